Context: an optimization exercise on an open-source flow, tuned for small area. The choices shown serve that exercise and are no tape-out recipe. Where RTL was checked, it was by simulation tests only, not by an equivalence proof against the original. Order is by start time. A run may have started before the one above it ended, and the first run may already hold edits. Some runs may be left out. An edit can pass the tests and still lose a function that they never use. The RTL of runs 4 and 5 was laid out without a check of its function. Power and IR drop assume default switching activity.

==> design.v <==
module en_clk_time (
	input	wire	clk, rst,
	output	reg	en_1clk,
	output	reg	en_clk,
	output	wire	deb_en,		 
	output	wire	sw_en		 
);
	reg	[3:0]	a;
	reg	[2:0]	b;
	reg	[6:0]	cnt_1clk;
	wire	a9	= a[3] & a[0];
	assign	deb_en	= b[1] & ~b[0] & ~a[3] & a[2] & ~a[1] & ~a[0];
	assign	sw_en		= b[1] & ~b[0] & ~a[3] & a[2] &  a[1] & ~a[0];
	always @(posedge clk or negedge rst) begin
		if (!rst) begin
			a <= 0; b <= 0; en_clk <= 0;
		end
		else if (a9) begin
			a <= 0; en_clk <= 1'b1;
			b <= b[2] ? 3'd0 : b + 1'b1;
		end
		else begin
			a <= a + 1'b1; en_clk <= 0;
		end
	end
	always @(posedge clk or negedge rst) begin
		if (!rst) begin
			en_1clk <= 0; cnt_1clk <= 0;
		end
		else if (en_clk) begin
			if (cnt_1clk[6] & cnt_1clk[5] & cnt_1clk[2]) begin
				en_1clk <= 1'b1; cnt_1clk <= 0;
			end
			else begin
				en_1clk <= 0; cnt_1clk <= cnt_1clk + 1'b1;
			end
		end
		else
			en_1clk <= 0;
	end
endmodule
module debouncer_control(
	input	wire			clk, rst,
	input	wire			deb_en, sw_en,
	input	wire	[4:0]	in_sw,
	output	wire	[4:0]	sw);
	reg	[4:0]	q, q2;
	always @(posedge clk or negedge rst) begin
		if (!rst) begin
			q <= 0; q2 <= 0;
		end
		else if (deb_en) begin
			q <= in_sw; q2 <= q;
		end
	end
	assign	sw = sw_en ? (q & ~q2) : 5'd0;
endmodule
module fsm (
	input	wire			clk, rst,
	input	wire	[4:0]	sw,
	output	wire	[5:0]	en_state,
	output	reg	[3:0]	cursor);
	reg	[2:0]	state;
	assign	en_state = {state == 3'd5, state == 3'd4, state == 3'd3,
							 state == 3'd2, state == 3'd1, state == 3'd0};
	always @(posedge clk or negedge rst) begin
		if (!rst)
			state <= 0;
		else if (sw[4])
			state <= (state == 3'd5) ? 3'd0 : state + 1'b1;
	end
	always @(posedge clk or negedge rst) begin
		if (!rst)
			cursor <= 0;
		else begin
			case (state)
				3'd1 : begin
					if (sw[0])
						cursor <= (cursor == 4'd5) ? 4'd0 : cursor + 1'b1;
					else if (sw[3])
						cursor <= (cursor == 4'd0) ? 4'd5 : cursor - 1'b1;
				end
				3'd2 : begin
					if (sw[0])
						cursor <= (cursor == 4'd7) ? 4'd0 : cursor + 1'b1;
					else if (sw[3])
						cursor <= (cursor == 4'd0) ? 4'd7 : cursor - 1'b1;
				end
				3'd3 : begin
					if (sw[0])
						cursor <= (cursor == 4'd13) ? 4'd0 : cursor + 1'b1;
					else if (sw[3])
						cursor <= (cursor == 4'd0) ? 4'd13 : cursor - 1'b1;
				end
				3'd5 : begin
					if (sw[0])
						cursor <= (cursor >= 4'd5) ? 4'd0 : cursor + 1'b1;
					else if (sw[3])
						cursor <= (cursor == 4'd0) ? 4'd5 : cursor - 1'b1;
				end
				default : cursor <= 0;
			endcase
		end
	end
endmodule
module watch_time (
	input	wire			clk, rst, en_1hz,
	input	wire			set_watch,
	input	wire	[5:0]	ld_hour,		 
	input	wire	[6:0]	ld_min, ld_sec,
	output	wire			ampm,
	output	reg	[1:0]	ht,
	output	reg	[3:0]	ho,
	output	reg	[2:0]	mt,
	output	reg	[3:0]	mo,
	output	reg	[2:0]	st,
	output	reg	[3:0]	so,
	output	reg			en_day);
	assign	ampm	= ht[1] | (ht[0] & (ho[3] | ho[2] | ho[1]));
	wire	s59	= st[2] & st[0] & so[3] & so[0];
	wire	m59	= mt[2] & mt[0] & mo[3] & mo[0];
	wire	h23	= ht[1] & ~ht[0] & ~ho[2] & ho[1] & ho[0];
	always @(posedge clk or negedge rst) begin
		if (!rst) begin
			{ht, ho, mt, mo, st, so} <= 0;
			en_day <= 0;
		end
		else if (set_watch) begin
			{ht, ho}	<= ld_hour;
			{mt, mo}	<= ld_min;
			{st, so}	<= ld_sec;
			en_day	<= 0;
		end
		else begin
			en_day <= 0;
			if (en_1hz) begin
				if (s59) begin
					{st, so} <= 0;
					if (m59) begin
						{mt, mo} <= 0;
						if (h23) begin
							{ht, ho} <= 0;
							en_day <= 1'b1;
						end
						else if (ht[1] & ht[0] & ho[0])
							{ht, ho} <= 0;
						else if (ho[3] & ho[0]) begin
							ht <= ht + 1'b1; ho <= 0;
						end
						else
							ho <= ho + 1'b1;
					end
					else if (mo[3] & mo[0]) begin
						mt <= mt + 1'b1; mo <= 0;
					end
					else
						mo <= mo + 1'b1;
				end
				else if (so[3] & so[0]) begin
					st <= st + 1'b1; so <= 0;
				end
				else
					so <= so + 1'b1;
			end
		end
	end
endmodule
module watch_date (
	input	wire			clk, rst, en_day,
	input	wire			set_date,
	input	wire	[15:0]	ld_year,
	input	wire	[3:0]	ld_month,
	input	wire	[4:0]	ld_day,
	output	reg	[4:0]	max_date,
	output	reg	[15:0]	year,
	output	reg	[3:0]	month,
	output	reg	[4:0]	day,
	output	wire	[2:0]	week);
	wire	[3:0]	y3 = year[15:12], y2 = year[11:8], y1 = year[7:4], y0 = year[3:0];
	wire	low0	= (year[7:0] == 8'd0);
	wire	leap	= (low0 ? (~y2[0] & ~(y2[1] ^ y3[0])) : (~y0[0] & ~(y0[1] ^ y1[0])));
	always @(*) begin
		case (month)
			4'd1, 4'd3, 4'd5, 4'd7, 4'd8, 4'd10, 4'd12 : max_date = 5'd31;
			4'd2		:	max_date = {4'b1110, leap};
			4'd4, 4'd6, 4'd9, 4'd11 : max_date = 5'd30;
			default	:	max_date = 5'd0;
		endcase
	end
	wire			jf		= (month == 4'd1) | (month == 4'd2);
	wire	[6:0]	klo	= {y1, 3'b0} + {y1, 1'b0} + y0;
	wire	[3:0]	hi		= {y3[0], 3'b0} + {y3[2:0], 1'b0} + y2;		 
	wire			yzero	= low0 & (year[15:8] == 8'd0);
	reg	[6:0]	k;
	reg	[3:0]	j;
	always @(*) begin
		if (!jf) begin
			k = klo; j = hi;
		end
		else if (yzero) begin
			k = 7'd83; j = 4'd3;
		end
		else if (low0) begin
			k = 7'd99; j = hi - 1'b1;
		end
		else begin
			k = klo - 1'b1; j = hi;
		end
	end
	reg	[5:0]	mterm;
	always @(*) begin
		case (month)
			4'd0 : mterm = 6'd2;		4'd1 : mterm = 6'd36;
			4'd2 : mterm = 6'd39;	4'd3 : mterm = 6'd10;
			4'd4 : mterm = 6'd13;	4'd5 : mterm = 6'd15;
			4'd6 : mterm = 6'd18;	4'd7 : mterm = 6'd20;
			4'd8 : mterm = 6'd23;	4'd9 : mterm = 6'd26;
			4'd10: mterm = 6'd28;	4'd11: mterm = 6'd31;
			4'd12: mterm = 6'd33;	4'd13: mterm = 6'd36;
			4'd14: mterm = 6'd39;	default: mterm = 6'd41;
		endcase
	end
	wire	[7:0]	wsum	= day + mterm + k + k[6:2] + j[3:2] - {j, 1'b0};
	wire	[4:0]	f1		= wsum[7:6] + wsum[5:3] + wsum[2:0];
	wire	[3:0]	f2		= f1[4:3] + f1[2:0];
	assign	week	= (f2 >= 4'd7) ? f2 - 4'd7 : f2[2:0];
	reg	[15:0]	year_inc;
	always @(*) begin
		year_inc = year;
		if (y0 != 4'd9)			year_inc[3:0] = y0 + 1'b1;
		else begin
			year_inc[3:0] = 0;
			if (y1 != 4'd9)		year_inc[7:4] = y1 + 1'b1;
			else begin
				year_inc[7:4] = 0;
				if (y2 != 4'd9)	year_inc[11:8] = y2 + 1'b1;
				else begin
					year_inc[11:8] = 0;
					year_inc[15:12] = y3 + 1'b1;
				end
			end
		end
	end
	wire	dmax	= (day == max_date);
	wire	m12	= (month == 4'd12);
	always @(posedge clk or negedge rst) begin
		if (!rst) begin
			year <= 0; month <= 0; day <= 0;
		end
		else if (set_date) begin
			year <= ld_year; month <= ld_month; day <= ld_day;
		end
		else if (en_day) begin
			if (dmax) begin
				day <= 5'd1;
				if (m12) begin
					month <= 4'd1;
					year <= (year == 16'h9999) ? 16'h0001 : year_inc;
				end
				else
					month <= month + 1'b1;
			end
			else
				day <= day + 1'b1;
		end
	end
endmodule
module set (
	input	wire			clk, rst,
	input	wire	[5:0]	en_state,
	input	wire	[4:0]	sw,
	input	wire	[3:0]	cursor,
	input	wire	[7:0]	bcd_hour, bcd_min, bcd_sec,
	input	wire	[15:0]	bcd_year,
	input	wire	[7:0]	bcd_month, bcd_day,
	input	wire	[4:0]	max_date,
	output	wire	[7:0]	o_hour, o_min, o_sec,
	output	wire	[15:0]	o_year,
	output	wire	[7:0]	o_month, o_day,
	output	wire	[7:0]	save_hour_q, save_min_q, save_sec_q,
	output	wire	[15:0]	save_year_q,
	output	wire	[7:0]	save_mon_q, save_day_q,
	output	wire	[7:0]	save_hour_d, save_min_d, save_sec_d,
	output	wire	[15:0]	save_year_d,
	output	wire	[7:0]	save_mon_d, save_day_d,
	output	wire	[7:0]	timer_hour_q, timer_min_q, timer_sec_q);
	reg		[7:0]	hour, hour_n;
	reg		[7:0]	min, min_n;
	reg		[7:0]	sec, sec_n;
	reg		[15:0]	year, year_n;
	reg		[7:0]	month, month_n;
	reg		[7:0]	day, day_n;
	reg		[7:0]	save_hour, save_hour_n;
	reg		[7:0]	save_min, save_min_n;
	reg		[7:0]	save_sec, save_sec_n;
	reg		[15:0]	save_year, save_year_n;
	reg		[7:0]	save_mon, save_mon_n;
	reg		[7:0]	save_day, save_day_n;
	reg		[7:0]	timer_hour, timer_hour_n;
	reg		[7:0]	timer_min, timer_min_n;
	reg		[7:0]	timer_sec, timer_sec_n;
	assign	{o_hour, o_min, o_sec, o_year, o_month, o_day} = {hour, min, sec, year, month, day};
	assign	{save_hour_q, save_min_q, save_sec_q, save_year_q, save_mon_q, save_day_q} =
				{save_hour, save_min, save_sec, save_year, save_mon, save_day};
	assign	{save_hour_d, save_min_d, save_sec_d, save_year_d, save_mon_d, save_day_d} =
				{save_hour_n, save_min_n, save_sec_n, save_year_n, save_mon_n, save_day_n};
	assign	{timer_hour_q, timer_min_q, timer_sec_q} = {timer_hour, timer_min, timer_sec};
	always @(*) begin
		hour_n = hour;
		min_n = min;
		sec_n = sec;
		year_n = year;
		month_n = month;
		day_n = day;
		save_hour_n = save_hour;
		save_min_n = save_min;
		save_sec_n = save_sec;
		save_year_n = save_year;
		save_mon_n = save_mon;
		save_day_n = save_day;
		timer_hour_n = timer_hour;
		timer_min_n = timer_min;
		timer_sec_n = timer_sec;
			case(en_state)
				6'b000001 : begin
					hour_n = bcd_hour;
					min_n = bcd_min; 
					sec_n = bcd_sec;
					year_n = bcd_year;
					month_n = bcd_month; 
					day_n = bcd_day;
				end
				6'b000010 : begin
					case(cursor)
						3'd0 : begin
							if (sw[1])
								if (sec[3:0] == 4'd9)
									sec_n[3:0]   = 4'd0;
								else
									sec_n[3:0]   = sec[3:0] + 1'd1;
							else if (sw[2])
								if (sec[3:0] == 4'd0)
									sec_n[3:0]   = 4'd9;
								else
									sec_n[3:0]   = sec[3:0] - 1'd1;
						end
						3'd1 : begin
							if (sw[1])
								if (sec[7:4] == 4'd5)
									sec_n[7:4]   = 4'd0;
								else
									sec_n[7:4]   = sec[7:4] + 1'd1;
							else if (sw[2])
								if (sec[7:4] == 4'd0)
									sec_n[7:4]   = 4'd5;
								else
									sec_n[7:4]   = sec[7:4] - 1'd1;
						end
						3'd2 : begin
							if (sw[1])
								if (min[3:0] == 4'd9)
									min_n[3:0]   = 4'd0;
								else
									min_n[3:0]   = min[3:0] + 1'd1;
							else if (sw[2])
								if (min[3:0] == 4'd0)
									min_n[3:0]   = 4'd9;
								else
									min_n[3:0]   = min[3:0] - 1'd1;
						end
						3'd3 : begin
							if (sw[1])
								if (min[7:4] == 4'd5)
									min_n[7:4]   = 4'd0;
								else
									min_n[7:4]   = min[7:4] + 1'd1;
							else if (sw[2])
								if (min[7:4] == 4'd0)
									min_n[7:4]   = 4'd5;
								else
									min_n[7:4]   = min[7:4] - 1'd1;
						end
						3'd4 : begin
							if (sw[1])
								if ((hour[7:4] == 4'd2) && (hour[3:0] >= 4'd4))
									hour_n[3:0]   = 4'd0;
								else if (hour[3:0] == 4'd9)
									hour_n[3:0]   = 4'd0;
								else
									hour_n[3:0]   = hour[3:0] + 1'd1;  
							else if (sw[2])
								if ((hour[7:4] == 4'd2) && (hour[3:0] == 4'd0))
									hour_n[3:0]   = 4'd3;
								else if (hour[3:0] == 4'd0)
									hour_n[3:0]   = 4'd9;
								else
									hour_n[3:0]   = hour[3:0] - 1'd1;
						end
						3'd5 : begin
							if (sw[1])
								if ((hour[7:4] == 4'd1) && (hour[3:0] >= 4'd4))
									hour_n[7:4]   = 4'd0;
								else if (hour[7:4] == 4'd2)
									hour_n[7:4]   = 4'd0;
								else
								hour_n[7:4]   = hour[7:4] + 1'd1; 
							else if (sw[2])
								if ((hour[7:4] == 4'd0) && (hour[3:0] >= 4'd4))
									hour_n[7:4]   = 4'd1;
								else if (hour[7:4] == 4'd0)
									hour_n[7:4]   = 4'd2;
								else
									hour_n[7:4]   = hour[7:4] - 1'd1;
						end
					endcase
				end
				6'b000100 : begin
					case(cursor)
						3'd0 : begin
							if (sw[1])
								if ((day[7:4] == (max_date / 4'd10)) && (day[3:0] >= (max_date % 4'd10)))
									day_n[3:0]    = day[7:4] ? 4'd0 : 4'd1;
								else if (day[3:0] == 4'd9)
									day_n[3:0]    = 4'd0;
								else
									day_n[3:0]    = day[3:0] + 1'd1;
							else if (sw[2])
								if ((day[7:4] == (max_date / 4'd10)) && (day[3:0] == 4'd0))
									day_n[3:0]    = (max_date % 4'd10);
								else if (((day[7:4] == 0) && (day[3:0] == 4'd1)) || (day[3:0] == 4'd0))
									day_n[3:0]    = 4'd9;
								else
									day_n[3:0]    = day[3:0] - 1'd1;
						end
						3'd1 : begin
							if (sw[1])
								if ((day[7:4] == (max_date / 4'd10 - 1'd1)) && (day[3:0] >= (max_date % 4'd10)))
									day_n[7:4]    = 4'd0;
								else if (day[7:4] == (max_date / 4'd10))
									day_n[7:4]    = day[3:0] ? 4'd0 : 4'd1;
								else
									day_n[7:4]    = day[7:4] + 1'd1;
							else if (sw[2])
								if ((day[7:4] == (max_date / 4'd10)) && (day[3:0] == 4'd0))
									day_n[3:0]    = (max_date % 4'd10);
								else if (day[7:4] == 4'd0)
									day_n[7:4]    = 4'd9;
								else
									day_n[3:0]    = day[3:0] - 1'd1;
						end
						3'd2 : begin
							if (sw[1])
								if ((month[7:4] == 4'd1) && (month[3:0] >= 4'd2))
									month_n[3:0]   = 4'd0;
								else if (month[3:0] == 4'd9)
									month_n[3:0]   = 4'd1;
								else
									month_n[3:0]  = month[3:0] + 1'd1;
							else if (sw[2])
								if ((month[7:4] == 4'd1) && (month[3:0] == 4'd0))
									month_n[3:0]   = 4'd2;
								else if (month[3:0] <= 4'd1)
									month_n[3:0]   = 4'd9;
								else
									month_n[3:0]  = month[3:0] - 1'd1;
						end
						3'd3 : begin
							if (sw[1])
								if ((month[7:4] == 4'd1) && (month[3:0] != 4'd0))
									month_n[7:4]  = 4'd0;
								else if (month[3:0] > 4'd2)
									month_n[7:4]  = 4'd0;
								else
									month_n[7:4]  = month[7:4] + 1'd1;
							else if (sw[2])
								if ((month[7:4] == 4'd0) && (month[3:0] > 4'd2))
									month_n[7:4]  = 4'd0;
								else
									month_n[7:4]  = !month[7:4];
						end
						3'd4 : begin
							if(sw[1])
								if (year[3:0] == 4'd9)
									year_n[3:0]   = year[15:4] ? 4'd0 : 4'd1;
								else
									year_n[3:0]   = year[3:0] + 1'd1;
							else if (sw[2])
								if ((!year[15:4] && (year[3:0] <= 4'd1)) || (year[3:0] == 4'd0))
									year_n[3:0]   = 4'd9;
								else
									year_n[3:0]   = year[3:0] - 4'd1;
						end
						3'd5 : begin
							if(sw[1])
								if (year[7:4] == 4'd9)
									year_n[7:4]   = {year[15:8], year[3:0]} ? 4'd0 : 4'd1;
								else
									year_n[7:4]   = year[7:4] + 1'd1;
							else if (sw[2])
									if ((!{year[15:8], year[3:0]} && (year[7:4] <= 4'd1)) || (year[7:4] == 4'd0))
										year_n[7:4]   = 4'd9;
									else
										year_n[7:4]   = year[7:4] - 4'd1;
						end
						3'd6 : begin
							if(sw[1])
								if (year[11:8] == 4'd9)
									year_n[11:8]   = {year[15:12], year[7:0]} ? 4'd0 : 4'd1;
								else
									year_n[11:8]   = year[11:8] + 1'd1;
							else if (sw[2])
								if ((!{year[15:12], year[7:0]} && (year[11:8] <= 4'd1)) || (year[11:8] == 4'd0))
									year_n[11:8]   = 4'd9;
								else
									year_n[11:8]   = year[11:8] - 4'd1;
						end
						3'd7 : begin
							if(sw[1])
								if (year[15:12] == 4'd9)
									year_n[15:12]   = year[11:0] ? 4'd0 : 4'd1;
								else
									year_n[15:12]   = year[15:12] + 1'd1;
							else if (sw[2])
								if ((!year[11:0] && (year[15:12] <= 4'd1)) || (year[15:12] == 4'd0))
									year_n[15:12]   = 4'd9;
								else
									year_n[15:12]   = year[15:12] - 4'd1;
						end
					endcase
				end
				6'b001000	:	begin
					case(cursor)
						4'd0 : begin
							if (sw[1])
								if (save_sec[3:0] == 4'd9)
									save_sec_n[3:0]   = 4'd0;
								else
									save_sec_n[3:0]   = save_sec[3:0] + 1'd1;
							else if (sw[2])
								if (save_sec[3:0] == 4'd0)
									save_sec_n[3:0]   = 4'd9;
								else
									save_sec_n[3:0]   = save_sec[3:0] - 1'd1;
						end
						4'd1 : begin
							if (sw[1])
								if (save_sec[7:4] == 4'd5)
									save_sec_n[7:4]   = 4'd0;
								else
									sec_n[7:4]   = save_sec[7:4] + 1'd1;
							else if (sw[2])
								if (save_sec[7:4] == 4'd0)
									save_sec_n[7:4]   = 4'd5;
								else
									save_sec_n[7:4]   = save_sec[7:4] - 1'd1;
						end
						4'd2 : begin
							if (sw[1])
								if (save_min[3:0] == 4'd9)
									save_min_n[3:0]   = 4'd0;
								else
									save_min_n[3:0]   = save_min[3:0] + 1'd1;
							else if (sw[2])
								if (save_min[3:0] == 4'd0)
									save_min_n[3:0]   = 4'd9;
								else
									save_min_n[3:0]   = save_min[3:0] - 1'd1;
						end
						4'd3 : begin
							if (sw[1])
								if (save_min[7:4] == 4'd5)
									save_min_n[7:4]   = 4'd0;
								else
									save_min_n[7:4]   = save_min[7:4] + 1'd1;
							else if (sw[2])
								if (save_min[7:4] == 4'd0)
									save_min_n[7:4]   = 4'd5;
								else
									save_min_n[7:4]   = save_min[7:4] - 1'd1;
						end
						4'd4 : begin
							if (sw[1])
								if ((save_hour[7:4] == 4'd2) && (save_hour[3:0] >= 4'd4))
									save_hour_n[3:0]   = 4'd0;
								else if (save_hour[3:0] == 4'd9)
									save_hour_n[3:0]   = 4'd0;
								else
									save_hour_n[3:0]   = save_hour[3:0] + 1'd1;  
							else if (sw[2])
								if ((save_hour[7:4] == 4'd2) && (save_hour[3:0] == 4'd0))
									save_hour_n[3:0]   = 4'd3;
								else if (save_hour[3:0] == 4'd0)
									save_hour_n[3:0]   = 4'd9;
								else
									save_hour_n[3:0]   = save_hour[3:0] - 1'd1;
						end
						4'd5 : begin
							if (sw[1])
								if ((save_hour[7:4] == 4'd1) && (save_hour[3:0] >= 4'd4))
									save_hour_n[7:4]   = 4'd0;
								else if (save_hour[7:4] == 4'd2)
									save_hour_n[7:4]   = 4'd0;
								else
									save_hour_n[7:4]   = save_hour[7:4] + 1'd1;  
							else if (sw[2])
								if ((save_hour[7:4] == 4'd0) && (save_hour[3:0] >= 4'd4))
									save_hour_n[7:4]   = 4'd1;
								else if (save_hour[7:4] == 4'd0)
									save_hour_n[7:4]   = 4'd2;
								else
									save_hour_n[7:4]   = save_hour[7:4] - 1'd1;
						end
						4'd6 : begin
							if (sw[1])
								if ((save_day[7:4] == (max_date / 4'd10)) && (save_day[3:0] >= (max_date % 4'd10)))
									save_day_n[3:0]    = save_day[7:4] ? 4'd0 : 4'd1;
								else if (save_day[3:0] == 4'd9)
									save_day_n[3:0]    = 4'd0;
								else
									save_day_n[3:0]    = save_day[3:0] + 1'd1;
							else if (sw[2])
								if ((save_day[7:4] == (max_date / 4'd10)) && (save_day[3:0] == 4'd0))
									save_day_n[3:0]    = (max_date % 4'd10);
								else if (((save_day[7:4] == 0) && (save_day[3:0] == 4'd1)) || (save_day[3:0] == 4'd0))
									save_day_n[3:0]    = 4'd9;
								else
									save_day_n[3:0]    = save_day[3:0] - 1'd1;
						end
						4'd7 : begin
							if (sw[1])
								if ((save_day[7:4] == (max_date / 4'd10 - 1'd1)) && (save_day[3:0] >= (max_date % 4'd10)))
									save_day_n[7:4]    = 4'd0;
								else if (save_day[7:4] == (max_date / 4'd10))
									save_day_n[7:4]    = save_day[3:0] ? 4'd0 : 4'd1;
								else
									save_day_n[7:4]    = save_day[7:4] + 1'd1;
							else if (sw[2])
								if ((save_day[7:4] == (max_date / 4'd10)) && (save_day[3:0] == 4'd0))
									save_day_n[3:0]    = (max_date % 4'd10);
								else if (save_day[7:4] == 4'd0)
									save_day_n[7:4]    = 4'd9;
								else
									save_day_n[3:0]    = save_day[3:0] - 1'd1;
						end
						4'd8 : begin
							if (sw[1])
								if ((save_mon[7:4] == 4'd1) && (save_mon[3:0] >= 4'd2))
									save_mon_n[3:0]   = 4'd0;
								else if (save_mon[3:0] == 4'd9)
									save_mon_n[3:0]   = 4'd1;
								else
									save_mon_n[3:0]  = save_mon[3:0] + 1'd1;
							else if (sw[2])
								if ((save_mon[7:4] == 4'd1) && (save_mon[3:0] == 4'd0))
									save_mon_n[3:0]   = 4'd2;
								else if (save_mon[3:0] <= 4'd1)
									save_mon_n[3:0]   = 4'd9;
								else
									save_mon_n[3:0]  = save_mon[3:0] - 1'd1;
						end
						4'd9 : begin
							if (sw[1])
								if ((save_mon[7:4] == 4'd1) && (save_mon[3:0] != 4'd0))
									save_mon_n[7:4]  = 4'd0;
								else if (save_mon[3:0] > 4'd2)
									save_mon_n[7:4]  = 4'd0;
								else
									save_mon_n[7:4]  = save_mon[7:4] + 1'd1;
							else if (sw[2])
								if ((save_mon[7:4] == 4'd0) && (save_mon[3:0] > 4'd2))
									save_mon_n[7:4]  = 4'd0;
								else
									save_mon_n[7:4]  = !save_mon[7:4];
						end
						4'd10 : begin
							if(sw[1])
								if (save_year[3:0] == 4'd9)
									save_year_n[3:0]   = save_year[15:4] ? 4'd0 : 4'd1;
								else
									save_year_n[3:0]   = save_year[3:0] + 1'd1;
							else if (sw[2])
								if ((!save_year[15:4] && (save_year[3:0] <= 4'd1)) || (save_year[3:0] == 4'd0))
									save_year_n[3:0]   = 4'd9;
								else
									save_year_n[3:0]   = save_year[3:0] - 4'd1;
						end
						4'd11 : begin
							if(sw[1])
								if (save_year[7:4] == 4'd9)
									save_year_n[7:4]   = {save_year[15:8], save_year[3:0]} ? 4'd0 : 4'd1;
								else
									save_year_n[7:4]   = save_year[7:4] + 1'd1;
							else if (sw[2])
								if ((!{save_year[15:8], save_year[3:0]} && (save_year[7:4] <= 4'd1)) || (save_year[7:4] == 4'd0))
									save_year_n[7:4]   = 4'd9;
								else
									save_year_n[7:4]   = save_year[7:4] - 4'd1;
						end
						4'd12 : begin
							if(sw[1])
								if (save_year[11:8] == 4'd9)
									save_year_n[11:8]   = {save_year[15:12], save_year[7:0]} ? 4'd0 : 4'd1;
								else
									save_year_n[11:8]   = save_year[11:8] + 1'd1;
							else if (sw[2])
								if ((!{save_year[15:12], save_year[7:0]} && (save_year[11:8] <= 4'd1)) || (save_year[11:8] == 4'd0))
									save_year_n[11:8]   = 4'd9;
								else
									save_year_n[11:8]   = save_year[11:8] - 4'd1;
						end
						4'd13 : begin
							if(sw[1])
								if (save_year[15:12] == 4'd9)
									save_year_n[15:12]   = save_year[11:0] ? 4'd0 : 4'd1;
								else
									save_year_n[15:12]   = save_year[15:12] + 1'd1;
							else if (sw[2])
								if ((!save_year[11:0] && (save_year[15:12] <= 4'd1)) || (save_year[15:12] == 4'd0))
									save_year_n[15:12]   = 4'd9;
								else
									save_year_n[15:12]   = save_year[15:12] - 4'd1;
						end	
					endcase  
				end
				6'b100000 	: 	begin
					case(cursor)
						3'd0 : begin
							if (sw[1])
								if (timer_sec[3:0] == 4'd9)
									timer_sec_n[3:0]   = 4'd0;
								else
									timer_sec_n[3:0]   = timer_sec[3:0] + 1'd1;
							else if (sw[2])
								if (timer_sec[3:0] == 4'd0)
									timer_sec_n[3:0]   = 4'd9;
								else
									timer_sec_n[3:0]   = timer_sec[3:0] - 1'd1;
						end
						3'd1 : begin
							if (sw[1])
								if (timer_sec[7:4] == 4'd5)
									timer_sec_n[7:4]   = 4'd0;
								else
									timer_sec_n[7:4]   = timer_sec[7:4] + 1'd1;
							else if (sw[2])
								if (timer_sec[7:4] == 4'd0)
									timer_sec_n[7:4]   = 4'd5;
								else
									timer_sec_n[7:4]   = timer_sec[7:4] - 1'd1;
						end
						3'd2 : begin
							if (sw[1])
								if (timer_min[3:0] == 4'd9)
									timer_min_n[3:0]   = 4'd0;
								else
									timer_min_n[3:0]   = timer_min[3:0] + 1'd1;
							else if (sw[2])
								if (timer_min[3:0] == 4'd0)
									timer_min_n[3:0]   = 4'd9;
								else
									timer_min_n[3:0]   = timer_min[3:0] - 1'd1;
						end
						3'd3 : begin
							if (sw[1])
								if (timer_min[7:4] == 4'd5)
									timer_min_n[7:4]   = 4'd0;
								else
									timer_min_n[7:4]   = timer_min[7:4] + 1'd1;
							else if (sw[2])
								if (timer_min[7:4] == 4'd0)
									timer_min_n[7:4]   = 4'd5;
								else
									timer_min_n[7:4]   = timer_min[7:4] - 1'd1;
						end
						3'd4 : begin
							if (sw[1])
								if ((timer_hour[7:4] == 4'd2) && (timer_hour[3:0] >= 4'd4))
									timer_hour_n[3:0]   = 4'd0;
								else if (timer_hour[3:0] == 4'd9)
									timer_hour_n[3:0]   = 4'd0;
								else
									timer_hour_n[3:0]   = timer_hour[3:0] + 1'd1;  
							else if (sw[2])
								if ((timer_hour[7:4] == 4'd0) && (timer_hour[3:0] == 4'd0))
									timer_hour_n[3:0]   = 4'd3;
								else if (timer_hour[3:0] == 4'd0)
									timer_hour_n[3:0]   = 4'd9;
								else
									timer_hour_n[3:0]   = timer_hour[3:0] - 1'd1;
						end
						3'd5 : begin
							if (sw[1])
								if ((timer_hour[7:4] == 4'd2) && (timer_hour[3:0] >= 4'd4))
									timer_hour_n[7:4]   = 4'd0;
								else if (timer_hour[7:4] == 4'd2)
									timer_hour_n[7:4]   = 4'd0;
								else
									timer_hour_n[7:4]   = timer_hour[7:4] + 1'd1;  
							else if (sw[2])
								if ((timer_hour[7:4] == 4'd0) && (timer_hour[3:0] >= 4'd0))
									timer_hour_n[7:4]   = 4'd2;
								else if (hour[7:4] == 4'd0)
									timer_hour_n[7:4]   = 4'd2;
								else
									timer_hour_n[7:4]   = timer_hour[7:4] - 1'd1;
						end
					endcase
				end
			endcase
	end
	always @(posedge clk or negedge rst) begin
		if (!rst) begin
			hour <= 0;
			min <= 0;
			sec <= 0;
			year <= 0;
			month <= 0;
			day <= 0;
			save_hour <= 0;
			save_min <= 0;
			save_sec <= 0;
			save_year <= 0;
			save_mon <= 0;
			save_day <= 0;
			timer_hour <= 0;
			timer_min <= 0;
			timer_sec <= 0;
		end
		else begin
			hour <= hour_n;
			min <= min_n;
			sec <= sec_n;
			year <= year_n;
			month <= month_n;
			day <= day_n;
			save_hour <= save_hour_n;
			save_min <= save_min_n;
			save_sec <= save_sec_n;
			save_year <= save_year_n;
			save_mon <= save_mon_n;
			save_day <= save_day_n;
			timer_hour <= timer_hour_n;
			timer_min <= timer_min_n;
			timer_sec <= timer_sec_n;
		end
	end
endmodule
module alarm (
	input	wire	clk, rst,		 
	input	wire	rst_sw,
	input	wire	match,			 
	output	reg	led);
	reg	hit, on;
	always @(posedge clk) begin
		hit <= match;
		if (!rst)
			on <= 0;
		else if (rst_sw)
			on <= 0;
		else if (hit)
			on <= 1'b1;
		led <= on;
	end
endmodule
module timer (
	input	wire			clk, rst, stop, en_1clk,
	input	wire	[7:0]	timer_hour, timer_min, timer_sec,
	output	reg	[1:0]	ht,
	output	reg	[3:0]	ho,
	output	reg	[2:0]	mt,
	output	reg	[3:0]	mo,
	output	reg	[2:0]	st,
	output	reg	[3:0]	so);
	wire	s0	= ({st, so} == 7'd0);
	wire	m0	= ({mt, mo} == 7'd0);
	wire	h0	= ({ht, ho} == 6'd0);
	always @(posedge clk or negedge rst) begin
		if (!rst)
			{ht, ho, mt, mo, st, so} <= 0;
		else if (stop) begin
			{ht, ho} <= {timer_hour[5:4], timer_hour[3:0]};
			{mt, mo} <= {timer_min[6:4], timer_min[3:0]};
			{st, so} <= {timer_sec[6:4], timer_sec[3:0]};
		end
		else if (en_1clk) begin
			if (s0) begin
				if (m0) begin
					if (!h0) begin
						if (ho == 4'd0) begin
							ht <= ht - 1'b1; ho <= 4'd9;
						end
						else
							ho <= ho - 1'b1;
						{mt, mo} <= {3'd5, 4'd9};
						{st, so} <= {3'd5, 4'd9};
					end
				end
				else begin
					if (mo == 4'd0) begin
						mt <= mt - 1'b1; mo <= 4'd9;
					end
					else
						mo <= mo - 1'b1;
					{st, so} <= {3'd5, 4'd9};
				end
			end
			else if (so == 4'd0) begin
				st <= st - 1'b1; so <= 4'd9;
			end
			else
				so <= so - 1'b1;
		end
	end
endmodule
module stopwatch (
	input	wire			clk, rst,
	input	wire			en_stop,
	input	wire	[4:0]	sw,
	input	wire			set_stop,
	output	reg	[2:0]	ht,
	output	reg	[3:0]	ho,
	output	reg	[2:0]	mt,
	output	reg	[3:0]	mo,
	output	reg	[3:0]	st,
	output	reg	[3:0]	so);
	reg	stop;
	always @(posedge clk or negedge rst) begin
		if (!rst)
			stop <= 0;
		else if (set_stop & sw[1])
			stop <= ~stop;
	end
	wire	s100	= st[3] & st[1];				 
	wire	m59	= mt[2] & mt[0] & mo[3] & mo[0];
	wire	h59	= ht[2] & ht[0] & ho[3] & ho[0];
	always @(posedge clk or negedge rst) begin
		if (!rst)
			{ht, ho, mt, mo, st, so} <= 0;
		else if (stop) begin
			if (en_stop) begin
				if (s100) begin
					{st, so} <= 0;
					if (m59) begin
						{mt, mo} <= 0;
						if (h59)
							{ht, ho} <= 0;
						else if (ho[3] & ho[0]) begin
							ht <= ht + 1'b1; ho <= 0;
						end
						else
							ho <= ho + 1'b1;
					end
					else if (mo[3] & mo[0]) begin
						mt <= mt + 1'b1; mo <= 0;
					end
					else
						mo <= mo + 1'b1;
				end
				else if (so[3] & so[0]) begin
					st <= st + 1'b1; so <= 0;
				end
				else
					so <= so + 1'b1;
			end
		end
		else if (sw[2])
			{ht, ho, mt, mo, st, so} <= 0;
	end
endmodule
module lcd_display_string (
	input	wire			clk,
	input	wire	[4:0]	index,
	input	wire	[5:0]	mode,			 
	input	wire	[15:0]	year,
	input	wire	[7:0]	month, day,
	input	wire	[7:0]	hour, min, sec,
	input	wire	[2:0]	week,
	input	wire			ampm,
	input	wire	[15:0]	save_year,
	input	wire	[7:0]	save_mon, save_day,
	input	wire	[7:0]	save_hour, save_min, save_sec,
	input	wire	[7:0]	sw_hour, sw_min, sw_sec,
	input	wire	[7:0]	tm_hour, tm_min, tm_sec,
	output	reg	[7:0]	out);
	function [3:0] dg;		 
		input [3:0] n;
		dg = (n > 4'd9) ? 4'd0 : n;
	endfunction
	function [7:0] ch;
		input [3:0] d;
		ch = {4'h3, d};
	endfunction
	reg	[15:0]	l_year;
	reg	[7:0]		l_month, l_day;
	reg	[7:0]		l_hour, l_min, l_sec;
	reg	[2:0]		l_week;
	reg				l_ampm;
	wire	m_watch = mode[0], m_setw = mode[1], m_setd = mode[2], m_alarm = mode[3],
			m_stop = mode[4], m_timer = mode[5];
	wire	m_time = m_watch | m_setw | m_setd;
	always @(posedge clk) begin
		if (m_time) begin
			l_year	<= year;
			l_month	<= month;
			l_day		<= day;
			l_hour	<= hour;
			l_min		<= min;
			l_sec		<= sec;
		end
		else if (m_alarm) begin
			l_year	<= {dg(save_year[15:12]), dg(save_year[11:8]), dg(save_year[7:4]), dg(save_year[3:0])};
			l_month	<= {dg(save_mon[7:4]), dg(save_mon[3:0])};
			l_day		<= {dg(save_day[7:4]), dg(save_day[3:0])};
			l_hour	<= {dg(save_hour[7:4]), dg(save_hour[3:0])};
			l_min		<= {dg(save_min[7:4]), dg(save_min[3:0])};
			l_sec		<= {dg(save_sec[7:4]), dg(save_sec[3:0])};
		end
		else if (m_stop) begin
			l_hour	<= sw_hour;
			l_min		<= sw_min;
			l_sec		<= {dg(sw_sec[7:4]), sw_sec[3:0]};
		end
		else if (m_timer) begin
			l_hour	<= tm_hour;
			l_min		<= tm_min;
			l_sec		<= tm_sec;
		end
		if (m_time | m_alarm) begin
			l_week	<= week;
			l_ampm	<= ampm;
		end
	end
	reg	[7:0]	w0, w1, w2;
	always @(*) begin
		case (l_week)
			3'd1 : {w0, w1, w2} = {8'h53, 8'h55, 8'h4E};	 
			3'd2 : {w0, w1, w2} = {8'h4D, 8'h4F, 8'h4E};	 
			3'd3 : {w0, w1, w2} = {8'h54, 8'h55, 8'h45};	 
			3'd4 : {w0, w1, w2} = {8'h57, 8'h45, 8'h44};	 
			3'd5 : {w0, w1, w2} = {8'h54, 8'h48, 8'h55};	 
			3'd6 : {w0, w1, w2} = {8'h46, 8'h52, 8'h49};	 
			default : {w0, w1, w2} = {8'h53, 8'h41, 8'h54};	 
		endcase
	end
	wire	[7:0]	am = l_ampm ? 8'h50 : 8'h41;
	reg	[7:0]	c_date;
	always @(*) begin
		case (index[3:0])
			4'd0 : c_date = 8'h59;
			4'd1 : c_date = 8'h3A;
			4'd2 : c_date = ch(l_year[15:12]);
			4'd3 : c_date = ch(l_year[11:8]);
			4'd4 : c_date = ch(l_year[7:4]);
			4'd5 : c_date = ch(l_year[3:0]);
			4'd6 : c_date = 8'h20;
			4'd7 : c_date = 8'h4D;
			4'd8 : c_date = 8'h3A;
			4'd9 : c_date = ch(l_month[7:4]);
			4'd10: c_date = ch(l_month[3:0]);
			4'd11: c_date = 8'h20;
			4'd12: c_date = 8'h44;
			4'd13: c_date = 8'h3A;
			4'd14: c_date = ch(l_day[7:4]);
			default: c_date = ch(l_day[3:0]);
		endcase
	end
	reg	[7:0]	c_hms;
	always @(*) begin
		case (index[2:0])
			3'd0 : c_hms = ch(l_hour[7:4]);
			3'd1 : c_hms = ch(l_hour[3:0]);
			3'd2 : c_hms = 8'h3A;
			3'd3 : c_hms = ch(l_min[7:4]);
			3'd4 : c_hms = ch(l_min[3:0]);
			3'd5 : c_hms = 8'h3A;
			3'd6 : c_hms = ch(l_sec[7:4]);
			default : c_hms = ch(l_sec[3:0]);
		endcase
	end
	reg	[7:0]	c;
	always @(*) begin
		c = 8'h20;
		if (m_watch) begin
			if (!index[4])
				c = c_date;
			else case (index[3:0])
				4'd0 : c = am;
				4'd1 : c = 8'h4D;
				4'd2 : c = 8'h20;
				4'd3 : c = ch(l_hour[7:4]);
				4'd4 : c = ch(l_hour[3:0]);
				4'd5 : c = 8'h3A;
				4'd6 : c = ch(l_min[7:4]);
				4'd7 : c = ch(l_min[3:0]);
				4'd8 : c = 8'h3A;
				4'd9 : c = ch(l_sec[7:4]);
				4'd10: c = ch(l_sec[3:0]);
				4'd11: c = 8'h20;
				4'd12: c = 8'h20;
				4'd13: c = w0;
				4'd14: c = w1;
				default: c = w2;
			endcase
		end
		else if (m_setw) begin
			case (index)
				5'd0 : c = 8'h54;	5'd1 : c = 8'h69;	5'd2 : c = 8'h6D;	5'd3 : c = 8'h65;
				5'd4 : c = 8'h20;	5'd5 : c = 8'h53;	5'd6 : c = 8'h65;	5'd7 : c = 8'h74;
				5'd8 : c = 8'h20;	5'd9 : c = 8'h4D;	5'd10: c = 8'h6F;	5'd11: c = 8'h64;
				5'd12: c = 8'h65;	5'd13: c = 8'h20;	5'd14: c = 8'h20;	5'd15: c = 8'h20;
				5'd16: c = w0;		5'd17: c = w1;		5'd18: c = w2;		5'd19: c = 8'h20;
				5'd20: c = 8'h20;	5'd21: c = am;		5'd22: c = 8'h4D;	5'd23: c = 8'h20;
				default: c = c_hms;
			endcase
		end
		else if (m_setd) begin
			if (!index[4])
				c = c_date;
			else case (index[3:0])
				4'd0 : c = 8'h44;	4'd1 : c = 8'h61;	4'd2 : c = 8'h74;	4'd3 : c = 8'h65;
				4'd4 : c = 8'h20;	4'd5 : c = 8'h53;	4'd6 : c = 8'h65;	4'd7 : c = 8'h74;
				4'd8 : c = 8'h20;	4'd9 : c = 8'h4D;	4'd10: c = 8'h6F;	4'd11: c = 8'h64;
				4'd12: c = 8'h65;	default: c = 8'h20;
			endcase
		end
		else if (m_alarm) begin
			if (!index[4])
				c = c_date;
			else case (index[3:0])
				4'd0 : c = 8'h61;	4'd1 : c = 8'h6c;	4'd2 : c = 8'h61;	4'd3 : c = 8'h72;
				4'd4 : c = 8'h6d;	4'd5 : c = am;		4'd6 : c = 8'h4D;	4'd7 : c = 8'h20;
				default: c = c_hms;
			endcase
		end
		else if (m_stop) begin
			case (index)
				5'd0 : c = 8'h73;	5'd1 : c = 8'h74;	5'd2 : c = 8'h6f;	5'd3 : c = 8'h70;
				5'd5 : c = 8'h77;	5'd6 : c = 8'h61;	5'd7 : c = 8'h74;	5'd8 : c = 8'h63;
				5'd9 : c = 8'h68;
				default: c = (index[4] & index[3]) ? c_hms : 8'h20;
			endcase
		end
		else if (m_timer) begin
			case (index)
				5'd5 : c = 8'h77;	5'd6 : c = 8'h61;	5'd7 : c = 8'h74;	5'd8 : c = 8'h63;
				5'd9 : c = 8'h68;
				default: c = (index[4] & index[3]) ? c_hms : 8'h20;
			endcase
		end
	end
	always @(posedge clk)
		out <= c;
endmodule
module lcd_driver (
	input	wire			clk, rst,
	input	wire	[7:0]	data_char,
	output	reg	[4:0]	index_char,
	output	reg			lcd_rs,
	output	wire			lcd_rw,
	output	wire			lcd_e,
	output	wire	[7:0]	lcd_data);
	parameter	IDLE			= 4'h0;
	parameter	FUNC_SET		= 4'h1;
	parameter	DISP_OFF		= 4'h2;
	parameter	DISP_CLEAR	= 4'h3;
	parameter	DISP_ON		= 4'h4;
	parameter	MODE_SET		= 4'h5;
	parameter	PRINT_STRING= 4'h6;
	parameter	LINE2			= 4'h7;
	parameter	RETURN_HOME	= 4'h8;
	reg	[5:0]	cnt_en;
	reg			en_clk;
	reg	[2:0]	wait_cnt;
	reg	[3:0]	state;
	reg	[7:0]	data_bus;
	assign	lcd_rw	= 1'b0;
	assign	lcd_data	= data_bus;
	assign	lcd_e		= (state != IDLE) & (cnt_en[5] ? (cnt_en[4:0] == 5'd0) : (cnt_en[4:1] != 4'd0));
	always @(posedge clk or negedge rst) begin
		if (!rst) begin
			cnt_en <= 0; en_clk <= 0;
		end
		else begin
			cnt_en <= cnt_en + 1'b1;
			en_clk <= &cnt_en;
		end
	end
	always @(posedge clk or negedge rst) begin
		if (!rst) begin
			state <= IDLE; wait_cnt <= 0;
		end
		else if (en_clk) begin
			case (state)
				IDLE : begin
					wait_cnt <= wait_cnt + 1'b1;
					if (&wait_cnt) state <= FUNC_SET;
				end
				FUNC_SET		: state <= DISP_OFF;
				DISP_OFF		: state <= DISP_CLEAR;
				DISP_CLEAR	: state <= DISP_ON;
				DISP_ON		: state <= MODE_SET;
				MODE_SET		: state <= PRINT_STRING;
				PRINT_STRING: if (index_char == 5'd15)
									state <= LINE2;
								  else if (index_char == 5'd31)
									state <= RETURN_HOME;
				default		: state <= PRINT_STRING;		 
			endcase
		end
	end
	always @(posedge clk or negedge rst) begin
		if (!rst)
			index_char <= 0;
		else if (state == PRINT_STRING && en_clk)
			index_char <= index_char + 1'b1;
	end
	always @(posedge clk or negedge rst) begin
		if (!rst) begin
			lcd_rs <= 0; data_bus <= 0;
		end
		else begin
			lcd_rs <= (state == PRINT_STRING);
			case (state)
				IDLE			: data_bus <= 8'h01;
				FUNC_SET		: data_bus <= 8'h38;
				DISP_OFF		: data_bus <= 8'h08;
				DISP_CLEAR	: data_bus <= 8'h01;
				DISP_ON		: data_bus <= 8'h0C;
				MODE_SET		: data_bus <= 8'h06;
				PRINT_STRING: data_bus <= data_char;
				LINE2			: data_bus <= 8'hC0;
				default		: data_bus <= 8'h80;		 
			endcase
		end
	end
endmodule
module clock(
	clk,
	rst,
	rst_sw,
	stop,
	in_sw,
	lcd_rs,
	lcd_rw,
	lcd_e,
	lcd_data,
	led);
	input					clk, rst;
	input		[4:0]		in_sw;
	input					rst_sw;
	input					stop;
	output				lcd_rs;			 
	output				lcd_rw;			 
	output				lcd_e;			 
	output	[7:0]		lcd_data;
	output				led;
	wire	rstn = ~rst;
	function [5:0] bcd5;		 
		input [4:0] x;
		bcd5 = {x / 5'd10, 4'd0} | (x % 5'd10);
	endfunction
	function [4:0] bcd4;		 
		input [3:0] x;
		bcd4 = (x > 4'd9) ? {1'b1, x - 4'd10} : {1'b0, x};
	endfunction
	wire	en_1hz, en_stop, deb_en, sw_en;
	en_clk_time EN_TIME (.clk(clk), .rst(rstn), .en_1clk(en_1hz), .en_clk(en_stop),
		.deb_en(deb_en), .sw_en(sw_en));
	wire	[4:0]	sw;
	debouncer_control DEB (.clk(clk), .rst(rstn), .deb_en(deb_en), .sw_en(sw_en),
		.in_sw(in_sw), .sw(sw));
	wire	[5:0]	en_state;
	wire	[3:0]	cursor;
	fsm FSM (.clk(clk), .rst(rstn), .sw(sw), .en_state(en_state), .cursor(cursor));
	wire	[7:0]		s_hour, s_min, s_sec, s_month, s_day;
	wire	[15:0]	s_year;
	wire	[7:0]		a_hour, a_min, a_sec, a_mon, a_day;
	wire	[15:0]	a_year;
	wire	[7:0]		an_hour, an_min, an_sec, an_mon, an_day;
	wire	[15:0]	an_year;
	wire	[7:0]		t_hour, t_min, t_sec;
	wire	[1:0]	w_ht;
	wire	[3:0]	w_ho, w_mo, w_so;
	wire	[2:0]	w_mt, w_st;
	wire			ampm, en_day;
	wire	[15:0]	year;
	wire	[3:0]	month;
	wire	[4:0]	day;
	wire	[2:0]	week;
	wire	[4:0]	max_date;
	wire	[4:0]	ld_hour_bin	= {s_hour[5:4], 3'b0} + {s_hour[7:4], 1'b0} + s_hour[3:0];
	wire	[5:0]	ld_hour		= bcd5(ld_hour_bin);
	wire	[3:0]	ld_month		= {s_month[4], 3'b0} + {s_month[6:4], 1'b0} + s_month[3:0];
	wire	[4:0]	ld_day		= {s_day[5:4], 3'b0} + {s_day[7:4], 1'b0} + s_day[3:0];
	wire	[7:0]	bcd_hour		= {2'b0, w_ht, w_ho};
	wire	[7:0]	bcd_min		= {1'b0, w_mt, w_mo};
	wire	[7:0]	bcd_sec		= {1'b0, w_st, w_so};
	wire	[7:0]	bcd_month	= {3'b0, bcd4(month)};
	wire	[7:0]	bcd_day		= {2'b0, bcd5(day)};
	set SET (
		.clk(clk), .rst(rstn), .en_state(en_state), .sw(sw), .cursor(cursor),
		.bcd_hour(bcd_hour), .bcd_min(bcd_min), .bcd_sec(bcd_sec),
		.bcd_year(year), .bcd_month(bcd_month), .bcd_day(bcd_day),
		.max_date(max_date),
		.o_hour(s_hour), .o_min(s_min), .o_sec(s_sec), .o_year(s_year), .o_month(s_month), .o_day(s_day),
		.save_hour_q(a_hour), .save_min_q(a_min), .save_sec_q(a_sec),
		.save_year_q(a_year), .save_mon_q(a_mon), .save_day_q(a_day),
		.save_hour_d(an_hour), .save_min_d(an_min), .save_sec_d(an_sec),
		.save_year_d(an_year), .save_mon_d(an_mon), .save_day_d(an_day),
		.timer_hour_q(t_hour), .timer_min_q(t_min), .timer_sec_q(t_sec));
	watch_time TIME (
		.clk(clk), .rst(rstn), .en_1hz(en_1hz), .set_watch(en_state[1]),
		.ld_hour(ld_hour), .ld_min(s_min[6:0]), .ld_sec(s_sec[6:0]),
		.ampm(ampm), .ht(w_ht), .ho(w_ho), .mt(w_mt), .mo(w_mo), .st(w_st), .so(w_so),
		.en_day(en_day));
	watch_date DATE (
		.clk(clk), .rst(rstn), .en_day(en_day), .set_date(en_state[2]),
		.ld_year(s_year), .ld_month(ld_month), .ld_day(ld_day),
		.max_date(max_date), .year(year), .month(month), .day(day), .week(week));
	wire	match	= (an_sec == s_sec) && (an_min == s_min) && (an_hour == {2'b0, ld_hour}) &&
					  (an_year == s_year) && (an_mon == {3'b0, bcd4(ld_month)}) &&
					  (an_day == {2'b0, bcd5(ld_day)});
	alarm ALARM (.clk(clk), .rst(rstn), .rst_sw(rst_sw), .match(match), .led(led));
	wire	[1:0]	tm_ht;
	wire	[3:0]	tm_ho, tm_mo, tm_so;
	wire	[2:0]	tm_mt, tm_st;
	timer TIMER (
		.clk(clk), .rst(rstn), .stop(stop), .en_1clk(en_1hz),
		.timer_hour(t_hour), .timer_min(t_min), .timer_sec(t_sec),
		.ht(tm_ht), .ho(tm_ho), .mt(tm_mt), .mo(tm_mo), .st(tm_st), .so(tm_so));
	wire	[2:0]	sp_ht, sp_mt;
	wire	[3:0]	sp_ho, sp_mo, sp_st, sp_so;
	stopwatch STOP (
		.clk(clk), .rst(rstn), .en_stop(en_stop), .sw(sw), .set_stop(en_state[4]),
		.ht(sp_ht), .ho(sp_ho), .mt(sp_mt), .mo(sp_mo), .st(sp_st), .so(sp_so));
	wire	[7:0]	data_char;
	wire	[4:0]	index_char;
	lcd_display_string STR (
		.clk(clk), .index(index_char), .mode(en_state),
		.year(year), .month(bcd_month), .day(bcd_day),
		.hour(bcd_hour), .min(bcd_min), .sec(bcd_sec), .week(week), .ampm(ampm),
		.save_year(a_year), .save_mon(a_mon), .save_day(a_day),
		.save_hour(a_hour), .save_min(a_min), .save_sec(a_sec),
		.sw_hour({1'b0, sp_ht, sp_ho}), .sw_min({1'b0, sp_mt, sp_mo}), .sw_sec({sp_st, sp_so}),
		.tm_hour({2'b0, tm_ht, tm_ho}), .tm_min({1'b0, tm_mt, tm_mo}), .tm_sec({1'b0, tm_st, tm_so}),
		.out(data_char));
	lcd_driver DRV (
		.clk(clk), .rst(rstn), .data_char(data_char), .index_char(index_char),
		.lcd_rs(lcd_rs), .lcd_rw(lcd_rw), .lcd_e(lcd_e), .lcd_data(lcd_data));
endmodule
==> run.sh <==
#!/bin/bash
# synth_recipe.tcl (not shown) runs the flow's synth.tcl, then flattens the netlist and writes it again
# the make line also repeats each setting of config.mk as NAME=value (left out here)
make -C /OpenROAD-flow-scripts/flow DESIGN_CONFIG=/design/flow/config.mk WORK_HOME=/design/flow/orfs CLKGATE_MAP_FILE= SYNTH_SCRIPT=/design/flow/synth_recipe.tcl finish
==> config.mk <==
export PLATFORM = sky130hd
export DESIGN_NAME = clock
export DESIGN_NICKNAME = clock
export VERILOG_FILES = /design/flow/design.v
export SDC_FILE = /design/flow/constraint.sdc
export NUM_CORES = 4
export LEC_CHECK = 0
export CAP_MARGIN = 20
export CORE_MARGIN = 2
export CORE_UTILIZATION = 40
export SLEW_MARGIN = 20
==> constraint.sdc <==
create_clock -name core_clock -period 25.0 [get_ports {clk}]
set_input_delay 5.0000 -clock core_clock [delete_from_list [all_inputs] [get_ports {clk}]]
set_output_delay 5.0000 -clock core_clock [all_outputs]
set_load 0.01 [all_outputs]
==> run_results.csv, run 1 <==
group,metric,value,unit
synthesis,yosysWarnings,12,
worst_setup_path,crit_fanout,7,
detailed_routing,vias,30500,
timing,fin_crit,8430,ps
timing,final_max_slew_viol_count,0,
timing,setup_slack,16570,ps
outcome,status,"timing/DRC/antenna clean",
synthesis,synthDistinctLibCells,102,
detailed_routing,ant_nets,0,
detailed_routing,drtPass1Iterations,7,
placement,pre_cts_ws,16660,ps
global_routing,grt_antenna_before_repair,3,
synthesis,netlist_instances,3890,
timing,worst_slew_margin_rel,0.205,
placement,placed_area,32000,µm²
timing,rsz0062_at_grt,"false",
timing,tns,0,ps
cells_and_area,seqCellArea,9070,µm²
worst_setup_path,max_stage_delay,610,ps
power_and_ir_drop,leakage,13.6,nW
cts,cts-root-buf,"clkbuf_16",
power_and_ir_drop,p_per_area,56.9,nW/µm²
worst_setup_path,cp_common_cell,"ha_1",
cts,cts_tree,"built",
timing,period_share,0.337,
cts,clk_latency,610,ps
detailed_routing,vias_per_cell,6.31,
global_routing,grt_max_degree,144,
detailed_routing,drtIter0Drc,3660,
cells_and_area,n_fill_cell,7750,
worst_setup_path,path_class,"reg2reg",
global_routing,grt.overflow.total,0,
worst_setup_path,critPathSlowestCell,"fa_1",
cts,ctsHoldBuffers,0,
placement,dpl.hpwl,79.4,mm
floorplanning,io_pins,21,
cts,clock_sinks,356,
floorplanning,die_x,282,µm
detailed_routing,routedWlPerCell,22.6,µm
cells_and_area,stdcell_area,33600,µm²
timing,setup-violations-final,0,
cts,ctsResizeCount,0,
global_routing,grt_pass1_vias,27800,
worst_setup_path,worstPathArrival,8770,ps
floorplanning,die_y,282,µm
worst_hold_path,hp-class,"reg2reg",
cts,cts_setup_buffers,0,
synthesis,syn_area,31000,µm²
worst_setup_path,critPathBufInv,5,
cts,cts_buffer_depth,3,
placement,io_buffers,19,
timing,skew,17.1,ps
global_routing,track_usage,0.270,
worst_setup_path,cp_num_cells,35,
synthesis,synth_seq_cells,356,
worst_setup_path,cp.required,25340,ps
worst_hold_path,holdPathStages,0,
floorplanning,dieArea,79800,µm²
timing,fmax,0.119,GHz
cells_and_area,multi_input_area,20200,µm²
detailed_routing,drt-total-wl,109,mm
detailed_routing,post-route-drc-count,0,
synthesis,async_flop_share,0.803,
timing,worst_pin_slew,1190,ps
cts,numCtsBuffers,44,
cts,h-tree-depth,2,
synthesis,syn_avg_cell_area,7.97,µm²
run,maxCapViolCount,0,
timing,hold_viol_final,0,
floorplanning,num_rows,102,
synthesis,synth-main-ff-cell,"dfrtp_1",
cts,clk_pin_slew,60,ps
cells_and_area,final_nets,4033,
cells_and_area,fin_util,0.435,
floorplanning,initial_core_util,0.402,
cells_and_area,area_growth,8.24,%
placement,gp_congestion,0.997,
synthesis,synth_edf_count,51,
synthesis,yosysSeqAreaShare,0.292,
power_and_ir_drop,peakVddDrop,64.4,µV
worst_setup_path,path_delay_family,"adder cells",
global_routing,grt_pass1_wl,168,mm
floorplanning,coreArea,77100,µm²
power_and_ir_drop,power,1.91,mW
cells_and_area,drive_gt1_frac,0.0640,
worst_setup_path,end_kind,"flop",
cells_and_area,n_antenna_cell,0,
synthesis,syn-num-nets,4159,
worst_setup_path,worstSetupStartpointType,"flop",
worst_setup_path,worstRegToRegCells,35,
==> synth_stat cells (25+ instances only) <==
master | count | area [µm²]
o211ai_1 | 53 | 398
nor4_1 | 37 | 231
xor2_1 | 41 | 359
nand3b_1 | 31 | 233
a211oi_1 | 39 | 293
mux2i_1 | 42 | 420
nor3_1 | 121 | 606
a31oi_1 | 58 | 363
a22oi_1 | 29 | 218
a21oi_1 | 286 | 1430
nand2b_1 | 35 | 219
o22ai_1 | 41 | 257
o221ai_1 | 25 | 219
or3_1 | 31 | 194
o31ai_1 | 40 | 300
clkbuf_1 | 211 | 792
and3_1 | 40 | 250
edfxtp_1 | 51 | 1530
and2_1 | 25 | 156
inv_1 | 205 | 769
nand3_1 | 159 | 796
ha_1 | 240 | 3000
nor3b_1 | 36 | 270
nor2b_1 | 43 | 269
or2_2 | 28 | 175
nand4_1 | 33 | 206
nor2_1 | 307 | 1150
o21ai_0 | 339 | 1700
xnor2_1 | 86 | 753
nand2_1 | 384 | 1440
dfrtp_1 | 286 | 7160
mux2_2 | 35 | 394
==> final cells by class <==
class / count / area share
repair buffers: 79 / 0.0195
well taps: 1040 / 0.0388
inverters: 208 / 0.0235
multi-input cells: 3075 / 0.603
clock inverters: 20 / 0.00865
flip-flops and latches: 356 / 0.270
clock buffers: 61 / 0.0368
==> final timing paths <==
check,start,to,slack [ps]
setup reg to reg,DATE.month[1],STR.l_week[1],16570
max in group asynchronous,rst,SET.timer_hour[7],18720
hold reg to reg,ALARM.on,ALARM.led,350
hold / removal,ALARM.on,ALARM.led,350
min in group asynchronous,rst,SET.day[3],4880
setup / recovery,DATE.month[1],STR.l_week[1],16570
==> power by group <==
part           switching (mW)  leakage, nW  internal, mW
Sequential             0.0816         4.56         0.631
Clock                   0.284        0.740         0.402
Combinational           0.316         8.29         0.195
==> cell usage in the layout (no fill, tap or decap), types with 24 or more instances in the layout <==
cell	instances
o21ai_0	339
mux2i_1	42
a211oi_1	39
mux2_2	35
a22oi_1	29
nand2b_1	35
xnor2_1	86
a221oi_1	24
or3_1	31
and3_1	40
xor2_1	41
or2_2	28
and2_1	24
nand4_1	33
nor4_1	37
nand3b_1	31
nand2_1	384
nor2_1	304
dfrtp_1	286
o211ai_1	53
nand3_1	158
edfxtp_1	51
nor3b_1	36
ha_1	239
a31oi_1	58
nor2b_1	42
o31ai_1	40
o221ai_1	25
a21oi_1	286
nor3_1	120
clkbuf_16	44
buf_4	59
inv_1	204
o22ai_1	41
==> through the flow <==
step / std cells / hold WS [ps]
after floorplan: 3890 / 331
after global placement: 4758 / 334
after detailed placement: 4758 / 343
after CTS: 4839 / 355
after global routing: 4839 / 367
final: 4839 / 353
==> layer usage <==
| layer | wire (µm) | GRT usage |
|---|---|---|
| met1 | 47200 | 0.379 |
| met4 | 4840 | 0.108 |
| met5 | 39 | 0 |
| met2 | 47100 | 0.411 |
| met3 | 10200 | 0.0453 |
==> registers in the layout (all words and copies together) (netlist names), 16 cells and up <==
signal / cells
SET.year: 16
SET.save_year: 16
DATE.year: 16
STR.l_year: 16
==> kinds of logic (layout without fill, tap and decap cells) <==
family	count (synthesis)	after routing	share of synthesized area
simple gates	1388	1388	0.222
flops	356	356	0.292
mux	78	78	0.0270
fa+ha+maj	263	263	0.111
other cells	1	1	0.000121
buf+inv	459	368	0.0568
compound gates	1217	1217	0.254
xor+xnor	128	128	0.0366
==> run 2, diff against run 1 <==
--- a/design.v
+++ b/design.v
@@ -274,574 +274,166 @@
 	input	wire	[15:0]	bcd_year,
 	input	wire	[7:0]	bcd_month, bcd_day,
 	input	wire	[4:0]	max_date,
-	output	wire	[7:0]	o_hour, o_min, o_sec,
-	output	wire	[15:0]	o_year,
-	output	wire	[7:0]	o_month, o_day,
-	output	wire	[7:0]	save_hour_q, save_min_q, save_sec_q,
-	output	wire	[15:0]	save_year_q,
-	output	wire	[7:0]	save_mon_q, save_day_q,
-	output	wire	[7:0]	save_hour_d, save_min_d, save_sec_d,
-	output	wire	[15:0]	save_year_d,
-	output	wire	[7:0]	save_mon_d, save_day_d,
-	output	wire	[7:0]	timer_hour_q, timer_min_q, timer_sec_q);
-	reg		[7:0]	hour, hour_n;
-	reg		[7:0]	min, min_n;
-	reg		[7:0]	sec, sec_n;
-	reg		[15:0]	year, year_n;
-	reg		[7:0]	month, month_n;
-	reg		[7:0]	day, day_n;
-	reg		[7:0]	save_hour, save_hour_n;
-	reg		[7:0]	save_min, save_min_n;
-	reg		[7:0]	save_sec, save_sec_n;
-	reg		[15:0]	save_year, save_year_n;
-	reg		[7:0]	save_mon, save_mon_n;
-	reg		[7:0]	save_day, save_day_n;
-	reg		[7:0]	timer_hour, timer_hour_n;
-	reg		[7:0]	timer_min, timer_min_n;
-	reg		[7:0]	timer_sec, timer_sec_n;
-	assign	{o_hour, o_min, o_sec, o_year, o_month, o_day} = {hour, min, sec, year, month, day};
-	assign	{save_hour_q, save_min_q, save_sec_q, save_year_q, save_mon_q, save_day_q} =
-				{save_hour, save_min, save_sec, save_year, save_mon, save_day};
-	assign	{save_hour_d, save_min_d, save_sec_d, save_year_d, save_mon_d, save_day_d} =
-				{save_hour_n, save_min_n, save_sec_n, save_year_n, save_mon_n, save_day_n};
-	assign	{timer_hour_q, timer_min_q, timer_sec_q} = {timer_hour, timer_min, timer_sec};
+	output	reg	[7:0]	s_hour, s_min, s_sec,
+	output	reg	[15:0]	s_year,
+	output	reg	[7:0]	s_mon, s_day,
+	output	reg	[7:0]	a_hour, a_min, a_sec,
+	output	reg	[15:0]	a_year,
+	output	reg	[7:0]	a_mon, a_day,
+	output	reg	[7:0]	an_hour, an_min, an_sec,
+	output	reg	[15:0]	an_year,
+	output	reg	[7:0]	an_mon, an_day,
+	output	reg	[7:0]	t_hour, t_min, t_sec);
+	wire	mW = en_state[0], mSW = en_state[1], mSD = en_state[2], mAL = en_state[3], mTM = en_state[5];
+	wire	inc = sw[1];
+	wire	dec = ~sw[1] & sw[2];
+	wire	act = sw[1] | sw[2];
+	wire	hsel	= mSW | mTM | (mAL & (cursor < 4'd6));
+	wire	[2:0]	hp = cursor[2:0];
+	wire	[7:0]	H	= ({8{mSW}} & s_hour) | ({8{mAL}} & a_hour) | ({8{mTM}} & t_hour);
+	wire	[7:0]	Mi	= ({8{mSW}} & s_min)  | ({8{mAL}} & a_min)  | ({8{mTM}} & t_min);
+	wire	[7:0]	Se	= ({8{mSW}} & s_sec)  | ({8{mAL}} & a_sec)  | ({8{mTM}} & t_sec);
+	wire	[7:0]	F	= hp[1] ? Mi : Se;
+	wire	[3:0]	ht = H[7:4], ho = H[3:0];
+	reg	[3:0]	hn;
 	always @(*) begin
-		hour_n = hour;
-		min_n = min;
-		sec_n = sec;
-		year_n = year;
-		month_n = month;
-		day_n = day;
-		save_hour_n = save_hour;
-		save_min_n = save_min;
-		save_sec_n = save_sec;
-		save_year_n = save_year;
-		save_mon_n = save_mon;
-		save_day_n = save_day;
-		timer_hour_n = timer_hour;
-		timer_min_n = timer_min;
-		timer_sec_n = timer_sec;
-			case(en_state)
-				6'b000001 : begin
-					hour_n = bcd_hour;
-					min_n = bcd_min; 
-					sec_n = bcd_sec;
-					year_n = bcd_year;
-					month_n = bcd_month; 
-					day_n = bcd_day;
-				end
-				6'b000010 : begin
-					case(cursor)
-						3'd0 : begin
-							if (sw[1])
-								if (sec[3:0] == 4'd9)
-									sec_n[3:0]   = 4'd0;
-								else
-									sec_n[3:0]   = sec[3:0] + 1'd1;
-							else if (sw[2])
-								if (sec[3:0] == 4'd0)
-									sec_n[3:0]   = 4'd9;
-								else
-									sec_n[3:0]   = sec[3:0] - 1'd1;
-						end
-						3'd1 : begin
-							if (sw[1])
-								if (sec[7:4] == 4'd5)
-									sec_n[7:4]   = 4'd0;
-								else
-									sec_n[7:4]   = sec[7:4] + 1'd1;
-							else if (sw[2])
-								if (sec[7:4] == 4'd0)
-									sec_n[7:4]   = 4'd5;
-								else
-									sec_n[7:4]   = sec[7:4] - 1'd1;
-						end
-						3'd2 : begin
-							if (sw[1])
-								if (min[3:0] == 4'd9)
-									min_n[3:0]   = 4'd0;
-								else
-									min_n[3:0]   = min[3:0] + 1'd1;
-							else if (sw[2])
-								if (min[3:0] == 4'd0)
-									min_n[3:0]   = 4'd9;
-								else
-									min_n[3:0]   = min[3:0] - 1'd1;
-						end
-						3'd3 : begin
-							if (sw[1])
-								if (min[7:4] == 4'd5)
-									min_n[7:4]   = 4'd0;
-								else
-									min_n[7:4]   = min[7:4] + 1'd1;
-							else if (sw[2])
-								if (min[7:4] == 4'd0)
-									min_n[7:4]   = 4'd5;
-								else
-									min_n[7:4]   = min[7:4] - 1'd1;
-						end
-						3'd4 : begin
-							if (sw[1])
-								if ((hour[7:4] == 4'd2) && (hour[3:0] >= 4'd4))
-									hour_n[3:0]   = 4'd0;
-								else if (hour[3:0] == 4'd9)
-									hour_n[3:0]   = 4'd0;
-								else
-									hour_n[3:0]   = hour[3:0] + 1'd1;  
-							else if (sw[2])
-								if ((hour[7:4] == 4'd2) && (hour[3:0] == 4'd0))
-									hour_n[3:0]   = 4'd3;
-								else if (hour[3:0] == 4'd0)
-									hour_n[3:0]   = 4'd9;
-								else
-									hour_n[3:0]   = hour[3:0] - 1'd1;
-						end
-						3'd5 : begin
-							if (sw[1])
-								if ((hour[7:4] == 4'd1) && (hour[3:0] >= 4'd4))
-									hour_n[7:4]   = 4'd0;
-								else if (hour[7:4] == 4'd2)
-									hour_n[7:4]   = 4'd0;
-								else
-								hour_n[7:4]   = hour[7:4] + 1'd1; 
-							else if (sw[2])
-								if ((hour[7:4] == 4'd0) && (hour[3:0] >= 4'd4))
-									hour_n[7:4]   = 4'd1;
-								else if (hour[7:4] == 4'd0)
-									hour_n[7:4]   = 4'd2;
-								else
-									hour_n[7:4]   = hour[7:4] - 1'd1;
-						end
-					endcase
-				end
-				6'b000100 : begin
-					case(cursor)
-						3'd0 : begin
-							if (sw[1])
-								if ((day[7:4] == (max_date / 4'd10)) && (day[3:0] >= (max_date % 4'd10)))
-									day_n[3:0]    = day[7:4] ? 4'd0 : 4'd1;
-								else if (day[3:0] == 4'd9)
-									day_n[3:0]    = 4'd0;
-								else
-									day_n[3:0]    = day[3:0] + 1'd1;
-							else if (sw[2])
-								if ((day[7:4] == (max_date / 4'd10)) && (day[3:0] == 4'd0))
-									day_n[3:0]    = (max_date % 4'd10);
-								else if (((day[7:4] == 0) && (day[3:0] == 4'd1)) || (day[3:0] == 4'd0))
-									day_n[3:0]    = 4'd9;
-								else
-									day_n[3:0]    = day[3:0] - 1'd1;
-						end
-						3'd1 : begin
-							if (sw[1])
-								if ((day[7:4] == (max_date / 4'd10 - 1'd1)) && (day[3:0] >= (max_date % 4'd10)))
-									day_n[7:4]    = 4'd0;
-								else if (day[7:4] == (max_date / 4'd10))
-									day_n[7:4]    = day[3:0] ? 4'd0 : 4'd1;
-								else
-									day_n[7:4]    = day[7:4] + 1'd1;
-							else if (sw[2])
-								if ((day[7:4] == (max_date / 4'd10)) && (day[3:0] == 4'd0))
-									day_n[3:0]    = (max_date % 4'd10);
-								else if (day[7:4] == 4'd0)
-									day_n[7:4]    = 4'd9;
-								else
-									day_n[3:0]    = day[3:0] - 1'd1;
-						end
-						3'd2 : begin
-							if (sw[1])
-								if ((month[7:4] == 4'd1) && (month[3:0] >= 4'd2))
-									month_n[3:0]   = 4'd0;
-								else if (month[3:0] == 4'd9)
-									month_n[3:0]   = 4'd1;
-								else
-									month_n[3:0]  = month[3:0] + 1'd1;
-							else if (sw[2])
-								if ((month[7:4] == 4'd1) && (month[3:0] == 4'd0))
-									month_n[3:0]   = 4'd2;
-								else if (month[3:0] <= 4'd1)
-									month_n[3:0]   = 4'd9;
-								else
-									month_n[3:0]  = month[3:0] - 1'd1;
-						end
-						3'd3 : begin
-							if (sw[1])
-								if ((month[7:4] == 4'd1) && (month[3:0] != 4'd0))
-									month_n[7:4]  = 4'd0;
-								else if (month[3:0] > 4'd2)
-									month_n[7:4]  = 4'd0;
-								else
-									month_n[7:4]  = month[7:4] + 1'd1;
-							else if (sw[2])
-								if ((month[7:4] == 4'd0) && (month[3:0] > 4'd2))
-									month_n[7:4]  = 4'd0;
-								else
-									month_n[7:4]  = !month[7:4];
-						end
-						3'd4 : begin
-							if(sw[1])
-								if (year[3:0] == 4'd9)
-									year_n[3:0]   = year[15:4] ? 4'd0 : 4'd1;
-								else
-									year_n[3:0]   = year[3:0] + 1'd1;
-							else if (sw[2])
-								if ((!year[15:4] && (year[3:0] <= 4'd1)) || (year[3:0] == 4'd0))
-									year_n[3:0]   = 4'd9;
-								else
-									year_n[3:0]   = year[3:0] - 4'd1;
-						end
-						3'd5 : begin
-							if(sw[1])
-								if (year[7:4] == 4'd9)
-									year_n[7:4]   = {year[15:8], year[3:0]} ? 4'd0 : 4'd1;
-								else
-									year_n[7:4]   = year[7:4] + 1'd1;
-							else if (sw[2])
-									if ((!{year[15:8], year[3:0]} && (year[7:4] <= 4'd1)) || (year[7:4] == 4'd0))
-										year_n[7:4]   = 4'd9;
-									else
-										year_n[7:4]   = year[7:4] - 4'd1;
-						end
-						3'd6 : begin
-							if(sw[1])
-								if (year[11:8] == 4'd9)
-									year_n[11:8]   = {year[15:12], year[7:0]} ? 4'd0 : 4'd1;
-								else
-									year_n[11:8]   = year[11:8] + 1'd1;
-							else if (sw[2])
-								if ((!{year[15:12], year[7:0]} && (year[11:8] <= 4'd1)) || (year[11:8] == 4'd0))
-									year_n[11:8]   = 4'd9;
-								else
-									year_n[11:8]   = year[11:8] - 4'd1;
-						end
-						3'd7 : begin
-							if(sw[1])
-								if (year[15:12] == 4'd9)
-									year_n[15:12]   = year[11:0] ? 4'd0 : 4'd1;
-								else
-									year_n[15:12]   = year[15:12] + 1'd1;
-							else if (sw[2])
-								if ((!year[11:0] && (year[15:12] <= 4'd1)) || (year[15:12] == 4'd0))
-									year_n[15:12]   = 4'd9;
-								else
-									year_n[15:12]   = year[15:12] - 4'd1;
-						end
-					endcase
-				end
-				6'b001000	:	begin
-					case(cursor)
-						4'd0 : begin
-							if (sw[1])
-								if (save_sec[3:0] == 4'd9)
-									save_sec_n[3:0]   = 4'd0;
-								else
-									save_sec_n[3:0]   = save_sec[3:0] + 1'd1;
-							else if (sw[2])
-								if (save_sec[3:0] == 4'd0)
-									save_sec_n[3:0]   = 4'd9;
-								else
-									save_sec_n[3:0]   = save_sec[3:0] - 1'd1;
-						end
-						4'd1 : begin
-							if (sw[1])
-								if (save_sec[7:4] == 4'd5)
-									save_sec_n[7:4]   = 4'd0;
-								else
-									sec_n[7:4]   = save_sec[7:4] + 1'd1;
-							else if (sw[2])
-								if (save_sec[7:4] == 4'd0)
-									save_sec_n[7:4]   = 4'd5;
-								else
-									save_sec_n[7:4]   = save_sec[7:4] - 1'd1;
-						end
-						4'd2 : begin
-							if (sw[1])
-								if (save_min[3:0] == 4'd9)
-									save_min_n[3:0]   = 4'd0;
-								else
-									save_min_n[3:0]   = save_min[3:0] + 1'd1;
-							else if (sw[2])
-								if (save_min[3:0] == 4'd0)
-									save_min_n[3:0]   = 4'd9;
-								else
-									save_min_n[3:0]   = save_min[3:0] - 1'd1;
-						end
-						4'd3 : begin
-							if (sw[1])
-								if (save_min[7:4] == 4'd5)
-									save_min_n[7:4]   = 4'd0;
-								else
-									save_min_n[7:4]   = save_min[7:4] + 1'd1;
-							else if (sw[2])
-								if (save_min[7:4] == 4'd0)
-									save_min_n[7:4]   = 4'd5;
-								else
-									save_min_n[7:4]   = save_min[7:4] - 1'd1;
-						end
-						4'd4 : begin
-							if (sw[1])
-								if ((save_hour[7:4] == 4'd2) && (save_hour[3:0] >= 4'd4))
-									save_hour_n[3:0]   = 4'd0;
-								else if (save_hour[3:0] == 4'd9)
-									save_hour_n[3:0]   = 4'd0;
-								else
-									save_hour_n[3:0]   = save_hour[3:0] + 1'd1;  
-							else if (sw[2])
-								if ((save_hour[7:4] == 4'd2) && (save_hour[3:0] == 4'd0))
-									save_hour_n[3:0]   = 4'd3;
-								else if (save_hour[3:0] == 4'd0)
-									save_hour_n[3:0]   = 4'd9;
-								else
-									save_hour_n[3:0]   = save_hour[3:0] - 1'd1;
-						end
-						4'd5 : begin
-							if (sw[1])
-								if ((save_hour[7:4] == 4'd1) && (save_hour[3:0] >= 4'd4))
-									save_hour_n[7:4]   = 4'd0;
-								else if (save_hour[7:4] == 4'd2)
-									save_hour_n[7:4]   = 4'd0;
-								else
-									save_hour_n[7:4]   = save_hour[7:4] + 1'd1;  
-							else if (sw[2])
-								if ((save_hour[7:4] == 4'd0) && (save_hour[3:0] >= 4'd4))
-									save_hour_n[7:4]   = 4'd1;
-								else if (save_hour[7:4] == 4'd0)
-									save_hour_n[7:4]   = 4'd2;
-								else
-									save_hour_n[7:4]   = save_hour[7:4] - 1'd1;
-						end
-						4'd6 : begin
-							if (sw[1])
-								if ((save_day[7:4] == (max_date / 4'd10)) && (save_day[3:0] >= (max_date % 4'd10)))
-									save_day_n[3:0]    = save_day[7:4] ? 4'd0 : 4'd1;
-								else if (save_day[3:0] == 4'd9)
-									save_day_n[3:0]    = 4'd0;
-								else
-									save_day_n[3:0]    = save_day[3:0] + 1'd1;
-							else if (sw[2])
-								if ((save_day[7:4] == (max_date / 4'd10)) && (save_day[3:0] == 4'd0))
-									save_day_n[3:0]    = (max_date % 4'd10);
-								else if (((save_day[7:4] == 0) && (save_day[3:0] == 4'd1)) || (save_day[3:0] == 4'd0))
-									save_day_n[3:0]    = 4'd9;
-								else
-									save_day_n[3:0]    = save_day[3:0] - 1'd1;
-						end
-						4'd7 : begin
-							if (sw[1])
-								if ((save_day[7:4] == (max_date / 4'd10 - 1'd1)) && (save_day[3:0] >= (max_date % 4'd10)))
-									save_day_n[7:4]    = 4'd0;
-								else if (save_day[7:4] == (max_date / 4'd10))
-									save_day_n[7:4]    = save_day[3:0] ? 4'd0 : 4'd1;
-								else
-									save_day_n[7:4]    = save_day[7:4] + 1'd1;
-							else if (sw[2])
-								if ((save_day[7:4] == (max_date / 4'd10)) && (save_day[3:0] == 4'd0))
-									save_day_n[3:0]    = (max_date % 4'd10);
-								else if (save_day[7:4] == 4'd0)
-									save_day_n[7:4]    = 4'd9;
-								else
-									save_day_n[3:0]    = save_day[3:0] - 1'd1;
-						end
-						4'd8 : begin
-							if (sw[1])
-								if ((save_mon[7:4] == 4'd1) && (save_mon[3:0] >= 4'd2))
-									save_mon_n[3:0]   = 4'd0;
-								else if (save_mon[3:0] == 4'd9)
-									save_mon_n[3:0]   = 4'd1;
-								else
-									save_mon_n[3:0]  = save_mon[3:0] + 1'd1;
-							else if (sw[2])
-								if ((save_mon[7:4] == 4'd1) && (save_mon[3:0] == 4'd0))
-									save_mon_n[3:0]   = 4'd2;
-								else if (save_mon[3:0] <= 4'd1)
-									save_mon_n[3:0]   = 4'd9;
-								else
-									save_mon_n[3:0]  = save_mon[3:0] - 1'd1;
-						end
-						4'd9 : begin
-							if (sw[1])
-								if ((save_mon[7:4] == 4'd1) && (save_mon[3:0] != 4'd0))
-									save_mon_n[7:4]  = 4'd0;
-								else if (save_mon[3:0] > 4'd2)
-									save_mon_n[7:4]  = 4'd0;
-								else
-									save_mon_n[7:4]  = save_mon[7:4] + 1'd1;
-							else if (sw[2])
-								if ((save_mon[7:4] == 4'd0) && (save_mon[3:0] > 4'd2))
-									save_mon_n[7:4]  = 4'd0;
-								else
-									save_mon_n[7:4]  = !save_mon[7:4];
-						end
-						4'd10 : begin
-							if(sw[1])
-								if (save_year[3:0] == 4'd9)
-									save_year_n[3:0]   = save_year[15:4] ? 4'd0 : 4'd1;
-								else
-									save_year_n[3:0]   = save_year[3:0] + 1'd1;
-							else if (sw[2])
-								if ((!save_year[15:4] && (save_year[3:0] <= 4'd1)) || (save_year[3:0] == 4'd0))
-									save_year_n[3:0]   = 4'd9;
-								else
-									save_year_n[3:0]   = save_year[3:0] - 4'd1;
-						end
-						4'd11 : begin
-							if(sw[1])
-								if (save_year[7:4] == 4'd9)
-									save_year_n[7:4]   = {save_year[15:8], save_year[3:0]} ? 4'd0 : 4'd1;
-								else
-									save_year_n[7:4]   = save_year[7:4] + 1'd1;
-							else if (sw[2])
-								if ((!{save_year[15:8], save_year[3:0]} && (save_year[7:4] <= 4'd1)) || (save_year[7:4] == 4'd0))
-									save_year_n[7:4]   = 4'd9;
-								else
-									save_year_n[7:4]   = save_year[7:4] - 4'd1;
-						end
-						4'd12 : begin
-							if(sw[1])
-								if (save_year[11:8] == 4'd9)
-									save_year_n[11:8]   = {save_year[15:12], save_year[7:0]} ? 4'd0 : 4'd1;
-								else
-									save_year_n[11:8]   = save_year[11:8] + 1'd1;
-							else if (sw[2])
-								if ((!{save_year[15:12], save_year[7:0]} && (save_year[11:8] <= 4'd1)) || (save_year[11:8] == 4'd0))
-									save_year_n[11:8]   = 4'd9;
-								else
-									save_year_n[11:8]   = save_year[11:8] - 4'd1;
-						end
-						4'd13 : begin
-							if(sw[1])
-								if (save_year[15:12] == 4'd9)
-									save_year_n[15:12]   = save_year[11:0] ? 4'd0 : 4'd1;
-								else
-									save_year_n[15:12]   = save_year[15:12] + 1'd1;
-							else if (sw[2])
-								if ((!save_year[11:0] && (save_year[15:12] <= 4'd1)) || (save_year[15:12] == 4'd0))
-									save_year_n[15:12]   = 4'd9;
-								else
-									save_year_n[15:12]   = save_year[15:12] - 4'd1;
-						end	
-					endcase  
+		case (hp)
+			3'd0, 3'd2 : begin			 
+				if (inc)	hn = (F[3:0] == 4'd9) ? 4'd0 : F[3:0] + 1'b1;
+				else		hn = (F[3:0] == 4'd0) ? 4'd9 : F[3:0] - 1'b1;
+			end
+			3'd1, 3'd3 : begin			 
+				if (inc)	hn = (F[7:4] == 4'd5) ? 4'd0 : F[7:4] + 1'b1;
+				else		hn = (F[7:4] == 4'd0) ? 4'd5 : F[7:4] - 1'b1;
+			end
+			3'd4 : begin					 
+				if (inc)
+					hn = ((ht == 4'd2) && (ho >= 4'd4)) ? 4'd0 : (ho == 4'd9) ? 4'd0 : ho + 1'b1;
+				else
+					hn = (((mTM ? ht == 4'd0 : ht == 4'd2)) && (ho == 4'd0)) ? 4'd3 :
+						  (ho == 4'd0) ? 4'd9 : ho - 1'b1;
+			end
+			default : begin				 
+				if (inc)
+					hn = ((ht == 4'd2) || (!mTM && (ht == 4'd1) && (ho >= 4'd4))) ? 4'd0 : ht + 1'b1;
+				else if (mTM)
+					hn = ((ht == 4'd0) || (s_hour[7:4] == 4'd0)) ? 4'd2 : ht - 1'b1;
+				else
+					hn = (ht == 4'd0) ? ((ho >= 4'd4) ? 4'd1 : 4'd2) : ht - 1'b1;
+			end
+		endcase
+	end
+	wire	[5:0]	hwe	= (hsel & act) ? (6'd1 << hp) : 6'd0;
+	wire			bug	= mAL & inc & (hp == 3'd1) & (a_sec[7:4] != 4'd5);
+	wire	[5:0]	we_S	= {6{mSW}} & hwe | {4'b0, bug, 1'b0};
+	wire	[5:0]	we_A	= {6{mAL & ~bug}} & hwe;
+	wire	[5:0]	we_T	= {6{mTM}} & hwe;
+	wire	dsel	= mSD | (mAL & (cursor >= 4'd6));
+	wire	[2:0]	dp = mSD ? cursor[2:0] : cursor[2:0] - 3'd6;
+	wire	[7:0]	D	= mSD ? s_day : a_day;
+	wire	[7:0]	Mo	= mSD ? s_mon : a_mon;
+	wire	[15:0]	Y	= mSD ? s_year : a_year;
+	wire	[3:0]	dt = D[7:4], dd = D[3:0];
+	wire	[3:0]	mt = Mo[7:4], mo = Mo[3:0];
+	reg	[3:0]	mx, mr;		 
+	always @(*) begin
+		case (max_date)
+			5'd28 : begin mx = 4'd2; mr = 4'd8; end
+			5'd29 : begin mx = 4'd2; mr = 4'd9; end
+			5'd30 : begin mx = 4'd3; mr = 4'd0; end
+			5'd31 : begin mx = 4'd3; mr = 4'd1; end
+			default : begin mx = 4'd0; mr = 4'd0; end
+		endcase
+	end
+	wire	[3:0]	yd = Y[{dp[1:0], 2'b00} +: 4];
+	wire			yz = ((Y & ~(16'hF << {dp[1:0], 2'b00})) == 16'd0);
+	reg	[3:0]	dn;
+	reg			d_ones;		 
+	always @(*) begin
+		d_ones = 0;
+		case (dp)
+			3'd0 : begin					 
+				if (inc)
+					dn = ((dt == mx) && (dd >= mr)) ? ((dt != 4'd0) ? 4'd0 : 4'd1) :
+						  (dd == 4'd9) ? 4'd0 : dd + 1'b1;
+				else
+					dn = ((dt == mx) && (dd == 4'd0)) ? mr :
+						  (((dt == 4'd0) && (dd == 4'd1)) || (dd == 4'd0)) ? 4'd9 : dd - 1'b1;
+			end
+			3'd1 : begin					 
+				if (inc)
+					dn = ((mx != 4'd0) && (dt == mx - 1'b1) && (dd >= mr)) ? 4'd0 :
+						  (dt == mx) ? ((dd != 4'd0) ? 4'd0 : 4'd1) : dt + 1'b1;
+				else if ((dt == mx) && (dd == 4'd0)) begin
+					dn = mr; d_ones = 1'b1;
 				end
-				6'b100000 	: 	begin
-					case(cursor)
-						3'd0 : begin
-							if (sw[1])
-								if (timer_sec[3:0] == 4'd9)
-									timer_sec_n[3:0]   = 4'd0;
-								else
-									timer_sec_n[3:0]   = timer_sec[3:0] + 1'd1;
-							else if (sw[2])
-								if (timer_sec[3:0] == 4'd0)
-									timer_sec_n[3:0]   = 4'd9;
-								else
-									timer_sec_n[3:0]   = timer_sec[3:0] - 1'd1;
-						end
-						3'd1 : begin
-							if (sw[1])
-								if (timer_sec[7:4] == 4'd5)
-									timer_sec_n[7:4]   = 4'd0;
-								else
-									timer_sec_n[7:4]   = timer_sec[7:4] + 1'd1;
-							else if (sw[2])
-								if (timer_sec[7:4] == 4'd0)
-									timer_sec_n[7:4]   = 4'd5;
-								else
-									timer_sec_n[7:4]   = timer_sec[7:4] - 1'd1;
-						end
-						3'd2 : begin
-							if (sw[1])
-								if (timer_min[3:0] == 4'd9)
-									timer_min_n[3:0]   = 4'd0;
-								else
-									timer_min_n[3:0]   = timer_min[3:0] + 1'd1;
-							else if (sw[2])
-								if (timer_min[3:0] == 4'd0)
-									timer_min_n[3:0]   = 4'd9;
-								else
-									timer_min_n[3:0]   = timer_min[3:0] - 1'd1;
-						end
-						3'd3 : begin
-							if (sw[1])
-								if (timer_min[7:4] == 4'd5)
-									timer_min_n[7:4]   = 4'd0;
-								else
-									timer_min_n[7:4]   = timer_min[7:4] + 1'd1;
-							else if (sw[2])
-								if (timer_min[7:4] == 4'd0)
-									timer_min_n[7:4]   = 4'd5;
-								else
-									timer_min_n[7:4]   = timer_min[7:4] - 1'd1;
-						end
-						3'd4 : begin
-							if (sw[1])
-								if ((timer_hour[7:4] == 4'd2) && (timer_hour[3:0] >= 4'd4))
-									timer_hour_n[3:0]   = 4'd0;
-								else if (timer_hour[3:0] == 4'd9)
-									timer_hour_n[3:0]   = 4'd0;
-								else
-									timer_hour_n[3:0]   = timer_hour[3:0] + 1'd1;  
-							else if (sw[2])
-								if ((timer_hour[7:4] == 4'd0) && (timer_hour[3:0] == 4'd0))
-									timer_hour_n[3:0]   = 4'd3;
-								else if (timer_hour[3:0] == 4'd0)
-									timer_hour_n[3:0]   = 4'd9;
-								else
-									timer_hour_n[3:0]   = timer_hour[3:0] - 1'd1;
-						end
-						3'd5 : begin
-							if (sw[1])
-								if ((timer_hour[7:4] == 4'd2) && (timer_hour[3:0] >= 4'd4))
-									timer_hour_n[7:4]   = 4'd0;
-								else if (timer_hour[7:4] == 4'd2)
-									timer_hour_n[7:4]   = 4'd0;
-								else
-									timer_hour_n[7:4]   = timer_hour[7:4] + 1'd1;  
-							else if (sw[2])
-								if ((timer_hour[7:4] == 4'd0) && (timer_hour[3:0] >= 4'd0))
-									timer_hour_n[7:4]   = 4'd2;
-								else if (hour[7:4] == 4'd0)
-									timer_hour_n[7:4]   = 4'd2;
-								else
-									timer_hour_n[7:4]   = timer_hour[7:4] - 1'd1;
-						end
-					endcase
+				else if (dt == 4'd0)
+					dn = 4'd9;
+				else begin
+					dn = dd - 1'b1; d_ones = 1'b1;
 				end
-			endcase
+			end
+			3'd2 : begin					 
+				if (inc)
+					dn = ((mt == 4'd1) && (mo >= 4'd2)) ? 4'd0 : (mo == 4'd9) ? 4'd1 : mo + 1'b1;
+				else
+					dn = ((mt == 4'd1) && (mo == 4'd0)) ? 4'd2 : (mo <= 4'd1) ? 4'd9 : mo - 1'b1;
+			end
+			3'd3 : begin					 
+				if (inc)
+					dn = (((mt == 4'd1) && (mo != 4'd0)) || (mo > 4'd2)) ? 4'd0 : mt + 1'b1;
+				else
+					dn = ((mt == 4'd0) && (mo > 4'd2)) ? 4'd0 : {3'b0, mt == 4'd0};
+			end
+			default : begin				 
+				if (inc)
+					dn = (yd == 4'd9) ? {3'b0, yz} : yd + 1'b1;
+				else
+					dn = ((yz && (yd <= 4'd1)) || (yd == 4'd0)) ? 4'd9 : yd - 1'b1;
+			end
+		endcase
+	end
+	wire	[2:0]	dwp	= d_ones ? 3'd0 : dp;
+	wire	[7:0]	dwe	= (dsel & act) ? (8'd1 << dwp) : 8'd0;
+	wire	[7:0]	we_SD	= {8{mSD}} & dwe;
+	wire	[7:0]	we_AD	= {8{mAL}} & dwe;
+	reg	[7:0]	sn_hour, sn_min, sn_sec, sn_mon, sn_day, tn_hour, tn_min, tn_sec;
+	reg	[15:0]	sn_year;
+	always @(*) begin
+		if (mW) begin
+			{sn_hour, sn_min, sn_sec} = {bcd_hour, bcd_min, bcd_sec};
+			{sn_year, sn_mon, sn_day} = {bcd_year, bcd_month, bcd_day};
+		end
+		else begin
+			sn_sec	= {we_S[1] ? hn : s_sec[7:4],  we_S[0] ? hn : s_sec[3:0]};
+			sn_min	= {we_S[3] ? hn : s_min[7:4],  we_S[2] ? hn : s_min[3:0]};
+			sn_hour	= {we_S[5] ? hn : s_hour[7:4], we_S[4] ? hn : s_hour[3:0]};
+			sn_day	= {we_SD[1] ? dn : s_day[7:4], we_SD[0] ? dn : s_day[3:0]};
+			sn_mon	= {we_SD[3] ? dn : s_mon[7:4], we_SD[2] ? dn : s_mon[3:0]};
+			sn_year	= {we_SD[7] ? dn : s_year[15:12], we_SD[6] ? dn : s_year[11:8],
+						   we_SD[5] ? dn : s_year[7:4],   we_SD[4] ? dn : s_year[3:0]};
+		end
+		an_sec	= {we_A[1] ? hn : a_sec[7:4],  we_A[0] ? hn : a_sec[3:0]};
+		an_min	= {we_A[3] ? hn : a_min[7:4],  we_A[2] ? hn : a_min[3:0]};
+		an_hour	= {we_A[5] ? hn : a_hour[7:4], we_A[4] ? hn : a_hour[3:0]};
+		an_day	= {we_AD[1] ? dn : a_day[7:4], we_AD[0] ? dn : a_day[3:0]};
+		an_mon	= {we_AD[3] ? dn : a_mon[7:4], we_AD[2] ? dn : a_mon[3:0]};
+		an_year	= {we_AD[7] ? dn : a_year[15:12], we_AD[6] ? dn : a_year[11:8],
+					   we_AD[5] ? dn : a_year[7:4],   we_AD[4] ? dn : a_year[3:0]};
+		tn_sec	= {we_T[1] ? hn : t_sec[7:4],  we_T[0] ? hn : t_sec[3:0]};
+		tn_min	= {we_T[3] ? hn : t_min[7:4],  we_T[2] ? hn : t_min[3:0]};
+		tn_hour	= {we_T[5] ? hn : t_hour[7:4], we_T[4] ? hn : t_hour[3:0]};
 	end
 	always @(posedge clk or negedge rst) begin
 		if (!rst) begin
-			hour <= 0;
-			min <= 0;
-			sec <= 0;
-			year <= 0;
-			month <= 0;
-			day <= 0;
-			save_hour <= 0;
-			save_min <= 0;
-			save_sec <= 0;
-			save_year <= 0;
-			save_mon <= 0;
-			save_day <= 0;
-			timer_hour <= 0;
-			timer_min <= 0;
-			timer_sec <= 0;
+			{s_hour, s_min, s_sec, s_year, s_mon, s_day} <= 0;
+			{a_hour, a_min, a_sec, a_year, a_mon, a_day} <= 0;
+			{t_hour, t_min, t_sec} <= 0;
 		end
 		else begin
-			hour <= hour_n;
-			min <= min_n;
-			sec <= sec_n;
-			year <= year_n;
-			month <= month_n;
-			day <= day_n;
-			save_hour <= save_hour_n;
-			save_min <= save_min_n;
-			save_sec <= save_sec_n;
-			save_year <= save_year_n;
-			save_mon <= save_mon_n;
-			save_day <= save_day_n;
-			timer_hour <= timer_hour_n;
-			timer_min <= timer_min_n;
-			timer_sec <= timer_sec_n;
+			{s_hour, s_min, s_sec, s_year, s_mon, s_day} <= {sn_hour, sn_min, sn_sec, sn_year, sn_mon, sn_day};
+			{a_hour, a_min, a_sec, a_year, a_mon, a_day} <= {an_hour, an_min, an_sec, an_year, an_mon, an_day};
+			{t_hour, t_min, t_sec} <= {tn_hour, tn_min, tn_sec};
 		end
 	end
 endmodule
@@ -1302,12 +894,10 @@
 		.bcd_hour(bcd_hour), .bcd_min(bcd_min), .bcd_sec(bcd_sec),
 		.bcd_year(year), .bcd_month(bcd_month), .bcd_day(bcd_day),
 		.max_date(max_date),
-		.o_hour(s_hour), .o_min(s_min), .o_sec(s_sec), .o_year(s_year), .o_month(s_month), .o_day(s_day),
-		.save_hour_q(a_hour), .save_min_q(a_min), .save_sec_q(a_sec),
-		.save_year_q(a_year), .save_mon_q(a_mon), .save_day_q(a_day),
-		.save_hour_d(an_hour), .save_min_d(an_min), .save_sec_d(an_sec),
-		.save_year_d(an_year), .save_mon_d(an_mon), .save_day_d(an_day),
-		.timer_hour_q(t_hour), .timer_min_q(t_min), .timer_sec_q(t_sec));
+		.s_hour(s_hour), .s_min(s_min), .s_sec(s_sec), .s_year(s_year), .s_mon(s_month), .s_day(s_day),
+		.a_hour(a_hour), .a_min(a_min), .a_sec(a_sec), .a_year(a_year), .a_mon(a_mon), .a_day(a_day),
+		.an_hour(an_hour), .an_min(an_min), .an_sec(an_sec), .an_year(an_year), .an_mon(an_mon), .an_day(an_day),
+		.t_hour(t_hour), .t_min(t_min), .t_sec(t_sec));
 	watch_time TIME (
 		.clk(clk), .rst(rstn), .en_1hz(en_1hz), .set_watch(en_state[1]),
 		.ld_hour(ld_hour), .ld_min(s_min[6:0]), .ld_sec(s_sec[6:0]),
==> run 2 against run 1 <==
Total power fell by 6.2%. Count of clock-buffer cells in the layout rose by 1. Non-clock buffer count down 4. Global-route usage rose by 0.14 points. Worst hold slack lost 3.0 ps. Wire length shrank 5.9%. Maximum frequency rose by 4.8%. Die area fell by 7.4%. Combinational power shrank 14%. Largest power group is now the clock network. Highest routed layer is now met4.
==> run_results.csv, run 2 <==
group,metric,value,unit
floorplanning,die_x,272,µm
detailed_routing,routedWlPerCell,23.4,µm
synthesis,async_flop_share,0.803,
floorplanning,die_y,272,µm
synthesis,yosysWarnings,12,
timing,fmax,0.124,GHz
cts,clk_latency,610,ps
global_routing,grt_max_degree,100,
worst_hold_path,hold_end,"ALARM.led",
synthesis,synth_most_common_cell,"nand2_1",
worst_setup_path,critPathSlowestCell,"fa_1",
timing,skew,22.4,ps
synthesis,netlist_instances,3487,
global_routing,track_usage,0.271,
detailed_routing,vias,27300,
worst_setup_path,path_class,"reg2reg",
floorplanning,initial_core_util,0.402,
synthesis,syn_avg_cell_area,8.22,µm²
cts,ctsHoldBuffers,0,
worst_setup_path,worstRegToRegCells,33,
power_and_ir_drop,p_per_area,57.2,nW/µm²
cts,ctsResizeCount,0,
timing,worst_pin_slew,1100,ps
floorplanning,coreArea,71200,µm²
run,maxCapViolCount,0,
worst_hold_path,holdPathStages,0,
worst_setup_path,crit_fanout,7,
synthesis,synth_area_leaders,"dfrtp_1, ha_1, o21ai_0",
power_and_ir_drop,power,1.79,mW
detailed_routing,vias_per_cell,6.20,
timing,rsz0062_at_grt,"false",
timing,tns,0,ps
outcome,status,"timing/DRC/antenna clean",
synthesis,synth_top_area_frac,0.250,
synthesis,synth_edf_count,51,
detailed_routing,drtIter0Drc,3331,
worst_setup_path,cp.required,25350,ps
global_routing,grt.overflow.total,0,
detailed_routing,ant_nets,0,
timing,hold_viol_final,0,
synthesis,synthDistinctLibCells,107,
cts,cts_tree,"built",
worst_setup_path,cp_common_cell,"ha_1",
worst_hold_path,hp-class,"reg2reg",
worst_setup_path,r2r-start,"DATE.month[1]",
cts,numCtsBuffers,46,
cells_and_area,final_nets,3613,
cts,cts_setup_buffers,0,
floorplanning,num_rows,98,
cts,clock_sinks,356,
cts,cts_buffer_depth,3,
synthesis,synth_seq_cells,356,
synthesis,yosysSeqAreaShare,0.316,
worst_hold_path,hold_start,"ALARM.on",
floorplanning,io_pins,21,
synthesis,synth-main-ff-cell,"dfrtp_1",
timing,fin_crit,8050,ps
worst_setup_path,rrSetupSlack,16950,ps
floorplanning,dieArea,73800,µm²
global_routing,grt_pass1_wl,157,mm
cells_and_area,n_fill_cell,7152,
cells_and_area,multi_input_area,18200,µm²
synthesis,syn_area,28700,µm²
timing,period_share,0.322,
global_routing,grt_pass1_vias,25400,
detailed_routing,post-route-drc-count,0,
cts,cts-root-buf,"clkbuf_16",
power_and_ir_drop,peakVddDrop,67.5,µV
cells_and_area,mostFrequentLayoutCell,"nand2_1",
cts,clk_pin_slew,60,ps
worst_setup_path,worstSetupStartpointType,"flop",
timing,final_max_slew_viol_count,0,
worst_setup_path,max_stage_delay,600,ps
global_routing,grt_antenna_before_repair,0,
cells_and_area,seqCellArea,9070,µm²
cells_and_area,n_antenna_cell,0,
cells_and_area,layout_common_cells,"nand2_1, nor2_1, o21ai_0",
detailed_routing,drtPass1Iterations,6,
synthesis,synthTopCellsByCount,"nand2_1, nor2_1, o21ai_0",
detailed_routing,drt-total-wl,103,mm
cells_and_area,drive_gt1_frac,0.0754,
timing,worst_slew_margin_rel,0.261,
placement,io_buffers,19,
cts,h-tree-depth,2,
worst_setup_path,worstPathArrival,8400,ps
synthesis,yosysTopAreaCell,"dfrtp_1",
power_and_ir_drop,leakage,13.1,nW
placement,gp_congestion,1.02,
placement,dpl.hpwl,74.8,mm
worst_setup_path,end_kind,"flop",
cells_and_area,area_growth,9.28,%
timing,setup-violations-final,0,
worst_setup_path,worstReg2RegEnd,"STR.l_week[1]",
synthesis,syn-num-nets,3688,
-- run 2: cell count changes in the layout (fill, tap and decap cells not counted), moves of 36 or more --
cell     previous run  this run
ha_1              239       171
nand3_1           158        99
mux2i_1            42        99
a21oi_1           286       243
inv_1             204       161
nor3_1            120        82
nor2_1            304       340
-- run 2: layout make-up --
cell class              count  share of cell area
clock buffers              62              0.0425
multi-input cells        2768               0.582
clock inverters            23             0.00827
repair buffers             75              0.0195
well taps                 950              0.0379
inverters                 165              0.0200
flip-flops and latches    356               0.289
-- run 2: worst max path at each step --
| stage | start | end | slack, ps | depth (start not counted) |
|---|---|---|---|---|
| floorplan | rst | DATE.day[0] | 12110 | 1 |
| CTS | DATE.month[1] | STR.l_week[1] | 16890 | 33 |
| finish | DATE.month[1] | STR.l_week[1] | 16950 | 33 |
| detailed placement | DATE.month[1] | STR.l_week[1] | 16920 | 33 |
| global placement | DATE.month[1] | STR.l_week[1] | 17010 | 33 |
| global route | DATE.month[1] | STR.l_week[1] | 16410 | 33 |
-- run 2: kinds of logic after synthesis --
kind of cell / count (synthesis) / share of synthesized area
compound gates: 1021 / 0.231
xor+xnor: 121 / 0.0379
fa+ha+maj: 194 / 0.0897
buf+inv: 363 / 0.0497
flops: 356 / 0.316
mux: 163 / 0.0643
other cells: 1 / 0.000131
simple gates: 1268 / 0.211
-- run 2: power breakdown --
| part | internal, mW | switching (mW) | total (mW) |
|---|---|---|---|
| combinational | 0.156 | 0.280 | 0.437 |
| clock | 0.417 | 0.287 | 0.705 |
| sequential | 0.614 | 0.0368 | 0.651 |
| total | 1.19 | 0.605 | 1.79 |
-- run 2: per-layer routing --
metal	global-route usage	share of wire
met5	0	0
met3	0.0496	0.086
met4	0.118	0.047
met2	0.417	0.44
met1	0.372	0.43
-- run 2: critical path: cells and delay by family (launching register included) --
| family | cells | cell delay (ps) |
|---|---|---|
| flops | 1 | 460 |
| simple gates | 3 | 270 |
| buf+inv | 5 | 390 |
| mux | 1 | 360 |
| xor+xnor | 3 | 500 |
| compound gates | 9 | 1460 |
| fa+ha+maj | 12 | 4360 |
-- run 2: stage by stage --
step | area [µm²] | utilization | setup WS [ps] | hold WS [ps] | instances
CTS | 31300 | 0.440 | 16890 | 352 | 4399
floorplan | 28700 | - | 12110 | 331 | 3487
global placement | 29700 | 0.417 | 17010 | 338 | 4314
finish | 31300 | 0.440 | 16950 | 350 | 4399
detailed placement | 29700 | 0.417 | 16920 | 341 | 4314
global route | 31300 | 0.440 | 16410 | 366 | 4399
==> run 3, diff against run 2 <==
--- a/config.mk
+++ b/config.mk
@@ -5,6 +5,7 @@
 export SDC_FILE = /design/flow/constraint.sdc
 export NUM_CORES = 4
 export LEC_CHECK = 0
+export ABC_AREA = 1
 export CAP_MARGIN = 20
 export CORE_MARGIN = 2
 export CORE_UTILIZATION = 40
==> run 3 against run 2 <==
Critical path depth up 4. First-iteration DRC count is 13% lower. Count of clock-buffer cells in the layout decreased by 4. Non-clock buffer count is 31 lower.
==> run_results.csv, run 3 <==
group,metric,value,unit
cells_and_area,stdcell_area,30300,µm²
floorplanning,die_x,267,µm
timing,fin_crit,8270,ps
placement,io_buffers,19,
cts,cts_setup_buffers,0,
global_routing,grt_antenna_before_repair,2,
power_and_ir_drop,seq_power_share,0.423,
timing,fmax,0.121,GHz
synthesis,synth_most_common_cell,"nand2_1",
global_routing,grt_pass1_vias,24700,
synthesis,synth_top_area_frac,0.258,
synthesis,syn_avg_cell_area,7.17,µm²
floorplanning,io_pins,21,
worst_setup_path,worstRegToRegCells,37,
synthesis,synth_area_leaders,"dfrtp_1, nand2_1, ha_1",
timing,worst_slew_margin_rel,0.246,
run,maxCapViolCount,0,
placement,pre_cts_ws,16730,ps
power_and_ir_drop,pwr-share-comb,0.122,
power_and_ir_drop,leakage,14.7,nW
cts,cts_tree,"built",
timing,rsz0062_at_grt,"false",
synthesis,synth_top_family_by_area,"simple AND/OR/NAND/NOR gates",
timing,tns,0,ps
cts,numCtsBuffers,45,
worst_setup_path,worstPathArrival,8610,ps
detailed_routing,drtPass1Iterations,9,
floorplanning,num_rows,96,
synthesis,synth_edf_count,51,
synthesis,yosysWarnings,12,
placement,placed_area,28800,µm²
worst_setup_path,worstSetupStartpointType,"flop",
placement,dpl.cell_count,4743,
detailed_routing,drt-total-wl,94.1,mm
synthesis,yosysTopAreaCell,"dfrtp_1",
floorplanning,die_y,267,µm
power_and_ir_drop,p_per_area,49.8,nW/µm²
timing,hold_viol_final,0,
worst_setup_path,end_kind,"flop",
cts,cts_buffer_depth,3,
detailed_routing,routedWlPerCell,19.5,µm
worst_hold_path,hp-class,"reg2reg",
cells_and_area,area_growth,9.22,%
synthesis,yosysSeqAreaShare,0.327,
synthesis,synth-xor-area-share,0.0287,
worst_setup_path,critPathCapture,"STR.l_week[0]",
synthesis,synth_seq_cells,356,
cells_and_area,layout_common_cells,"nand2_1, inv_1, nand3_1",
power_and_ir_drop,clkPwrFrac,0.455,
power_and_ir_drop,power,1.51,mW
cts,ctsResizeCount,0,
cts,cts-root-buf,"clkbuf_16",
synthesis,synth_fa_ha_area_frac,0.0920,
global_routing,track_usage,0.261,
placement,gp_congestion,0.998,
synthesis,synthTopCellsByCount,"nand2_1, inv_1, nand3_1",
timing,setup-violations-final,0,
synthesis,async_flop_share,0.803,
synthesis,synth-main-ff-cell,"dfrtp_1",
synthesis,netlist_instances,3867,
cells_and_area,final_nets,4060,
floorplanning,dieArea,71500,µm²
synthesis,synth-simple-area-share,0.303,
timing,period_share,0.331,
cts,h-tree-depth,2,
synthesis,synthMuxAreaShare,0.00365,
detailed_routing,vias_per_cell,5.55,
cts,clock_sinks,356,
worst_setup_path,rrSetupSlack,16730,ps
global_routing,grt.overflow.total,0,
timing,skew,28.2,ps
global_routing,grt_max_degree,111,
worst_setup_path,critPathLaunch,"DATE.month[0]",
detailed_routing,drtIter0Drc,2906,
placement,dpl.hpwl,70.9,mm
cells_and_area,mostFrequentLayoutCell,"nand2_1",
power_and_ir_drop,p_sw,0.423,mW
synthesis,syn_area,27700,µm²
timing,final_max_slew_viol_count,0,
synthesis,syn-num-nets,4068,
worst_setup_path,r2r-start,"DATE.month[0]",
floorplanning,initial_core_util,0.404,
timing,holdWs,346,ps
synthesis,synth_compound_area_frac,0.152,
detailed_routing,ant_nets,0,
timing,setup_slack,16730,ps
detailed_routing,vias,26800,
synthesis,synthDistinctLibCells,71,
worst_setup_path,worstReg2RegEnd,"STR.l_week[0]",
worst_setup_path,max_stage_delay,500,ps
cts,clk_latency,590,ps
outcome,status,"timing/DRC/antenna clean",
worst_setup_path,crit_fanout,10,
power_and_ir_drop,p_int,1.09,mW
power_and_ir_drop,swShare,0.280,
cts,ctsHoldBuffers,0,
cells_and_area,drive_gt1_frac,0.0707,
worst_setup_path,cp.required,25340,ps
timing,worst_pin_slew,1130,ps
power_and_ir_drop,peakVddDrop,35.6,µV
global_routing,grt_pass1_wl,144,mm
cts,clk_pin_slew,70,ps
detailed_routing,post-route-drc-count,0,
floorplanning,coreArea,68600,µm²
cells_and_area,fin_util,0.442,
cells_and_area,finalNonFillerCells,4824,
worst_setup_path,path_class,"reg2reg",
worst_setup_path,critPathSlowestCell,"fa_1",
-- run 3: cell types whose count changed in the layout (fill, tap and decap cells not counted), moves of 41 or more --
| cell | before | now |
|---|---|---|
| nand2_1 | 406 | 954 |
| inv_1 | 161 | 509 |
| nand3_1 | 99 | 358 |
| a21oi_1 | 243 | 130 |
| mux2i_1 | 99 | 0 |
| o221ai_1 | 15 | 70 |
| nor2b_1 | 54 | 0 |
| xnor2_1 | 82 | 33 |
| nand4_1 | 28 | 69 |
-- run 3: layout make-up --
| type | instances | area [µm²] |
|---|---|---|
| Clock inverter | 22 | 280 |
| Clock buffer | 58 | 1260 |
| Tap cell | 931 | 1160 |
| Inverter | 543 | 2050 |
| Sequential cell | 356 | 9070 |
| Fill cell | 6989 | 38300 |
| Timing Repair Buffer | 44 | 378 |
| Antenna cell | 1 | 2.50 |
| Multi-Input combinational cell | 2869 | 16100 |
-- run 3: kinds of logic after synthesis --
logic type | after synthesis
buf+inv | 642
mux | 9
simple gates | 1889
compound gates | 688
other cells | 1
xor+xnor | 90
flops | 356
fa+ha+maj | 192
-- run 3: worst min path at each step --
stage / startpoint / end / cells after the start
finish: ALARM.on / ALARM.led / 0
global route: ALARM.on / ALARM.led / 0
CTS: ALARM.on / ALARM.led / 0
detailed placement: ALARM.on / ALARM.led / 0
global placement: ALARM.on / ALARM.led / 0
floorplan: ALARM.on / ALARM.led / 0
-- run 3: metal layers --
layer  global-route usage  vias to the layer above  part of all wire
met5                    0                        -           0.00014
met4               0.0891                        2             0.035
met3               0.0666                      202              0.11
met2                0.389                     1197              0.42
met1                0.366                    12500              0.44
li1                     -                    12900                 -
-- run 3: critical path: cells and delay by family, from the launching register on --
family / cells / cell delay [ps]
simple gates: 9 / 1300
flops: 1 / 410
compound gates: 6 / 1210
buf+inv: 7 / 720
fa+ha+maj: 11 / 3750
xor+xnor: 4 / 630
-- run 3: power groups by stage --
stage	registers [mW]	clock network, mW	logic [mW]
floorplan	0.639	0	0.123
global placement	0.647	0	0.176
detailed placement	0.647	0	0.177
CTS	0.637	0.698	0.178
global route	0.641	0.721	0.204
finish	0.637	0.687	0.184
==> run 4, diff against run 3 <==
--- a/design.v
+++ b/design.v
@@ -59,15 +59,19 @@
 	input	wire			clk, rst,
 	input	wire	[4:0]	sw,
 	output	wire	[5:0]	en_state,
+	output	wire	[2:0]	mode,
+	output	wire	[2:0]	mode_nx,
 	output	reg	[3:0]	cursor);
 	reg	[2:0]	state;
+	assign	mode = state;
 	assign	en_state = {state == 3'd5, state == 3'd4, state == 3'd3,
 							 state == 3'd2, state == 3'd1, state == 3'd0};
+	assign	mode_nx = sw[4] ? ((state == 3'd5) ? 3'd0 : state + 1'b1) : state;
 	always @(posedge clk or negedge rst) begin
 		if (!rst)
 			state <= 0;
-		else if (sw[4])
-			state <= (state == 3'd5) ? 3'd0 : state + 1'b1;
+		else
+			state <= mode_nx;
 	end
 	always @(posedge clk or negedge rst) begin
 		if (!rst)
@@ -423,6 +427,9 @@
 		tn_sec	= {we_T[1] ? hn : t_sec[7:4],  we_T[0] ? hn : t_sec[3:0]};
 		tn_min	= {we_T[3] ? hn : t_min[7:4],  we_T[2] ? hn : t_min[3:0]};
 		tn_hour	= {we_T[5] ? hn : t_hour[7:4], we_T[4] ? hn : t_hour[3:0]};
+		sn_sec[7] = 1'b0;		sn_min[7] = 1'b0;
+		an_sec[7] = 1'b0;		an_min[7] = 1'b0;		an_hour[7:6] = 2'b0;
+		tn_sec[7] = 1'b0;		tn_min[7] = 1'b0;		tn_hour[7:6] = 2'b0;
 	end
 	always @(posedge clk or negedge rst) begin
 		if (!rst) begin
@@ -561,8 +568,9 @@
 endmodule
 module lcd_display_string (
 	input	wire			clk,
-	input	wire	[4:0]	index,
-	input	wire	[5:0]	mode,			 
+	input	wire	[4:0]	index_nx,		 
+	input	wire	[2:0]	mode,			 
+	input	wire	[2:0]	mode_nx,		 
 	input	wire	[15:0]	year,
 	input	wire	[7:0]	month, day,
 	input	wire	[7:0]	hour, min, sec,
@@ -574,200 +582,197 @@
 	input	wire	[7:0]	sw_hour, sw_min, sw_sec,
 	input	wire	[7:0]	tm_hour, tm_min, tm_sec,
 	output	reg	[7:0]	out);
-	function [3:0] dg;		 
-		input [3:0] n;
-		dg = (n > 4'd9) ? 4'd0 : n;
-	endfunction
-	function [7:0] ch;
-		input [3:0] d;
-		ch = {4'h3, d};
-	endfunction
 	reg	[15:0]	l_year;
 	reg	[7:0]		l_month, l_day;
-	reg	[7:0]		l_hour, l_min, l_sec;
 	reg	[2:0]		l_week;
 	reg				l_ampm;
-	wire	m_watch = mode[0], m_setw = mode[1], m_setd = mode[2], m_alarm = mode[3],
-			m_stop = mode[4], m_timer = mode[5];
-	wire	m_time = m_watch | m_setw | m_setd;
-	always @(posedge clk) begin
-		if (m_time) begin
-			l_year	<= year;
-			l_month	<= month;
-			l_day		<= day;
-			l_hour	<= hour;
-			l_min		<= min;
-			l_sec		<= sec;
-		end
-		else if (m_alarm) begin
-			l_year	<= {dg(save_year[15:12]), dg(save_year[11:8]), dg(save_year[7:4]), dg(save_year[3:0])};
-			l_month	<= {dg(save_mon[7:4]), dg(save_mon[3:0])};
-			l_day		<= {dg(save_day[7:4]), dg(save_day[3:0])};
-			l_hour	<= {dg(save_hour[7:4]), dg(save_hour[3:0])};
-			l_min		<= {dg(save_min[7:4]), dg(save_min[3:0])};
-			l_sec		<= {dg(save_sec[7:4]), dg(save_sec[3:0])};
-		end
-		else if (m_stop) begin
-			l_hour	<= sw_hour;
-			l_min		<= sw_min;
-			l_sec		<= {dg(sw_sec[7:4]), sw_sec[3:0]};
-		end
-		else if (m_timer) begin
-			l_hour	<= tm_hour;
-			l_min		<= tm_min;
-			l_sec		<= tm_sec;
-		end
-		if (m_time | m_alarm) begin
-			l_week	<= week;
-			l_ampm	<= ampm;
-		end
-	end
-	reg	[7:0]	w0, w1, w2;
-	always @(*) begin
-		case (l_week)
-			3'd1 : {w0, w1, w2} = {8'h53, 8'h55, 8'h4E};	 
-			3'd2 : {w0, w1, w2} = {8'h4D, 8'h4F, 8'h4E};	 
-			3'd3 : {w0, w1, w2} = {8'h54, 8'h55, 8'h45};	 
-			3'd4 : {w0, w1, w2} = {8'h57, 8'h45, 8'h44};	 
-			3'd5 : {w0, w1, w2} = {8'h54, 8'h48, 8'h55};	 
-			3'd6 : {w0, w1, w2} = {8'h46, 8'h52, 8'h49};	 
-			default : {w0, w1, w2} = {8'h53, 8'h41, 8'h54};	 
-		endcase
-	end
-	wire	[7:0]	am = l_ampm ? 8'h50 : 8'h41;
-	reg	[7:0]	c_date;
-	always @(*) begin
-		case (index[3:0])
-			4'd0 : c_date = 8'h59;
-			4'd1 : c_date = 8'h3A;
-			4'd2 : c_date = ch(l_year[15:12]);
-			4'd3 : c_date = ch(l_year[11:8]);
-			4'd4 : c_date = ch(l_year[7:4]);
-			4'd5 : c_date = ch(l_year[3:0]);
-			4'd6 : c_date = 8'h20;
-			4'd7 : c_date = 8'h4D;
-			4'd8 : c_date = 8'h3A;
-			4'd9 : c_date = ch(l_month[7:4]);
-			4'd10: c_date = ch(l_month[3:0]);
-			4'd11: c_date = 8'h20;
-			4'd12: c_date = 8'h44;
-			4'd13: c_date = 8'h3A;
-			4'd14: c_date = ch(l_day[7:4]);
-			default: c_date = ch(l_day[3:0]);
+	wire	m_time	= (mode == 3'd0) | (mode == 3'd1) | (mode == 3'd2);
+	wire	m_alarm	= (mode == 3'd3);
+	wire	[15:0]	n_year	= m_time ? year  : m_alarm ? save_year : l_year;
+	wire	[7:0]		n_month	= m_time ? month : m_alarm ? save_mon  : l_month;
+	wire	[7:0]		n_day		= m_time ? day   : m_alarm ? save_day  : l_day;
+	wire	[2:0]		n_week	= (m_time | m_alarm) ? week : l_week;
+	wire				n_ampm	= (m_time | m_alarm) ? ampm : l_ampm;
+	reg	[7:0]		n_hour, n_min, n_sec;
+	always @(*) begin
+		case (mode)
+			3'd0, 3'd1, 3'd2 : {n_hour, n_min, n_sec} = {hour, min, sec};
+			3'd3 : {n_hour, n_min, n_sec} = {save_hour, save_min, save_sec};
+			3'd4 : {n_hour, n_min, n_sec} = {sw_hour, sw_min, sw_sec};
+			default : {n_hour, n_min, n_sec} = {tm_hour, tm_min, tm_sec};
 		endcase
 	end
-	reg	[7:0]	c_hms;
-	always @(*) begin
-		case (index[2:0])
-			3'd0 : c_hms = ch(l_hour[7:4]);
-			3'd1 : c_hms = ch(l_hour[3:0]);
-			3'd2 : c_hms = 8'h3A;
-			3'd3 : c_hms = ch(l_min[7:4]);
-			3'd4 : c_hms = ch(l_min[3:0]);
-			3'd5 : c_hms = 8'h3A;
-			3'd6 : c_hms = ch(l_sec[7:4]);
-			default : c_hms = ch(l_sec[3:0]);
-		endcase
-	end
-	reg	[7:0]	c;
-	always @(*) begin
-		c = 8'h20;
-		if (m_watch) begin
-			if (!index[4])
-				c = c_date;
-			else case (index[3:0])
-				4'd0 : c = am;
-				4'd1 : c = 8'h4D;
-				4'd2 : c = 8'h20;
-				4'd3 : c = ch(l_hour[7:4]);
-				4'd4 : c = ch(l_hour[3:0]);
-				4'd5 : c = 8'h3A;
-				4'd6 : c = ch(l_min[7:4]);
-				4'd7 : c = ch(l_min[3:0]);
-				4'd8 : c = 8'h3A;
-				4'd9 : c = ch(l_sec[7:4]);
-				4'd10: c = ch(l_sec[3:0]);
-				4'd11: c = 8'h20;
-				4'd12: c = 8'h20;
-				4'd13: c = w0;
-				4'd14: c = w1;
-				default: c = w2;
-			endcase
-		end
-		else if (m_setw) begin
-			case (index)
-				5'd0 : c = 8'h54;	5'd1 : c = 8'h69;	5'd2 : c = 8'h6D;	5'd3 : c = 8'h65;
-				5'd4 : c = 8'h20;	5'd5 : c = 8'h53;	5'd6 : c = 8'h65;	5'd7 : c = 8'h74;
-				5'd8 : c = 8'h20;	5'd9 : c = 8'h4D;	5'd10: c = 8'h6F;	5'd11: c = 8'h64;
-				5'd12: c = 8'h65;	5'd13: c = 8'h20;	5'd14: c = 8'h20;	5'd15: c = 8'h20;
-				5'd16: c = w0;		5'd17: c = w1;		5'd18: c = w2;		5'd19: c = 8'h20;
-				5'd20: c = 8'h20;	5'd21: c = am;		5'd22: c = 8'h4D;	5'd23: c = 8'h20;
-				default: c = c_hms;
-			endcase
-		end
-		else if (m_setd) begin
-			if (!index[4])
-				c = c_date;
-			else case (index[3:0])
-				4'd0 : c = 8'h44;	4'd1 : c = 8'h61;	4'd2 : c = 8'h74;	4'd3 : c = 8'h65;
-				4'd4 : c = 8'h20;	4'd5 : c = 8'h53;	4'd6 : c = 8'h65;	4'd7 : c = 8'h74;
-				4'd8 : c = 8'h20;	4'd9 : c = 8'h4D;	4'd10: c = 8'h6F;	4'd11: c = 8'h64;
-				4'd12: c = 8'h65;	default: c = 8'h20;
+	always @(posedge clk) begin
+		l_year	<= n_year;
+		l_month	<= n_month;
+		l_day		<= n_day;
+		l_week	<= n_week;
+		l_ampm	<= n_ampm;
+	end
+	wire	[4:0]	index = index_nx;
+	wire	[2:0]	md = mode_nx;
+	localparam	K_CONST = 2'd0, K_DIGIT = 2'd1, K_WEEK = 2'd2, K_AMPM = 2'd3;
+	reg	[1:0]	kind;
+	reg	[3:0]	dsel;		 
+	reg	[1:0]	wsel;		 
+	reg	[7:0]	k;			 
+	always @(*) begin
+		kind = K_CONST; dsel = 4'd0; wsel = 2'd0; k = 8'h20;
+		if ((md == 3'd0 || md == 3'd2 || md == 3'd3) && !index[4]) begin
+			case (index[3:0])
+				4'd0 : k = 8'h59;
+				4'd1 : k = 8'h3A;
+				4'd2, 4'd3, 4'd4, 4'd5 : begin kind = K_DIGIT; dsel = {2'b00, index[1:0] - 2'd2}; end
+				4'd7 : k = 8'h4D;
+				4'd8 : k = 8'h3A;
+				4'd9 : begin kind = K_DIGIT; dsel = 4'd4; end
+				4'd10: begin kind = K_DIGIT; dsel = 4'd5; end
+				4'd12: k = 8'h44;
+				4'd13: k = 8'h3A;
+				4'd14: begin kind = K_DIGIT; dsel = 4'd6; end
+				4'd15: begin kind = K_DIGIT; dsel = 4'd7; end
+				default : k = 8'h20;
 			endcase
 		end
-		else if (m_alarm) begin
-			if (!index[4])
-				c = c_date;
-			else case (index[3:0])
-				4'd0 : c = 8'h61;	4'd1 : c = 8'h6c;	4'd2 : c = 8'h61;	4'd3 : c = 8'h72;
-				4'd4 : c = 8'h6d;	4'd5 : c = am;		4'd6 : c = 8'h4D;	4'd7 : c = 8'h20;
-				default: c = c_hms;
+		else if (md == 3'd0) begin		 
+			case (index[3:0])
+				4'd0 : kind = K_AMPM;
+				4'd1 : k = 8'h4D;
+				4'd3 : begin kind = K_DIGIT; dsel = 4'd8; end
+				4'd4 : begin kind = K_DIGIT; dsel = 4'd9; end
+				4'd5 : k = 8'h3A;
+				4'd6 : begin kind = K_DIGIT; dsel = 4'd10; end
+				4'd7 : begin kind = K_DIGIT; dsel = 4'd11; end
+				4'd8 : k = 8'h3A;
+				4'd9 : begin kind = K_DIGIT; dsel = 4'd12; end
+				4'd10: begin kind = K_DIGIT; dsel = 4'd13; end
+				4'd13: begin kind = K_WEEK; wsel = 2'd0; end
+				4'd14: begin kind = K_WEEK; wsel = 2'd1; end
+				4'd15: begin kind = K_WEEK; wsel = 2'd2; end
+				default : k = 8'h20;
 			endcase
 		end
-		else if (m_stop) begin
-			case (index)
-				5'd0 : c = 8'h73;	5'd1 : c = 8'h74;	5'd2 : c = 8'h6f;	5'd3 : c = 8'h70;
-				5'd5 : c = 8'h77;	5'd6 : c = 8'h61;	5'd7 : c = 8'h74;	5'd8 : c = 8'h63;
-				5'd9 : c = 8'h68;
-				default: c = (index[4] & index[3]) ? c_hms : 8'h20;
+		else if (index[4] & index[3] & (md != 3'd2)) begin	 
+			case (index[2:0])
+				3'd0 : begin kind = K_DIGIT; dsel = 4'd8; end
+				3'd1 : begin kind = K_DIGIT; dsel = 4'd9; end
+				3'd3 : begin kind = K_DIGIT; dsel = 4'd10; end
+				3'd4 : begin kind = K_DIGIT; dsel = 4'd11; end
+				3'd6 : begin kind = K_DIGIT; dsel = 4'd12; end
+				3'd7 : begin kind = K_DIGIT; dsel = 4'd13; end
+				default : k = 8'h3A;
 			endcase
 		end
-		else if (m_timer) begin
-			case (index)
-				5'd5 : c = 8'h77;	5'd6 : c = 8'h61;	5'd7 : c = 8'h74;	5'd8 : c = 8'h63;
-				5'd9 : c = 8'h68;
-				default: c = (index[4] & index[3]) ? c_hms : 8'h20;
+		else begin
+			case (md)
+				3'd1 : case (index)			 
+					5'd0 : k = 8'h54;	5'd1 : k = 8'h69;	5'd2 : k = 8'h6D;	5'd3 : k = 8'h65;
+					5'd5 : k = 8'h53;	5'd6 : k = 8'h65;	5'd7 : k = 8'h74;
+					5'd9 : k = 8'h4D;	5'd10: k = 8'h6F;	5'd11: k = 8'h64;	5'd12: k = 8'h65;
+					5'd16: begin kind = K_WEEK; wsel = 2'd0; end
+					5'd17: begin kind = K_WEEK; wsel = 2'd1; end
+					5'd18: begin kind = K_WEEK; wsel = 2'd2; end
+					5'd21: kind = K_AMPM;
+					5'd22: k = 8'h4D;
+					default : k = 8'h20;
+				endcase
+				3'd2 : case (index[3:0])	 
+					4'd0 : k = 8'h44;	4'd1 : k = 8'h61;	4'd2 : k = 8'h74;	4'd3 : k = 8'h65;
+					4'd5 : k = 8'h53;	4'd6 : k = 8'h65;	4'd7 : k = 8'h74;
+					4'd9 : k = 8'h4D;	4'd10: k = 8'h6F;	4'd11: k = 8'h64;	4'd12: k = 8'h65;
+					default : k = 8'h20;
+				endcase
+				3'd3 : case (index[3:0])	 
+					4'd0 : k = 8'h61;	4'd1 : k = 8'h6c;	4'd2 : k = 8'h61;	4'd3 : k = 8'h72;
+					4'd4 : k = 8'h6d;	4'd5 : kind = K_AMPM;	4'd6 : k = 8'h4D;
+					default : k = 8'h20;
+				endcase
+				3'd4 : case (index)			 
+					5'd0 : k = 8'h73;	5'd1 : k = 8'h74;	5'd2 : k = 8'h6f;	5'd3 : k = 8'h70;
+					5'd5 : k = 8'h77;	5'd6 : k = 8'h61;	5'd7 : k = 8'h74;	5'd8 : k = 8'h63;
+					5'd9 : k = 8'h68;
+					default : k = 8'h20;
+				endcase
+				default : case (index)		 
+					5'd5 : k = 8'h77;	5'd6 : k = 8'h61;	5'd7 : k = 8'h74;	5'd8 : k = 8'h63;
+					5'd9 : k = 8'h68;
+					default : k = 8'h20;
+				endcase
 			endcase
 		end
 	end
-	always @(posedge clk)
-		out <= c;
+	reg	[3:0]	d;
+	always @(*) begin
+		case (dsel)
+			4'd0 : d = n_year[15:12];
+			4'd1 : d = n_year[11:8];
+			4'd2 : d = n_year[7:4];
+			4'd3 : d = n_year[3:0];
+			4'd4 : d = n_month[7:4];
+			4'd5 : d = n_month[3:0];
+			4'd6 : d = n_day[7:4];
+			4'd7 : d = n_day[3:0];
+			4'd8 : d = n_hour[7:4];
+			4'd9 : d = n_hour[3:0];
+			4'd10: d = n_min[7:4];
+			4'd11: d = n_min[3:0];
+			4'd12: d = n_sec[7:4];
+			default : d = n_sec[3:0];
+		endcase
+	end
+	reg	[7:0]	wl;
+	always @(*) begin
+		case ({n_week, wsel})
+			{3'd1, 2'd0}, {3'd0, 2'd0}, {3'd7, 2'd0} : wl = 8'h53;
+			{3'd2, 2'd0} : wl = 8'h4D;
+			{3'd3, 2'd0}, {3'd5, 2'd0} : wl = 8'h54;
+			{3'd4, 2'd0} : wl = 8'h57;
+			{3'd6, 2'd0} : wl = 8'h46;
+			{3'd0, 2'd1}, {3'd7, 2'd1} : wl = 8'h41;
+			{3'd1, 2'd1}, {3'd3, 2'd1} : wl = 8'h55;
+			{3'd2, 2'd1} : wl = 8'h4F;
+			{3'd4, 2'd1} : wl = 8'h45;
+			{3'd5, 2'd1} : wl = 8'h48;
+			{3'd6, 2'd1} : wl = 8'h52;
+			{3'd0, 2'd2}, {3'd7, 2'd2} : wl = 8'h54;
+			{3'd1, 2'd2}, {3'd2, 2'd2} : wl = 8'h4E;
+			{3'd3, 2'd2} : wl = 8'h45;
+			{3'd4, 2'd2} : wl = 8'h44;
+			{3'd5, 2'd2} : wl = 8'h55;
+			default : wl = 8'h49;		 
+		endcase
+	end
+	reg	[7:0]	chr;
+	always @(posedge clk) begin
+		case (kind)
+			K_DIGIT : chr <= {4'h3, (d > 4'd9) ? 4'd0 : d};
+			K_WEEK  : chr <= wl;
+			K_AMPM  : chr <= n_ampm ? 8'h50 : 8'h41;
+			default : chr <= k;
+		endcase
+		out <= chr;
+	end
 endmodule
 module lcd_driver (
 	input	wire			clk, rst,
 	input	wire	[7:0]	data_char,
-	output	reg	[4:0]	index_char,
+	output	wire	[4:0]	index_char,
+	output	wire	[4:0]	index_nx,		 
 	output	reg			lcd_rs,
 	output	wire			lcd_rw,
 	output	wire			lcd_e,
 	output	wire	[7:0]	lcd_data);
-	parameter	IDLE			= 4'h0;
-	parameter	FUNC_SET		= 4'h1;
-	parameter	DISP_OFF		= 4'h2;
-	parameter	DISP_CLEAR	= 4'h3;
-	parameter	DISP_ON		= 4'h4;
-	parameter	MODE_SET		= 4'h5;
-	parameter	PRINT_STRING= 4'h6;
-	parameter	LINE2			= 4'h7;
-	parameter	RETURN_HOME	= 4'h8;
+	localparam	P_INIT = 2'd0, P_PRINT = 2'd1, P_CMD = 2'd2;
 	reg	[5:0]	cnt_en;
 	reg			en_clk;
-	reg	[2:0]	wait_cnt;
-	reg	[3:0]	state;
+	reg	[1:0]	phase;
+	reg	[4:0]	cnt;
 	reg	[7:0]	data_bus;
+	wire	idle	= (phase == P_INIT) & ~cnt[3];
 	assign	lcd_rw	= 1'b0;
 	assign	lcd_data	= data_bus;
-	assign	lcd_e		= (state != IDLE) & (cnt_en[5] ? (cnt_en[4:0] == 5'd0) : (cnt_en[4:1] != 4'd0));
+	assign	lcd_e		= ~idle & (cnt_en[5] ? (cnt_en[4:0] == 5'd0) : (cnt_en[4:1] != 4'd0));
+	assign	index_char = (phase == P_INIT) ? 5'd0 : cnt;
 	always @(posedge clk or negedge rst) begin
 		if (!rst) begin
 			cnt_en <= 0; en_clk <= 0;
@@ -777,51 +782,53 @@
 			en_clk <= &cnt_en;
 		end
 	end
-	always @(posedge clk or negedge rst) begin
-		if (!rst) begin
-			state <= IDLE; wait_cnt <= 0;
-		end
-		else if (en_clk) begin
-			case (state)
-				IDLE : begin
-					wait_cnt <= wait_cnt + 1'b1;
-					if (&wait_cnt) state <= FUNC_SET;
-				end
-				FUNC_SET		: state <= DISP_OFF;
-				DISP_OFF		: state <= DISP_CLEAR;
-				DISP_CLEAR	: state <= DISP_ON;
-				DISP_ON		: state <= MODE_SET;
-				MODE_SET		: state <= PRINT_STRING;
-				PRINT_STRING: if (index_char == 5'd15)
-									state <= LINE2;
-								  else if (index_char == 5'd31)
-									state <= RETURN_HOME;
-				default		: state <= PRINT_STRING;		 
+	reg	[1:0]	phase_nx;
+	reg	[4:0]	cnt_nx;
+	always @(*) begin
+		phase_nx = phase; cnt_nx = cnt;
+		if (en_clk) begin
+			case (phase)
+				P_INIT : begin
+					if (cnt[3] & cnt[2]) begin		 
+						phase_nx = P_PRINT; cnt_nx = 5'd0;
+					end
+					else
+						cnt_nx = cnt + 1'b1;
+				end
+				P_PRINT : begin
+					cnt_nx = cnt + 1'b1;
+					if (cnt[3:0] == 4'd15)				 
+						phase_nx = P_CMD;
+				end
+				default : phase_nx = P_PRINT;
 			endcase
 		end
 	end
+	assign	index_nx = (phase_nx == P_INIT) ? 5'd0 : cnt_nx;
 	always @(posedge clk or negedge rst) begin
-		if (!rst)
-			index_char <= 0;
-		else if (state == PRINT_STRING && en_clk)
-			index_char <= index_char + 1'b1;
+		if (!rst) begin
+			phase <= P_INIT; cnt <= 0;
+		end
+		else begin
+			phase <= phase_nx; cnt <= cnt_nx;
+		end
 	end
 	always @(posedge clk or negedge rst) begin
 		if (!rst) begin
 			lcd_rs <= 0; data_bus <= 0;
 		end
 		else begin
-			lcd_rs <= (state == PRINT_STRING);
-			case (state)
-				IDLE			: data_bus <= 8'h01;
-				FUNC_SET		: data_bus <= 8'h38;
-				DISP_OFF		: data_bus <= 8'h08;
-				DISP_CLEAR	: data_bus <= 8'h01;
-				DISP_ON		: data_bus <= 8'h0C;
-				MODE_SET		: data_bus <= 8'h06;
-				PRINT_STRING: data_bus <= data_char;
-				LINE2			: data_bus <= 8'hC0;
-				default		: data_bus <= 8'h80;		 
+			lcd_rs <= (phase == P_PRINT);
+			case (phase)
+				P_INIT : case (cnt[3:0])
+					4'd8  : data_bus <= 8'h38;		 
+					4'd9  : data_bus <= 8'h08;		 
+					4'd11 : data_bus <= 8'h0C;		 
+					4'd12 : data_bus <= 8'h06;		 
+					default : data_bus <= 8'h01;	 
+				endcase
+				P_PRINT : data_bus <= data_char;
+				default : data_bus <= cnt[4] ? 8'hC0 : 8'h80;	 
 			endcase
 		end
 	end
@@ -863,7 +870,9 @@
 		.in_sw(in_sw), .sw(sw));
 	wire	[5:0]	en_state;
 	wire	[3:0]	cursor;
-	fsm FSM (.clk(clk), .rst(rstn), .sw(sw), .en_state(en_state), .cursor(cursor));
+	wire	[2:0]	mode;
+	wire	[2:0]	mode_nx;
+	fsm FSM (.clk(clk), .rst(rstn), .sw(sw), .en_state(en_state), .mode(mode), .mode_nx(mode_nx), .cursor(cursor));
 	wire	[7:0]		s_hour, s_min, s_sec, s_month, s_day;
 	wire	[15:0]	s_year;
 	wire	[7:0]		a_hour, a_min, a_sec, a_mon, a_day;
@@ -924,9 +933,9 @@
 		.clk(clk), .rst(rstn), .en_stop(en_stop), .sw(sw), .set_stop(en_state[4]),
 		.ht(sp_ht), .ho(sp_ho), .mt(sp_mt), .mo(sp_mo), .st(sp_st), .so(sp_so));
 	wire	[7:0]	data_char;
-	wire	[4:0]	index_char;
+	wire	[4:0]	index_char, index_nx;
 	lcd_display_string STR (
-		.clk(clk), .index(index_char), .mode(en_state),
+		.clk(clk), .index_nx(index_nx), .mode(mode), .mode_nx(mode_nx),
 		.year(year), .month(bcd_month), .day(bcd_day),
 		.hour(bcd_hour), .min(bcd_min), .sec(bcd_sec), .week(week), .ampm(ampm),
 		.save_year(a_year), .save_mon(a_mon), .save_day(a_day),
@@ -935,6 +944,6 @@
 		.tm_hour({2'b0, tm_ht, tm_ho}), .tm_min({1'b0, tm_mt, tm_mo}), .tm_sec({1'b0, tm_st, tm_so}),
 		.out(data_char));
 	lcd_driver DRV (
-		.clk(clk), .rst(rstn), .data_char(data_char), .index_char(index_char),
+		.clk(clk), .rst(rstn), .data_char(data_char), .index_char(index_char), .index_nx(index_nx),
 		.lcd_rs(lcd_rs), .lcd_rw(lcd_rw), .lcd_e(lcd_e), .lcd_data(lcd_data));
 endmodule
--- a/config.mk
+++ b/config.mk
@@ -9,4 +9,7 @@
 export CAP_MARGIN = 20
 export CORE_MARGIN = 2
 export CORE_UTILIZATION = 40
+export CTS_CLUSTER_DIAMETER = 100
+export CTS_CLUSTER_SIZE = 24
+export GPL_TIMING_DRIVEN = 0
 export SLEW_MARGIN = 20
==> run 4 against run 3 <==
Critical path depth increased by 10. Utilization shrank 0.45 points. First-iteration DRC count increased by 4.9%. Highest routed layer is now met4.
==> run_results.csv, run 4 <==
group,metric,value,unit
outcome,status,"timing/DRC/antenna clean",
floorplanning,die_x,257,µm
global_routing,grt_max_degree,101,
timing,fmax,0.0991,GHz
global_routing,track_usage,0.275,
synthesis,syn_avg_cell_area,6.71,µm²
synthesis,synthTopCellsByCount,"nand2_1, inv_1, nor2_1",
global_routing,grt_pass1_wl,142,mm
timing,skew,23.7,ps
synthesis,synth-main-ff-cell,"dfrtp_1",
detailed_routing,vias,26300,
cts,cts_setup_buffers,0,
synthesis,syn-num-nets,4026,
worst_setup_path,crit_fanout,10,
timing,hold_viol_final,0,
worst_setup_path,critPathSlowestCell,"fa_1",
cells_and_area,n_antenna_cell,0,
worst_setup_path,path_class,"reg2reg",
synthesis,async_flop_share,0.836,
detailed_routing,drt-total-wl,93.1,mm
detailed_routing,drtPass1Iterations,6,
worst_setup_path,cp.required,25430,ps
detailed_routing,vias_per_cell,5.55,
worst_setup_path,rrSetupSlack,14900,ps
worst_setup_path,worstSetupStartpointType,"flop",
cells_and_area,fin_util,0.437,
timing,setup-violations-final,0,
cts,ctsResizeCount,0,
floorplanning,die_y,257,µm
detailed_routing,routedWlPerCell,19.7,µm
detailed_routing,post-route-drc-count,0,
timing,fin_crit,10100,ps
worst_setup_path,max_stage_delay,500,ps
synthesis,synthDistinctLibCells,61,
floorplanning,coreArea,63200,µm²
worst_setup_path,cp_common_cell,"inv_1",
detailed_routing,ant_nets,0,
cells_and_area,drive_gt1_frac,0.0430,
synthesis,synth_top_area_frac,0.264,
floorplanning,dieArea,66200,µm²
timing,worst_slew_margin_rel,0.186,
placement,io_buffers,19,
cts,h-tree-depth,1,
floorplanning,num_rows,92,
cts,clk_pin_slew,90,ps
worst_setup_path,end_kind,"flop",
cells_and_area,layout_common_cells,"nand2_1, inv_1, nor2_1",
cells_and_area,final_nets,4070,
global_routing,grt.overflow.total,0,
worst_setup_path,worstPathArrival,10530,ps
cts,ctsHoldBuffers,0,
cells_and_area,mostFrequentLayoutCell,"nand2_1",
cts,cts-root-buf,"clkbuf_16",
floorplanning,initial_core_util,0.406,
timing,worst_pin_slew,1220,ps
synthesis,syn_area,25700,µm²
timing,rsz0062_at_grt,"false",
synthesis,synth_seq_cells,324,
cts,numCtsBuffers,20,
timing,period_share,0.404,
synthesis,netlist_instances,3826,
worst_hold_path,hp-class,"reg2reg",
synthesis,yosysSeqAreaShare,0.306,
cts,clock_sinks,324,
synthesis,synth_area_leaders,"dfrtp_1, nand2_1, ha_1",
placement,dpl.hpwl,73.6,mm
synthesis,synth_most_common_cell,"nand2_1",
global_routing,grt_pass1_vias,24200,
synthesis,yosysWarnings,12,
placement,gp_congestion,1.02,
detailed_routing,drtIter0Drc,3048,
cts,cts_tree,"built",
synthesis,yosysTopAreaCell,"dfrtp_1",
cells_and_area,area_growth,7.67,%
run,maxCapViolCount,0,
global_routing,grt_antenna_before_repair,0,
floorplanning,io_pins,21,
timing,tns,0,ps
cts,clk_latency,570,ps
timing,final_max_slew_viol_count,0,
cts,cts_buffer_depth,3,
synthesis,synth_edf_count,0,
[run 4: stage by stage]
step	instances	cell area [µm²]	worst slack, ps	hold WS [ps]
4_1_cts	4728	27600	14920	336
5_1_grt	4728	27600	13980	340
3_3_place_gp	4691	26900	8230	313
2_1_floorplan	3826	25700	12530	310
6_report	4728	27600	14900	334
3_5_place_dp	4694	27000	14950	314
[run 4: worst paths after layout]
| path | startpoint | end | depth (start not counted) |
|---|---|---|---|
| setup reg to reg | DATE.month[0] | STR.chr[0] | 47 |
| hold reg to reg | STR.chr[1] | STR.out[1] | 0 |
| min in group asynchronous | rst | SET.a_year[7] | 2 |
| hold / removal | STR.chr[1] | STR.out[1] | 0 |
| setup / recovery | DATE.month[0] | STR.chr[0] | 47 |
| max in group asynchronous | rst | DEB.q[3] | 4 |
[run 4: cell families (layout without fill, tap and decap cells)]
| family | after synthesis | after routing | share of synthesized area |
|---|---|---|---|
| AO/OA/AOI/OAI | 659 | 659 | 0.153 |
| XOR/XNOR | 87 | 87 | 0.0297 |
| adder cells (fa/ha/maj) | 191 | 191 | 0.0990 |
| buffers and inverters | 624 | 680 | 0.0937 |
| flip-flops | 324 | 324 | 0.306 |
| multiplexers | 3 | 3 | 0.00132 |
| other | 1 | 1 | 0.000146 |
| AND/OR/NAND/NOR | 1937 | 1937 | 0.318 |
[run 4: metal layers]
| layer | track usage | wire (µm) |
|---|---|---|
| met3 | 0.0344 | 6800 |
| met5 | 0 | 0 |
| met2 | 0.438 | 41100 |
| met1 | 0.377 | 40600 |
| met4 | 0.115 | 4590 |
[run 4: final cells by class]
class                           count  area, µm²
Multi-Input combinational cell   2878      15400
Timing Repair Buffer               22        253
Inverter                          538       2030
Clock inverter                     10        101
Clock buffer                       24        537
Buffer                             86        385
Tap cell                          846       1060
Fill cell                        6690      35600
Sequential cell                   324       7840
[run 4: critical path: cells and delay by family, from the launching register on]
kind	cells	cell delay, ps
adders and majority gates	11	3660
and+or+nand+nor	12	2440
AOI/OAI and AO/OA	10	1680
buffers and inverters	11	1240
xor gates and xnor gates	3	520
DFF	1	420
Power of run 4 is not shown: default switching activity piles up to over one toggle a cycle in this logic, so the estimate is an artifact.
==> run 5, diff against run 4 <==
--- a/config.mk
+++ b/config.mk
@@ -9,7 +9,7 @@
 export CAP_MARGIN = 20
 export CORE_MARGIN = 2
 export CORE_UTILIZATION = 40
-export CTS_CLUSTER_DIAMETER = 100
-export CTS_CLUSTER_SIZE = 24
+export CTS_CLUSTER_DIAMETER = 70
+export CTS_CLUSTER_SIZE = 30
 export GPL_TIMING_DRIVEN = 0
 export SLEW_MARGIN = 20
==> run 5 against run 4 <==
Still clean. First-iteration DRC count shrank 4.1%. Maximum frequency is essentially flat. Worst hold slack gained 1.4 ps. Critical path depth is the same. Count of clock-buffer cells in the layout grew 4. Final cell count grew 0.38%. Synthesized cell count is the same. Utilization grew 0.71 points. Non-clock buffer count is the same. Via count grew 0.38%. Register-to-register slack is essentially flat. Highest routed layer unchanged.
==> run_results.csv, run 5 <==
group,metric,value,unit
worst_setup_path,critPathBufInv,11,
synthesis,yosysTopAreaCell,"dfrtp_1",
global_routing,grt_pass1_wl,143,mm
timing,hold_viol_final,0,
worst_setup_path,end_kind,"flop",
cells_and_area,area_growth,9.43,%
cells_and_area,final_nets,4078,
detailed_routing,drtPass1Iterations,8,
timing,tns,0,ps
timing,rsz0062_at_grt,"false",
floorplanning,dieArea,66200,µm²
worst_setup_path,cp.required,25510,ps
worst_setup_path,worstSetupStartpointType,"flop",
global_routing,track_usage,0.276,
timing,setup-violations-final,0,
floorplanning,initial_core_util,0.406,
cts,cts-root-buf,"clkbuf_16",
detailed_routing,drtIter0Drc,2923,
floorplanning,coreArea,63200,µm²
placement,gp_congestion,1.02,
cts,cts_setup_buffers,0,
synthesis,synth_area_leaders,"dfrtp_1, nand2_1, ha_1",
synthesis,synth_top_area_frac,0.264,
cts,cts_buffer_depth,3,
synthesis,synthTopCellsByCount,"nand2_1, inv_1, nor2_1",
floorplanning,die_x,257,µm
worst_setup_path,path_class,"reg2reg",
synthesis,syn_avg_cell_area,6.71,µm²
worst_setup_path,max_stage_delay,500,ps
worst_setup_path,path_delay_family,"adder cells",
outcome,status,"timing/DRC/antenna clean",
global_routing,grt_max_degree,101,
synthesis,synth_edf_count,0,
run,maxCapViolCount,0,
floorplanning,io_pins,21,
cells_and_area,n_antenna_cell,0,
detailed_routing,drt-total-wl,93.5,mm
worst_setup_path,worstPathArrival,10610,ps
timing,period_share,0.404,
timing,fin_crit,10100,ps
timing,worst_slew_margin_rel,0.216,
synthesis,netlist_instances,3826,
synthesis,synth_most_common_cell,"nand2_1",
cts,cts_tree,"built",
placement,pre_cts_ws,14950,ps
detailed_routing,ant_nets,0,
floorplanning,die_y,257,µm
worst_setup_path,cp_common_cell,"inv_1",
worst_setup_path,crit_fanout,10,
global_routing,grt.overflow.total,0,
worst_hold_path,hp-class,"reg2reg",
synthesis,yosysWarnings,12,
cells_and_area,layout_common_cells,"nand2_1, inv_1, nor2_1",
detailed_routing,vias,26400,
global_routing,grt_antenna_before_repair,0,
synthesis,syn_area,25700,µm²
cts,clock_sinks,324,
cts,ctsHoldBuffers,0,
synthesis,async_flop_share,0.836,
floorplanning,num_rows,92,
placement,dpl.hpwl,73.6,mm
detailed_routing,vias_per_cell,5.55,
cells_and_area,mostFrequentLayoutCell,"nand2_1",
synthesis,synthDistinctLibCells,61,
synthesis,synth-main-ff-cell,"dfrtp_1",
timing,final_max_slew_viol_count,0,
cts,numCtsBuffers,28,
synthesis,yosysSeqAreaShare,0.306,
detailed_routing,routedWlPerCell,19.7,µm
detailed_routing,post-route-drc-count,0,
timing,setup_slack,14900,ps
timing,fmax,0.0990,GHz
timing,skew,36.0,ps
cts,clk_pin_slew,100,ps
cts,clk_latency,640,ps
global_routing,grt_pass1_vias,24300,
worst_setup_path,critPathSlowestCell,"nor3_2",
cells_and_area,drive_gt1_frac,0.0482,
cts,ctsResizeCount,0,
synthesis,synth_seq_cells,324,
synthesis,syn-num-nets,4026,
placement,io_buffers,19,
cts,h-tree-depth,1,
timing,worst_pin_slew,1180,ps
==> run 5: cell counts after synthesis <==
No cell type changed its count.
==> run 5: cell type report <==
type                            count  area, µm²
Sequential cell                   324       7840
Multi-Input combinational cell   2878      15400
Clock buffer                       28        701
Buffer                             86        385
Fill cell                        6652      35100
Tap cell                          846       1060
Clock inverter                     24        389
Timing Repair Buffer               22        253
Inverter                          538       2030
==> run 5: worst reg2reg max path: cells and delay by family, from the launching register on <==
family,cells,cell delay [ps]
fa+ha+maj,11,3670
simple gates,12,2470
buf+inv,11,1250
flops,1,420
compound gates,10,1680
xor+xnor,3,520
==> run 5: final timing paths <==
kind / from / to / slack [ps] / cells past startpoint
min in group asynchronous: rst / DATE.year[11] / 4910 / 2
min reg2reg: STR.chr[4] / STR.out[4] / 340 / 0
min: STR.chr[4] / STR.out[4] / 340 / 0
max: DATE.month[0] / STR.chr[0] / 14900 / 47
max reg2reg: DATE.month[0] / STR.chr[0] / 14900 / 47
max in group asynchronous: rst / EN_TIME.b[1] / 18650 / 4
==> run 5: kinds of logic after synthesis <==
logic type	synth area share
other cells	0.000146
mux	0.00132
compound gates	0.153
xor+xnor	0.0297
simple gates	0.318
buf+inv	0.0937
fa+ha+maj	0.0990
flops	0.306
==> run 5: routing by layer <==
layer | up-vias | routed length, µm | GRT usage
met4 | 0 | 4900 | 0.127
li1 | 12700 | - | -
met5 | - | 0 | 0
met2 | 1197 | 40800 | 0.434
met3 | 226 | 7390 | 0.0368
met1 | 12300 | 40400 | 0.377
==> run 5: stage by stage <==
step                hold slack [ps]  area (µm²)  cells   util
finish                          335       28100   4746  0.444
global route                    342       28100   4746  0.444
CTS                             336       28100   4746  0.444
detailed placement              314       27000   4694  0.427
global placement                313       26900   4691  0.426
floorplan                       310       25700   3826      -
Power of run 5 is left out for the same reason.
==> run 6, diff against run 5 <==
--- a/design.v
+++ b/design.v
@@ -293,52 +293,38 @@
 	wire	dec = ~sw[1] & sw[2];
 	wire	act = sw[1] | sw[2];
 	wire	hsel	= mSW | mTM | (mAL & (cursor < 4'd6));
-	wire	[2:0]	hp = cursor[2:0];
+	wire	[2:0]	pos	= (mSW | mSD | mTM | hsel) ? cursor[2:0] : cursor[2:0] - 3'd6;
+	wire	[1:0]	pr		= pos[2:1];		 
+	wire			sub	= pos[0];		 
 	wire	[7:0]	H	= ({8{mSW}} & s_hour) | ({8{mAL}} & a_hour) | ({8{mTM}} & t_hour);
 	wire	[7:0]	Mi	= ({8{mSW}} & s_min)  | ({8{mAL}} & a_min)  | ({8{mTM}} & t_min);
 	wire	[7:0]	Se	= ({8{mSW}} & s_sec)  | ({8{mAL}} & a_sec)  | ({8{mTM}} & t_sec);
-	wire	[7:0]	F	= hp[1] ? Mi : Se;
-	wire	[3:0]	ht = H[7:4], ho = H[3:0];
-	reg	[3:0]	hn;
-	always @(*) begin
-		case (hp)
-			3'd0, 3'd2 : begin			 
-				if (inc)	hn = (F[3:0] == 4'd9) ? 4'd0 : F[3:0] + 1'b1;
-				else		hn = (F[3:0] == 4'd0) ? 4'd9 : F[3:0] - 1'b1;
-			end
-			3'd1, 3'd3 : begin			 
-				if (inc)	hn = (F[7:4] == 4'd5) ? 4'd0 : F[7:4] + 1'b1;
-				else		hn = (F[7:4] == 4'd0) ? 4'd5 : F[7:4] - 1'b1;
-			end
-			3'd4 : begin					 
-				if (inc)
-					hn = ((ht == 4'd2) && (ho >= 4'd4)) ? 4'd0 : (ho == 4'd9) ? 4'd0 : ho + 1'b1;
-				else
-					hn = (((mTM ? ht == 4'd0 : ht == 4'd2)) && (ho == 4'd0)) ? 4'd3 :
-						  (ho == 4'd0) ? 4'd9 : ho - 1'b1;
-			end
-			default : begin				 
-				if (inc)
-					hn = ((ht == 4'd2) || (!mTM && (ht == 4'd1) && (ho >= 4'd4))) ? 4'd0 : ht + 1'b1;
-				else if (mTM)
-					hn = ((ht == 4'd0) || (s_hour[7:4] == 4'd0)) ? 4'd2 : ht - 1'b1;
-				else
-					hn = (ht == 4'd0) ? ((ho >= 4'd4) ? 4'd1 : 4'd2) : ht - 1'b1;
-			end
-		endcase
-	end
-	wire	[5:0]	hwe	= (hsel & act) ? (6'd1 << hp) : 6'd0;
-	wire			bug	= mAL & inc & (hp == 3'd1) & (a_sec[7:4] != 4'd5);
-	wire	[5:0]	we_S	= {6{mSW}} & hwe | {4'b0, bug, 1'b0};
-	wire	[5:0]	we_A	= {6{mAL & ~bug}} & hwe;
-	wire	[5:0]	we_T	= {6{mTM}} & hwe;
-	wire	dsel	= mSD | (mAL & (cursor >= 4'd6));
-	wire	[2:0]	dp = mSD ? cursor[2:0] : cursor[2:0] - 3'd6;
 	wire	[7:0]	D	= mSD ? s_day : a_day;
 	wire	[7:0]	Mo	= mSD ? s_mon : a_mon;
 	wire	[15:0]	Y	= mSD ? s_year : a_year;
-	wire	[3:0]	dt = D[7:4], dd = D[3:0];
-	wire	[3:0]	mt = Mo[7:4], mo = Mo[3:0];
+	reg	[7:0]	pair;
+	always @(*) begin
+		if (hsel)
+			case (pr)
+				2'd0 : pair = Se;
+				2'd1 : pair = Mi;
+				default : pair = H;
+			endcase
+		else
+			case (pr)
+				2'd0 : pair = D;
+				2'd1 : pair = Mo;
+				2'd2 : pair = Y[7:0];
+				default : pair = Y[15:8];
+			endcase
+	end
+	wire	[3:0]	x	= sub ? pair[7:4] : pair[3:0];	 
+	wire	[3:0]	o	= sub ? pair[3:0] : pair[7:4];	 
+	wire	tSM	= hsel & ~pr[1];			 
+	wire	tH		= hsel & pr[1];			 
+	wire	tD		= ~hsel & (pr == 2'd0);	 
+	wire	tM		= ~hsel & (pr == 2'd1);	 
+	wire	tY		= ~hsel & pr[1];			 
 	reg	[3:0]	mx, mr;		 
 	always @(*) begin
 		case (max_date)
@@ -349,56 +335,73 @@
 			default : begin mx = 4'd0; mr = 4'd0; end
 		endcase
 	end
-	wire	[3:0]	yd = Y[{dp[1:0], 2'b00} +: 4];
-	wire			yz = ((Y & ~(16'hF << {dp[1:0], 2'b00})) == 16'd0);
-	reg	[3:0]	dn;
-	reg			d_ones;		 
+	wire	[3:0]	yzd	= {Y[15:12] == 4'd0, Y[11:8] == 4'd0, Y[7:4] == 4'd0, Y[3:0] == 4'd0};
+	reg			yz;
 	always @(*) begin
-		d_ones = 0;
-		case (dp)
-			3'd0 : begin					 
-				if (inc)
-					dn = ((dt == mx) && (dd >= mr)) ? ((dt != 4'd0) ? 4'd0 : 4'd1) :
-						  (dd == 4'd9) ? 4'd0 : dd + 1'b1;
-				else
-					dn = ((dt == mx) && (dd == 4'd0)) ? mr :
-						  (((dt == 4'd0) && (dd == 4'd1)) || (dd == 4'd0)) ? 4'd9 : dd - 1'b1;
-			end
-			3'd1 : begin					 
-				if (inc)
-					dn = ((mx != 4'd0) && (dt == mx - 1'b1) && (dd >= mr)) ? 4'd0 :
-						  (dt == mx) ? ((dd != 4'd0) ? 4'd0 : 4'd1) : dt + 1'b1;
-				else if ((dt == mx) && (dd == 4'd0)) begin
-					dn = mr; d_ones = 1'b1;
-				end
-				else if (dt == 4'd0)
-					dn = 4'd9;
-				else begin
-					dn = dd - 1'b1; d_ones = 1'b1;
-				end
-			end
-			3'd2 : begin					 
-				if (inc)
-					dn = ((mt == 4'd1) && (mo >= 4'd2)) ? 4'd0 : (mo == 4'd9) ? 4'd1 : mo + 1'b1;
-				else
-					dn = ((mt == 4'd1) && (mo == 4'd0)) ? 4'd2 : (mo <= 4'd1) ? 4'd9 : mo - 1'b1;
-			end
-			3'd3 : begin					 
-				if (inc)
-					dn = (((mt == 4'd1) && (mo != 4'd0)) || (mo > 4'd2)) ? 4'd0 : mt + 1'b1;
-				else
-					dn = ((mt == 4'd0) && (mo > 4'd2)) ? 4'd0 : {3'b0, mt == 4'd0};
-			end
-			default : begin				 
-				if (inc)
-					dn = (yd == 4'd9) ? {3'b0, yz} : yd + 1'b1;
-				else
-					dn = ((yz && (yd <= 4'd1)) || (yd == 4'd0)) ? 4'd9 : yd - 1'b1;
-			end
+		case ({pr[0], sub})
+			2'd0 : yz = yzd[3] & yzd[2] & yzd[1];
+			2'd1 : yz = yzd[3] & yzd[2] & yzd[0];
+			2'd2 : yz = yzd[3] & yzd[1] & yzd[0];
+			default : yz = yzd[2] & yzd[1] & yzd[0];
 		endcase
 	end
-	wire	[2:0]	dwp	= d_ones ? 3'd0 : dp;
-	wire	[7:0]	dwe	= (dsel & act) ? (8'd1 << dwp) : 8'd0;
+	wire	dd_t	= tD & sub & dec;
+	wire	dd_t9	= dd_t & (x == 4'd0) & ~((x == mx) && (o == 4'd0));
+	wire	[3:0]	xe	= (dd_t & ~dd_t9) ? o : x;	 
+	wire	[3:0]	xi	= xe + 1'b1;
+	wire	[3:0]	xd	= xe - 1'b1;
+	wire	x0		= (x == 4'd0);
+	wire	x9		= (x == 4'd9);
+	reg	[3:0]	nv;
+	always @(*) begin
+		if (inc) begin
+			if (tSM)
+				nv = (x == (sub ? 4'd5 : 4'd9)) ? 4'd0 : xi;
+			else if (tH & ~sub)
+				nv = (((o == 4'd2) && (x >= 4'd4)) || x9) ? 4'd0 : xi;
+			else if (tH)
+				nv = ((x == 4'd2) || (!mTM && (x == 4'd1) && (o >= 4'd4))) ? 4'd0 : xi;
+			else if (tD & ~sub)
+				nv = ((o == mx) && (x >= mr)) ? ((o != 4'd0) ? 4'd0 : 4'd1) : x9 ? 4'd0 : xi;
+			else if (tD)
+				nv = ((mx != 4'd0) && (x == mx - 1'b1) && (o >= mr)) ? 4'd0 :
+					  (x == mx) ? ((o != 4'd0) ? 4'd0 : 4'd1) : xi;
+			else if (tM & ~sub)
+				nv = ((o == 4'd1) && (x >= 4'd2)) ? 4'd0 : x9 ? 4'd1 : xi;
+			else if (tM)
+				nv = (((x == 4'd1) && (o != 4'd0)) || (o > 4'd2)) ? 4'd0 : xi;
+			else
+				nv = x9 ? {3'b0, yz} : xi;
+		end
+		else begin
+			if (tSM)
+				nv = x0 ? (sub ? 4'd5 : 4'd9) : xd;
+			else if (tH & ~sub)
+				nv = ((mTM ? o == 4'd0 : o == 4'd2) && x0) ? 4'd3 : x0 ? 4'd9 : xd;
+			else if (tH & mTM)
+				nv = (x0 || (s_hour[7:4] == 4'd0)) ? 4'd2 : xd;
+			else if (tH)
+				nv = x0 ? ((o >= 4'd4) ? 4'd1 : 4'd2) : xd;
+			else if (tD & ~sub)
+				nv = ((o == mx) && x0) ? mr : (((o == 4'd0) && (x == 4'd1)) || x0) ? 4'd9 : xd;
+			else if (tD)
+				nv = dd_t9 ? 4'd9 : ((x == mx) && (o == 4'd0)) ? mr : xd;
+			else if (tM & ~sub)
+				nv = ((o == 4'd1) && x0) ? 4'd2 : (x <= 4'd1) ? 4'd9 : xd;
+			else if (tM)
+				nv = (x0 && (o > 4'd2)) ? 4'd0 : {3'b0, x0};
+			else
+				nv = ((yz && (x <= 4'd1)) || x0) ? 4'd9 : xd;
+		end
+	end
+	wire	[3:0]	hn = nv, dn = nv;
+	wire	[5:0]	hwe	= (hsel & act) ? (6'd1 << pos) : 6'd0;
+	wire			bug	= mAL & inc & (pos == 3'd1) & (a_sec[7:4] != 4'd5);
+	wire	[5:0]	we_S	= {6{mSW}} & hwe | {4'b0, bug, 1'b0};
+	wire	[5:0]	we_A	= {6{mAL & ~bug}} & hwe;
+	wire	[5:0]	we_T	= {6{mTM}} & hwe;
+	wire	[2:0]	dwp	= (dd_t & ~dd_t9) ? 3'd0 : pos;
+	wire	[7:0]	dwe	= (~hsel & act) ? (8'd1 << dwp) : 8'd0;
 	wire	[7:0]	we_SD	= {8{mSD}} & dwe;
 	wire	[7:0]	we_AD	= {8{mAL}} & dwe;
 	reg	[7:0]	sn_hour, sn_min, sn_sec, sn_mon, sn_day, tn_hour, tn_min, tn_sec;
--- a/config.mk
+++ b/config.mk
@@ -9,7 +9,7 @@
 export CAP_MARGIN = 20
 export CORE_MARGIN = 2
 export CORE_UTILIZATION = 40
-export CTS_CLUSTER_DIAMETER = 70
-export CTS_CLUSTER_SIZE = 30
+export CTS_CLUSTER_DIAMETER = 100
+export CTS_CLUSTER_SIZE = 24
 export GPL_TIMING_DRIVEN = 0
 export SLEW_MARGIN = 20
==> run 6 against run 5 <==
Global-route usage is 2.1 points higher. Final cell count shrank 5.9%. Flip-flop and latch count unchanged. Via count shrank 3.6%. Final area shrank 4.8%. Non-clock buffer count grew 1. Clock skew grew 9.2 ps. Count of clock-buffer cells in the layout is 3 lower. Critical endpoint unchanged.
==> run_results.csv, run 6 <==
group,metric,value,unit
synthesis,synthTopCellsByCount,"nand2_1, inv_1, o21ai_0",
placement,placed_area,26100,µm²
worst_setup_path,path_class,"reg2reg",
global_routing,grt_pass1_vias,23200,
timing,worst_pin_slew,1180,ps
worst_setup_path,cp_common_cell,"inv_1",
cells_and_area,n_fill_cell,6486,
cts,cts_buffer_depth,3,
power_and_ir_drop,seq_power_share,0.486,
detailed_routing,routed-wl-met3,8.76,mm
detailed_routing,m1WireLength,42.2,mm
floorplanning,coreArea,61500,µm²
worst_setup_path,critPathBufInv,8,
synthesis,synth_most_common_cell,"nand2_1",
global_routing,track_usage,0.297,
power_and_ir_drop,peakVddDrop,56.7,µV
timing,skew,45.2,ps
detailed_routing,routedWlPerCell,21.6,µm
detailed_routing,drtIter0Drc,3194,
cells_and_area,drive_gt1_frac,0.0435,
floorplanning,dieArea,64000,µm²
timing,tns,0,ps
synthesis,synth_top_area_frac,0.273,
cells_and_area,stdcell_area,26700,µm²
global_routing,grt_pass1_wl,143,mm
cts,h-tree-depth,1,
cells_and_area,layout_common_cells,"nand2_1, inv_1, o21ai_0",
detailed_routing,post-route-drc-count,0,
worst_hold_path,hold_start,"STR.chr[2]",
synthesis,synth-main-ff-cell,"dfrtp_1",
power_and_ir_drop,power,1.17,mW
cells_and_area,n_antenna_cell,0,
timing,fin_crit,9740,ps
cts,clock_sinks,324,
worst_setup_path,critPathSlowestCell,"fa_1",
synthesis,synth_edf_count,0,
power_and_ir_drop,clkPwrFrac,0.337,
synthesis,syn_avg_cell_area,6.85,µm²
synthesis,yosysTopAreaCell,"dfrtp_1",
detailed_routing,ant_nets,0,
timing,fmax,0.103,GHz
power_and_ir_drop,p_sw,0.391,mW
cts,numCtsBuffers,21,
detailed_routing,drt-total-wl,96.5,mm
cts,cts-root-buf,"clkbuf_16",
cts,clk_latency,600,ps
synthesis,yosysSeqAreaShare,0.316,
global_routing,grt.overflow.total,0,
cts,ctsHoldBuffers,0,
floorplanning,num_rows,91,
placement,io_buffers,19,
global_routing,grt_max_degree,96,
timing,setup_slack,15260,ps
timing,hold_viol_final,0,
synthesis,syn_area,24800,µm²
global_routing,grt_antenna_before_repair,1,
synthesis,yosysWarnings,12,
worst_setup_path,r2r-start,"DATE.year[0]",
detailed_routing,highest_layer,"met4",
placement,dpl.hpwl,76.7,mm
synthesis,netlist_instances,3620,
synthesis,synthDistinctLibCells,69,
cells_and_area,seqCellArea,7840,µm²
cts,cts_setup_buffers,0,
floorplanning,die_y,253,µm
timing,worst_slew_margin_rel,0.204,
run,maxCapViolCount,0,
power_and_ir_drop,p_int,0.778,mW
cells_and_area,area_growth,7.79,%
placement,pre_cts_ws,15250,ps
timing,final_max_slew_viol_count,0,
placement,gp_congestion,1.04,
worst_hold_path,hp-class,"reg2reg",
cts,cts_tree,"built",
cells_and_area,multi_input_area,14400,µm²
synthesis,syn-num-nets,3796,
detailed_routing,vias_per_cell,5.69,
floorplanning,initial_core_util,0.403,
timing,period_share,0.390,
worst_setup_path,worstSetupStartpointType,"flop",
detailed_routing,vias,25400,
timing,rsz0062_at_grt,"false",
worst_setup_path,max_stage_delay,560,ps
worst_setup_path,cp.required,25450,ps
detailed_routing,route.met2.wl,40.2,mm
timing,setup-violations-final,0,
timing,holdWs,321,ps
power_and_ir_drop,pwr-share-comb,0.176,
power_and_ir_drop,p_per_area,43.7,nW/µm²
outcome,status,"timing/DRC/antenna clean",
worst_setup_path,critPathLaunch,"DATE.year[0]",
cells_and_area,mostFrequentLayoutCell,"nand2_1",
worst_setup_path,path_delay_family,"adder cells",
cts,ctsResizeCount,0,
detailed_routing,drtPass1Iterations,8,
power_and_ir_drop,swShare,0.334,
worst_setup_path,end_kind,"flop",
synthesis,synth_seq_cells,324,
cts,clk_pin_slew,100,ps
worst_setup_path,worstPathArrival,10190,ps
floorplanning,die_x,253,µm
worst_setup_path,crit_fanout,9,
synthesis,async_flop_share,0.836,
cells_and_area,final_nets,3841,
power_and_ir_drop,leakage,13.1,nW
synthesis,synth_area_leaders,"dfrtp_1, nand2_1, inv_1",
floorplanning,io_pins,21,
-- run 6: changes by cell type after synthesis, moves of 17 or more --
cell,before,now
ha_1,171,147
inv_1,510,540
nand2_1,1124,931
nand3_1,309,291
nand4_1,48,31
nor2_1,325,292
o21ai_0,270,319
-- run 6: final cells by class --
type,count,share of cell area
multi-input cells,2649,0.540
clock buffers,25,0.0206
flip-flops and latches,324,0.293
plain buffers,87,0.0156
well taps,790,0.0370
clock inverters,11,0.00501
inverters,560,0.0789
repair buffers,22,0.00945
-- run 6: cells by family after synthesis --
kind of cell               after synthesis  synth area share
and+or+nand+nor                       1707             0.298
AOI/OAI and AO/OA                      698             0.166
buffers and inverters                  647             0.102
DFF                                    324             0.316
adders and majority gates              167            0.0903
xor gates and xnor gates                72            0.0254
muxes                                    4           0.00182
other                                    1          0.000151
-- run 6: metal layers --
metal	track usage	vias to the layer above
met1	0.419	11900
met5	0	-
li1	-	12000
met2	0.448	1212
met3	0.0446	228
met4	0.137	0
-- run 6: worst paths after layout --
kind                       slack (ps)  cells past startpoint           to
setup / recovery                15260                     45   STR.chr[0]
hold / removal                    320                      0   STR.out[2]
setup reg to reg                15260                     45   STR.chr[0]
hold reg to reg                   320                      0   STR.out[2]
max in group asynchronous       18720                      4    STOP.stop
min in group asynchronous        4920                      2  DATE.day[1]
-- run 6: power by group through the flow --
stage	Clock [mW]	Combinational (mW)	Sequential (mW)
after CTS	0.398	0.202	0.568
final	0.394	0.206	0.568
after detailed placement	0	0.201	0.579
after global routing	0.413	0.230	0.571
after global placement	0	0.199	0.579
after floorplan	0	0.141	0.570
-- run 6: per-stage QoR --
step	instances	util
2_1_floorplan	3620	-
3_3_place_gp	4429	0.423
3_5_place_dp	4432	0.424
4_1_cts	4468	0.435
5_1_grt	4468	0.435
6_report	4468	0.435
==> run 7, diff against run 6 <==
--- a/design.v
+++ b/design.v
@@ -73,38 +73,18 @@
 		else
 			state <= mode_nx;
 	end
+	wire			edit	= (state == 3'd1) | (state == 3'd2) | (state == 3'd3) | (state == 3'd5);
+	wire	[3:0]	last	= (state == 3'd3) ? 4'd13 : (state == 3'd2) ? 4'd7 : 4'd5;
+	wire			at_end	= (cursor == last);		 
 	always @(posedge clk or negedge rst) begin
 		if (!rst)
 			cursor <= 0;
-		else begin
-			case (state)
-				3'd1 : begin
-					if (sw[0])
-						cursor <= (cursor == 4'd5) ? 4'd0 : cursor + 1'b1;
-					else if (sw[3])
-						cursor <= (cursor == 4'd0) ? 4'd5 : cursor - 1'b1;
-				end
-				3'd2 : begin
-					if (sw[0])
-						cursor <= (cursor == 4'd7) ? 4'd0 : cursor + 1'b1;
-					else if (sw[3])
-						cursor <= (cursor == 4'd0) ? 4'd7 : cursor - 1'b1;
-				end
-				3'd3 : begin
-					if (sw[0])
-						cursor <= (cursor == 4'd13) ? 4'd0 : cursor + 1'b1;
-					else if (sw[3])
-						cursor <= (cursor == 4'd0) ? 4'd13 : cursor - 1'b1;
-				end
-				3'd5 : begin
-					if (sw[0])
-						cursor <= (cursor >= 4'd5) ? 4'd0 : cursor + 1'b1;
-					else if (sw[3])
-						cursor <= (cursor == 4'd0) ? 4'd5 : cursor - 1'b1;
-				end
-				default : cursor <= 0;
-			endcase
-		end
+		else if (!edit)
+			cursor <= 0;
+		else if (sw[0])
+			cursor <= at_end ? 4'd0 : cursor + 1'b1;
+		else if (sw[3])
+			cursor <= (cursor == 4'd0) ? last : cursor - 1'b1;
 	end
 endmodule
 module watch_time (
@@ -121,9 +101,14 @@
 	output	reg	[3:0]	so,
 	output	reg			en_day);
 	assign	ampm	= ht[1] | (ht[0] & (ho[3] | ho[2] | ho[1]));
-	wire	s59	= st[2] & st[0] & so[3] & so[0];
-	wire	m59	= mt[2] & mt[0] & mo[3] & mo[0];
+	wire	so9	= so[3] & so[0], st5 = st[2] & st[0];
+	wire	mo9	= mo[3] & mo[0], mt5 = mt[2] & mt[0];
 	wire	h23	= ht[1] & ~ht[0] & ~ho[2] & ho[1] & ho[0];
+	wire	h31	= ht[1] & ht[0] & ho[0];
+	wire	c1		= en_1hz & so9;
+	wire	c2		= c1 & st5;						 
+	wire	c3		= c2 & mo9;
+	wire	c4		= c3 & mt5;						 
 	always @(posedge clk or negedge rst) begin
 		if (!rst) begin
 			{ht, ho, mt, mo, st, so} <= 0;
@@ -136,35 +121,19 @@
 			en_day	<= 0;
 		end
 		else begin
-			en_day <= 0;
-			if (en_1hz) begin
-				if (s59) begin
-					{st, so} <= 0;
-					if (m59) begin
-						{mt, mo} <= 0;
-						if (h23) begin
-							{ht, ho} <= 0;
-							en_day <= 1'b1;
-						end
-						else if (ht[1] & ht[0] & ho[0])
-							{ht, ho} <= 0;
-						else if (ho[3] & ho[0]) begin
-							ht <= ht + 1'b1; ho <= 0;
-						end
-						else
-							ho <= ho + 1'b1;
-					end
-					else if (mo[3] & mo[0]) begin
-						mt <= mt + 1'b1; mo <= 0;
-					end
-					else
-						mo <= mo + 1'b1;
-				end
-				else if (so[3] & so[0]) begin
-					st <= st + 1'b1; so <= 0;
+			en_day <= c4 & h23;
+			if (en_1hz)	so <= so9 ? 4'd0 : so + 1'b1;
+			if (c1)	st <= st5 ? 3'd0 : st + 1'b1;
+			if (c2)	mo <= mo9 ? 4'd0 : mo + 1'b1;
+			if (c3)	mt <= mt5 ? 3'd0 : mt + 1'b1;
+			if (c4) begin
+				if (h23 | h31)
+					{ht, ho} <= 0;
+				else if (ho[3] & ho[0]) begin
+					ht <= ht + 1'b1; ho <= 0;
 				end
 				else
-					so <= so + 1'b1;
+					ho <= ho + 1'b1;
 			end
 		end
 	end
@@ -287,7 +256,10 @@
 	output	reg	[7:0]	an_hour, an_min, an_sec,
 	output	reg	[15:0]	an_year,
 	output	reg	[7:0]	an_mon, an_day,
-	output	reg	[7:0]	t_hour, t_min, t_sec);
+	output	reg	[7:0]	t_hour, t_min, t_sec,
+	output	wire			ad_we,			 
+	output	wire	[2:0]	ad_pos,			 
+	output	wire	[3:0]	ad_old);		 
 	wire	mW = en_state[0], mSW = en_state[1], mSD = en_state[2], mAL = en_state[3], mTM = en_state[5];
 	wire	inc = sw[1];
 	wire	dec = ~sw[1] & sw[2];
@@ -404,6 +376,9 @@
 	wire	[7:0]	dwe	= (~hsel & act) ? (8'd1 << dwp) : 8'd0;
 	wire	[7:0]	we_SD	= {8{mSD}} & dwe;
 	wire	[7:0]	we_AD	= {8{mAL}} & dwe;
+	assign	ad_we		= mAL & ~hsel & act;
+	assign	ad_pos	= ~dwp;
+	assign	ad_old	= xe;
 	reg	[7:0]	sn_hour, sn_min, sn_sec, sn_mon, sn_day, tn_hour, tn_min, tn_sec;
 	reg	[15:0]	sn_year;
 	always @(*) begin
@@ -473,9 +448,14 @@
 	output	reg	[3:0]	mo,
 	output	reg	[2:0]	st,
 	output	reg	[3:0]	so);
-	wire	s0	= ({st, so} == 7'd0);
-	wire	m0	= ({mt, mo} == 7'd0);
-	wire	h0	= ({ht, ho} == 6'd0);
+	wire	so0 = (so == 4'd0), st0 = (st == 3'd0), mo0 = (mo == 4'd0),
+			mt0 = (mt == 3'd0), ho0 = (ho == 4'd0), ht0 = (ht == 2'd0);
+	wire	run	= en_1clk & ~(so0 & st0 & mo0 & mt0 & ho0 & ht0);
+	wire	c1	= run & so0;
+	wire	c2	= c1 & st0;
+	wire	c3	= c2 & mo0;
+	wire	c4	= c3 & mt0;
+	wire	c5	= c4 & ho0;
 	always @(posedge clk or negedge rst) begin
 		if (!rst)
 			{ht, ho, mt, mo, st, so} <= 0;
@@ -484,33 +464,13 @@
 			{mt, mo} <= {timer_min[6:4], timer_min[3:0]};
 			{st, so} <= {timer_sec[6:4], timer_sec[3:0]};
 		end
-		else if (en_1clk) begin
-			if (s0) begin
-				if (m0) begin
-					if (!h0) begin
-						if (ho == 4'd0) begin
-							ht <= ht - 1'b1; ho <= 4'd9;
-						end
-						else
-							ho <= ho - 1'b1;
-						{mt, mo} <= {3'd5, 4'd9};
-						{st, so} <= {3'd5, 4'd9};
-					end
-				end
-				else begin
-					if (mo == 4'd0) begin
-						mt <= mt - 1'b1; mo <= 4'd9;
-					end
-					else
-						mo <= mo - 1'b1;
-					{st, so} <= {3'd5, 4'd9};
-				end
-			end
-			else if (so == 4'd0) begin
-				st <= st - 1'b1; so <= 4'd9;
-			end
-			else
-				so <= so - 1'b1;
+		else begin
+			if (run)	so <= so0 ? 4'd9 : so - 1'b1;
+			if (c1)	st <= st0 ? 3'd5 : st - 1'b1;
+			if (c2)	mo <= mo0 ? 4'd9 : mo - 1'b1;
+			if (c3)	mt <= mt0 ? 3'd5 : mt - 1'b1;
+			if (c4)	ho <= ho0 ? 4'd9 : ho - 1'b1;
+			if (c5)	ht <= ht - 1'b1;
 		end
 	end
 endmodule
@@ -533,40 +493,30 @@
 			stop <= ~stop;
 	end
 	wire	s100	= st[3] & st[1];				 
-	wire	m59	= mt[2] & mt[0] & mo[3] & mo[0];
-	wire	h59	= ht[2] & ht[0] & ho[3] & ho[0];
+	wire	so9	= so[3] & so[0];
+	wire	mo9	= mo[3] & mo[0], mt5 = mt[2] & mt[0];
+	wire	ho9	= ho[3] & ho[0];
+	wire	run	= stop & en_stop;
+	wire	c2		= run & s100;					 
+	wire	c3		= c2 & mo9;
+	wire	c4		= c3 & mt5;						 
+	wire	c5		= c4 & ho9;
 	always @(posedge clk or negedge rst) begin
 		if (!rst)
 			{ht, ho, mt, mo, st, so} <= 0;
-		else if (stop) begin
-			if (en_stop) begin
-				if (s100) begin
-					{st, so} <= 0;
-					if (m59) begin
-						{mt, mo} <= 0;
-						if (h59)
-							{ht, ho} <= 0;
-						else if (ho[3] & ho[0]) begin
-							ht <= ht + 1'b1; ho <= 0;
-						end
-						else
-							ho <= ho + 1'b1;
-					end
-					else if (mo[3] & mo[0]) begin
-						mt <= mt + 1'b1; mo <= 0;
-					end
-					else
-						mo <= mo + 1'b1;
-				end
-				else if (so[3] & so[0]) begin
-					st <= st + 1'b1; so <= 0;
-				end
-				else
-					so <= so + 1'b1;
+		else if (!stop & sw[2])
+			{ht, ho, mt, mo, st, so} <= 0;
+		else begin
+			if (run) begin
+				if (s100)		{st, so} <= 0;
+				else if (so9)	begin st <= st + 1'b1; so <= 0; end
+				else				so <= so + 1'b1;
 			end
+			if (c2)	mo <= mo9 ? 4'd0 : mo + 1'b1;
+			if (c3)	mt <= mt5 ? 3'd0 : mt + 1'b1;
+			if (c4)	ho <= ho9 ? 4'd0 : ho + 1'b1;
+			if (c5)	ht <= (ht[2] & ht[0]) ? 3'd0 : ht + 1'b1;
 		end
-		else if (sw[2])
-			{ht, ho, mt, mo, st, so} <= 0;
 	end
 endmodule
 module lcd_display_string (
@@ -584,16 +534,26 @@
 	input	wire	[7:0]	save_hour, save_min, save_sec,
 	input	wire	[7:0]	sw_hour, sw_min, sw_sec,
 	input	wire	[7:0]	tm_hour, tm_min, tm_sec,
+	input	wire			ad_we,
+	input	wire	[2:0]	ad_pos,
+	input	wire	[3:0]	ad_old,
 	output	reg	[7:0]	out);
-	reg	[15:0]	l_year;
-	reg	[7:0]		l_month, l_day;
 	reg	[2:0]		l_week;
 	reg				l_ampm;
 	wire	m_time	= (mode == 3'd0) | (mode == 3'd1) | (mode == 3'd2);
 	wire	m_alarm	= (mode == 3'd3);
-	wire	[15:0]	n_year	= m_time ? year  : m_alarm ? save_year : l_year;
-	wire	[7:0]		n_month	= m_time ? month : m_alarm ? save_mon  : l_month;
-	wire	[7:0]		n_day		= m_time ? day   : m_alarm ? save_day  : l_day;
+	wire	[15:0]	n_year	= m_time ? year  : save_year;
+	wire	[7:0]		n_month	= m_time ? month : save_mon;
+	wire	[7:0]		n_day		= m_time ? day   : save_day;
+	reg				ed_valid;
+	reg	[2:0]		ed_pos;
+	reg	[3:0]		ed_old;
+	always @(posedge clk)
+		if (m_alarm) begin
+			ed_valid	<= ad_we & (mode_nx != 3'd3);
+			ed_pos	<= ad_pos;
+			ed_old	<= ad_old;
+		end
 	wire	[2:0]		n_week	= (m_time | m_alarm) ? week : l_week;
 	wire				n_ampm	= (m_time | m_alarm) ? ampm : l_ampm;
 	reg	[7:0]		n_hour, n_min, n_sec;
@@ -606,9 +566,6 @@
 		endcase
 	end
 	always @(posedge clk) begin
-		l_year	<= n_year;
-		l_month	<= n_month;
-		l_day		<= n_day;
 		l_week	<= n_week;
 		l_ampm	<= n_ampm;
 	end
@@ -723,6 +680,7 @@
 			default : d = n_sec[3:0];
 		endcase
 	end
+	wire	[3:0]	dx = (!m_time && !m_alarm && ed_valid && !dsel[3] && (dsel[2:0] == ed_pos)) ? ed_old : d;
 	reg	[7:0]	wl;
 	always @(*) begin
 		case ({n_week, wsel})
@@ -748,7 +706,7 @@
 	reg	[7:0]	chr;
 	always @(posedge clk) begin
 		case (kind)
-			K_DIGIT : chr <= {4'h3, (d > 4'd9) ? 4'd0 : d};
+			K_DIGIT : chr <= {4'h3, (dx > 4'd9) ? 4'd0 : dx};
 			K_WEEK  : chr <= wl;
 			K_AMPM  : chr <= n_ampm ? 8'h50 : 8'h41;
 			default : chr <= k;
@@ -883,6 +841,9 @@
 	wire	[7:0]		an_hour, an_min, an_sec, an_mon, an_day;
 	wire	[15:0]	an_year;
 	wire	[7:0]		t_hour, t_min, t_sec;
+	wire				ad_we;
+	wire	[2:0]		ad_pos;
+	wire	[3:0]		ad_old;
 	wire	[1:0]	w_ht;
 	wire	[3:0]	w_ho, w_mo, w_so;
 	wire	[2:0]	w_mt, w_st;
@@ -909,7 +870,8 @@
 		.s_hour(s_hour), .s_min(s_min), .s_sec(s_sec), .s_year(s_year), .s_mon(s_month), .s_day(s_day),
 		.a_hour(a_hour), .a_min(a_min), .a_sec(a_sec), .a_year(a_year), .a_mon(a_mon), .a_day(a_day),
 		.an_hour(an_hour), .an_min(an_min), .an_sec(an_sec), .an_year(an_year), .an_mon(an_mon), .an_day(an_day),
-		.t_hour(t_hour), .t_min(t_min), .t_sec(t_sec));
+		.t_hour(t_hour), .t_min(t_min), .t_sec(t_sec),
+		.ad_we(ad_we), .ad_pos(ad_pos), .ad_old(ad_old));
 	watch_time TIME (
 		.clk(clk), .rst(rstn), .en_1hz(en_1hz), .set_watch(en_state[1]),
 		.ld_hour(ld_hour), .ld_min(s_min[6:0]), .ld_sec(s_sec[6:0]),
@@ -945,6 +907,7 @@
 		.save_hour(a_hour), .save_min(a_min), .save_sec(a_sec),
 		.sw_hour({1'b0, sp_ht, sp_ho}), .sw_min({1'b0, sp_mt, sp_mo}), .sw_sec({sp_st, sp_so}),
 		.tm_hour({2'b0, tm_ht, tm_ho}), .tm_min({1'b0, tm_mt, tm_mo}), .tm_sec({1'b0, tm_st, tm_so}),
+		.ad_we(ad_we), .ad_pos(ad_pos), .ad_old(ad_old),
 		.out(data_char));
 	lcd_driver DRV (
 		.clk(clk), .rst(rstn), .data_char(data_char), .index_char(index_char), .index_nx(index_nx),
==> run 7 against run 6 <==
Critical path type unchanged. Largest power group unchanged. Total power rose by 15%. Worst setup slack worse by 110 ps. Critical path depth is 3 higher. Worst hold slack better by 12 ps. First-iteration DRC count fell by 10%. Final area decreased by 4.5%.
==> run_results.csv, run 7 <==
group,metric,value,unit
timing,hold_viol_final,0,
detailed_routing,routedWlPerCell,21.4,µm
floorplanning,initial_core_util,0.402,
worst_setup_path,crit_fanout,8,
timing,fin_crit,9850,ps
cells_and_area,n_antenna_cell,0,
timing,setup-violations-final,0,
worst_setup_path,worstSetupStartpointType,"flop",
worst_hold_path,holdPathStages,0,
global_routing,track_usage,0.293,
timing,rsz0062_at_grt,"false",
cts,cts_tree,"built",
placement,io_buffers,19,
worst_hold_path,hold_start,"STR.chr[4]",
timing,period_share,0.394,
worst_setup_path,end_kind,"flop",
worst_hold_path,hp-class,"reg2reg",
global_routing,grt_max_degree,95,
cts,ctsHoldBuffers,0,
worst_setup_path,worstReg2RegEnd,"STR.chr[0]",
synthesis,synth_area_leaders,"dfrtp_1, nand2_1, inv_1",
detailed_routing,post-route-drc-count,0,
timing,final_max_slew_viol_count,0,
cells_and_area,n_fill_cell,6217,
cells_and_area,final_nets,3631,
cts,cts-root-buf,"clkbuf_16",
timing,worst_pin_slew,1200,ps
timing,tns,0,ps
synthesis,synth_top_area_frac,0.287,
worst_setup_path,max_stage_delay,540,ps
cts,clock_sinks,300,
floorplanning,die_y,247,µm
worst_hold_path,hold_end,"STR.out[4]",
worst_setup_path,rrSetupSlack,15150,ps
power_and_ir_drop,leakage,12.7,nW
floorplanning,coreArea,58800,µm²
synthesis,yosysTopAreaCell,"dfrtp_1",
worst_setup_path,worstPathArrival,10270,ps
synthesis,syn_avg_cell_area,6.92,µm²
cells_and_area,drive_gt1_frac,0.0521,
detailed_routing,vias,24300,
floorplanning,num_rows,89,
synthesis,syn-num-nets,3588,
floorplanning,io_pins,21,
worst_setup_path,cp_common_cell,"nand2_1",
worst_setup_path,cp.required,25430,ps
detailed_routing,ant_nets,0,
global_routing,grt_pass1_wl,135,mm
cts,clk_latency,590,ps
floorplanning,die_x,247,µm
worst_setup_path,r2r-start,"DATE.year[4]",
placement,gp_congestion,1.02,
timing,worst_slew_margin_rel,0.198,
synthesis,synthDistinctLibCells,69,
placement,dpl.hpwl,71.3,mm
synthesis,synth_edf_count,8,
power_and_ir_drop,power,1.34,mW
power_and_ir_drop,p_per_area,52.5,nW/µm²
detailed_routing,drt-total-wl,90.7,mm
detailed_routing,drtPass1Iterations,9,
worst_setup_path,worstRegToRegCells,48,
synthesis,synth_most_common_cell,"nand2_1",
cells_and_area,mostFrequentLayoutCell,"nand2_1",
worst_setup_path,path_class,"reg2reg",
power_and_ir_drop,peakVddDrop,72.9,µV
synthesis,netlist_instances,3420,
worst_setup_path,critPathSlowestCell,"fa_1",
run,maxCapViolCount,0,
cts,cts_setup_buffers,0,
synthesis,synth-main-ff-cell,"dfrtp_1",
outcome,status,"timing/DRC/antenna clean",
synthesis,yosysSeqAreaShare,0.315,
cts,cts_buffer_depth,3,
global_routing,grt.overflow.total,0,
detailed_routing,drtIter0Drc,2867,
synthesis,synth_seq_cells,300,
timing,skew,43.7,ps
cells_and_area,layout_common_cells,"nand2_1, inv_1, o21ai_0",
cts,h-tree-depth,1,
synthesis,synthTopCellsByCount,"nand2_1, inv_1, o21ai_0",
worst_setup_path,critPathLaunch,"DATE.year[4]",
cells_and_area,area_growth,7.96,%
floorplanning,dieArea,61100,µm²
cts,clk_pin_slew,100,ps
synthesis,async_flop_share,0.903,
detailed_routing,vias_per_cell,5.71,
cts,ctsResizeCount,0,
global_routing,grt_pass1_vias,22100,
synthesis,syn_area,23700,µm²
cts,numCtsBuffers,19,
synthesis,yosysWarnings,12,
global_routing,grt_antenna_before_repair,1,
timing,fmax,0.102,GHz
[run 7: changes by cell type after synthesis, sizes merged, moves of 8 or more]
| cell | delta |
|---|---|
| nand2 | -80 |
| nand3 | -42 |
| inv | -36 |
| o22ai | -14 |
| edfxtp | +8 |
| a211oi | +13 |
| a21oi | +10 |
| or2 | +12 |
| dfxtp | -32 |
| o21ai | -25 |
| ha | -8 |
[run 7: power by group]
part	leakage (nW)	switching, mW	internal (mW)	total [mW]
combinational	8.44	0.301	0.131	0.432
sequential	3.91	0.0354	0.513	0.548
clock	0.311	0.202	0.160	0.362
[run 7: how the worst max path moves through the flow]
stage / slack (ps) / to
floorplan: 12530 / DATE.day[0]
detailed placement: 15110 / STR.chr[0]
CTS: 15100 / STR.chr[0]
global placement: 8190 / EN_TIME.cnt_1clk[3]
finish: 15150 / STR.chr[0]
global route: 14090 / STR.chr[0]
[run 7: area by class of cell]
cell class                      count  area [µm²]  area share
Multi-Input combinational cell   2515       13900       0.543
Sequential cell                   300        7440       0.291
Inverter                          528        1990      0.0780
Tap cell                          773         967      0.0379
Clock buffer                       23         532      0.0208
Buffer                             77         374      0.0146
Timing Repair Buffer               22         253     0.00989
Clock inverter                     10         109     0.00426
[run 7: critical path: cells and delay by family, from the launching register on]
family                   cells  cell delay (ps)
AO/OA/AOI/OAI                8             1260
adder cells (fa/ha/maj)     11             3680
AND/OR/NAND/NOR             18             2790
XOR/XNOR                     3              550
flip-flops                   1              490
buffers and inverters        8              950
[run 7: through the flow]
| stage | area (µm²) | hold WS (ps) | setup slack, ps | util | std cells |
|---|---|---|---|---|---|
| 3_5_place_dp | 24900 | 313 | 15110 | 0.424 | 4215 |
| 5_1_grt | 25500 | 342 | 14090 | 0.434 | 4248 |
| 3_3_place_gp | 24800 | 311 | 8190 | 0.422 | 4212 |
| 2_1_floorplan | 23700 | 310 | 12530 | - | 3420 |
| 6_report | 25500 | 333 | 15150 | 0.434 | 4248 |
| 4_1_cts | 25500 | 336 | 15100 | 0.434 | 4248 |
[run 7: cell families (layout without fill, tap and decap cells)]
logic type               count (synthesis)  in the layout  share of synthesized area
multiplexers                             7              7                    0.00333
AND/OR/NAND/NOR                       1595           1595                      0.293
other                                    1              1                   0.000158
AO/OA/AOI/OAI                          679            679                      0.171
XOR/XNOR                                74             74                     0.0277
flip-flops                             300            300                      0.315
buffers and inverters                  605            660                     0.0997
adder cells (fa/ha/maj)                159            159                     0.0904
[run 7: per-layer routing]
metal,track usage,vias up,wire [µm]
li1,-,11400,-
met2,0.445,1226,38600
met4,0.136,2,5110
met1,0.403,11400,38500
met5,0,-,15
met3,0.0524,261,8530
==> run 8, diff against run 7 <==
--- a/config.mk
+++ b/config.mk
@@ -8,7 +8,7 @@
 export ABC_AREA = 1
 export CAP_MARGIN = 20
 export CORE_MARGIN = 2
-export CORE_UTILIZATION = 40
+export CORE_UTILIZATION = 60
 export CTS_CLUSTER_DIAMETER = 100
 export CTS_CLUSTER_SIZE = 24
 export GPL_TIMING_DRIVEN = 0
==> run 8 against run 7 <==
Synthesized cell count unchanged. Clock power decreased by 8.0%. Final cell count decreased by 6.1%. Largest cell class unchanged.
==> run_results.csv, run 8 <==
group,metric,value,unit
synthesis,synthDistinctLibCells,69,
worst_setup_path,critPathLaunch,"DATE.year[4]",
worst_setup_path,cp.required,25440,ps
cts,cts-root-buf,"clkbuf_16",
floorplanning,die_x,203,µm
timing,tns,0,ps
synthesis,yosysTopAreaCell,"dfrtp_1",
global_routing,track_usage,0.449,
timing,period_share,0.406,
synthesis,yosysSeqAreaShare,0.315,
timing,final_max_slew_viol_count,0,
floorplanning,dieArea,41000,µm²
placement,gp_congestion,1.14,
cts,cts_buffer_depth,3,
timing,worst_pin_slew,1250,ps
global_routing,grt_max_degree,101,
placement,dpl.cell_count,3962,
cts,cts_setup_buffers,0,
worst_setup_path,end_kind,"flop",
floorplanning,coreArea,38800,µm²
synthesis,synth_seq_cells,300,
global_routing,grt_antenna_before_repair,1,
detailed_routing,highest_layer,"met4",
synthesis,async_flop_share,0.903,
detailed_routing,vias_per_cell,6.41,
floorplanning,initial_core_util,0.609,
worst_hold_path,hp-class,"reg2reg",
cells_and_area,area_growth,6.26,%
detailed_routing,ant_nets,0,
timing,hold_viol_final,0,
cts,h-tree-depth,1,
synthesis,yosysWarnings,12,
global_routing,grt_pass1_wl,141,mm
placement,dpl.hpwl,72.5,mm
floorplanning,die_y,203,µm
detailed_routing,route.met2.wl,40.0,mm
synthesis,synth_most_common_cell,"nand2_1",
synthesis,netlist_instances,3420,
cells_and_area,drive_gt1_frac,0.0501,
cells_and_area,final_nets,3632,
worst_setup_path,crit_fanout,8,
placement,io_buffers,19,
worst_hold_path,hold_start,"STR.chr[4]",
detailed_routing,routedWlPerCell,23.3,µm
cells_and_area,seqCellArea,7440,µm²
cts,clk_pin_slew,100,ps
cells_and_area,mostFrequentLayoutCell,"nand2_1",
worst_setup_path,critPathSlowestCell,"fa_1",
cts,ctsHoldBuffers,0,
run,maxCapViolCount,0,
detailed_routing,drtPass1Iterations,9,
worst_setup_path,worstSetupStartpointType,"flop",
timing,worst_slew_margin_rel,0.168,
detailed_routing,vias,25600,
cts,clock_sinks,300,
cts,cts_tree,"built",
timing,skew,37.7,ps
power_and_ir_drop,leakage,12.6,nW
cts,clk_latency,590,ps
synthesis,synth-main-ff-cell,"dfrtp_1",
timing,fmax,0.0985,GHz
cells_and_area,multi_input_area,13900,µm²
cells_and_area,layout_common_cells,"nand2_1, inv_1, o21ai_0",
synthesis,syn_avg_cell_area,6.92,µm²
worst_setup_path,path_class,"reg2reg",
floorplanning,io_pins,21,
power_and_ir_drop,p_per_area,53.2,nW/µm²
detailed_routing,m1WireLength,34.1,mm
timing,fin_crit,10150,ps
worst_setup_path,max_stage_delay,550,ps
power_and_ir_drop,peakVddDrop,217,µV
cells_and_area,finalNonFillerCells,3990,
global_routing,grt_pass1_vias,24400,
synthesis,synth_top_area_frac,0.287,
worst_setup_path,cp_common_cell,"nand2_1",
worst_setup_path,worstPathArrival,10590,ps
floorplanning,num_rows,72,
synthesis,syn_area,23700,µm²
cts,ctsResizeCount,0,
detailed_routing,drtIter0Drc,3643,
global_routing,grt.overflow.total,0,
detailed_routing,routed-wl-met3,10.8,mm
detailed_routing,drt-total-wl,92.9,mm
worst_setup_path,r2r-start,"DATE.year[4]",
cells_and_area,n_fill_cell,3463,
timing,rsz0062_at_grt,"false",
cts,numCtsBuffers,18,
synthesis,syn-num-nets,3588,
detailed_routing,post-route-drc-count,0,
timing,setup-violations-final,0,
synthesis,synth_edf_count,8,
outcome,status,"timing/DRC/antenna clean",
synthesis,synthTopCellsByCount,"nand2_1, inv_1, o21ai_0",
synthesis,synth_area_leaders,"dfrtp_1, nand2_1, inv_1",
## run 8: cell count changes in the layout (fill, tap and decap cells not counted), sizes merged
cell      before  now
clkinv        15   11
diode          0    1
buf           34   36
clkbuf        69   68
clkinvlp       1    0
## run 8: area by class of cell
| class | count | area share |
|---|---|---|
| antenna | 1 | 0.0000995 |
| buffer | 77 | 0.0149 |
| clock buffer | 22 | 0.0185 |
| clock inverter | 5 | 0.00323 |
| inverter | 528 | 0.0792 |
| multi-input combinational | 2515 | 0.552 |
| sequential | 300 | 0.296 |
| tap | 518 | 0.0258 |
| timing repair buffer | 24 | 0.0105 |
## run 8: stage by stage
step                      hold WS [ps]  setup slack (ps)  instance area (µm²)  utilization  power (mW)
final                              335             14850                25100        0.648        1.34
after global routing               340             14140                25100        0.648        1.38
after CTS                          335             15000                25100        0.647        1.31
after detailed placement           312             15030                24600        0.633       0.986
after global placement             312              8950                24500        0.631       0.962
after floorplan                    310             12530                23700            -       0.823
## run 8: kinds of logic after synthesis
logic type / synth area share
AO/OA/AOI/OAI: 0.171
XOR/XNOR: 0.0277
adder cells (fa/ha/maj): 0.0904
buffers and inverters: 0.0997
flip-flops: 0.315
multiplexers: 0.00333
other: 0.000158
AND/OR/NAND/NOR: 0.293
## run 8: report_power, final
group	internal [mW]	leakage, nW	switching [mW]
combinational	0.133	8.44	0.330
sequential	0.513	3.91	0.0301
clock	0.140	0.265	0.193
## run 8: worst max-delay path, delay by kind of cell (launching register included)
| kind | cells | cell delay [ps] |
|---|---|---|
| AOI/OAI and AO/OA | 7 | 1250 |
| xor gates and xnor gates | 4 | 630 |
| adders and majority gates | 11 | 3780 |
| buffers and inverters | 9 | 1030 |
| DFF | 1 | 480 |
| and+or+nand+nor | 18 | 2800 |
## run 8: final timing paths
path                                      to  slack (ps)  depth (start not counted)
worst max register to register    STR.chr[0]       14850                         49
worst min register to register    STR.out[4]         330                          0
min in group asynchronous       EN_TIME.a[0]        4950                          2
worst min-delay path              STR.out[4]         330                          0
max in group asynchronous       DATE.year[7]       19070                          3
worst max-delay path              STR.chr[0]       14850                         49
## run 8: per-layer routing
metal  GRT usage  vias up
met4       0.322        0
li1            -    11400
met1       0.552    11900
met2       0.694     1799
met5           0        -
met3       0.104      456
==> run 9, diff against run 8 <==
--- a/design.v
+++ b/design.v
@@ -193,7 +193,8 @@
 			4'd14: mterm = 6'd39;	default: mterm = 6'd41;
 		endcase
 	end
-	wire	[7:0]	wsum	= day + mterm + k + k[6:2] + j[3:2] - {j, 1'b0};
+	wire	[4:0]	jc		= {j[3:2], 3'b0} - j[3:2] + {j[1:0], 1'b0};	 
+	wire	[7:0]	wsum	= day + mterm + k + k[6:2] - jc;
 	wire	[4:0]	f1		= wsum[7:6] + wsum[5:3] + wsum[2:0];
 	wire	[3:0]	f2		= f1[4:3] + f1[2:0];
 	assign	week	= (f2 >= 4'd7) ? f2 - 4'd7 : f2[2:0];
==> run 9 against run 8 <==
Final area decreased by 0.76%. Clock power decreased by 5%. Utilization shrank 0.19 points. Wire length is 2.2% lower. Worst hold slack worse by 1.6 ps. Critical path type unchanged. Largest power group unchanged. Highest routed layer is now met5.
==> run_results.csv, run 9 <==
group,metric,value,unit
outcome,status,"timing/DRC/antenna clean",
worst_setup_path,r2r-start,"DATE.year[0]",
synthesis,syn-num-nets,3588,
synthesis,synth-main-ff-cell,"dfrtp_1",
power_and_ir_drop,peakVddDrop,192,µV
detailed_routing,drt-total-wl,90.9,mm
cells_and_area,n_fill_cell,3471,
cts,cts-root-buf,"clkbuf_16",
cells_and_area,area_growth,6.04,%
floorplanning,num_rows,72,
detailed_routing,drtPass1Iterations,7,
floorplanning,coreArea,38600,µm²
timing,skew,46.2,ps
detailed_routing,drtIter0Drc,3998,
timing,worst_pin_slew,1260,ps
floorplanning,die_x,202,µm
cts,ctsHoldBuffers,0,
global_routing,track_usage,0.440,
worst_setup_path,worstPathArrival,10720,ps
worst_setup_path,rrSetupSlack,14700,ps
global_routing,grt_pass1_wl,137,mm
detailed_routing,vias_per_cell,6.36,
timing,rsz0062_at_grt,"false",
worst_setup_path,path_class,"reg2reg",
cells_and_area,stdcell_area,25000,µm²
worst_setup_path,worstReg2RegEnd,"STR.chr[4]",
timing,tns,0,ps
worst_setup_path,crit_fanout,8,
placement,io_buffers,19,
synthesis,synth_top_area_frac,0.288,
detailed_routing,vias,25400,
worst_setup_path,worstRegToRegCells,46,
synthesis,synth_most_common_cell,"nand2_1",
cells_and_area,layout_common_cells,"nand2_1, inv_1, nor2_1",
synthesis,yosysSeqAreaShare,0.316,
synthesis,syn_area,23500,µm²
floorplanning,die_y,202,µm
cts,h-tree-depth,1,
worst_hold_path,holdPathStages,0,
cts,cts_setup_buffers,0,
timing,final_max_slew_viol_count,0,
power_and_ir_drop,leakage,12.6,nW
worst_hold_path,hold_end,"STR.out[6]",
worst_setup_path,end_kind,"flop",
timing,fmax,0.0970,GHz
placement,placed_area,24400,µm²
cells_and_area,drive_gt1_frac,0.0432,
worst_setup_path,critPathLaunch,"DATE.year[0]",
worst_setup_path,max_stage_delay,640,ps
synthesis,synth_edf_count,8,
cts,cts_tree,"built",
cts,clock_sinks,300,
synthesis,async_flop_share,0.903,
worst_setup_path,critPathSlowestCell,"nor4_2",
global_routing,grt_pass1_vias,23700,
cts,clk_pin_slew,100,ps
synthesis,syn_avg_cell_area,6.87,µm²
synthesis,yosysWarnings,12,
timing,hold_viol_final,0,
placement,dpl.hpwl,70.8,mm
timing,worst_slew_margin_rel,0.150,
cts,ctsResizeCount,0,
floorplanning,initial_core_util,0.609,
worst_setup_path,cp.required,25420,ps
timing,setup-violations-final,0,
global_routing,grt.overflow.total,0,
placement,gp_congestion,1.11,
synthesis,yosysTopAreaCell,"dfrtp_1",
cells_and_area,mostFrequentLayoutCell,"nand2_1",
worst_hold_path,hold_start,"STR.chr[6]",
worst_setup_path,worstSetupStartpointType,"flop",
detailed_routing,post-route-drc-count,0,
synthesis,synthTopCellsByCount,"nand2_1, inv_1, nor2_1",
timing,fin_crit,10300,ps
run,maxCapViolCount,0,
cells_and_area,final_nets,3628,
cts,cts_buffer_depth,3,
synthesis,netlist_instances,3425,
floorplanning,dieArea,40800,µm²
cts,numCtsBuffers,17,
timing,period_share,0.412,
worst_hold_path,hp-class,"reg2reg",
worst_setup_path,cp_common_cell,"inv_1",
detailed_routing,routedWlPerCell,22.8,µm
global_routing,grt_antenna_before_repair,2,
synthesis,synth_seq_cells,300,
detailed_routing,ant_nets,0,
synthesis,synth_area_leaders,"dfrtp_1, nand2_1, inv_1",
cts,clk_latency,580,ps
global_routing,grt_max_degree,102,
synthesis,synthDistinctLibCells,68,
power_and_ir_drop,p_per_area,52.1,nW/µm²
floorplanning,io_pins,21,
run 9: layout make-up:
| type | count | area [µm²] | area share |
|---|---|---|---|
| multi-input combinational | 2488 | 13600 | 0.546 |
| sequential | 300 | 7440 | 0.298 |
| inverter | 555 | 2090 | 0.0838 |
| tap | 518 | 648 | 0.0260 |
| clock buffer | 22 | 444 | 0.0178 |
| buffer | 82 | 394 | 0.0158 |
| timing repair buffer | 21 | 245 | 0.00983 |
| clock inverter | 4 | 52.6 | 0.00211 |
| antenna | 4 | 10.0 | 0.000401 |
run 9: critical path: cells and delay by family, from the launching register on:
kind | cells | cell delay (ps)
xor+xnor | 5 | 980
simple gates | 11 | 1860
flops | 1 | 470
buf+inv | 10 | 1090
fa+ha+maj | 10 | 3670
compound gates | 10 | 2120
run 9: layer usage:
layer,GRT usage,vias up,share of wire,wire length (µm)
met2,0.669,1816,0.42,38400
met1,0.579,11900,0.38,34400
li1,-,11300,-,-
met3,0.108,389,0.13,11900
met4,0.236,2,0.068,6190
met5,0,-,0.00014,13
run 9: cell families after synthesis:
| group | count (synthesis) | synth area share |
|---|---|---|
| simple gates | 1569 | 0.288 |
| compound gates | 683 | 0.172 |
| buf+inv | 637 | 0.105 |
| flops | 300 | 0.316 |
| fa+ha+maj | 154 | 0.0886 |
| xor+xnor | 78 | 0.0290 |
| mux | 3 | 0.00144 |
| other cells | 1 | 0.000159 |
run 9: worst max-delay path by stage:
stage | to | slack (ps) | depth (start not counted)
floorplan | DATE.day[0] | 12530 | 1
global placement | DRV.data_bus[4] | 8770 | 2
detailed placement | STR.chr[4] | 14440 | 46
CTS | STR.chr[4] | 14410 | 46
global route | STR.chr[4] | 13860 | 47
finish | STR.chr[4] | 14700 | 46
run 9: power by group:
group,switching (mW),internal (mW)
clock,0.186,0.131
combinational,0.313,0.122
sequential,0.0325,0.515
run 9: stage by stage:
| stage | hold WS (ps) | setup slack [ps] | util | cells | total power, mW |
|---|---|---|---|---|---|
| 6_report | 333 | 14700 | 0.646 | 3994 | 1.30 |
| 5_1_grt | 338 | 13860 | 0.645 | 3990 | 1.34 |
| 4_1_cts | 335 | 14410 | 0.645 | 3990 | 1.27 |
| 3_5_place_dp | 315 | 14440 | 0.632 | 3964 | 0.958 |
| 3_3_place_gp | 313 | 8770 | 0.631 | 3962 | 0.939 |
| 2_1_floorplan | 310 | 12530 | - | 3425 | 0.812 |
==> run 10, diff against run 9 <==
--- a/config.mk
+++ b/config.mk
@@ -9,7 +9,7 @@
 export CAP_MARGIN = 20
 export CORE_MARGIN = 2
 export CORE_UTILIZATION = 60
-export CTS_CLUSTER_DIAMETER = 100
-export CTS_CLUSTER_SIZE = 24
+export CTS_CLUSTER_DIAMETER = 80
+export CTS_CLUSTER_SIZE = 20
 export GPL_TIMING_DRIVEN = 0
 export SLEW_MARGIN = 20
==> run 10 against run 9 <==
Sequential power about the same. Final area up 1.7%. Flip-flop and latch count unchanged. Via count about the same. Critical endpoint unchanged. Largest cell class unchanged. Highest routed layer unchanged.
==> run_results.csv, run 10 <==
group,metric,value,unit
timing,skew,20.2,ps
detailed_routing,drtPass1Iterations,8,
cts,cts-root-buf,"clkbuf_16",
power_and_ir_drop,swShare,0.400,
timing,hold_viol_final,0,
cts,cts_tree,"built",
synthesis,synth_compound_area_frac,0.172,
detailed_routing,vias_per_cell,6.34,
cells_and_area,fin_util,0.657,
detailed_routing,ant_nets,0,
timing,period_share,0.411,
cts,numCtsBuffers,26,
synthesis,yosysWarnings,12,
synthesis,netlist_instances,3425,
timing,final_max_slew_viol_count,0,
worst_setup_path,critPathLaunch,"DATE.year[0]",
timing,setup-violations-final,0,
cts,clock_sinks,300,
detailed_routing,post-route-drc-count,0,
synthesis,synthTopCellsByCount,"nand2_1, inv_1, nor2_1",
worst_setup_path,worstPathArrival,10750,ps
cts,ctsResizeCount,0,
power_and_ir_drop,leakage,12.8,nW
synthesis,synth-simple-area-share,0.288,
floorplanning,dieArea,40800,µm²
synthesis,synth_fa_ha_area_frac,0.0886,
floorplanning,io_pins,21,
cts,cts_buffer_depth,3,
power_and_ir_drop,pwr-share-comb,0.302,
cts,ctsHoldBuffers,0,
timing,fmax,0.0972,GHz
detailed_routing,drtIter0Drc,3896,
cells_and_area,n_fill_cell,3428,
global_routing,grt_pass1_wl,138,mm
placement,io_buffers,19,
timing,worst_slew_margin_rel,0.165,
worst_setup_path,worstSetupStartpointType,"flop",
worst_setup_path,path_class,"reg2reg",
cts,clk_pin_slew,80,ps
synthesis,synthMuxAreaShare,0.00144,
worst_setup_path,cp_common_cell,"inv_1",
global_routing,grt_pass1_vias,24100,
detailed_routing,vias,25400,
worst_setup_path,r2r-start,"DATE.year[0]",
placement,pre_cts_ws,14440,ps
cells_and_area,final_nets,3637,
worst_setup_path,end_kind,"flop",
floorplanning,die_x,202,µm
power_and_ir_drop,seq_power_share,0.381,
cells_and_area,layout_common_cells,"nand2_1, inv_1, nor2_1",
placement,dpl.cell_count,3964,
synthesis,synth-main-ff-cell,"dfrtp_1",
global_routing,track_usage,0.443,
synthesis,synth_area_leaders,"dfrtp_1, nand2_1, inv_1",
cts,h-tree-depth,1,
synthesis,syn-num-nets,3588,
power_and_ir_drop,p_per_area,56.7,nW/µm²
timing,rsz0062_at_grt,"false",
synthesis,async_flop_share,0.903,
global_routing,grt_antenna_before_repair,3,
worst_setup_path,critPathSlowestCell,"nor4_2",
synthesis,synth-xor-area-share,0.0290,
synthesis,syn_area,23500,µm²
worst_hold_path,hp-class,"reg2reg",
synthesis,synthDistinctLibCells,68,
power_and_ir_drop,peakVddDrop,201,µV
global_routing,grt_max_degree,102,
floorplanning,num_rows,72,
timing,worst_pin_slew,1250,ps
worst_hold_path,hold_start,"STR.chr[6]",
outcome,status,"timing/DRC/antenna clean",
synthesis,syn_avg_cell_area,6.87,µm²
synthesis,synth_top_area_frac,0.288,
cts,clk_latency,600,ps
cells_and_area,finalNonFillerCells,4011,
power_and_ir_drop,clkPwrFrac,0.317,
global_routing,grt.overflow.total,0,
synthesis,yosysTopAreaCell,"dfrtp_1",
power_and_ir_drop,p_int,0.863,mW
worst_setup_path,worstRegToRegCells,46,
run,maxCapViolCount,0,
cells_and_area,mostFrequentLayoutCell,"nand2_1",
timing,setup_slack,14720,ps
timing,fin_crit,10280,ps
worst_setup_path,cp.required,25470,ps
placement,dpl.hpwl,70.8,mm
floorplanning,die_y,202,µm
cells_and_area,area_growth,7.85,%
power_and_ir_drop,p_sw,0.576,mW
detailed_routing,routedWlPerCell,22.8,µm
synthesis,synth_top_family_by_area,"simple AND/OR/NAND/NOR gates",
floorplanning,coreArea,38600,µm²
synthesis,synth_seq_cells,300,
synthesis,synth_most_common_cell,"nand2_1",
cells_and_area,drive_gt1_frac,0.0496,
floorplanning,initial_core_util,0.609,
worst_hold_path,holdPathStages,0,
timing,tns,0,ps
cts,cts_setup_buffers,0,
worst_setup_path,max_stage_delay,630,ps
detailed_routing,drt-total-wl,91.4,mm
cells_and_area,stdcell_area,25400,µm²
worst_setup_path,crit_fanout,8,
placement,placed_area,24400,µm²
synthesis,synth_edf_count,8,
synthesis,yosysSeqAreaShare,0.316,
placement,gp_congestion,1.11,
run 10: cell type report:
class	instances	area, µm²	area share
flip-flops and latches	300	7440	0.293
repair buffers	21	245	0.00966
multi-input cells	2488	13600	0.537
clock inverters	16	224	0.00883
clock buffers	28	701	0.0276
inverters	555	2090	0.0824
well taps	518	648	0.0255
diodes	3	7.51	0.000296
plain buffers	82	394	0.0155
run 10: power groups by stage:
stage | clock, mW | combinational (mW) | sequential (mW)
2_1_floorplan | 0 | 0.267 | 0.545
5_1_grt | 0.468 | 0.460 | 0.551
3_5_place_dp | 0 | 0.401 | 0.557
4_1_cts | 0.452 | 0.403 | 0.547
6_report | 0.456 | 0.435 | 0.548
3_3_place_gp | 0 | 0.385 | 0.555
run 10: per-stage QoR:
step | hold slack (ps) | power, mW
2_1_floorplan | 310 | 0.812
3_3_place_gp | 313 | 0.939
3_5_place_dp | 315 | 0.958
4_1_cts | 333 | 1.40
5_1_grt | 339 | 1.48
6_report | 331 | 1.44
run 10: final timing paths:
kind                              endpoint  slack (ps)
setup / recovery                STR.chr[4]       14720
hold / removal                  STR.out[6]         330
setup reg to reg                STR.chr[4]       14720
hold reg to reg                 STR.out[6]         330
max in group asynchronous  DRV.data_bus[5]       19090
min in group asynchronous    FSM.cursor[0]        4940
run 10: worst max-delay path, delay by kind of cell, from the launching register on:
kind | cells | cell delay [ps]
buf+inv | 10 | 1080
compound gates | 10 | 2100
xor+xnor | 5 | 1000
fa+ha+maj | 10 | 3660
flops | 1 | 460
simple gates | 11 | 1840
run 10: layer usage:
| layer | up-vias | global-route usage | share of wire |
|---|---|---|---|
| li1 | 11400 | - | - |
| met1 | 11800 | 0.575 | 0.37 |
| met2 | 1796 | 0.673 | 0.42 |
| met3 | 391 | 0.114 | 0.13 |
| met4 | 4 | 0.253 | 0.068 |
| met5 | - | 0.00952 | 0.00021 |
run 10: cell families after synthesis:
kind of cell / count (synthesis)
buffers and inverters: 637
multiplexers: 3
AO/OA/AOI/OAI: 683
XOR/XNOR: 78
other: 1
AND/OR/NAND/NOR: 1569
flip-flops: 300
adder cells (fa/ha/maj): 154
==> run 11, diff against run 10 <==
--- a/config.mk
+++ b/config.mk
@@ -8,8 +8,8 @@
 export ABC_AREA = 1
 export CAP_MARGIN = 20
 export CORE_MARGIN = 2
-export CORE_UTILIZATION = 60
-export CTS_CLUSTER_DIAMETER = 80
-export CTS_CLUSTER_SIZE = 20
+export CORE_UTILIZATION = 50
+export CTS_CLUSTER_DIAMETER = 100
+export CTS_CLUSTER_SIZE = 24
 export GPL_TIMING_DRIVEN = 0
 export SLEW_MARGIN = 20
==> run 11 against run 10 <==
Via count down 3.5%. Wire length decreased by 0.37%. Critical path depth up 1. Maximum frequency grew 1.7%. Clock skew rose by 19 ps. Die area rose by 20%. Total power fell by 7.4%. Critical path type unchanged.
==> run_results.csv, run 11 <==
group,metric,value,unit
detailed_routing,routedWlPerCell,22.3,µm
timing,setup_slack,14890,ps
cells_and_area,mostFrequentLayoutCell,"nand2_1",
global_routing,grt_antenna_before_repair,4,
worst_setup_path,cp_common_cell,"inv_1",
detailed_routing,drtPass1Iterations,7,
power_and_ir_drop,leakage,12.6,nW
synthesis,yosysTopAreaCell,"dfrtp_1",
detailed_routing,vias_per_cell,6.01,
cts,clock_sinks,300,
synthesis,async_flop_share,0.903,
cts,clk_pin_slew,100,ps
worst_setup_path,critPathBufInv,11,
cts,ctsResizeCount,0,
floorplanning,dieArea,48800,µm²
power_and_ir_drop,p_per_area,52.9,nW/µm²
detailed_routing,post-route-drc-count,0,
detailed_routing,ant_nets,0,
floorplanning,initial_core_util,0.507,
synthesis,yosysSeqAreaShare,0.316,
cells_and_area,area_growth,7.07,%
cts,h-tree-depth,1,
worst_setup_path,worstPathArrival,10540,ps
worst_setup_path,path_delay_family,"adder cells",
timing,final_max_slew_viol_count,0,
outcome,status,"timing/DRC/antenna clean",
cells_and_area,drive_gt1_frac,0.0454,
worst_hold_path,hp-class,"reg2reg",
synthesis,synthDistinctLibCells,68,
placement,placed_area,24600,µm²
placement,gp_congestion,1.12,
cts,cts-root-buf,"clkbuf_16",
timing,setup-violations-final,0,
worst_setup_path,cp.required,25430,ps
synthesis,synth_most_common_cell,"nand2_1",
synthesis,synth_top_area_frac,0.288,
global_routing,grt.overflow.total,0,
cts,cts_tree,"built",
timing,fin_crit,10110,ps
floorplanning,num_rows,79,
detailed_routing,drt-total-wl,91.1,mm
power_and_ir_drop,peakVddDrop,192,µV
synthesis,synth-main-ff-cell,"dfrtp_1",
synthesis,synth_area_leaders,"dfrtp_1, nand2_1, inv_1",
global_routing,grt_max_degree,71,
cts,cts_setup_buffers,0,
detailed_routing,drtIter0Drc,2967,
timing,fmax,0.0989,GHz
timing,worst_pin_slew,1190,ps
synthesis,yosysWarnings,12,
synthesis,syn_area,23500,µm²
synthesis,synth_edf_count,8,
synthesis,syn-num-nets,3588,
worst_setup_path,path_class,"reg2reg",
cts,cts_buffer_depth,3,
timing,rsz0062_at_grt,"false",
placement,dpl.hpwl,72.2,mm
cts,ctsHoldBuffers,0,
floorplanning,die_x,221,µm
synthesis,synth_seq_cells,300,
floorplanning,io_pins,21,
timing,worst_slew_margin_rel,0.207,
global_routing,track_usage,0.365,
placement,io_buffers,19,
worst_setup_path,end_kind,"flop",
floorplanning,die_y,221,µm
timing,hold_viol_final,0,
synthesis,synthTopCellsByCount,"nand2_1, inv_1, nor2_1",
placement,pre_cts_ws,14570,ps
floorplanning,coreArea,46500,µm²
cells_and_area,final_nets,3631,
run,maxCapViolCount,0,
cells_and_area,n_fill_cell,4701,
timing,holdWs,338,ps
detailed_routing,vias,24500,
worst_setup_path,crit_fanout,8,
timing,period_share,0.404,
worst_setup_path,worstSetupStartpointType,"flop",
cells_and_area,layout_common_cells,"nand2_1, inv_1, nor2_1",
cts,numCtsBuffers,19,
cells_and_area,stdcell_area,25200,µm²
global_routing,grt_pass1_vias,22800,
synthesis,syn_avg_cell_area,6.87,µm²
synthesis,netlist_instances,3425,
global_routing,grt_pass1_wl,137,mm
worst_setup_path,critPathSlowestCell,"nor4_2",
timing,skew,38.7,ps
worst_setup_path,max_stage_delay,590,ps
timing,tns,0,ps
cts,clk_latency,570,ps
[run 11: cell counts after synthesis]
No cell type changed its count.
[run 11: worst paths after layout]
check                        startpoint          end  slack [ps]  depth (start not counted)
hold reg to reg              STR.chr[2]   STR.out[2]         340                          0
setup / recovery           DATE.year[0]   STR.chr[4]       14890                         47
max in group asynchronous           rst   STOP.ho[0]       19290                          3
min in group asynchronous           rst  TIME.en_day        4890                          2
setup reg to reg           DATE.year[0]   STR.chr[4]       14890                         47
hold / removal               STR.chr[2]   STR.out[2]         340                          0
[run 11: cells by family (layout without fill, tap and decap cells)]
| kind of cell | count (synthesis) | in the layout | share of synthesized area |
|---|---|---|---|
| mux | 3 | 3 | 0.00144 |
| simple gates | 1569 | 1569 | 0.288 |
| xor+xnor | 78 | 78 | 0.0290 |
| compound gates | 683 | 683 | 0.172 |
| fa+ha+maj | 154 | 154 | 0.0886 |
| buf+inv | 637 | 690 | 0.105 |
| flops | 300 | 300 | 0.316 |
| other cells | 1 | 2 | 0.000159 |
[run 11: area by class of cell]
cell class              count  area, µm²  area share
plain buffers              82        393      0.0156
diodes                      1       2.50   0.0000993
repair buffers             22        273      0.0108
inverters                 555       2090      0.0830
well taps                 607        759      0.0301
flip-flops and latches    300       7440       0.295
multi-input cells        2488      13600       0.541
clock inverters             9        113     0.00447
clock buffers              22        497      0.0197
[run 11: stage by stage]
| step | std cells | total power, mW | util |
|---|---|---|---|
| after floorplan | 3425 | 0.812 | - |
| after global placement | 4051 | 0.955 | 0.527 |
| after detailed placement | 4054 | 0.970 | 0.529 |
| after CTS | 4085 | 1.32 | 0.542 |
| after global routing | 4085 | 1.39 | 0.542 |
| final | 4086 | 1.33 | 0.542 |
[run 11: metal layers]
| layer | vias up | GRT usage | part of all wire |
|---|---|---|---|
| met2 | 1310 | 0.562 | 0.43 |
| met5 | - | 0 | 0.00045 |
| met4 | 6 | 0.160 | 0.053 |
| met3 | 248 | 0.0766 | 0.10 |
| li1 | 11300 | - | - |
| met1 | 11600 | 0.497 | 0.41 |
[run 11: power by group]
group | leakage [nW] | switching, mW | internal, mW
clock | 0.298 | 0.200 | 0.152
sequential | 3.91 | 0.0327 | 0.515
combinational | 8.41 | 0.311 | 0.122
total | 12.6 | 0.543 | 0.790

## re-timing with driven ports
How much do the figures lean on ideal ports? The routed layouts below were timed once more, with nothing changed but the port constraints. Step 1, drivers: a clkbuf_16 drives clk and a buf_2 each remaining input, both assumed. Step 2 also shifts input and output timing later by t, the mid clock arrival at the registers, as if the neighbouring blocks saw the same clock. a / b / c = ideal / step 1 / step 2; a / b = the first two.
run	t (ns)	slack for setup (ns)	hold slack, ns	clock arrival spread, ns	slew at the worst register clock pin (ns)
run 1	0.665	16.567 / 16.567 / 16.567	0.353 / 0.353 / 0.353	0.018 / 0.019	0.06 / 0.06
run 2	0.656	16.952 / 16.952 / 16.952	0.350 / 0.350 / 0.350	0.026 / 0.026	0.07 / 0.07
run 3	0.640	16.729 / 16.729 / 16.729	0.346 / 0.346 / 0.346	0.028 / 0.028	0.07 / 0.07
run 4	0.628	14.904 / 14.904 / 14.904	0.334 / 0.334 / 0.334	0.024 / 0.024	0.12 / 0.12
run 5	0.679	14.897 / 14.897 / 14.897	0.335 / 0.335 / 0.335	0.036 / 0.037	0.10 / 0.10
run 6	0.634	15.261 / 15.261 / 15.261	0.321 / 0.321 / 0.321	0.048 / 0.048	0.11 / 0.11
run 7	0.628	15.152 / 15.152 / 15.152	0.333 / 0.333 / 0.333	0.044 / 0.044	0.11 / 0.11
run 8	0.629	14.849 / 14.849 / 14.849	0.335 / 0.335 / 0.335	0.037 / 0.038	0.12 / 0.12
run 9	0.619	14.696 / 14.696 / 14.696	0.333 / 0.333 / 0.333	0.047 / 0.047	0.12 / 0.12
run 10	0.651	14.716 / 14.716 / 14.716	0.331 / 0.331 / 0.331	0.021 / 0.021	0.09 / 0.09
run 11	0.613	14.888 / 14.888 / 14.888	0.338 / 0.338 / 0.338	0.039 / 0.039	0.11 / 0.11
After both steps every run listed still meets setup and hold.
